Source: an optimization exercise on an open RTL-to-GDS flow (aim: small area and a short achievable clock period). Production flows keep margins and buffers that such runs may drop.
Function was checked by simulation only, so behaviour that the tests miss may differ from the original.
Order is by start time. A run may have started before the one above it ended, and the first run may already hold edits.
Not every run is shown, and edits may drop behaviour that the tests do not exercise.

==> flow/design.v <==
module pc(
	        input wire         clk,
	        input wire         is_jump,
	        input wire         is_branch,
	        input wire         is_exception,
	        input wire         reset,
	        input wire [31:0]  pc_jump,
	        input wire [31:0]  pc_branch,
	        input wire         pc_write,
          output wire [31:0] out_pc
	        );
   wire [31:0]               in_pc;
   reg [31:0]                pc;
   assign in_pc = is_jump?		 	pc_jump :
				          is_branch?	 	pc_branch:
				          is_exception? 32'h2000: pc+4;
   always @(posedge clk) begin
	    if (reset) pc <= 32'h1000;
	    else if (pc_write) pc <= in_pc;
   end
   assign out_pc = reset?32'h1000: pc;
endmodule
module fetch(
	           input wire                   clk,
	           input wire                   is_jump,
	           input wire                   is_branch,
	           input wire                   is_exception,
	           input wire                   reset,
	           input wire [32-1:0]  pc_jump,
	           input wire [32-1:0]  pc_branch,
	           output wire [32-1:0] pc_out,
	           input wire                   pc_write
	           );
	 pc pc(
	       .clk(clk),
	       .is_jump(is_jump),
	       .is_branch(is_branch),
	       .is_exception(is_exception),
	       .reset(reset),
	       .pc_jump(pc_jump),
	       .pc_branch(pc_branch),
	       .pc_write(pc_write),
         .out_pc(pc_out)
	       );
endmodule
module control (
                clk,
                we,
                reset,
                opcode,
                regwrite,	 
                memtoreg,	 
                branch,		 
                memwrite,	 
                memread,	 
                byteword,	 
                alusrc		 
                );
   input clk;
   input we;
   input reset;
   input [5:0] opcode;
	 output wire regwrite;
	 output wire branch;
	 output reg  alusrc;
	 output reg  byteword;
	 output reg  memwrite;
	 output reg  memread;
	 output reg  memtoreg;
   assign branch = (opcode == 6'h4 | opcode == 6'h5)? 1: 0;
   assign regwrite = (   opcode == 6'h0 
                       | opcode == 6'h20 
                       | opcode == 6'h23 
                       | opcode == 6'h9 
                       | opcode == 6'h8 
                       | opcode == 6'hF 
                       | opcode == 6'hD) ? 1 : 0;
	 always @(posedge clk) begin
      if (reset) begin
        memtoreg 	<= 1'b0;
        memwrite 	<= 0;
        memread 	<= 0;
        byteword 	<= 1'b0;
        alusrc 		<= 1'b0;
      end
      else begin
         if (we) begin
         case (opcode)
           6'h0: begin
              memtoreg 	<= 0;
              memwrite 	<= 0;
              memread 	<= 0;
              byteword 	<= 1'b0;
              alusrc 		<= 1;
           end
           6'h20: begin
              memtoreg 	<= 1;
              memwrite 	<= 0;
              memread 	<= 1;
              byteword 	<= 0;
              alusrc 		<= 0;
           end
           6'h23: begin
              memtoreg 	<= 1;
              memwrite 	<= 0;
              memread 	<= 1;
              byteword 	<= 1;
              alusrc 		<= 0;
           end
           6'h28: begin
              memtoreg 	<= 1'b0;
              memwrite 	<= 1;
              memread 	<= 0;
              byteword 	<= 0;
              alusrc 		<= 0;
           end
           6'h2b: begin
              memtoreg 	<= 1'b0;
              memwrite 	<= 1;
              memread 	<= 0;
              byteword 	<= 1;
              alusrc 		<= 0;
           end
           6'h4: begin
              memtoreg 	<= 1'b0;
              memwrite 	<= 0;
              memread 	<= 0;
              byteword 	<= 1'b0;
              alusrc 		<= 1;
           end
           6'h2: begin
              memtoreg 	<= 1'b0;
              memwrite 	<= 0;
              memread 	<= 0;
              byteword 	<= 1'b0;
              alusrc 		<= 1'b0;
           end
           6'h9: begin
              memtoreg 	<= 1'b0;
              memwrite 	<= 0;
              memread 	<= 0;
              byteword 	<= 1'b0;
              alusrc 		<= 0;
           end
           6'h8: begin
              memtoreg 	<= 1'b0;
              memwrite 	<= 0;
              memread 	<= 0;
              byteword 	<= 1'b0;
              alusrc 		<= 0;
           end
           6'hF: begin
              memtoreg <= 1'b0;
              memwrite <= 0;
              memread <= 0;
              byteword <= 1'b0;
              alusrc <= 0;
           end
           6'hD: begin
              memtoreg <= 1'b0;
              memwrite <= 0;
              memread <= 0;
              byteword <= 1'b0;
              alusrc <= 0;
           end
           6'h5: begin
              memtoreg <= 1'b0;
              memwrite <= 0;
              memread <= 0;
              byteword <= 1'b0;
              alusrc <= 1;
           end
           6'hff: begin
              memtoreg 	<= 1'b0;
              memwrite 	<= 0;
              memread 	<= 0;
              byteword 	<= 1'b0;
              alusrc 	<= 1'b0;
           end
           default: begin
              memtoreg 	<= 1'b0;
              memwrite 	<= 0;
              memread 	<= 0;
              byteword 	<= 1'b0;
              alusrc 	<= 1'b0;
           end
         endcase  
         end
      end
	 end
endmodule
module decode_top(
    clk,		     
    reset,		     
    we,
    pc,		         
    instruction,	 
    out_pc,
    src_reg1,		 
    src_reg2,		 
    dest_reg,	     
    mimmediat,	     
    regwrite,	     
    memtoreg,	     
    branch,	         
    memwrite,	     
    memread,	     
    byteword,	     
    alusrc,          
    funct_code,      
    op_code,
    shamt,           
    is_mult,          
    jump_addr,       
    is_jump,          
    out_addr_reg1,
    out_addr_reg2
);
    input wire clk;
    input wire reset;
    input wire we;
    input wire [32-1:0] pc;
    input wire [32-1:0] instruction;
    output wire [5-1:0] src_reg1;		 
    output wire [5-1:0] src_reg2;		 
    output reg [32-1:0]  out_pc;
    output reg [5-1:0] out_addr_reg1;
    output reg [5-1:0] out_addr_reg2;
    output wire [5-1:0]  dest_reg;
    output reg [4:0]            shamt;
    output reg [32-1:0] mimmediat;
    output [32-1:0] jump_addr;
    output is_jump; 
    output wire regwrite;
    output memtoreg;
    output wire branch;
    output wire memwrite;
    output wire memread;
    output wire byteword;
    output wire alusrc;
    output reg[5:0] funct_code;
    output reg[5:0] op_code;
    output wire is_mult;
    wire [5:0]                   opcode;	 
    wire [5:0]                   functcode; 
    wire [5-1:0] dst;
    wire [5-1:0] dst_load;
    wire [32-1:0] jump_imm;
    wire [32-1:0]  uns_mimmediat;
    wire [32-1:0]  sig_mimmediat;
    assign opcode = instruction[31:26];
    assign functcode = instruction[5:0];
    assign dst = instruction[15:11];
    assign dst_load = instruction[20:16];
    assign src_reg1 = instruction[25:21];
    assign src_reg2 = instruction[20:16];
    assign jump_imm = instruction[25:0];
    assign jump_addr = pc & 32'hf0000000 | (jump_imm << 2);
    assign is_jump = (opcode == 6'h2);
   assign sig_mimmediat[32-1:0] = {{11{instruction[15]}},instruction[15:0]};
   assign uns_mimmediat[32-1:0] = {{11{1'b0}},instruction[15:0]};
   assign dest_reg = 
          (opcode == 6'h28 | opcode == 6'h2b) ? 0
        : (opcode == 6'h23 | opcode == 6'hD | opcode == 6'h8 | opcode == 6'hF) ? dst_load
        : (opcode == 6'hff) ? {5{1'b0}}
        : dst;
    assign is_mult = (opcode == 6'h0 && functcode == 6'h18) ? 1
        : 0;
    always @(posedge clk) begin            
        if (we) begin
            shamt <= instruction[10:6];
            out_pc <= pc;
            op_code <= opcode;
            funct_code <= functcode;
            out_addr_reg1 <= src_reg1;
            mimmediat <= sig_mimmediat;
            if (opcode == 6'h23) begin
                out_addr_reg2 <= 5'b0;
            end
            else begin
                out_addr_reg2 <= src_reg2;
            end
        end
    end
    control control (
        .clk(clk),
        .we(we),
        .reset(reset),
        .opcode(opcode),
        .memwrite(memwrite),
        .memread(memread),
        .memtoreg(memtoreg),
        .branch(branch),
        .regwrite(regwrite),
        .alusrc(alusrc),
        .byteword(byteword)
    );
endmodule
module regfile(
	             input wire                  clk,
               input wire                  reset,
	             input wire [5-1:0]  rreg1,
               input wire [5-1:0]  rreg2,
	             output wire [32-1:0] rdata1,
	             output wire [32-1:0] rdata2,
	             input wire                  regwrite,
	             input wire [5-1:0]  wreg,
	             input wire [32-1:0]  wdata
               );
   integer                                 i;
   reg [32-1:0]                     mem [32-1:0];
   assign rdata1 = ((rreg1 == wreg) && regwrite)? wdata : mem[rreg1][32-1:0];
   assign rdata2 = ((rreg2 == wreg) && regwrite)? wdata : mem[rreg2][32-1:0];
   always @(posedge clk) 
     begin
        if (reset) begin
		       for (i = 0; i < 32; i = i+1) begin
			        mem[i] <= {32{1'b0}};
		       end
	      end else if (regwrite == 1 && wreg != 0)
	        begin
		         mem[wreg] <= wdata;
	        end
     end
endmodule
module alu(
	input wire [4:0]           aluop,
	input wire [32-1:0] src1,
	input wire [32-1:0] src2,
  input wire [4:0]           shamt, 
	output reg                 zero,
	output reg                 overflow,
	output reg [32-1:0] out
	);
	wire [32-1:0] sum  = src1 + src2;
	wire [32-1:0] diff = src1 - src2;
	always @* begin
		zero = 0;
		overflow = 0;
		out = {32{1'b0}};
		case (aluop)
		5'h1: begin
					out = sum;
					if ((src1[32-1] == src2[32-1]) && (sum[32-1] != src1[32-1])) overflow = 1;
			end
		5'h2: begin
					out = diff;
					if ((src1[32-1] != src2[32-1]) && (diff[32-1] != src1[32-1])) overflow = 1;
		end
    5'h6: begin
       out = src1 | src2;
    end
    5'h7: begin
       out = {src2[15:0],{16{1'b0}}};
    end
     5'h8: begin
        out = src1 << shamt;
     end
		5'h4: begin
					out = src1;
			end
		5'h5: begin
					out = 32'd0;
			end
		default: ;
		endcase
	end
endmodule
module alucontrol(
	input wire [5:0] funct,
	input wire [5:0] opcode,
	output reg [4:0] aluop_out
);
always @* begin
		aluop_out = 5'h0;
		case (opcode)
			6'h20:       aluop_out = 5'h1;
			6'h23:       aluop_out = 5'h1;
			6'h28:       aluop_out = 5'h1;
			6'h9:        aluop_out = 5'h1;
			6'h8:      aluop_out = 5'h1;
      6'h4:       aluop_out = 5'h2;
			6'h2b:       aluop_out = 5'h1;
      6'hD:       aluop_out = 5'h6;
      6'hF:       aluop_out = 5'h7;
			6'h10:       aluop_out = 5'h4;
			6'h2:      aluop_out = 5'h5;
			6'h0:
		    case (funct)
			    6'h20: aluop_out = 5'h1;
			    6'h18: aluop_out = 5'h3;
			    6'h22: aluop_out = 5'h2;
          6'h0: aluop_out = 5'h8;
			    default: ;
		    endcase
      default: ;
    endcase
end
endmodule
module exec1(
    input wire                  clk,
    input wire                  regwrite_in,  
    input wire                  alusrc,  
    input wire                  reset,
    input wire                  we, 
    input wire [5:0]            opcode,  
    input wire [5:0]            funct_code,  
    input wire [32-1:0]  reg1_data,  
    input wire [32-1:0]  reg2_data,  
    input wire [32-1:0]  immediat,  
    input wire [32-1:0] old_pc,  
    input wire [5-1:0]  dst_reg_in,  
    input wire                  do_read, 
    input wire                  do_write, 
    input wire                  is_byte,
    input wire [4:0]            shamt,  
    input wire                  memtoreg, 
    input wire [1:0]            forward_src1,  
    input wire [1:0]            forward_src2,  
    input wire [32-1:0]  wb_forward,  
    input wire [32-1:0]  mem_forward,  
    input wire [32-1:0]  dc_memresult_forward,  
    output reg                  regwrite_out,  
    output reg                  zero,  
    output reg [32-1:0]  data_store,
    output reg                  overflow,  
    output reg [32-1:0]  alu_result,  
    output wire [32-1:0] wire_alu_result,  
    output reg                  do_read_out,
    output reg                  do_write_out,
    output reg                  is_byte_out,
    output reg                  memtoreg_out,
    output reg [5-1:0]  dst_reg  
);
   wire                                  alu_zero;
   wire                                  alu_overflow;
   wire [32-1:0]                  aluresult;
   wire [4:0]                            aluop;
   wire [32-1:0]                  operand1;
   wire [32-1:0]                  operand2;
   wire [32-1:0]                  reg2_fw_selection;
    assign operand1 = (forward_src1 == 0) ? reg1_data
        : (forward_src1 == 1) ? mem_forward
        : (forward_src1 == 2) ? wb_forward : 32'b0;
    assign reg2_fw_selection = (forward_src2 == 0) ? reg2_data
        : (forward_src2 == 1) ? mem_forward
        : (forward_src2 == 2) ? wb_forward : dc_memresult_forward;
    assign operand2 = alusrc ? reg2_fw_selection : immediat;
    assign wire_alu_result = aluresult;
    always @(posedge clk) begin
        if (reset) begin
            do_read_out <= 1'b0;
            memtoreg_out <= 1'b0;
            data_store <= {32{1'b0}};
            zero <= 1'b0;
            overflow <= 1'b0;
            alu_result <= {32{1'b0}};
            dst_reg <= {5{1'b0}};
            regwrite_out <= 1'b0;
            do_write_out <= 1'b0;
            is_byte_out <= 1'b0;
        end else if (we) begin
            do_read_out <= do_read;
            memtoreg_out <= memtoreg;
            data_store <= reg2_fw_selection;
            zero <= alu_zero;
            overflow <= alu_overflow;
            alu_result <= aluresult;
            dst_reg <= dst_reg_in;
            regwrite_out <= regwrite_in;
            do_write_out <= do_write;
            is_byte_out <= is_byte;
        end  
    end  
    alucontrol alucontrol(
        .funct(funct_code),
        .opcode(opcode),
        .aluop_out(aluop)
    );
    alu alu(
        .aluop(aluop),
        .src1(operand1),
        .src2(operand2),
        .shamt(shamt),
        .zero(alu_zero),
        .overflow(alu_overflow),
        .out(aluresult)
    );
endmodule
module M1(
          input wire                 clk,
          input wire                 reset,
          input wire                 we,
          input wire                 regwrite_mult_in,  
          input wire [5-1:0] wreg_in,  
          input wire [5:0]           opcode,
          input wire [5:0]           funct_code,
          input wire [32-1:0] src1,
          input wire [32-1:0] src2,
          output reg                 regwrite_out,
          output reg                 m1zero,
          output reg                 m1overflow,
          output reg [5-1:0] dst_reg,
          output reg [32-1:0] m1result
          );
   wire [((32*2)-1):0] temp;  
   assign temp = src1*src2;
   always @(posedge clk) begin
      if (reset) begin
        regwrite_out <= 1'd0;
        m1zero <= 1'd0;
        m1overflow <= 1'd0;
        dst_reg <= {5{1'd0}};
        m1result <= {32{1'd0}};
      end
        if (we) begin
            case (opcode)
                6'h0: begin
                    case (funct_code)
                        6'h18: begin
                            m1zero <= 0;
                            m1result <= temp[32-1:0];
                            if({32{m1result[32-1]}} != temp[((32*2)-1):32]) m1overflow <= 1;
                            else m1overflow <= 0;
                        end
                        default:
                        ;
                    endcase
                end
            default:
            ;
            endcase
            regwrite_out <= regwrite_mult_in;
            dst_reg <= wreg_in;
        end
	 end
endmodule
module M2(
          input wire                 clk,
          input wire                 reset,
          input wire                 we,
          input wire                 regwrite_mult_in,  
          input wire [5-1:0] wreg_in,  
          input wire [32-1:0] pre_m1result,
          input wire                 pre_zero,
          input wire                 pre_overflow,
          output reg                 regwrite_out,
          output reg                 zero,
          output reg                 overflow,
          output reg [32-1:0] m2result,
          output reg [5-1:0] dst_reg
          );
	 always @(posedge clk) begin
            if (reset) begin
               regwrite_out <= 1'd0;
               zero <= 1'd0;
               overflow <= 1'd0;
               m2result <= {32{1'd0}};
               dst_reg <= {5{1'd0}};
            end
            if (we) begin
		        m2result <= pre_m1result;
		        zero <= pre_zero;
		        overflow <= pre_overflow;
                regwrite_out <= regwrite_mult_in;
               dst_reg <= wreg_in;
            end
	 end
endmodule
module M3(
          input wire                 clk,
          input wire                 reset,
          input wire                 we,
          input wire                 regwrite_mult_in,  
          input wire [5-1:0] wreg_in,  
          input wire [32-1:0] pre_m2result,
          input wire                 pre_zero,
          input wire                 pre_overflow,
          output reg                 regwrite_out,
          output reg                 zero,
          output reg                 overflow,
          output reg [32-1:0] m3result,
          output reg [5-1:0] dst_reg
          );
   always @(posedge clk) begin
            if (reset) begin
               regwrite_out <= 1'd0;
               zero <= 1'd0;
               overflow <= 1'd0;
               m3result <= {32{1'd0}};
               dst_reg <= {5{1'd0}};
            end
            if (we) begin
            m3result <= pre_m2result;
            zero <= pre_zero;
            overflow <= pre_overflow;
             regwrite_out <= regwrite_mult_in;
               dst_reg <= wreg_in;
            end
   end
endmodule
module M4(
          input wire                 clk,
          input wire                 reset,
          input wire                 we,
          input wire                 regwrite_mult_in,  
          input wire [5-1:0] wreg_in,  
          input wire [32-1:0] pre_m3result,
          input wire                 pre_zero,
          input wire                 pre_overflow,
          output reg                 regwrite_out,
          output reg                 zero,
          output reg                 overflow,
          output reg [32-1:0] m4result,
          output reg [5-1:0] dst_reg
          );
   always @(posedge clk) begin
            if (reset) begin
               regwrite_out <= 1'd0;
               zero <= 1'd0;
               overflow <= 1'd0;
               m4result <= {32{1'd0}};
               dst_reg <= {5{1'd0}};
            end
            if (we) begin
            m4result <= pre_m3result;
            zero <= pre_zero;
            overflow <= pre_overflow;
        regwrite_out <= regwrite_mult_in;
               dst_reg <= wreg_in;
            end
   end
endmodule  
module M5(
          input wire                 clk,
          input wire                 reset,
          input wire                 we,
          input wire                 regwrite_mult_in,  
          input wire [5-1:0] wreg_in,  
          input wire [32-1:0] pre_m4result,
          input wire                 pre_zero,
          input wire                 pre_overflow,
          output reg                 regwrite_out,
          output reg                 zero,
          output reg                 overflow,
          output reg [32-1:0] m5result,
          output reg [5-1:0] dst_reg
          );
      always @(posedge clk) begin
            if (reset) begin
               regwrite_out <= 1'd0;
               zero <= 1'd0;
               overflow <= 1'd0;
               m5result <= {32{1'd0}};
               dst_reg <= {5{1'd0}};
            end
            if (we) begin
                  m5result <= pre_m4result;
                  zero <= pre_zero;
                  overflow <= pre_overflow;
              regwrite_out <= regwrite_mult_in;
               dst_reg <= wreg_in;
            end
      end
endmodule
module cache (
	input wire clk,
	input wire reset,
	input wire [32-1:0] addr,
	input wire do_read,
	input wire is_byte,
	input wire do_write,
	input wire [32-1:0] data_in,
	output wire [32-1:0] data_out,
	output reg hit,
	output reg mem_write_req,
	output reg [32-1:0] mem_write_addr,
	output reg [128-1:0] mem_write_data,
	input wire mem_write_ack,
	output reg mem_read_req,
	output reg [32-1:0] mem_read_addr,
	input wire [128-1:0] mem_read_data,
	input wire mem_read_ack
);
parameter DEPTH = 4;  
localparam WB   = $clog2(128) - 3;  
localparam DB   = $clog2(DEPTH);  
wire [WB-1:0]     offset = addr[WB-1:0];
wire [DB-1:0]     index  = addr[WB+DB-1:WB];
wire [31-WB-DB:0] tag    = addr[31:WB+DB];
wire [DB-1:0]     mem_read_index = mem_read_addr[WB+DB-1:WB];
wire [31-WB-DB:0] mem_read_tag   = mem_read_addr[31:WB+DB];
reg [DEPTH-1:0]  validbits;
reg [DEPTH-1:0]  dirtybits;
reg [31-WB-DB:0] tags [0:DEPTH-1];
reg [128-1:0]  lines [0:DEPTH-1];
wire [128-1:0] line_out = lines[index];
wire [31:0]      word_out = (128 == 32) ?
	line_out :
	line_out[(addr[WB-1:2]+1)*32-1-:32];
wire [7:0]       byte_out = line_out[(offset+1)*8-1-:8];
wire hit_int = (tags[index] == tag) && validbits[index]? 1: 0;
wire do_sth = do_read | do_write;
wire write_done = mem_write_req & mem_write_ack;
wire fill = mem_read_req & mem_read_ack & (~mem_write_req | write_done);
   assign data_out = (hit && is_byte)?{24'h000000, byte_out}: hit? word_out: 32'h00000000;
always @* if (~do_sth | reset)
	hit = 1'b0;
else hit = hit_int;
integer i;
always @(posedge clk) begin
	if (reset) begin
		validbits <= {DEPTH{1'b0}};
		dirtybits <= {DEPTH{1'b0}};
		mem_write_req  <= 0;
		mem_write_addr <= 0;
		mem_write_data <= 0;
		mem_read_req   <= 0;
		mem_read_addr  <= 0;
	end else begin
		if (write_done) mem_write_req <= 1'b0;
		if (fill) begin
			lines[mem_read_index]     <= mem_read_data;
			tags[mem_read_index]      <= mem_read_tag;
			validbits[mem_read_index] <= 1'b1;
			dirtybits[mem_read_index] <= 1'b0;
			mem_read_req <= 1'b0;
		end
		if (do_sth) begin
			if (hit_int) begin
				if (do_write) begin
					if (is_byte) lines[index][(offset+1)*8-1-:8] <= data_in[7:0];
					else if (128 == 32) lines[index] <= data_in;
					else lines[index][(addr[WB-1:2]+1)*32-1-:32] <= data_in;
					dirtybits[index] <= 1'b1;
				end
			end else if (~mem_read_req & ~mem_write_req) begin
				if (validbits[index] & dirtybits[index]) begin
					mem_write_addr <= {tags[index], index, {WB{1'b0}}};
					mem_write_data <= lines[index];
					mem_write_req <= 1'b1;
				end
				validbits[index] <= 1'b0;
				mem_read_addr <= {tag, index, {WB{1'b0}}};
				mem_read_req <= 1'b1;
			end
		end
	end
end
endmodule
module arbiter (
	input wire clk,
	input wire reset,
	input wire ic_read_req,
	output reg ic_read_ack,
	input wire [32-1:0] ic_read_addr,
	output reg [128-1:0] ic_read_data,
	input wire dc_read_req,
	output reg dc_read_ack,
	input wire [32-1:0] dc_read_addr,
	output reg [128-1:0] dc_read_data,
	input wire dc_write_req,
	output reg dc_write_ack,
	input wire [32-1:0] dc_write_addr,
	input wire [128-1:0] dc_write_data,
	output reg mem_enable,
	output reg mem_rw,	 
	input wire mem_ack,
	output reg [32-1:0] mem_addr,
	output reg [128-1:0] mem_data_in,
	input wire [128-1:0] mem_data_out
);
reg [1:0] arb_state;
wire done = mem_enable & mem_ack;
always @(posedge clk) begin
	if (reset) begin
		arb_state    <= 2'b00;
		mem_enable   <= 1'b0;
		mem_rw       <= 1'b1;
		mem_addr     <= 0;
		mem_data_in  <= 0;
		ic_read_ack  <= 1'b0;
		dc_read_ack  <= 1'b0;
		dc_write_ack <= 1'b0;
		ic_read_data <= 0;
		dc_read_data <= 0;
	end else begin
		ic_read_ack  <= 1'b0;
		dc_read_ack  <= 1'b0;
		dc_write_ack <= 1'b0;
		case (arb_state)
			2'b00: begin  
				if (~mem_ack) begin
					if (dc_write_req & ~dc_write_ack) begin
						arb_state <= 2'b10;
						mem_rw <= 1'b0;
						mem_addr <= dc_write_addr;
						mem_data_in <= dc_write_data;
						mem_enable <= 1'b1;
					end else if (dc_read_req & ~dc_read_ack) begin
						arb_state <= 2'b11;
						mem_rw <= 1'b1;
						mem_addr <= dc_read_addr;
						mem_enable <= 1'b1;
					end else if (ic_read_req & ~ic_read_ack) begin
						arb_state <= 2'b01;
						mem_rw <= 1'b1;
						mem_addr <= ic_read_addr;
						mem_enable <= 1'b1;
					end
				end
			end
			2'b01: begin  
				if (done) begin
					ic_read_data <= mem_data_out;
					ic_read_ack <= 1'b1;
					mem_enable <= 1'b0;
				end
				if (~mem_enable & ~mem_ack) arb_state <= 2'b00;
			end
			2'b10: begin  
				if (done) begin
					dc_write_ack <= 1'b1;
					mem_enable <= 1'b0;
				end
				if (~mem_enable & ~mem_ack) arb_state <= 2'b00;
			end
			2'b11: begin  
				if (done) begin
					dc_read_data <= mem_data_out;
					dc_read_ack <= 1'b1;
					mem_enable <= 1'b0;
				end
				if (~mem_enable & ~mem_ack) arb_state <= 2'b00;
			end
		endcase
	end
end
endmodule
module forwarding_control(
    if_id_branch_src1,  
    if_id_branch_src2,  
    id_ex_src1,      
    id_ex_src2,      
    id_ex_dst_reg,   
    ex_mem_regwrite,    
    ex_mem_dest_reg,    
    ex_mem_readmem,     
    id_ex_writemem,    
    mem_wb_regwrite,     
    mem_wb_dest_reg,     
    forward_src1,     
    forward_src2,     
    forward_mem,       
    forward_branch_src1,  
    forward_branch_src2   
 );
    input wire [5-1:0] if_id_branch_src1;
    input wire [5-1:0] if_id_branch_src2;
    input wire [5-1:0] id_ex_src1;
    input wire [5-1:0] id_ex_src2;
    input wire [5-1:0] id_ex_dst_reg;
    input wire                 ex_mem_regwrite;
    input wire                 ex_mem_readmem;
    input wire [5-1:0] ex_mem_dest_reg;
    input wire                 id_ex_writemem;
    input wire                 mem_wb_regwrite;
    input wire [5-1:0] mem_wb_dest_reg;
    output wire [1:0]          forward_src1;
    output wire [1:0]          forward_src2;
    output wire [1:0]          forward_mem;
    output wire               forward_branch_src1;
    output wire               forward_branch_src2;
   assign forward_branch_src1 = (ex_mem_regwrite && (id_ex_dst_reg == if_id_branch_src1));
   assign forward_branch_src2 = (ex_mem_regwrite && (id_ex_dst_reg == if_id_branch_src2));
   assign forward_src1 = (ex_mem_regwrite && ex_mem_dest_reg != 0
                         && (ex_mem_dest_reg == id_ex_src1))? 2'b01:
                          (mem_wb_regwrite && mem_wb_dest_reg != 0
                           && (mem_wb_dest_reg == id_ex_src1))? 2'b10: 2'b00;
   assign forward_src2 = (ex_mem_regwrite && ex_mem_dest_reg != 0
                                                  && (ex_mem_dest_reg == id_ex_src2) && ~ex_mem_readmem)? 2'b01:
                                                  (mem_wb_regwrite && mem_wb_dest_reg != 0
                                                   && (mem_wb_dest_reg == id_ex_src2))? 2'b10:
                         (ex_mem_readmem && ex_mem_dest_reg != 0 && id_ex_writemem && (ex_mem_dest_reg == id_ex_src2))? 2'b11: 2'b00;
   assign forward_mem = (ex_mem_regwrite && id_ex_writemem && ex_mem_dest_reg != 0
                         && (ex_mem_dest_reg == id_ex_src2))? 2'b01: 2'b00;
endmodule
 module hazard_control(
    id_ex_reg_addr1,      
    id_ex_reg_addr2,      
    ex_mem_memread,
    id_ex_memwrite,
    ex_mem_dst_reg,
    stall        
 );
    input wire [5-1:0] id_ex_reg_addr1;
    input wire [5-1:0] id_ex_reg_addr2;
    input wire ex_mem_memread;
    input wire id_ex_memwrite;
    input wire [5-1:0] ex_mem_dst_reg;
    output wire stall;
    assign stall = (ex_mem_memread
        && ((ex_mem_dst_reg == id_ex_reg_addr1) || ((ex_mem_dst_reg == id_ex_reg_addr2 ) && ~id_ex_memwrite)));
endmodule
 module hazard_control_mult(
    id_dst_reg,
    id_src1,
    id_src2,
    id_regwrite,
    id_is_mult,
    m1_dst_reg,
    m1_regwrite,
    m2_dst_reg,
    m2_regwrite,
    m3_dst_reg,
    m3_regwrite,
    m4_dst_reg,
    m4_regwrite,
    m5_dst_reg,
    m5_regwrite,
    id_ex_dst_reg,
    id_ex_regwrite,
    ex_mem_dst_reg,
    ex_mem_regwrite,
    stall
 );
    input wire [5-1:0]  id_dst_reg;
    input wire [5-1:0]  id_src1;
    input wire [5-1:0]  id_src2;
    input wire                  id_regwrite;
    input wire                  id_is_mult;
    input wire [5-1:0]  m1_dst_reg;
    input wire                  m1_regwrite;
    input wire [5-1:0]  m2_dst_reg;
    input wire                  m2_regwrite;
    input wire [5-1:0]  m3_dst_reg;
    input wire                  m3_regwrite;
    input wire [5-1:0]  m4_dst_reg;
    input wire                  m4_regwrite;
    input wire [5-1:0]  m5_dst_reg;
    input wire                  m5_regwrite;
    input wire [5-1:0]  id_ex_dst_reg;
    input wire                  id_ex_regwrite;
    input wire [5-1:0]  ex_mem_dst_reg;
    input wire                  ex_mem_regwrite;
    output wire stall;
    assign stall =   
              (id_src1 == m1_dst_reg && m1_regwrite && id_src1 != 0) ? 1
            : (id_src2 == m1_dst_reg && m1_regwrite && id_src2 != 0) ? 1
            : (id_src1 == m2_dst_reg && m2_regwrite && id_src2 != 0) ? 1
            : (id_src2 == m2_dst_reg && m2_regwrite && id_src2 != 0) ? 1
            : (id_src1 == m3_dst_reg && m3_regwrite && id_src2 != 0) ? 1
            : (id_src2 == m3_dst_reg && m3_regwrite && id_src2 != 0) ? 1
            : (id_src1 == m4_dst_reg && m4_regwrite && id_src2 != 0) ? 1
            : (id_src2 == m4_dst_reg && m4_regwrite && id_src2 != 0) ? 1
            : (id_src1 == m5_dst_reg && m5_regwrite && id_src2 != 0) ? 1
            : (id_src2 == m5_dst_reg && m5_regwrite && id_src2 != 0) ? 1
            : (id_dst_reg == m1_dst_reg && id_regwrite && m1_regwrite && id_dst_reg != 0) ? 1  
            : (id_dst_reg == m2_dst_reg && id_regwrite && m2_regwrite && id_dst_reg != 0) ? 1  
            : (id_dst_reg == m3_dst_reg && id_regwrite && m3_regwrite && id_dst_reg != 0) ? 1  
            : (id_is_mult && id_src1 == id_ex_dst_reg && id_ex_regwrite && id_src1 != 0) ? 1   
            : (id_is_mult && id_src2 == id_ex_dst_reg && id_ex_regwrite && id_src2 != 0) ? 1
            : (id_is_mult && id_src1 == ex_mem_dst_reg && ex_mem_regwrite && id_src1 != 0) ? 1
            : (id_is_mult && id_src2 == ex_mem_dst_reg && ex_mem_regwrite && id_src2 != 0) ? 1
            : 0;
endmodule
module cpu(
    input wire                  clk,
    input wire                  reset,
    output wire                 mem_enable,
    output wire                 mem_rw,
    input wire                  mem_ack,
    output wire [32-1:0] mem_addr,
    input wire [128-1:0]     mem_data_out,
    output wire [128-1:0]    mem_data_in,
    output wire                 dbg_wb_en,
    output wire [5-1:0] dbg_wb_reg,
    output wire [32-1:0] dbg_wb_data
);
    wire [5-1:0] addr_reg1;
    wire [5-1:0] addr_reg2;
    reg  [5-1:0] id_dest_reg;
    wire [5-1:0] id_dest_reg_wire;
    wire                 id_regwrite_wire;
    wire                 id_regwrite_mult_in_wire;
    wire 		         ex_regwrite;
    wire [5-1:0] ex_dst_reg;
    wire                 id_memread;
    wire                 id_memwrite;
    wire                  ex_do_write;
    wire                  ex_do_read;
    wire                 hazard_stall;
    wire                 hazard_stall_mult;
    reg [5-1:0]  id_addr_reg1;
    reg [5-1:0]  id_addr_reg2;
    reg                   id_regwrite;
    reg                   id_regwrite_mult_in;
   wire [5-1:0]  m1_dst_reg;
   wire m1_regwrite_out;
   wire [5-1:0]  m2_dst_reg;
   wire m2_regwrite_out;
   wire [5-1:0]  m3_dst_reg;
   wire m3_regwrite_out;
   wire [5-1:0]  m4_dst_reg;
   wire m4_regwrite_out;
   wire [5-1:0]  m5_dst_reg;
   wire m5_regwrite_out;
    hazard_control hazards (
        .id_ex_reg_addr1(id_addr_reg1),
        .id_ex_reg_addr2(id_addr_reg2),
        .ex_mem_memread(ex_do_read),
        .id_ex_memwrite(id_memwrite),
        .ex_mem_dst_reg(ex_dst_reg),
        .stall(hazard_stall)
    );
    hazard_control_mult hazards_mult (
        .id_dst_reg(id_dest_reg_wire),
        .id_src1(addr_reg1),
        .id_src2(addr_reg2),
        .id_regwrite(id_regwrite_wire),
        .id_is_mult(id_regwrite_mult_in_wire),
        .m1_dst_reg(id_dest_reg),
        .m1_regwrite(id_regwrite_mult_in),
        .m2_dst_reg(m1_dst_reg),
        .m2_regwrite(m1_regwrite_out),
        .m3_dst_reg(m2_dst_reg),
        .m3_regwrite(m2_regwrite_out),
        .m4_dst_reg(m3_dst_reg),
        .m4_regwrite(m3_regwrite_out),
        .m5_dst_reg(m4_dst_reg),
        .m5_regwrite(m4_regwrite_out),
        .id_ex_dst_reg(id_dest_reg),
        .id_ex_regwrite(id_regwrite),
        .ex_mem_dst_reg(ex_dst_reg),
        .ex_mem_regwrite(ex_regwrite),
        .stall(hazard_stall_mult)
    );
    wire [5-1:0] id_src1;
    wire [5-1:0] id_src2;
    reg [5-1:0]  dc_dst_reg;  
    reg                  dc_regwrite;
    wire [1:0]           forward_src1;
    wire [1:0]           forward_src2;
    wire [1:0]           forward_mem;
    wire                 forward_branch_src1;
    wire                 forward_branch_src2;
    reg [32-1:0] if_instruction; 
    forwarding_control forwarding (
        .if_id_branch_src1(if_instruction[25:21]),
        .if_id_branch_src2(if_instruction[20:16]),
        .id_ex_src1(id_src1),
        .id_ex_src2(id_src2),
        .id_ex_dst_reg(id_dest_reg),
        .ex_mem_regwrite(ex_regwrite),
        .ex_mem_dest_reg(ex_dst_reg),
        .ex_mem_readmem(ex_do_read),
        .mem_wb_regwrite(dc_regwrite),
        .mem_wb_dest_reg(dc_dst_reg),
        .id_ex_writemem(id_memwrite),
        .forward_src1(forward_src1),
        .forward_src2(forward_src2),
        .forward_mem(forward_mem),
        .forward_branch_src1(forward_branch_src1),
        .forward_branch_src2(forward_branch_src2)
    );
    wire [5-1:0]                wb_wreg;  
    wire [32-1:0]                wb_wdata;  
    wire                                wb_regwrite;  
    wire [32-1:0]               addr_branch;
    reg                                 pc_write;
    wire                                id_is_jump;
    wire [32-1:0]               id_pc_jump;
    wire                                is_branch;
    wire                                if_is_exception = 1'b0;
    reg [32-1:0]                if_pc;
   wire [32-1:0]                pc;
   reg                                  if_id_write;
   reg                                  if_id_reset;
    reg                                 pc_reset;
    fetch fetch(
        .clk(clk),
        .is_jump(id_is_jump),
        .is_branch(is_branch),
        .is_exception(if_is_exception),
        .reset(pc_reset),
        .pc_jump(id_pc_jump),
        .pc_branch(addr_branch),
        .pc_out(pc),
        .pc_write(pc_write)
    );
    wire                                ic_is_byte;
    wire [32-1:0]                ic_data_out;
    wire [32-1:0]                ic_memresult_wire;
    wire                                ic_hit;
    wire                                ic_mem_read_req;
    wire [32-1:0]                ic_mem_read_addr;
    wire [128-1:0]                   ic_mem_read_data;
    wire                                ic_mem_read_ack;
    cache Icache(
        .clk(clk),
        .reset(reset),
        .addr(pc),
        .do_read(1'b1 & (~is_branch)),
        .is_byte(1'b0),
        .do_write(1'b0),
        .data_in(32'h0),
        .data_out(ic_memresult_wire),
        .hit(ic_hit),
        .mem_write_req(),
        .mem_write_addr(),
        .mem_write_data(),
        .mem_write_ack(1'b0),
        .mem_read_req(ic_mem_read_req),
        .mem_read_addr(ic_mem_read_addr),
        .mem_read_data(ic_mem_read_data),
        .mem_read_ack(ic_mem_read_ack)
    );
    always @(posedge clk) begin
        if (if_id_reset) begin
           if_instruction <= 32'hffffffff;  
           if_pc <= {32{1'b0}};
        end
        else if (if_id_write) begin
          if_instruction[32-1:0] <= ic_memresult_wire;
           if_pc <= pc;
        end
    end
    wire                                ex_zero;
    wire                                ex_overflow;
    wire [32-1:0]                ex_result;
    reg                                id_ex_write;
    reg                                id_ex_reset;
    wire [32-1:0] data_reg1;
    wire [32-1:0] data_reg2;
    wire                  id_bne;
    wire [32-1:0] id_pc;
    reg [32-1:0] id_data_reg1;
    reg [32-1:0] id_data_reg2;
   wire [32-1:0] id_mimmediat;
   wire                   id_memtoreg;
   wire                   id_is_branch;
   wire                   id_byteword;
   wire                   id_alusrc;
   wire [5:0]             id_opcode;
   wire [5:0]             id_funct_code;
   wire [32-1:0]   id_branch_1;
   wire [32-1:0]   id_branch_2;
   wire [4:0]             id_shamt;
    regfile registers(
        .clk(clk),
        .reset(reset),
        .rreg1(addr_reg1),
        .rreg2(addr_reg2),
        .wreg(wb_wreg),
        .wdata(wb_wdata),
        .regwrite(wb_regwrite),
        .rdata1(data_reg1),
        .rdata2(data_reg2)
    );
   decode_top decode(
        .clk(clk),
        .reset(id_ex_reset),
        .instruction(if_instruction),
        .pc(if_pc),
        .out_pc(id_pc),
        .we(id_ex_write),
        .src_reg1(addr_reg1),
        .src_reg2(addr_reg2),
        .dest_reg(id_dest_reg_wire),	     
        .mimmediat(id_mimmediat),	     
        .regwrite(id_regwrite_wire),	 
        .memtoreg(id_memtoreg),      
        .branch(id_is_branch),	     
        .memwrite(id_memwrite),	 
        .memread(id_memread),	     
        .byteword(id_byteword),	 
        .alusrc(id_alusrc),	     
        .funct_code(id_funct_code),		     
        .op_code(id_opcode),
        .shamt(id_shamt),  
        .is_mult(id_regwrite_mult_in_wire),
        .is_jump(id_is_jump),
        .jump_addr(id_pc_jump),
        .out_addr_reg1(id_src1),
        .out_addr_reg2(id_src2)
    );
   wire [32-1:0]   ex_wire_alu_result; 
   assign addr_branch = if_pc+4 + ({{16{if_instruction[15]}},if_instruction[15:0]} << 2);
   assign is_branch = id_is_branch & id_bne;
   assign id_branch_1 = forward_branch_src1? ex_wire_alu_result: data_reg1;
   assign id_branch_2 = forward_branch_src2? ex_wire_alu_result: data_reg2;
   assign id_bne = (id_branch_1 != id_branch_2);
   always @(posedge clk) begin  
      if (id_ex_reset) begin
        id_data_reg1 <= 32'b0;
        id_data_reg2 <= 32'b0;
        id_addr_reg1 <= 32'b0;
        id_addr_reg2 <= 32'b0;
        id_dest_reg <= 32'b0;
        id_regwrite <= 0;
        id_regwrite_mult_in <= 0;
      end
      else if (id_ex_write) begin 
        id_data_reg1 <= data_reg1;
        id_data_reg2 <= data_reg2;
        id_addr_reg1 <= addr_reg1;
        id_addr_reg2 <= addr_reg2;
        id_dest_reg <= id_dest_reg_wire;
        id_regwrite <= id_regwrite_wire;
        id_regwrite_mult_in <= id_regwrite_mult_in_wire;
      end
   end
   wire [32-1:0]                ex_reg_to_mem; 
   wire                                ex_memtoreg;
   wire                                ex_is_byte;
   wire                                ex_is_branch;
   reg                                ex_mem_reset;
   reg                                ex_mem_write;
   wire [32-1:0]               dc_memresult_forward;
   exec1 exec1(
               .clk(clk),
               .regwrite_in(id_regwrite),
               .alusrc(id_alusrc),
               .reset(ex_mem_reset),
               .we(ex_mem_write),
               .opcode(id_opcode),
               .funct_code(id_funct_code),
               .reg1_data(id_data_reg1),
               .reg2_data(id_data_reg2),
               .immediat(id_mimmediat),
               .old_pc(id_pc),
               .shamt(id_shamt),
               .dst_reg_in(id_dest_reg),
               .do_read(id_memread),
               .do_write(id_memwrite),
               .is_byte(~id_byteword),
               .memtoreg(id_memtoreg),
               .forward_src1(forward_src1),
               .forward_src2(forward_src2),
               .wb_forward(wb_wdata),
               .mem_forward(ex_result),  
               .dc_memresult_forward(dc_memresult_forward),
               .regwrite_out(ex_regwrite),
               .zero(ex_zero),
               .data_store(ex_reg_to_mem),
               .overflow(ex_overflow),
               .wire_alu_result(ex_wire_alu_result),
               .alu_result(ex_result),
               .do_write_out(ex_do_write),
               .do_read_out(ex_do_read),
               .is_byte_out(ex_is_byte),
               .memtoreg_out(ex_memtoreg),
               .dst_reg(ex_dst_reg)
               );
    wire                                m1_zero;
    wire                                m1_overflow;
    wire [32-1:0]                m1_result;
    M1 M1(
        .clk(clk),
        .regwrite_mult_in(id_regwrite_mult_in),
        .wreg_in(id_dest_reg),
        .reset(ex_mem_reset),
        .we(ex_mem_write),
        .opcode(id_opcode),
        .funct_code(id_funct_code),
        .src1(id_data_reg1),
        .src2(id_data_reg2),
        .regwrite_out(m1_regwrite_out),
        .m1zero(m1_zero),
        .m1overflow(m1_overflow),
        .dst_reg(m1_dst_reg),
        .m1result(m1_result)
    );
   wire                                m2_zero;
   wire                                m2_overflow;
   wire [32-1:0]                m2_result;
   M2 M2(
	       .clk(clk),
	       .regwrite_mult_in(m1_regwrite_out),
         .pre_m1result(m1_result),
         .reset(ex_mem_reset),
         .we(ex_mem_write),
         .pre_zero(m1_zero),
         .pre_overflow(m1_overflow),
         .wreg_in(m1_dst_reg),
         .regwrite_out(m2_regwrite_out),
         .zero(m2_zero),
         .overflow(m2_overflow),
	       .m2result(m2_result),
         .dst_reg(m2_dst_reg)
	       );
   wire                                m3_zero;
   wire                                m3_overflow;
   wire [32-1:0]                m3_result;
   M3 M3(
	       .clk(clk),
	       .regwrite_mult_in(m2_regwrite_out),
         .pre_m2result(m2_result),
         .reset(ex_mem_reset),
         .we(ex_mem_write),
         .pre_zero(m2_zero),
         .pre_overflow(m2_overflow),
         .wreg_in(m2_dst_reg),
         .regwrite_out(m3_regwrite_out),
         .zero(m3_zero),
         .overflow(m3_overflow),
	       .m3result(m3_result),
         .dst_reg(m3_dst_reg)
	       );
   wire                                m4_zero;
   wire                                m4_overflow;
   wire [32-1:0]                m4_result;
   M4 M4(
	       .clk(clk),
	       .regwrite_mult_in(m3_regwrite_out),
         .pre_m3result(m3_result),
         .reset(ex_mem_reset),
         .we(ex_mem_write),
         .pre_zero(m3_zero),
         .pre_overflow(m3_overflow),
         .wreg_in(m3_dst_reg),
         .regwrite_out(m4_regwrite_out),
         .zero(m4_zero),
         .overflow(m4_overflow),
	       .m4result(m4_result),
         .dst_reg(m4_dst_reg)
	       );
   wire                                m5_zero;
   wire                                m5_overflow;
   wire [32-1:0]                m5_result;
   M5 M5(
	       .clk(clk),
	       .regwrite_mult_in(m4_regwrite_out),
         .pre_m4result(m4_result),
         .reset(ex_mem_reset),
         .we(ex_mem_write),
         .pre_zero(m4_zero),
         .pre_overflow(m4_overflow),
         .wreg_in(m4_dst_reg),
         .regwrite_out(m5_regwrite_out),
         .zero(m5_zero),
         .overflow(m5_overflow),
	       .m5result(m5_result),
         .dst_reg(m5_dst_reg)
	       );
   reg [32-1:0]                 dc_wdata;
   wire                                dc_is_byte;
   wire                                dc_is_write;
   reg [32-1:0]                 dc_memresult;
   wire                                dc_hit;
   wire                                dc_mem_write_req;
   wire [32-1:0]                dc_mem_write_addr;
   wire [128-1:0]                   dc_mem_write_data;
   wire                                dc_mem_write_ack;
   wire                                dc_mem_read_req;
   wire [32-1:0]                dc_mem_read_addr;
   wire [128-1:0]                   dc_mem_read_data;
   wire                                dc_mem_read_ack;
   reg                                 mem_wb_reset;
   reg                                 mem_wb_write;
    cache Dcache(
        .clk(clk),
        .reset(reset),
        .addr(ex_result),
        .do_read(ex_do_read),
        .is_byte(ex_is_byte),
        .do_write(ex_do_write),
        .data_in(ex_reg_to_mem),
        .data_out(dc_memresult_forward),
        .hit(dc_hit),
        .mem_write_req(dc_mem_write_req),
        .mem_write_addr(dc_mem_write_addr),
        .mem_write_data(dc_mem_write_data),
        .mem_write_ack(dc_mem_write_ack),
        .mem_read_req(dc_mem_read_req),
        .mem_read_addr(dc_mem_read_addr),
        .mem_read_data(dc_mem_read_data),
        .mem_read_ack(dc_mem_read_ack)
    );
    assign wb_wreg = dc_regwrite? dc_dst_reg : m5_dst_reg;
    assign wb_wdata = dc_regwrite? dc_wdata : m5_result;
    assign wb_regwrite = m5_regwrite_out | dc_regwrite;
    assign dbg_wb_en = wb_regwrite;
    assign dbg_wb_reg = wb_wreg;
    assign dbg_wb_data = wb_wdata;
   always @(posedge clk) begin
      if (mem_wb_reset) begin
        dc_dst_reg <= {5{1'b0}};
        dc_regwrite <= 1'b0;
        dc_wdata <= {32{1'b0}};
        dc_memresult <= {32{1'b0}};
      end
      else if (mem_wb_write) begin
         dc_dst_reg <= ex_dst_reg;
         dc_regwrite <= ex_regwrite;
         dc_memresult <= dc_memresult_forward;
         dc_wdata <= ex_memtoreg? dc_memresult_forward : ex_result;
      end
   end
    arbiter Arbiter(
        .clk(clk),
        .reset(reset),
        .ic_read_req(ic_mem_read_req),
        .ic_read_ack(ic_mem_read_ack),
        .ic_read_addr(ic_mem_read_addr),
        .ic_read_data(ic_mem_read_data),
        .dc_read_req(dc_mem_read_req),
        .dc_read_ack(dc_mem_read_ack),
        .dc_read_addr(dc_mem_read_addr),
        .dc_read_data(dc_mem_read_data),
        .dc_write_req(dc_mem_write_req),
        .dc_write_ack(dc_mem_write_ack),
        .dc_write_addr(dc_mem_write_addr),
        .dc_write_data(dc_mem_write_data),
        .mem_enable(mem_enable),
        .mem_rw(mem_rw),
        .mem_ack(mem_ack),
        .mem_addr(mem_addr),
        .mem_data_in(mem_data_in),
        .mem_data_out(mem_data_out)
    );
   wire dc_enable = ex_do_read | ex_do_write;
   wire ic_stall = ~ic_hit & ~reset;
   wire dc_stall = ~dc_hit & dc_enable;
   always @* begin
      if (reset) begin
         pc_reset <= 1'b1;
         pc_write <= 1'b1;
         if_id_reset <= 1'b1;
         if_id_write <= 1'b1;
         id_ex_reset <= 1'b1;
         id_ex_write <= 1'b1;
         ex_mem_reset <= 1'b1;
         ex_mem_write <= 1'b1;
         mem_wb_reset <= 1'b1;
         mem_wb_write <= 1'b1;
      end else if (dc_stall) begin  
         pc_reset <= 1'b0;
         pc_write <= 1'b0;
         if_id_reset <= 1'b0;
         if_id_write <= 1'b0;
         id_ex_reset <= 1'b0;
         id_ex_write <= 1'b0;
         ex_mem_reset <= 1'b0;
         ex_mem_write <= 1'b0;
         mem_wb_reset <= 1'b1;
         mem_wb_write <= 1'b0;
      end  
      else if (hazard_stall_mult) begin
         pc_reset <= 1'b0;
         pc_write <= 1'b0;
         if_id_reset <= 1'b0;
         if_id_write <= 1'b0;
         id_ex_reset <= 1'b1;
         id_ex_write <= 1'b1;
         ex_mem_reset <= 1'b0;
         ex_mem_write <= 1'b1;
         mem_wb_reset <= 1'b0;
         mem_wb_write <= 1'b1;
      end  
      else if (hazard_stall) begin
         pc_reset <= 1'b0;
         pc_write <= 1'b0;
         if_id_reset <= 1'b0;
         if_id_write <= 1'b0;
         id_ex_reset <= 1'b0;
         id_ex_write <= 1'b0;
         ex_mem_reset <= 1'b1;
         ex_mem_write <= 1'b1;
         mem_wb_reset <= 1'b0;
         mem_wb_write <= 1'b1;
      end  
      else if(is_branch) begin
         pc_reset <= 1'b0;
         pc_write <= 1'b1;
         if_id_reset <= 1'b1;
         if_id_write <= 1'b1;
         id_ex_reset <= 1'b0;
         id_ex_write <= 1'b1;
         ex_mem_reset <= 1'b0;
         ex_mem_write <= 1'b1;
         mem_wb_reset <= 1'b0;
         mem_wb_write <= 1'b1;
      end
      else if(ic_stall) begin
         pc_reset <= 1'b0;
         pc_write <= 1'b0;
         if_id_reset <= 1'b1;
         if_id_write <= 1'b1;
         id_ex_reset <= 1'b0;
         id_ex_write <= 1'b1;
         ex_mem_reset <= 1'b0;
         ex_mem_write <= 1'b1;
         mem_wb_reset <= 1'b0;
         mem_wb_write <= 1'b1;
      end  
      else begin
         pc_reset <= 1'b0;
         pc_write <= 1'b1;
         if_id_reset <= 1'b0;
         if_id_write <= 1'b1;
         id_ex_reset <= 1'b0;
         id_ex_write <= 1'b1;
         ex_mem_reset <= 1'b0;
         ex_mem_write <= 1'b1;
         mem_wb_reset <= 1'b0;
         mem_wb_write <= 1'b1;
      end
    end
endmodule
==> flow/run.sh <==
#!/bin/bash
# synth_recipe.tcl (not shown) runs the flow's synth.tcl, then flattens the netlist and writes it again
# the make line also repeats each setting of config.mk as NAME=value (left out here)
make -C /OpenROAD-flow-scripts/flow DESIGN_CONFIG=/design/flow/config.mk WORK_HOME=/design/flow/orfs CLKGATE_MAP_FILE= SYNTH_SCRIPT=/design/flow/synth_recipe.tcl finish
==> flow/config.mk <==
export PLATFORM = sky130hd
export DESIGN_NAME = cpu
export DESIGN_NICKNAME = cpu
export VERILOG_FILES = /design/flow/design.v
export SDC_FILE = /design/flow/constraint.sdc
export NUM_CORES = 4
export LEC_CHECK = 0
export CAP_MARGIN = 20
export CORE_MARGIN = 2
export CORE_UTILIZATION = 40
export SLEW_MARGIN = 20
==> flow/constraint.sdc <==
create_clock -name core_clock -period 11.0 [get_ports {clk}]
set_input_delay 2.2000 -clock core_clock [delete_from_list [all_inputs] [get_ports {clk}]]
set_output_delay 2.2000 -clock core_clock [all_outputs]
set_load 0.01 [all_outputs]
==> results by group, run 1 <==
Outcome
  • Outcome: complete, no violations

Synth
  • Synth warn: 17
  • Dominant register cell in the synthesized netlist: sky130_fd_sc_hd__edfxtp_1
  • Netlist area before placement: 180000 µm²
  • Async S/R FF share, synth: 0
  • Sequential area share after synthesis: 0.516
  • Number of enable-type register cells in the synthesized netlist: 2446
  • Count of state elements after synthesis: 3429
  • Syn Area/Cell: 11.0 µm²
  • Number of unique standard cell types used by synthesis: 122
  • Synth Instances: 16400

Layout
  • Area growth from synthesis to final layout: 13.2%
  • Most flop-heavy register: registers.mem
  • Share of cells above drive strength 1: 0.139
  • Layout Nets: 17300
  • Filler cells: 41300
  • Max reg flops: 1024
  • Area of the multi-input gates: 80800 µm²
  • Combined flip-flop and latch cell area: 93200 µm²
  • Registers with the most flip-flops: registers.mem: 1024 flops, Dcache.lines: 512 flops, Icache.lines: 512 flops

Setup path
  • Family of cells with the greatest summed delay on the critical path: compound AO/OA/AOI/OAI gates
  • Worst reg2reg path endpoint: fetch.pc.pc[15]
  • Classification of the worst setup path: register to register
  • Reg-to-reg slack, setup: 500 ps
  • Cell type with the highest occurrence count on the critical path: sky130_fd_sc_hd__buf_4
  • CP required: 11900 ps
  • Type of destination of the critical path: register
  • Critical Path Stages: 35
  • Launching element type of the critical path: register
  • Peak per-stage delay on the critical path: 690 ps
  • Worst path bufs/invs: 5
  • Arrival time reported for the critical path endpoint: 11400 ps
  • Logic depth of the worst register-to-register path: 35
  • Worst setup path endpoint: fetch.pc.pc[15]
  • Slowest CP cell: sky130_fd_sc_hd__o31ai_1
  • Highest fanout seen on the critical path: 40

Placement
  • Gp weighted congestion: 1.09
  • Port buffer count: 326
  • HPWL after DPL: 546000 µm

Clock network
  • Clock tree from TritonCTS: done
  • Number of buffers created by CTS: 372
  • Clock Pin Slew Worst Setup and Hold Paths: 60 ps
  • Total number of H-tree levels: 5
  • Total clock sinks: 3429
  • Clock tree root buffer cell: sky130_fd_sc_hd__clkbuf_16
  • Clock buffer depth: 4
  • Total of hold buffers inserted after clock tree synthesis: 0
  • Skew-Pair Late Insertion Delay: 1010 ps

STA
  • Post-Route Skew: 103 ps
  • Sum of negative setup slack: 0 ps
  • Count of final setup violators: 0
  • Highest attainable clock frequency: 95.2 MHz
  • Crit path time final: 10500 ps
  • Worst-margin pin slew: 1320 ps
  • Period utilisation layout: 0.955
  • Final hold violations: 0
  • Remaining max-slew budget at the tightest pin: 0.121
  • Setup repair after global routing missed its margin: no
  • Number of max-slew violations in the final report: 0

Die
  • Number of core rows: 246
  • Initial Util: 0.402
  • CORE AREA: 449000 µm²
  • Die Width: 676 µm
  • Die Span Y: 676 µm
  • Die outline area: 457000 µm²
  • Count of boundary I/O pins: 331

Global route
  • Largest net degree at the start of global routing: 267
  • Via count of the first global-routing pass: 132000
  • GR Overflow Total: 0
  • Total Routing Usage GR: 0.328
  • Global-route wire length before repair: 1050000 µm
  • Number of antenna violations at the first check in global routing: 64

Drt
  • Average wire per cell in the routed design: 33.7 µm
  • Number of remaining DRC errors: 0
  • Total Wirelength: 767000 µm
  • Via density per instance: 6.17
  • Remaining number of nets flagged by the antenna check after routing: 0
  • First-pass iteration count of the detailed router: 10
  • Overall via count from detail_route: 140000
  • Initial detailed-routing violation count: 20600

Worst hold path
  • Min-delay worst type: register to register

Flow run
  • Max-cap viol count: 0
what timing repair did:
item	4_1_cts	5_1_grt
setup endpoints to repair	0	76
hold endpoints to repair	0	0
resized for setup	0	1
buffers inserted	0	1
worst reg2reg max path, delay by kind of cell (launching register included):
kind	cells	cell delay, ps
adders and majority gates	1	430
AOI/OAI and AO/OA	18	5140
and+or+nand+nor	8	2070
muxes	1	380
buffers and inverters	5	1480
DFF	1	610
xor gates and xnor gates	2	310
synthesized netlist by cell type, types with 17 or more instances:
cell type	instances	area (µm²)
sky130_fd_sc_hd__a32oi_1	24	210
sky130_fd_sc_hd__mux4_2	770	17300
sky130_fd_sc_hd__and2_1	329	2060
sky130_fd_sc_hd__o21ai_0	528	2640
sky130_fd_sc_hd__clkbuf_1	1007	3780
sky130_fd_sc_hd__a22oi_1	162	1220
sky130_fd_sc_hd__a21o_1	34	255
sky130_fd_sc_hd__o21a_1	36	270
sky130_fd_sc_hd__nand2b_1	67	419
sky130_fd_sc_hd__nor2_1	1863	6990
sky130_fd_sc_hd__nor3_1	166	831
sky130_fd_sc_hd__o221ai_1	44	385
sky130_fd_sc_hd__nand3_1	166	831
sky130_fd_sc_hd__o311ai_0	23	201
sky130_fd_sc_hd__nand4_1	38	238
sky130_fd_sc_hd__nor2b_1	125	782
sky130_fd_sc_hd__a211oi_1	77	578
sky130_fd_sc_hd__and3_1	89	557
sky130_fd_sc_hd__inv_1	642	2410
sky130_fd_sc_hd__or3_1	30	188
sky130_fd_sc_hd__buf_4	26	195
sky130_fd_sc_hd__xnor2_1	238	2080
sky130_fd_sc_hd__edfxtp_1	2446	73500
sky130_fd_sc_hd__a222oi_1	17	170
sky130_fd_sc_hd__dfxtp_1	983	19700
sky130_fd_sc_hd__a311oi_1	17	149
sky130_fd_sc_hd__nor4_1	73	457
sky130_fd_sc_hd__a221oi_1	128	1120
sky130_fd_sc_hd__o22ai_1	83	519
sky130_fd_sc_hd__mux2i_1	309	3090
sky130_fd_sc_hd__nand2_1	2567	9640
sky130_fd_sc_hd__a31oi_1	134	838
sky130_fd_sc_hd__a21oi_1	1445	7230
sky130_fd_sc_hd__o211ai_1	81	608
sky130_fd_sc_hd__or4_1	17	128
sky130_fd_sc_hd__a22o_1	59	517
sky130_fd_sc_hd__buf_6	25	282
sky130_fd_sc_hd__fa_1	410	8210
sky130_fd_sc_hd__ha_1	229	2870
sky130_fd_sc_hd__buf_2	119	596
sky130_fd_sc_hd__o31ai_1	62	465
sky130_fd_sc_hd__buf_1	114	428
sky130_fd_sc_hd__xor2_1	128	1120
sky130_fd_sc_hd__or2_2	22	138
sky130_fd_sc_hd__mux2_2	85	957
how the worst min path moves through the flow:
stage | startpoint | cells after the start | endpoint
2_1_floorplan | if_instruction[28] | 0 | decode.op_code[2]
3_3_place_gp | Icache.dirtybits[2] | 2 | Icache.dirtybits[2]
3_5_place_dp | Icache.dirtybits[2] | 2 | Icache.dirtybits[2]
4_1_cts | Dcache.mem_write_data[105] | 2 | Arbiter.mem_data_in[105]
5_1_grt | Icache.dirtybits[2] | 2 | Icache.dirtybits[2]
6_report | Dcache.mem_write_data[105] | 2 | Arbiter.mem_data_in[105]
routing by layer:
layer  track usage  routed length [µm]  vias up
met5             0                 284        -
met4         0.196               56200       42
met3        0.0838               84500     1893
met2         0.494              337000     8761
met1         0.426              289000    70600
li1              -                   -    59100
logic make-up (layout without fill, tap and decap cells):
family / after synthesis / in the layout / synth area share
fa+ha+maj: 639 / 639 / 0.0614
compound gates: 3203 / 3203 / 0.110
simple gates: 5640 / 5640 / 0.133
other cells: 1 / 59 / 0.0000208
buf+inv: 1941 / 2307 / 0.0428
xor+xnor: 366 / 366 / 0.0178
flops: 3429 / 3429 / 0.516
mux: 1174 / 1174 / 0.119
through the flow:
step	cells	util	hold slack (ps)	setup WS, ps	instance area, µm²
after floorplan	16400	-	406	623	181000
after global placement	22100	0.428	422	292	192000
after detailed placement	22100	0.428	425	214	192000
after CTS	22700	0.455	399	606	204000
after global routing	22700	0.455	448	121	204000
final	22800	0.455	399	498	204000
cell type report:
| class | instances | area share |
|---|---|---|
| flip-flops and latches | 3429 | 0.456 |
| multi-input cells | 11100 | 0.395 |
| clock buffers | 532 | 0.0514 |
| repair buffers | 973 | 0.0418 |
| well taps | 5952 | 0.0364 |
| inverters | 649 | 0.0120 |
| clock inverters | 153 | 0.00670 |
| diodes | 23 | 0.000282 |
cells in the final DEF, fill, tap and decap left out, drive strengths merged, types with 37 or more instances in the layout:
cell type / instances
nor3: 170
ha: 229
and2: 334
mux2: 86
a211oi: 82
dfxtp: 983
mux2i: 318
o31ai: 72
fa: 410
nand2: 2568
o211ai: 82
edfxtp: 2446
nor4: 78
mux4: 770
nor2: 1865
and3: 89
o21a: 37
nor2b: 125
clkinv: 119
o21ai: 545
clkdlybuf4s50: 325
nand4: 39
nand3: 166
a31oi: 139
a22o: 59
inv: 666
a21oi: 1448
clkbuf: 533
o221ai: 44
a22oi: 162
xor2: 128
o22ai: 83
a221oi: 133
xnor2: 238
nand2b: 67
buf: 647
Power of run 1 is not shown: the default activity estimate is doubtful for this run.
==> run 2, diff against run 1 <==
==> flow/design.v (replaced) <==
module cpu(
    input wire                  clk,
    input wire                  reset,
    output wire                 mem_enable,
    output wire                 mem_rw,
    input wire                  mem_ack,
    output wire [32-1:0] mem_addr,
    input wire [128-1:0]     mem_data_out,
    output wire [128-1:0]    mem_data_in,
    output wire                 dbg_wb_en,
    output wire [5-1:0] dbg_wb_reg,
    output wire [32-1:0] dbg_wb_data
);
   integer i;
   reg [31:2]  pc;
   reg [31:0]  if_instruction;
   reg [31:2]  if_pc;
   reg [31:0]  id_data_reg1, id_data_reg2;
   reg [4:0]   id_addr_reg1, id_addr_reg2;    
   reg [4:0]   id_dest_reg;
   reg         id_regwrite, id_regwrite_mult_in;
   reg [4:0]   id_src1, id_src2;              
   reg [4:0]   id_shamt;
   reg [15:0]  id_imm;
   reg         id_op_add, id_op_sub, id_op_or, id_op_lui, id_op_sll, id_op_mov;
   reg         id_memread, id_memwrite, id_byteword, id_alusrc;
   reg [31:0]  ex_result;
   reg [31:0]  ex_data_store;
   reg [4:0]   ex_dst_reg;
   reg         ex_regwrite, ex_do_read, ex_do_write, ex_memtoreg, ex_is_byte;
   reg [31:0]  m1_result, m2_result, m3_result, m4_result, m5_result;
   reg [4:0]   m1_dst_reg, m2_dst_reg, m3_dst_reg, m4_dst_reg, m5_dst_reg;
   reg         m1_regwrite, m2_regwrite, m3_regwrite, m4_regwrite, m5_regwrite;
   reg [31:0]  dc_wdata;
   reg [4:0]   dc_dst_reg;
   reg         dc_regwrite;
   reg [31:0]  rf [1:31];
   reg [127:0] ic_line [0:3];
   reg [25:0]  ic_tag [0:3];
   reg [3:0]   ic_valid;
   reg         ic_req;
   reg [31:4]  ic_req_addr;
   reg [127:0] dc_line [0:3];
   reg [25:0]  dc_tag [0:3];
   reg [3:0]   dc_valid;
   reg [3:0]   dc_dirty;
   reg         dc_wreq, dc_rreq;
   reg [1:0]   arb_state;
   reg         arb_enable;
   reg         ic_read_ack, dc_read_ack, dc_write_ack;
   wire        wb_regwrite = m5_regwrite | dc_regwrite;
   wire [4:0]  wb_wreg     = dc_regwrite ? dc_dst_reg : m5_dst_reg;
   wire [31:0] wb_wdata    = dc_regwrite ? dc_wdata : m5_result;
   assign dbg_wb_en   = wb_regwrite;
   assign dbg_wb_reg  = wb_wreg;
   assign dbg_wb_data = wb_wdata;
   wire [5:0]  opcode = if_instruction[31:26];
   wire [5:0]  functc = if_instruction[5:0];
   wire [4:0]  rs     = if_instruction[25:21];
   wire [4:0]  rt     = if_instruction[20:16];
   wire [4:0]  rd     = if_instruction[15:11];
   wire op_rtype = opcode == 6'h0;
   wire op_ldb   = opcode == 6'h20;
   wire op_ldw   = opcode == 6'h23;
   wire op_stb   = opcode == 6'h28;
   wire op_stw   = opcode == 6'h2b;
   wire op_li    = opcode == 6'h9;
   wire op_addi  = opcode == 6'h8;
   wire op_ori   = opcode == 6'hD;
   wire op_lui   = opcode == 6'hF;
   wire op_beq   = opcode == 6'h4;
   wire op_bne   = opcode == 6'h5;
   wire op_mov   = opcode == 6'h10;
   wire op_jump  = opcode == 6'h2;
   wire op_stall = opcode == 6'h3f;
   wire [4:0] id_dest_wire =
          (op_stb | op_stw) ? 5'd0
        : (op_ldw | op_ori | op_addi | op_lui) ? rt
        : op_stall ? 5'd0
        : rd;
   wire id_regwrite_wire = op_rtype | op_ldb | op_ldw | op_li | op_addi | op_lui | op_ori;
   wire id_is_mult = op_rtype & (functc == 6'h18);
   wire [31:0] rf1 = (rs == 5'd0) ? 32'd0 : rf[rs];
   wire [31:0] rf2 = (rt == 5'd0) ? 32'd0 : rf[rt];
   wire [31:0] data_reg1 = ((rs == wb_wreg) && wb_regwrite) ? wb_wdata : rf1;
   wire [31:0] data_reg2 = ((rt == wb_wreg) && wb_regwrite) ? wb_wdata : rf2;
   wire [1:0]   dc_idx  = ex_result[5:4];
   wire [25:0]  dc_rtag = ex_result[31:6];
   wire [127:0] dc_lout = dc_line[dc_idx];
   wire [31:0]  dc_word = dc_lout[ex_result[3:2]*32 +: 32];
   wire [7:0]   dc_byte = dc_lout[ex_result[3:0]*8 +: 8];
   wire [31:0]  dc_data_out = ex_is_byte ? {24'h0, dc_byte} : dc_word;
   wire         dc_hit_int = dc_valid[dc_idx] && (dc_tag[dc_idx] == dc_rtag);
   wire         dc_do = ex_do_read | ex_do_write;
   wire ex_fw1 = ex_regwrite && ex_dst_reg != 0 && ex_dst_reg == id_src1;
   wire dc_fw1 = dc_regwrite && dc_dst_reg != 0 && dc_dst_reg == id_src1;
   wire ex_fw2 = ex_regwrite && ex_dst_reg != 0 && ex_dst_reg == id_src2 && ~ex_do_read;
   wire dc_fw2 = dc_regwrite && dc_dst_reg != 0 && dc_dst_reg == id_src2;
   wire ld_fw2 = ex_do_read && ex_dst_reg != 0 && id_memwrite && ex_dst_reg == id_src2;
   wire [31:0] operand1 = ex_fw1 ? ex_result : dc_fw1 ? dc_wdata : id_data_reg1;
   wire [31:0] reg2_sel = ex_fw2 ? ex_result : dc_fw2 ? dc_wdata : id_data_reg2;
   wire [31:0] reg2_fw  = (ex_fw2 | dc_fw2 | ~ld_fw2) ? reg2_sel : dc_data_out;
   wire [31:0] operand2 = id_alusrc ? reg2_sel : {5'd0, {11{id_imm[15]}}, id_imm};
   wire [31:0] sum  = operand1 + operand2;
   wire [31:0] diff = operand1 - operand2;
   wire [31:0] alu_out =
          id_op_add ? sum
        : id_op_sub ? diff
        : id_op_or  ? (operand1 | operand2)
        : id_op_lui ? {operand2[15:0], 16'h0}
        : id_op_sll ? (operand1 << id_shamt)
        : id_op_mov ? operand1
        : 32'd0;
   wire fwb1 = ex_regwrite && (id_dest_reg == rs);
   wire fwb2 = ex_regwrite && (id_dest_reg == rt);
   wire [31:0] br1 = fwb1 ? alu_out : data_reg1;
   wire [31:0] br2 = fwb2 ? alu_out : data_reg2;
   wire is_branch = (op_beq | op_bne) & (br1 != br2);
   wire lu_stall = ex_do_read &&
        ((ex_dst_reg == id_addr_reg1) || ((ex_dst_reg == id_addr_reg2) && ~id_memwrite));
   wire rs_nz = rs != 0;
   wire rt_nz = rt != 0;
   wire raw1 = id_regwrite_mult_in && ((rs == id_dest_reg && rs_nz) || (rt == id_dest_reg && rt_nz));
   wire rawn = rt_nz && (
          (m1_regwrite && (rs == m1_dst_reg || rt == m1_dst_reg))
        | (m2_regwrite && (rs == m2_dst_reg || rt == m2_dst_reg))
        | (m3_regwrite && (rs == m3_dst_reg || rt == m3_dst_reg))
        | (m4_regwrite && (rs == m4_dst_reg || rt == m4_dst_reg)));
   wire waw = id_regwrite_wire && id_dest_wire != 0 && (
          (id_regwrite_mult_in && id_dest_wire == id_dest_reg)
        | (m1_regwrite && id_dest_wire == m1_dst_reg)
        | (m2_regwrite && id_dest_wire == m2_dst_reg));
   wire rawm = id_is_mult && (
          (id_regwrite && ((rs == id_dest_reg && rs_nz) || (rt == id_dest_reg && rt_nz)))
        | (ex_regwrite && ((rs == ex_dst_reg && rs_nz) || (rt == ex_dst_reg && rt_nz))));
   wire mult_stall = raw1 | rawn | waw | rawm;
   wire [1:0]   ic_idx  = pc[5:4];
   wire [127:0] ic_lout = ic_line[ic_idx];
   wire [31:0]  ic_word = ic_lout[pc[3:2]*32 +: 32];
   wire         ic_hit_int = ic_valid[ic_idx] && (ic_tag[ic_idx] == pc[31:6]);
   wire dc_stall = dc_do & ~dc_hit_int;
   wire go        = ~dc_stall & ~mult_stall & ~lu_stall;
   wire pc_write  = go & (is_branch | ic_hit_int);
   wire if_bubble = is_branch | ~ic_hit_int;
   wire id_ex_reset = ~dc_stall & mult_stall;
   wire id_ex_write = ~dc_stall & (mult_stall | ~lu_stall);
   wire ex_mem_reset = ~dc_stall & ~mult_stall & lu_stall;
   wire ex_mem_write = ~dc_stall;
   wire [31:2] pc_branch = if_pc + 30'd1 + {{14{if_instruction[15]}}, if_instruction[15:0]};
   wire [31:2] pc_jump   = {if_pc[31:28], if_instruction[25:0]};
   always @(posedge clk) begin
      if (reset) pc <= 32'h1000 >> 2;
      else if (pc_write) pc <= op_jump ? pc_jump : is_branch ? pc_branch : pc + 30'd1;
   end
   always @(posedge clk) begin
      if (reset) if_instruction <= 32'hffffffff;
      else if (go) if_instruction <= if_bubble ? 32'hffffffff : ic_word;
      if (reset | go) if_pc <= pc;
   end
   always @(posedge clk) begin
      if (reset | id_ex_reset) begin
         id_data_reg1 <= 32'd0;
         id_data_reg2 <= 32'd0;
         id_addr_reg1 <= 5'd0;
         id_addr_reg2 <= 5'd0;
         id_dest_reg <= 5'd0;
         id_regwrite <= 1'b0;
         id_regwrite_mult_in <= 1'b0;
         id_memread <= 1'b0;
         id_memwrite <= 1'b0;
         id_byteword <= 1'b0;
         id_alusrc <= 1'b0;
      end else if (id_ex_write) begin
         id_data_reg1 <= data_reg1;
         id_data_reg2 <= data_reg2;
         id_addr_reg1 <= rs;
         id_addr_reg2 <= rt;
         id_dest_reg <= id_dest_wire;
         id_regwrite <= id_regwrite_wire;
         id_regwrite_mult_in <= id_is_mult;
         id_memread <= op_ldb | op_ldw;
         id_memwrite <= op_stb | op_stw;
         id_byteword <= op_ldw | op_stw;
         id_alusrc <= op_rtype | op_beq | op_bne;
      end
      if (reset | id_ex_write) begin
         id_src1 <= rs;
         id_src2 <= op_ldw ? 5'd0 : rt;
         id_shamt <= if_instruction[10:6];
         id_imm <= if_instruction[15:0];
         id_op_add <= op_ldb | op_ldw | op_stb | op_stw | op_li | op_addi
                      | (op_rtype & functc == 6'h20);
         id_op_sub <= op_beq | (op_rtype & functc == 6'h22);
         id_op_or  <= op_ori;
         id_op_lui <= op_lui;
         id_op_sll <= op_rtype & functc == 6'h0;
         id_op_mov <= op_mov;
      end
   end
   always @(posedge clk) begin
      if (reset | ex_mem_reset) begin
         ex_regwrite <= 1'b0;
         ex_do_read <= 1'b0;
         ex_do_write <= 1'b0;
      end else if (ex_mem_write) begin
         ex_regwrite <= id_regwrite;
         ex_do_read <= id_memread;
         ex_do_write <= id_memwrite;
      end
      if (reset | ex_mem_write) begin
         ex_result <= alu_out;
         ex_data_store <= reg2_fw;
         ex_dst_reg <= id_dest_reg;
         ex_memtoreg <= id_memread;
         ex_is_byte <= ~id_byteword;
      end
   end
   wire [31:0] product = id_data_reg1 * id_data_reg2;
   always @(posedge clk) begin
      if (reset | ex_mem_write) begin
         m1_result <= product;
         m2_result <= m1_result;
         m3_result <= m2_result;
         m4_result <= m3_result;
         m5_result <= m4_result;
         m1_dst_reg <= id_dest_reg;
         m2_dst_reg <= m1_dst_reg;
         m3_dst_reg <= m2_dst_reg;
         m4_dst_reg <= m3_dst_reg;
         m5_dst_reg <= m4_dst_reg;
         m1_regwrite <= id_regwrite_mult_in;
         m2_regwrite <= m1_regwrite;
         m3_regwrite <= m2_regwrite;
         m4_regwrite <= m3_regwrite;
         m5_regwrite <= m4_regwrite;
      end
   end
   always @(posedge clk) begin
      dc_regwrite <= ~reset & ~dc_stall & ex_regwrite;
      dc_dst_reg <= ex_dst_reg;
      dc_wdata <= ex_memtoreg ? dc_data_out : ex_result;
   end
   always @(posedge clk) begin
      for (i = 1; i < 32; i = i + 1) begin
         if (reset) rf[i] <= 32'd0;
         else if (wb_regwrite && wb_wreg == i) rf[i] <= wb_wdata;
      end
   end
   wire arb_done = arb_enable & mem_ack;
   always @(posedge clk) begin
      if (reset) begin
         arb_state <= 2'b00;
         arb_enable <= 1'b0;
         ic_read_ack <= 1'b0;
         dc_read_ack <= 1'b0;
         dc_write_ack <= 1'b0;
      end else begin
         ic_read_ack <= 1'b0;
         dc_read_ack <= 1'b0;
         dc_write_ack <= 1'b0;
         case (arb_state)
            2'b00: begin
               if (~mem_ack) begin
                  if (dc_wreq & ~dc_write_ack) begin
                     arb_state <= 2'b10;
                     arb_enable <= 1'b1;
                  end else if (dc_rreq & ~dc_read_ack) begin
                     arb_state <= 2'b11;
                     arb_enable <= 1'b1;
                  end else if (ic_req & ~ic_read_ack) begin
                     arb_state <= 2'b01;
                     arb_enable <= 1'b1;
                  end
               end
            end
            default: begin
               if (arb_done) begin
                  ic_read_ack <= arb_state == 2'b01;
                  dc_write_ack <= arb_state == 2'b10;
                  dc_read_ack <= arb_state == 2'b11;
                  arb_enable <= 1'b0;
               end
               if (~arb_enable & ~mem_ack) arb_state <= 2'b00;
            end
         endcase
      end
   end
   assign mem_enable  = arb_enable;
   assign mem_rw      = arb_state != 2'b10;
   assign mem_addr    = arb_state == 2'b01 ? {ic_req_addr, 4'h0}
                      : arb_state == 2'b10 ? {dc_tag[dc_idx], dc_idx, 4'h0}
                      : {ex_result[31:4], 4'h0};
   assign mem_data_in = dc_lout;
   wire [1:0] ic_fidx = ic_req_addr[5:4];
   always @(posedge clk) begin
      if (reset) begin
         ic_valid <= 4'b0;
         ic_req <= 1'b0;
      end else begin
         if (ic_read_ack) begin
            ic_tag[ic_fidx] <= ic_req_addr[31:6];
            ic_valid[ic_fidx] <= 1'b1;
            ic_req <= 1'b0;
         end
         if (~is_branch & ~ic_hit_int & ~ic_req) begin
            ic_valid[ic_idx] <= 1'b0;
            ic_req_addr <= pc[31:4];
            ic_req <= 1'b1;
         end
      end
   end
   always @(posedge clk) begin
      if (arb_done && arb_state == 2'b01) ic_line[ic_fidx] <= mem_data_out;
   end
   always @(posedge clk) begin
      if (reset) begin
         dc_valid <= 4'b0;
         dc_dirty <= 4'b0;
         dc_wreq <= 1'b0;
         dc_rreq <= 1'b0;
      end else begin
         if (dc_write_ack) dc_wreq <= 1'b0;
         if (dc_read_ack) begin
            dc_tag[dc_idx] <= dc_rtag;
            dc_valid[dc_idx] <= 1'b1;
            dc_dirty[dc_idx] <= 1'b0;
            dc_rreq <= 1'b0;
         end
         if (dc_do) begin
            if (dc_hit_int) begin
               if (ex_do_write) dc_dirty[dc_idx] <= 1'b1;
            end else if (~dc_rreq & ~dc_wreq) begin
               if (dc_valid[dc_idx] & dc_dirty[dc_idx]) dc_wreq <= 1'b1;
               dc_valid[dc_idx] <= 1'b0;
               dc_rreq <= 1'b1;
            end
         end
      end
   end
   always @(posedge clk) begin
      if (arb_done && arb_state == 2'b11)
         dc_line[dc_idx] <= mem_data_out;
      else if (~reset & dc_do & dc_hit_int & ex_do_write) begin
         if (ex_is_byte) dc_line[dc_idx][ex_result[3:0]*8 +: 8] <= ex_data_store[7:0];
         else dc_line[dc_idx][ex_result[3:2]*32 +: 32] <= ex_data_store;
      end
   end
endmodule
==> results by group, run 2 <==
Outcome
  • Outcome: complete, no violations

Clock network
  • Post-CTS setup-driven buffer insertion count: 0
  • Post_cts resized: 0
  • Clock buffer depth: 4
  • Clock tree from TritonCTS: done
  • Clock Pin Slew Worst Setup and Hold Paths: 60 ps
  • Total clock sinks: 2783
  • Total number of H-tree levels: 5
  • Number of buffers created by CTS: 311
  • Skew-Pair Late Insertion Delay: 970 ps
  • Clock tree root buffer cell: sky130_fd_sc_hd__clkbuf_16
  • Total of hold buffers inserted after clock tree synthesis: 0

Synth
  • Top cells by instance count after synthesis: 1578 x sky130_fd_sc_hd__edfxtp_1, 1513 x sky130_fd_sc_hd__nor2_1, 1205 x sky130_fd_sc_hd__dfxtp_1
  • Count of state elements after synthesis: 2783
  • Dominant register cell in the synthesized netlist: sky130_fd_sc_hd__edfxtp_1
  • Cell type contributing the most total cell area after synthesis: sky130_fd_sc_hd__edfxtp_1
  • Sequential area share after synthesis: 0.490
  • Number of enable-type register cells in the synthesized netlist: 1578
  • Top-area cell type share of the netlist area: 0.325
  • Syn Area/Cell: 10.9 µm²
  • Synth Instances: 13400
  • Synth warn: 34
  • Async S/R FF share, synth: 0
  • Netlist area before placement: 146000 µm²
  • Most area-consuming cells after synthesis: sky130_fd_sc_hd__edfxtp_1 32%, sky130_fd_sc_hd__dfxtp_1 17%, sky130_fd_sc_hd__mux4_2 5.9%, sky130_fd_sc_hd__fa_1 5.6%, sky130_fd_sc_hd__a211oi_1 5.5%
  • Most common cell in the netlist: sky130_fd_sc_hd__edfxtp_1
  • Number of unique standard cell types used by synthesis: 107

Setup path
  • Peak per-stage delay on the critical path: 920 ps
  • Arrival time reported for the critical path endpoint: 10350 ps
  • Launching element type of the critical path: register
  • Highest fanout seen on the critical path: 46
  • Type of destination of the critical path: register
  • Slowest CP cell: sky130_fd_sc_hd__a2111oi_0
  • Classification of the worst setup path: register to register
  • CP required: 11820 ps

STA
  • Worst-margin pin slew: 1370 ps
  • Crit path time final: 9520 ps
  • Count of final setup violators: 0
  • Number of max-slew violations in the final report: 0
  • Remaining max-slew budget at the tightest pin: 0.0772
  • Post-Route Skew: 89.4 ps
  • Period utilisation layout: 0.866
  • Setup repair after global routing missed its margin: no
  • Final hold violations: 0
  • Highest attainable clock frequency: 105 MHz
  • Sum of negative setup slack: 0 ps

Die
  • Count of boundary I/O pins: 331
  • Die Width: 608 µm
  • Initial Util: 0.402
  • Die Span Y: 608 µm
  • Number of core rows: 221
  • Die outline area: 370000 µm²
  • CORE AREA: 363000 µm²

Drt
  • Remaining number of nets flagged by the antenna check after routing: 0
  • Number of remaining DRC errors: 0
  • First-pass iteration count of the detailed router: 9
  • Total Wirelength: 657000 µm
  • Overall via count from detail_route: 122000
  • Average wire per cell in the routed design: 35.8 µm
  • Initial detailed-routing violation count: 21300
  • Via density per instance: 6.64

Layout
  • Most common cell after layout, fill and taps aside: sky130_fd_sc_hd__edfxtp_1
  • Filler cells: 33400
  • Share of cells above drive strength 1: 0.120
  • Area growth from synthesis to final layout: 13.7%
  • Registers with the most flip-flops: rf: 992 flops, dc_line: 512 flops, ic_line: 512 flops
  • Most flop-heavy register: rf
  • Max reg flops: 992
  • Layout Nets: 14100
  • Leading cell types in the layout, fill and taps excluded: 1578 x sky130_fd_sc_hd__edfxtp_1, 1410 x sky130_fd_sc_hd__nor2_1, 1186 x sky130_fd_sc_hd__dfxtp_1

Global route
  • Via count of the first global-routing pass: 114000
  • Number of antenna violations at the first check in global routing: 71
  • GR Overflow Total: 0
  • Total Routing Usage GR: 0.344
  • Largest net degree at the start of global routing: 189
  • Global-route wire length before repair: 907000 µm

Flow run
  • Max-cap viol count: 0

Worst hold path
  • Min-delay worst type: register to register

Placement
  • HPWL after DPL: 443000 µm
  • Port buffer count: 326
  • Gp weighted congestion: 1.04
[run 2: cell types whose count changed after synthesis, sizes merged, moves of 222 or more]
cell	before	now
a211oi	82	1070
edfxtp	2446	1578
nor2	1865	1514
nand2	2568	748
dfxtp	983	1205
mux4	770	383
a21oi	1448	483
a22oi	162	737
[run 2: worst max-delay path, delay by kind of cell (launching register included)]
kind / cells / cell delay (ps)
XOR/XNOR: 1 / 200
multiplexers: 2 / 710
AO/OA/AOI/OAI: 12 / 3860
buffers and inverters: 4 / 1030
AND/OR/NAND/NOR: 7 / 2270
adder cells (fa/ha/maj): 1 / 480
flip-flops: 1 / 810
[run 2: kinds of logic (layout without fill, tap and decap cells)]
logic type      count (synthesis)  after routing  synth area share
mux                           644            644            0.0778
compound gates               3531           3531             0.171
other cells                     1             40         0.0000257
fa+ha+maj                     658            658            0.0776
xor+xnor                      323            323            0.0194
buf+inv                      1749           1892            0.0461
simple gates                 3691           3691             0.118
flops                        2783           2783             0.490
[run 2: area by class of cell]
class / instances / area, µm² / share of cell area
diodes: 36 / 90.1 / 0.000543
clock buffers: 415 / 8690 / 0.0524
clock inverters: 144 / 1670 / 0.0101
inverters: 590 / 2220 / 0.0134
multi-input cells: 8851 / 69000 / 0.416
flip-flops and latches: 2783 / 71600 / 0.431
well taps: 4794 / 6000 / 0.0362
repair buffers: 743 / 6610 / 0.0398
[run 2: metal layers]
layer  global-route usage  vias up  wire length (µm)  part of all wire
li1                     -    49700                 -                 -
met1                0.440    59900            241000              0.37
met2                0.495     9628            273000              0.41
met3                0.105     2580             87100              0.13
met4                0.238       26             56700             0.086
met5                    0        -               171           0.00026
[run 2: final timing paths]
check,from,endpoint,slack (ps),cells past startpoint
worst max register to register,dc_regwrite,pc[25],1480,27
worst max-delay path,dc_regwrite,pc[25],1480,27
worst min register to register,m1_result[5],m2_result[5],400,0
worst min-delay path,m1_result[5],m2_result[5],400,0
[run 2: stage by stage]
| stage | util | cell area, µm² | hold WS, ps | worst slack (ps) | std cells |
|---|---|---|---|---|---|
| final | 0.457 | 166000 | 400 | 1480 | 18400 |
| after detailed placement | 0.428 | 155000 | 405 | 1820 | 17800 |
| after global placement | 0.428 | 155000 | 400 | 1770 | 17800 |
| after CTS | 0.457 | 166000 | 403 | 1790 | 18300 |
| after global routing | 0.457 | 166000 | 406 | 1070 | 18300 |
| after floorplan | - | 146000 | 360 | 2280 | 13400 |
Power of run 2 is not shown: the default activity estimate is doubtful for this run.
==> run 3, diff against run 2 <==
--- a/flow/design.v
+++ b/flow/design.v
@@ -1,2 +1,1596 @@
+module mul_tree1(
+   input wire [31:0] a,
+   input wire [31:0] b,
+   output wire [121:0] cs
+);
+   wire t0 = (a[0] & b[0]);
+   wire t1 = (a[0] & b[1]);
+   wire t2 = (a[1] & b[0]);
+   wire t3 = (a[0] & b[2]);
+   wire t4 = (a[1] & b[1]);
+   wire t5 = (a[2] & b[0]);
+   wire t6 = (a[0] & b[3]);
+   wire t7 = (a[1] & b[2]);
+   wire t8 = (a[2] & b[1]);
+   wire t9 = (a[3] & b[0]);
+   wire t10 = (a[0] & b[4]);
+   wire t11 = (a[1] & b[3]);
+   wire t12 = (a[2] & b[2]);
+   wire t13 = (a[3] & b[1]);
+   wire t14 = (a[4] & b[0]);
+   wire t15 = (a[0] & b[5]);
+   wire t16 = (a[1] & b[4]);
+   wire t17 = (a[2] & b[3]);
+   wire t18 = (a[3] & b[2]);
+   wire t19 = (a[4] & b[1]);
+   wire t20 = (a[5] & b[0]);
+   wire t21 = (a[0] & b[6]);
+   wire t22 = (a[1] & b[5]);
+   wire t23 = (a[2] & b[4]);
+   wire t24 = (a[3] & b[3]);
+   wire t25 = (a[4] & b[2]);
+   wire t26 = (a[5] & b[1]);
+   wire t27 = (a[6] & b[0]);
+   wire t28 = (a[0] & b[7]);
+   wire t29 = (a[1] & b[6]);
+   wire t30 = (a[2] & b[5]);
+   wire t31 = (a[3] & b[4]);
+   wire t32 = (a[4] & b[3]);
+   wire t33 = (a[5] & b[2]);
+   wire t34 = (a[6] & b[1]);
+   wire t35 = (a[7] & b[0]);
+   wire t36 = (a[0] & b[8]);
+   wire t37 = (a[1] & b[7]);
+   wire t38 = (a[2] & b[6]);
+   wire t39 = (a[3] & b[5]);
+   wire t40 = (a[4] & b[4]);
+   wire t41 = (a[5] & b[3]);
+   wire t42 = (a[6] & b[2]);
+   wire t43 = (a[7] & b[1]);
+   wire t44 = (a[8] & b[0]);
+   wire t45 = (a[0] & b[9]);
+   wire t46 = (a[1] & b[8]);
+   wire t47 = (a[2] & b[7]);
+   wire t48 = (a[3] & b[6]);
+   wire t49 = (a[4] & b[5]);
+   wire t50 = (a[5] & b[4]);
+   wire t51 = (a[6] & b[3]);
+   wire t52 = (a[7] & b[2]);
+   wire t53 = (a[8] & b[1]);
+   wire t54 = (a[9] & b[0]);
+   wire t55 = (a[0] & b[10]);
+   wire t56 = (a[1] & b[9]);
+   wire t57 = (a[2] & b[8]);
+   wire t58 = (a[3] & b[7]);
+   wire t59 = (a[4] & b[6]);
+   wire t60 = (a[5] & b[5]);
+   wire t61 = (a[6] & b[4]);
+   wire t62 = (a[7] & b[3]);
+   wire t63 = (a[8] & b[2]);
+   wire t64 = (a[9] & b[1]);
+   wire t65 = (a[10] & b[0]);
+   wire t66 = (a[0] & b[11]);
+   wire t67 = (a[1] & b[10]);
+   wire t68 = (a[2] & b[9]);
+   wire t69 = (a[3] & b[8]);
+   wire t70 = (a[4] & b[7]);
+   wire t71 = (a[5] & b[6]);
+   wire t72 = (a[6] & b[5]);
+   wire t73 = (a[7] & b[4]);
+   wire t74 = (a[8] & b[3]);
+   wire t75 = (a[9] & b[2]);
+   wire t76 = (a[10] & b[1]);
+   wire t77 = (a[11] & b[0]);
+   wire t78 = (a[0] & b[12]);
+   wire t79 = (a[1] & b[11]);
+   wire t80 = (a[2] & b[10]);
+   wire t81 = (a[3] & b[9]);
+   wire t82 = (a[4] & b[8]);
+   wire t83 = (a[5] & b[7]);
+   wire t84 = (a[6] & b[6]);
+   wire t85 = (a[7] & b[5]);
+   wire t86 = (a[8] & b[4]);
+   wire t87 = (a[9] & b[3]);
+   wire t88 = (a[10] & b[2]);
+   wire t89 = (a[11] & b[1]);
+   wire t90 = (a[12] & b[0]);
+   wire t91 = (a[0] & b[13]);
+   wire t92 = (a[1] & b[12]);
+   wire t93 = (a[2] & b[11]);
+   wire t94 = (a[3] & b[10]);
+   wire t95 = (a[4] & b[9]);
+   wire t96 = (a[5] & b[8]);
+   wire t97 = (a[6] & b[7]);
+   wire t98 = (a[7] & b[6]);
+   wire t99 = (a[8] & b[5]);
+   wire t100 = (a[9] & b[4]);
+   wire t101 = (a[10] & b[3]);
+   wire t102 = (a[11] & b[2]);
+   wire t103 = (a[12] & b[1]);
+   wire t104 = (a[13] & b[0]);
+   wire t105 = (a[0] & b[14]);
+   wire t106 = (a[1] & b[13]);
+   wire t107 = (a[2] & b[12]);
+   wire t108 = (a[3] & b[11]);
+   wire t109 = (a[4] & b[10]);
+   wire t110 = (a[5] & b[9]);
+   wire t111 = (a[6] & b[8]);
+   wire t112 = (a[7] & b[7]);
+   wire t113 = (a[8] & b[6]);
+   wire t114 = (a[9] & b[5]);
+   wire t115 = (a[10] & b[4]);
+   wire t116 = (a[11] & b[3]);
+   wire t117 = (a[12] & b[2]);
+   wire t118 = (a[13] & b[1]);
+   wire t119 = (a[14] & b[0]);
+   wire t120 = (a[0] & b[15]);
+   wire t121 = (a[1] & b[14]);
+   wire t122 = (a[2] & b[13]);
+   wire t123 = (a[3] & b[12]);
+   wire t124 = (a[4] & b[11]);
+   wire t125 = (a[5] & b[10]);
+   wire t126 = (a[6] & b[9]);
+   wire t127 = (a[7] & b[8]);
+   wire t128 = (a[8] & b[7]);
+   wire t129 = (a[9] & b[6]);
+   wire t130 = (a[10] & b[5]);
+   wire t131 = (a[11] & b[4]);
+   wire t132 = (a[12] & b[3]);
+   wire t133 = (a[13] & b[2]);
+   wire t134 = (a[14] & b[1]);
+   wire t135 = (a[15] & b[0]);
+   wire t136 = (a[0] & b[16]);
+   wire t137 = (a[1] & b[15]);
+   wire t138 = (a[2] & b[14]);
+   wire t139 = (a[3] & b[13]);
+   wire t140 = (a[4] & b[12]);
+   wire t141 = (a[5] & b[11]);
+   wire t142 = (a[6] & b[10]);
+   wire t143 = (a[7] & b[9]);
+   wire t144 = (a[8] & b[8]);
+   wire t145 = (a[9] & b[7]);
+   wire t146 = (a[10] & b[6]);
+   wire t147 = (a[11] & b[5]);
+   wire t148 = (a[12] & b[4]);
+   wire t149 = (a[13] & b[3]);
+   wire t150 = (a[14] & b[2]);
+   wire t151 = (a[15] & b[1]);
+   wire t152 = (a[16] & b[0]);
+   wire t153 = (a[0] & b[17]);
+   wire t154 = (a[1] & b[16]);
+   wire t155 = (a[2] & b[15]);
+   wire t156 = (a[3] & b[14]);
+   wire t157 = (a[4] & b[13]);
+   wire t158 = (a[5] & b[12]);
+   wire t159 = (a[6] & b[11]);
+   wire t160 = (a[7] & b[10]);
+   wire t161 = (a[8] & b[9]);
+   wire t162 = (a[9] & b[8]);
+   wire t163 = (a[10] & b[7]);
+   wire t164 = (a[11] & b[6]);
+   wire t165 = (a[12] & b[5]);
+   wire t166 = (a[13] & b[4]);
+   wire t167 = (a[14] & b[3]);
+   wire t168 = (a[15] & b[2]);
+   wire t169 = (a[16] & b[1]);
+   wire t170 = (a[17] & b[0]);
+   wire t171 = (a[0] & b[18]);
+   wire t172 = (a[1] & b[17]);
+   wire t173 = (a[2] & b[16]);
+   wire t174 = (a[3] & b[15]);
+   wire t175 = (a[4] & b[14]);
+   wire t176 = (a[5] & b[13]);
+   wire t177 = (a[6] & b[12]);
+   wire t178 = (a[7] & b[11]);
+   wire t179 = (a[8] & b[10]);
+   wire t180 = (a[9] & b[9]);
+   wire t181 = (a[10] & b[8]);
+   wire t182 = (a[11] & b[7]);
+   wire t183 = (a[12] & b[6]);
+   wire t184 = (a[13] & b[5]);
+   wire t185 = (a[14] & b[4]);
+   wire t186 = (a[15] & b[3]);
+   wire t187 = (a[16] & b[2]);
+   wire t188 = (a[17] & b[1]);
+   wire t189 = (a[18] & b[0]);
+   wire t190 = (a[0] & b[19]);
+   wire t191 = (a[1] & b[18]);
+   wire t192 = (a[2] & b[17]);
+   wire t193 = (a[3] & b[16]);
+   wire t194 = (a[4] & b[15]);
+   wire t195 = (a[5] & b[14]);
+   wire t196 = (a[6] & b[13]);
+   wire t197 = (a[7] & b[12]);
+   wire t198 = (a[8] & b[11]);
+   wire t199 = (a[9] & b[10]);
+   wire t200 = (a[10] & b[9]);
+   wire t201 = (a[11] & b[8]);
+   wire t202 = (a[12] & b[7]);
+   wire t203 = (a[13] & b[6]);
+   wire t204 = (a[14] & b[5]);
+   wire t205 = (a[15] & b[4]);
+   wire t206 = (a[16] & b[3]);
+   wire t207 = (a[17] & b[2]);
+   wire t208 = (a[18] & b[1]);
+   wire t209 = (a[19] & b[0]);
+   wire t210 = (a[0] & b[20]);
+   wire t211 = (a[1] & b[19]);
+   wire t212 = (a[2] & b[18]);
+   wire t213 = (a[3] & b[17]);
+   wire t214 = (a[4] & b[16]);
+   wire t215 = (a[5] & b[15]);
+   wire t216 = (a[6] & b[14]);
+   wire t217 = (a[7] & b[13]);
+   wire t218 = (a[8] & b[12]);
+   wire t219 = (a[9] & b[11]);
+   wire t220 = (a[10] & b[10]);
+   wire t221 = (a[11] & b[9]);
+   wire t222 = (a[12] & b[8]);
+   wire t223 = (a[13] & b[7]);
+   wire t224 = (a[14] & b[6]);
+   wire t225 = (a[15] & b[5]);
+   wire t226 = (a[16] & b[4]);
+   wire t227 = (a[17] & b[3]);
+   wire t228 = (a[18] & b[2]);
+   wire t229 = (a[19] & b[1]);
+   wire t230 = (a[20] & b[0]);
+   wire t231 = (a[0] & b[21]);
+   wire t232 = (a[1] & b[20]);
+   wire t233 = (a[2] & b[19]);
+   wire t234 = (a[3] & b[18]);
+   wire t235 = (a[4] & b[17]);
+   wire t236 = (a[5] & b[16]);
+   wire t237 = (a[6] & b[15]);
+   wire t238 = (a[7] & b[14]);
+   wire t239 = (a[8] & b[13]);
+   wire t240 = (a[9] & b[12]);
+   wire t241 = (a[10] & b[11]);
+   wire t242 = (a[11] & b[10]);
+   wire t243 = (a[12] & b[9]);
+   wire t244 = (a[13] & b[8]);
+   wire t245 = (a[14] & b[7]);
+   wire t246 = (a[15] & b[6]);
+   wire t247 = (a[16] & b[5]);
+   wire t248 = (a[17] & b[4]);
+   wire t249 = (a[18] & b[3]);
+   wire t250 = (a[19] & b[2]);
+   wire t251 = (a[20] & b[1]);
+   wire t252 = (a[21] & b[0]);
+   wire t253 = (a[0] & b[22]);
+   wire t254 = (a[1] & b[21]);
+   wire t255 = (a[2] & b[20]);
+   wire t256 = (a[3] & b[19]);
+   wire t257 = (a[4] & b[18]);
+   wire t258 = (a[5] & b[17]);
+   wire t259 = (a[6] & b[16]);
+   wire t260 = (a[7] & b[15]);
+   wire t261 = (a[8] & b[14]);
+   wire t262 = (a[9] & b[13]);
+   wire t263 = (a[10] & b[12]);
+   wire t264 = (a[11] & b[11]);
+   wire t265 = (a[12] & b[10]);
+   wire t266 = (a[13] & b[9]);
+   wire t267 = (a[14] & b[8]);
+   wire t268 = (a[15] & b[7]);
+   wire t269 = (a[16] & b[6]);
+   wire t270 = (a[17] & b[5]);
+   wire t271 = (a[18] & b[4]);
+   wire t272 = (a[19] & b[3]);
+   wire t273 = (a[20] & b[2]);
+   wire t274 = (a[21] & b[1]);
+   wire t275 = (a[22] & b[0]);
+   wire t276 = (a[0] & b[23]);
+   wire t277 = (a[1] & b[22]);
+   wire t278 = (a[2] & b[21]);
+   wire t279 = (a[3] & b[20]);
+   wire t280 = (a[4] & b[19]);
+   wire t281 = (a[5] & b[18]);
+   wire t282 = (a[6] & b[17]);
+   wire t283 = (a[7] & b[16]);
+   wire t284 = (a[8] & b[15]);
+   wire t285 = (a[9] & b[14]);
+   wire t286 = (a[10] & b[13]);
+   wire t287 = (a[11] & b[12]);
+   wire t288 = (a[12] & b[11]);
+   wire t289 = (a[13] & b[10]);
+   wire t290 = (a[14] & b[9]);
+   wire t291 = (a[15] & b[8]);
+   wire t292 = (a[16] & b[7]);
+   wire t293 = (a[17] & b[6]);
+   wire t294 = (a[18] & b[5]);
+   wire t295 = (a[19] & b[4]);
+   wire t296 = (a[20] & b[3]);
+   wire t297 = (a[21] & b[2]);
+   wire t298 = (a[22] & b[1]);
+   wire t299 = (a[23] & b[0]);
+   wire t300 = (a[0] & b[24]);
+   wire t301 = (a[1] & b[23]);
+   wire t302 = (a[2] & b[22]);
+   wire t303 = (a[3] & b[21]);
+   wire t304 = (a[4] & b[20]);
+   wire t305 = (a[5] & b[19]);
+   wire t306 = (a[6] & b[18]);
+   wire t307 = (a[7] & b[17]);
+   wire t308 = (a[8] & b[16]);
+   wire t309 = (a[9] & b[15]);
+   wire t310 = (a[10] & b[14]);
+   wire t311 = (a[11] & b[13]);
+   wire t312 = (a[12] & b[12]);
+   wire t313 = (a[13] & b[11]);
+   wire t314 = (a[14] & b[10]);
+   wire t315 = (a[15] & b[9]);
+   wire t316 = (a[16] & b[8]);
+   wire t317 = (a[17] & b[7]);
+   wire t318 = (a[18] & b[6]);
+   wire t319 = (a[19] & b[5]);
+   wire t320 = (a[20] & b[4]);
+   wire t321 = (a[21] & b[3]);
+   wire t322 = (a[22] & b[2]);
+   wire t323 = (a[23] & b[1]);
+   wire t324 = (a[24] & b[0]);
+   wire t325 = (a[0] & b[25]);
+   wire t326 = (a[1] & b[24]);
+   wire t327 = (a[2] & b[23]);
+   wire t328 = (a[3] & b[22]);
+   wire t329 = (a[4] & b[21]);
+   wire t330 = (a[5] & b[20]);
+   wire t331 = (a[6] & b[19]);
+   wire t332 = (a[7] & b[18]);
+   wire t333 = (a[8] & b[17]);
+   wire t334 = (a[9] & b[16]);
+   wire t335 = (a[10] & b[15]);
+   wire t336 = (a[11] & b[14]);
+   wire t337 = (a[12] & b[13]);
+   wire t338 = (a[13] & b[12]);
+   wire t339 = (a[14] & b[11]);
+   wire t340 = (a[15] & b[10]);
+   wire t341 = (a[16] & b[9]);
+   wire t342 = (a[17] & b[8]);
+   wire t343 = (a[18] & b[7]);
+   wire t344 = (a[19] & b[6]);
+   wire t345 = (a[20] & b[5]);
+   wire t346 = (a[21] & b[4]);
+   wire t347 = (a[22] & b[3]);
+   wire t348 = (a[23] & b[2]);
+   wire t349 = (a[24] & b[1]);
+   wire t350 = (a[25] & b[0]);
+   wire t351 = (a[0] & b[26]);
+   wire t352 = (a[1] & b[25]);
+   wire t353 = (a[2] & b[24]);
+   wire t354 = (a[3] & b[23]);
+   wire t355 = (a[4] & b[22]);
+   wire t356 = (a[5] & b[21]);
+   wire t357 = (a[6] & b[20]);
+   wire t358 = (a[7] & b[19]);
+   wire t359 = (a[8] & b[18]);
+   wire t360 = (a[9] & b[17]);
+   wire t361 = (a[10] & b[16]);
+   wire t362 = (a[11] & b[15]);
+   wire t363 = (a[12] & b[14]);
+   wire t364 = (a[13] & b[13]);
+   wire t365 = (a[14] & b[12]);
+   wire t366 = (a[15] & b[11]);
+   wire t367 = (a[16] & b[10]);
+   wire t368 = (a[17] & b[9]);
+   wire t369 = (a[18] & b[8]);
+   wire t370 = (a[19] & b[7]);
+   wire t371 = (a[20] & b[6]);
+   wire t372 = (a[21] & b[5]);
+   wire t373 = (a[22] & b[4]);
+   wire t374 = (a[23] & b[3]);
+   wire t375 = (a[24] & b[2]);
+   wire t376 = (a[25] & b[1]);
+   wire t377 = (a[26] & b[0]);
+   wire t378 = (a[0] & b[27]);
+   wire t379 = (a[1] & b[26]);
+   wire t380 = (a[2] & b[25]);
+   wire t381 = (a[3] & b[24]);
+   wire t382 = (a[4] & b[23]);
+   wire t383 = (a[5] & b[22]);
+   wire t384 = (a[6] & b[21]);
+   wire t385 = (a[7] & b[20]);
+   wire t386 = (a[8] & b[19]);
+   wire t387 = (a[9] & b[18]);
+   wire t388 = (a[10] & b[17]);
+   wire t389 = (a[11] & b[16]);
+   wire t390 = (a[12] & b[15]);
+   wire t391 = (a[13] & b[14]);
+   wire t392 = (a[14] & b[13]);
+   wire t393 = (a[15] & b[12]);
+   wire t394 = (a[16] & b[11]);
+   wire t395 = (a[17] & b[10]);
+   wire t396 = (a[18] & b[9]);
+   wire t397 = (a[19] & b[8]);
+   wire t398 = (a[20] & b[7]);
+   wire t399 = (a[21] & b[6]);
+   wire t400 = (a[22] & b[5]);
+   wire t401 = (a[23] & b[4]);
+   wire t402 = (a[24] & b[3]);
+   wire t403 = (a[25] & b[2]);
+   wire t404 = (a[26] & b[1]);
+   wire t405 = (a[27] & b[0]);
+   wire t406 = (a[0] & b[28]);
+   wire t407 = (a[1] & b[27]);
+   wire t408 = (a[2] & b[26]);
+   wire t409 = (a[3] & b[25]);
+   wire t410 = (a[4] & b[24]);
+   wire t411 = (a[5] & b[23]);
+   wire t412 = (a[6] & b[22]);
+   wire t413 = (a[7] & b[21]);
+   wire t414 = (a[8] & b[20]);
+   wire t415 = (a[9] & b[19]);
+   wire t416 = (a[10] & b[18]);
+   wire t417 = (a[11] & b[17]);
+   wire t418 = (a[12] & b[16]);
+   wire t419 = (a[13] & b[15]);
+   wire t420 = (a[14] & b[14]);
+   wire t421 = (a[15] & b[13]);
+   wire t422 = (a[16] & b[12]);
+   wire t423 = (a[17] & b[11]);
+   wire t424 = (a[18] & b[10]);
+   wire t425 = (a[19] & b[9]);
+   wire t426 = (a[20] & b[8]);
+   wire t427 = (a[21] & b[7]);
+   wire t428 = (a[22] & b[6]);
+   wire t429 = (a[23] & b[5]);
+   wire t430 = (a[24] & b[4]);
+   wire t431 = (a[25] & b[3]);
+   wire t432 = (a[26] & b[2]);
+   wire t433 = (a[27] & b[1]);
+   wire t434 = (a[28] & b[0]);
+   wire t435 = (a[0] & b[29]);
+   wire t436 = (a[1] & b[28]);
+   wire t437 = (a[2] & b[27]);
+   wire t438 = (a[3] & b[26]);
+   wire t439 = (a[4] & b[25]);
+   wire t440 = (a[5] & b[24]);
+   wire t441 = (a[6] & b[23]);
+   wire t442 = (a[7] & b[22]);
+   wire t443 = (a[8] & b[21]);
+   wire t444 = (a[9] & b[20]);
+   wire t445 = (a[10] & b[19]);
+   wire t446 = (a[11] & b[18]);
+   wire t447 = (a[12] & b[17]);
+   wire t448 = (a[13] & b[16]);
+   wire t449 = (a[14] & b[15]);
+   wire t450 = (a[15] & b[14]);
+   wire t451 = (a[16] & b[13]);
+   wire t452 = (a[17] & b[12]);
+   wire t453 = (a[18] & b[11]);
+   wire t454 = (a[19] & b[10]);
+   wire t455 = (a[20] & b[9]);
+   wire t456 = (a[21] & b[8]);
+   wire t457 = (a[22] & b[7]);
+   wire t458 = (a[23] & b[6]);
+   wire t459 = (a[24] & b[5]);
+   wire t460 = (a[25] & b[4]);
+   wire t461 = (a[26] & b[3]);
+   wire t462 = (a[27] & b[2]);
+   wire t463 = (a[28] & b[1]);
+   wire t464 = (a[29] & b[0]);
+   wire t465 = (a[0] & b[30]);
+   wire t466 = (a[1] & b[29]);
+   wire t467 = (a[2] & b[28]);
+   wire t468 = (a[3] & b[27]);
+   wire t469 = (a[4] & b[26]);
+   wire t470 = (a[5] & b[25]);
+   wire t471 = (a[6] & b[24]);
+   wire t472 = (a[7] & b[23]);
+   wire t473 = (a[8] & b[22]);
+   wire t474 = (a[9] & b[21]);
+   wire t475 = (a[10] & b[20]);
+   wire t476 = (a[11] & b[19]);
+   wire t477 = (a[12] & b[18]);
+   wire t478 = (a[13] & b[17]);
+   wire t479 = (a[14] & b[16]);
+   wire t480 = (a[15] & b[15]);
+   wire t481 = (a[16] & b[14]);
+   wire t482 = (a[17] & b[13]);
+   wire t483 = (a[18] & b[12]);
+   wire t484 = (a[19] & b[11]);
+   wire t485 = (a[20] & b[10]);
+   wire t486 = (a[21] & b[9]);
+   wire t487 = (a[22] & b[8]);
+   wire t488 = (a[23] & b[7]);
+   wire t489 = (a[24] & b[6]);
+   wire t490 = (a[25] & b[5]);
+   wire t491 = (a[26] & b[4]);
+   wire t492 = (a[27] & b[3]);
+   wire t493 = (a[28] & b[2]);
+   wire t494 = (a[29] & b[1]);
+   wire t495 = (a[30] & b[0]);
+   wire t496 = (a[0] & b[31]);
+   wire t497 = (a[1] & b[30]);
+   wire t498 = (a[2] & b[29]);
+   wire t499 = (a[3] & b[28]);
+   wire t500 = (a[4] & b[27]);
+   wire t501 = (a[5] & b[26]);
+   wire t502 = (a[6] & b[25]);
+   wire t503 = (a[7] & b[24]);
+   wire t504 = (a[8] & b[23]);
+   wire t505 = (a[9] & b[22]);
+   wire t506 = (a[10] & b[21]);
+   wire t507 = (a[11] & b[20]);
+   wire t508 = (a[12] & b[19]);
+   wire t509 = (a[13] & b[18]);
+   wire t510 = (a[14] & b[17]);
+   wire t511 = (a[15] & b[16]);
+   wire t512 = (a[16] & b[15]);
+   wire t513 = (a[17] & b[14]);
+   wire t514 = (a[18] & b[13]);
+   wire t515 = (a[19] & b[12]);
+   wire t516 = (a[20] & b[11]);
+   wire t517 = (a[21] & b[10]);
+   wire t518 = (a[22] & b[9]);
+   wire t519 = (a[23] & b[8]);
+   wire t520 = (a[24] & b[7]);
+   wire t521 = (a[25] & b[6]);
+   wire t522 = (a[26] & b[5]);
+   wire t523 = (a[27] & b[4]);
+   wire t524 = (a[28] & b[3]);
+   wire t525 = (a[29] & b[2]);
+   wire t526 = (a[30] & b[1]);
+   wire t527 = (a[31] & b[0]);
+   wire t528 = t406 ^ t407;
+   wire t529 = t406 & t407;
+   wire t530 = t435 ^ t436 ^ t437;
+   wire t531 = (t435 & t436) | (t435 & t437) | (t436 & t437);
+   wire t532 = t438 ^ t439;
+   wire t533 = t438 & t439;
+   wire t534 = t465 ^ t466 ^ t467;
+   wire t535 = (t465 & t466) | (t465 & t467) | (t466 & t467);
+   wire t536 = t468 ^ t469 ^ t470;
+   wire t537 = (t468 & t469) | (t468 & t470) | (t469 & t470);
+   wire t538 = t471 ^ t472;
+   wire t539 = t471 & t472;
+   wire t540 = t496 ^ t497 ^ t498;
+   wire t541 = (t496 & t497) | (t496 & t498) | (t497 & t498);
+   wire t542 = t499 ^ t500 ^ t501;
+   wire t543 = (t499 & t500) | (t499 & t501) | (t500 & t501);
+   wire t544 = t502 ^ t503 ^ t504;
+   wire t545 = (t502 & t503) | (t502 & t504) | (t503 & t504);
+   wire t546 = t505 ^ t506;
+   wire t547 = t505 & t506;
+   wire t548 = t190 ^ t191;
+   wire t549 = t190 & t191;
+   wire t550 = t210 ^ t211 ^ t212;
+   wire t551 = (t210 & t211) | (t210 & t212) | (t211 & t212);
+   wire t552 = t213 ^ t214;
+   wire t553 = t213 & t214;
+   wire t554 = t231 ^ t232 ^ t233;
+   wire t555 = (t231 & t232) | (t231 & t233) | (t232 & t233);
+   wire t556 = t234 ^ t235 ^ t236;
+   wire t557 = (t234 & t235) | (t234 & t236) | (t235 & t236);
+   wire t558 = t237 ^ t238;
+   wire t559 = t237 & t238;
+   wire t560 = t253 ^ t254 ^ t255;
+   wire t561 = (t253 & t254) | (t253 & t255) | (t254 & t255);
+   wire t562 = t256 ^ t257 ^ t258;
+   wire t563 = (t256 & t257) | (t256 & t258) | (t257 & t258);
+   wire t564 = t259 ^ t260 ^ t261;
+   wire t565 = (t259 & t260) | (t259 & t261) | (t260 & t261);
+   wire t566 = t262 ^ t263;
+   wire t567 = t262 & t263;
+   wire t568 = t276 ^ t277 ^ t278;
+   wire t569 = (t276 & t277) | (t276 & t278) | (t277 & t278);
+   wire t570 = t279 ^ t280 ^ t281;
+   wire t571 = (t279 & t280) | (t279 & t281) | (t280 & t281);
+   wire t572 = t282 ^ t283 ^ t284;
+   wire t573 = (t282 & t283) | (t282 & t284) | (t283 & t284);
+   wire t574 = t285 ^ t286 ^ t287;
+   wire t575 = (t285 & t286) | (t285 & t287) | (t286 & t287);
+   wire t576 = t288 ^ t289;
+   wire t577 = t288 & t289;
+   wire t578 = t300 ^ t301 ^ t302;
+   wire t579 = (t300 & t301) | (t300 & t302) | (t301 & t302);
+   wire t580 = t303 ^ t304 ^ t305;
+   wire t581 = (t303 & t304) | (t303 & t305) | (t304 & t305);
+   wire t582 = t306 ^ t307 ^ t308;
+   wire t583 = (t306 & t307) | (t306 & t308) | (t307 & t308);
+   wire t584 = t309 ^ t310 ^ t311;
+   wire t585 = (t309 & t310) | (t309 & t311) | (t310 & t311);
+   wire t586 = t312 ^ t313 ^ t314;
+   wire t587 = (t312 & t313) | (t312 & t314) | (t313 & t314);
+   wire t588 = t315 ^ t316;
+   wire t589 = t315 & t316;
+   wire t590 = t325 ^ t326 ^ t327;
+   wire t591 = (t325 & t326) | (t325 & t327) | (t326 & t327);
+   wire t592 = t328 ^ t329 ^ t330;
+   wire t593 = (t328 & t329) | (t328 & t330) | (t329 & t330);
+   wire t594 = t331 ^ t332 ^ t333;
+   wire t595 = (t331 & t332) | (t331 & t333) | (t332 & t333);
+   wire t596 = t334 ^ t335 ^ t336;
+   wire t597 = (t334 & t335) | (t334 & t336) | (t335 & t336);
+   wire t598 = t337 ^ t338 ^ t339;
+   wire t599 = (t337 & t338) | (t337 & t339) | (t338 & t339);
+   wire t600 = t340 ^ t341 ^ t342;
+   wire t601 = (t340 & t341) | (t340 & t342) | (t341 & t342);
+   wire t602 = t343 ^ t344;
+   wire t603 = t343 & t344;
+   wire t604 = t351 ^ t352 ^ t353;
+   wire t605 = (t351 & t352) | (t351 & t353) | (t352 & t353);
+   wire t606 = t354 ^ t355 ^ t356;
+   wire t607 = (t354 & t355) | (t354 & t356) | (t355 & t356);
+   wire t608 = t357 ^ t358 ^ t359;
+   wire t609 = (t357 & t358) | (t357 & t359) | (t358 & t359);
+   wire t610 = t360 ^ t361 ^ t362;
+   wire t611 = (t360 & t361) | (t360 & t362) | (t361 & t362);
+   wire t612 = t363 ^ t364 ^ t365;
+   wire t613 = (t363 & t364) | (t363 & t365) | (t364 & t365);
+   wire t614 = t366 ^ t367 ^ t368;
+   wire t615 = (t366 & t367) | (t366 & t368) | (t367 & t368);
+   wire t616 = t369 ^ t370 ^ t371;
+   wire t617 = (t369 & t370) | (t369 & t371) | (t370 & t371);
+   wire t618 = t372 ^ t373;
+   wire t619 = t372 & t373;
+   wire t620 = t378 ^ t379 ^ t380;
+   wire t621 = (t378 & t379) | (t378 & t380) | (t379 & t380);
+   wire t622 = t381 ^ t382 ^ t383;
+   wire t623 = (t381 & t382) | (t381 & t383) | (t382 & t383);
+   wire t624 = t384 ^ t385 ^ t386;
+   wire t625 = (t384 & t385) | (t384 & t386) | (t385 & t386);
+   wire t626 = t387 ^ t388 ^ t389;
+   wire t627 = (t387 & t388) | (t387 & t389) | (t388 & t389);
+   wire t628 = t390 ^ t391 ^ t392;
+   wire t629 = (t390 & t391) | (t390 & t392) | (t391 & t392);
+   wire t630 = t393 ^ t394 ^ t395;
+   wire t631 = (t393 & t394) | (t393 & t395) | (t394 & t395);
+   wire t632 = t396 ^ t397 ^ t398;
+   wire t633 = (t396 & t397) | (t396 & t398) | (t397 & t398);
+   wire t634 = t399 ^ t400 ^ t401;
+   wire t635 = (t399 & t400) | (t399 & t401) | (t400 & t401);
+   wire t636 = t402 ^ t403;
+   wire t637 = t402 & t403;
+   wire t638 = t528 ^ t408 ^ t409;
+   wire t639 = (t528 & t408) | (t528 & t409) | (t408 & t409);
+   wire t640 = t410 ^ t411 ^ t412;
+   wire t641 = (t410 & t411) | (t410 & t412) | (t411 & t412);
+   wire t642 = t413 ^ t414 ^ t415;
+   wire t643 = (t413 & t414) | (t413 & t415) | (t414 & t415);
+   wire t644 = t416 ^ t417 ^ t418;
+   wire t645 = (t416 & t417) | (t416 & t418) | (t417 & t418);
+   wire t646 = t419 ^ t420 ^ t421;
+   wire t647 = (t419 & t420) | (t419 & t421) | (t420 & t421);
+   wire t648 = t422 ^ t423 ^ t424;
+   wire t649 = (t422 & t423) | (t422 & t424) | (t423 & t424);
+   wire t650 = t425 ^ t426 ^ t427;
+   wire t651 = (t425 & t426) | (t425 & t427) | (t426 & t427);
+   wire t652 = t428 ^ t429 ^ t430;
+   wire t653 = (t428 & t429) | (t428 & t430) | (t429 & t430);
+   wire t654 = t431 ^ t432 ^ t433;
+   wire t655 = (t431 & t432) | (t431 & t433) | (t432 & t433);
+   wire t656 = t530 ^ t532 ^ t440;
+   wire t657 = (t530 & t532) | (t530 & t440) | (t532 & t440);
+   wire t658 = t441 ^ t442 ^ t443;
+   wire t659 = (t441 & t442) | (t441 & t443) | (t442 & t443);
+   wire t660 = t444 ^ t445 ^ t446;
+   wire t661 = (t444 & t445) | (t444 & t446) | (t445 & t446);
+   wire t662 = t447 ^ t448 ^ t449;
+   wire t663 = (t447 & t448) | (t447 & t449) | (t448 & t449);
+   wire t664 = t450 ^ t451 ^ t452;
+   wire t665 = (t450 & t451) | (t450 & t452) | (t451 & t452);
+   wire t666 = t453 ^ t454 ^ t455;
+   wire t667 = (t453 & t454) | (t453 & t455) | (t454 & t455);
+   wire t668 = t456 ^ t457 ^ t458;
+   wire t669 = (t456 & t457) | (t456 & t458) | (t457 & t458);
+   wire t670 = t459 ^ t460 ^ t461;
+   wire t671 = (t459 & t460) | (t459 & t461) | (t460 & t461);
+   wire t672 = t462 ^ t463 ^ t464;
+   wire t673 = (t462 & t463) | (t462 & t464) | (t463 & t464);
+   wire t674 = t534 ^ t536 ^ t538;
+   wire t675 = (t534 & t536) | (t534 & t538) | (t536 & t538);
+   wire t676 = t473 ^ t474 ^ t475;
+   wire t677 = (t473 & t474) | (t473 & t475) | (t474 & t475);
+   wire t678 = t476 ^ t477 ^ t478;
+   wire t679 = (t476 & t477) | (t476 & t478) | (t477 & t478);
+   wire t680 = t479 ^ t480 ^ t481;
+   wire t681 = (t479 & t480) | (t479 & t481) | (t480 & t481);
+   wire t682 = t482 ^ t483 ^ t484;
+   wire t683 = (t482 & t483) | (t482 & t484) | (t483 & t484);
+   wire t684 = t485 ^ t486 ^ t487;
+   wire t685 = (t485 & t486) | (t485 & t487) | (t486 & t487);
+   wire t686 = t488 ^ t489 ^ t490;
+   wire t687 = (t488 & t489) | (t488 & t490) | (t489 & t490);
+   wire t688 = t491 ^ t492 ^ t493;
+   wire t689 = (t491 & t492) | (t491 & t493) | (t492 & t493);
+   wire t690 = t494 ^ t495 ^ t531;
+   wire t691 = (t494 & t495) | (t494 & t531) | (t495 & t531);
+   wire t692 = t540 ^ t542 ^ t544;
+   wire t693 = (t540 & t542) | (t540 & t544) | (t542 & t544);
+   wire t694 = t546 ^ t507 ^ t508;
+   wire t695 = (t546 & t507) | (t546 & t508) | (t507 & t508);
+   wire t696 = t509 ^ t510 ^ t511;
+   wire t697 = (t509 & t510) | (t509 & t511) | (t510 & t511);
+   wire t698 = t512 ^ t513 ^ t514;
+   wire t699 = (t512 & t513) | (t512 & t514) | (t513 & t514);
+   wire t700 = t515 ^ t516 ^ t517;
+   wire t701 = (t515 & t516) | (t515 & t517) | (t516 & t517);
+   wire t702 = t518 ^ t519 ^ t520;
+   wire t703 = (t518 & t519) | (t518 & t520) | (t519 & t520);
+   wire t704 = t521 ^ t522 ^ t523;
+   wire t705 = (t521 & t522) | (t521 & t523) | (t522 & t523);
+   wire t706 = t524 ^ t525 ^ t526;
+   wire t707 = (t524 & t525) | (t524 & t526) | (t525 & t526);
+   wire t708 = t527 ^ t535 ^ t537;
+   wire t709 = (t527 & t535) | (t527 & t537) | (t535 & t537);
+   wire t710 = t91 ^ t92;
+   wire t711 = t91 & t92;
+   wire t712 = t105 ^ t106 ^ t107;
+   wire t713 = (t105 & t106) | (t105 & t107) | (t106 & t107);
+   wire t714 = t108 ^ t109;
+   wire t715 = t108 & t109;
+   wire t716 = t120 ^ t121 ^ t122;
+   wire t717 = (t120 & t121) | (t120 & t122) | (t121 & t122);
+   wire t718 = t123 ^ t124 ^ t125;
+   wire t719 = (t123 & t124) | (t123 & t125) | (t124 & t125);
+   wire t720 = t126 ^ t127;
+   wire t721 = t126 & t127;
+   wire t722 = t136 ^ t137 ^ t138;
+   wire t723 = (t136 & t137) | (t136 & t138) | (t137 & t138);
+   wire t724 = t139 ^ t140 ^ t141;
+   wire t725 = (t139 & t140) | (t139 & t141) | (t140 & t141);
+   wire t726 = t142 ^ t143 ^ t144;
+   wire t727 = (t142 & t143) | (t142 & t144) | (t143 & t144);
+   wire t728 = t145 ^ t146;
+   wire t729 = t145 & t146;
+   wire t730 = t153 ^ t154 ^ t155;
+   wire t731 = (t153 & t154) | (t153 & t155) | (t154 & t155);
+   wire t732 = t156 ^ t157 ^ t158;
+   wire t733 = (t156 & t157) | (t156 & t158) | (t157 & t158);
+   wire t734 = t159 ^ t160 ^ t161;
+   wire t735 = (t159 & t160) | (t159 & t161) | (t160 & t161);
+   wire t736 = t162 ^ t163 ^ t164;
+   wire t737 = (t162 & t163) | (t162 & t164) | (t163 & t164);
+   wire t738 = t165 ^ t166;
+   wire t739 = t165 & t166;
+   wire t740 = t171 ^ t172 ^ t173;
+   wire t741 = (t171 & t172) | (t171 & t173) | (t172 & t173);
+   wire t742 = t174 ^ t175 ^ t176;
+   wire t743 = (t174 & t175) | (t174 & t176) | (t175 & t176);
+   wire t744 = t177 ^ t178 ^ t179;
+   wire t745 = (t177 & t178) | (t177 & t179) | (t178 & t179);
+   wire t746 = t180 ^ t181 ^ t182;
+   wire t747 = (t180 & t181) | (t180 & t182) | (t181 & t182);
+   wire t748 = t183 ^ t184 ^ t185;
+   wire t749 = (t183 & t184) | (t183 & t185) | (t184 & t185);
+   wire t750 = t186 ^ t187;
+   wire t751 = t186 & t187;
+   wire t752 = t548 ^ t192 ^ t193;
+   wire t753 = (t548 & t192) | (t548 & t193) | (t192 & t193);
+   wire t754 = t194 ^ t195 ^ t196;
+   wire t755 = (t194 & t195) | (t194 & t196) | (t195 & t196);
+   wire t756 = t197 ^ t198 ^ t199;
+   wire t757 = (t197 & t198) | (t197 & t199) | (t198 & t199);
+   wire t758 = t200 ^ t201 ^ t202;
+   wire t759 = (t200 & t201) | (t200 & t202) | (t201 & t202);
+   wire t760 = t203 ^ t204 ^ t205;
+   wire t761 = (t203 & t204) | (t203 & t205) | (t204 & t205);
+   wire t762 = t206 ^ t207 ^ t208;
+   wire t763 = (t206 & t207) | (t206 & t208) | (t207 & t208);
+   wire t764 = t550 ^ t552 ^ t215;
+   wire t765 = (t550 & t552) | (t550 & t215) | (t552 & t215);
+   wire t766 = t216 ^ t217 ^ t218;
+   wire t767 = (t216 & t217) | (t216 & t218) | (t217 & t218);
+   wire t768 = t219 ^ t220 ^ t221;
+   wire t769 = (t219 & t220) | (t219 & t221) | (t220 & t221);
+   wire t770 = t222 ^ t223 ^ t224;
+   wire t771 = (t222 & t223) | (t222 & t224) | (t223 & t224);
+   wire t772 = t225 ^ t226 ^ t227;
+   wire t773 = (t225 & t226) | (t225 & t227) | (t226 & t227);
+   wire t774 = t228 ^ t229 ^ t230;
+   wire t775 = (t228 & t229) | (t228 & t230) | (t229 & t230);
+   wire t776 = t554 ^ t556 ^ t558;
+   wire t777 = (t554 & t556) | (t554 & t558) | (t556 & t558);
+   wire t778 = t239 ^ t240 ^ t241;
+   wire t779 = (t239 & t240) | (t239 & t241) | (t240 & t241);
+   wire t780 = t242 ^ t243 ^ t244;
+   wire t781 = (t242 & t243) | (t242 & t244) | (t243 & t244);
+   wire t782 = t245 ^ t246 ^ t247;
+   wire t783 = (t245 & t246) | (t245 & t247) | (t246 & t247);
+   wire t784 = t248 ^ t249 ^ t250;
+   wire t785 = (t248 & t249) | (t248 & t250) | (t249 & t250);
+   wire t786 = t251 ^ t252 ^ t551;
+   wire t787 = (t251 & t252) | (t251 & t551) | (t252 & t551);
+   wire t788 = t560 ^ t562 ^ t564;
+   wire t789 = (t560 & t562) | (t560 & t564) | (t562 & t564);
+   wire t790 = t566 ^ t264 ^ t265;
+   wire t791 = (t566 & t264) | (t566 & t265) | (t264 & t265);
+   wire t792 = t266 ^ t267 ^ t268;
+   wire t793 = (t266 & t267) | (t266 & t268) | (t267 & t268);
+   wire t794 = t269 ^ t270 ^ t271;
+   wire t795 = (t269 & t270) | (t269 & t271) | (t270 & t271);
+   wire t796 = t272 ^ t273 ^ t274;
+   wire t797 = (t272 & t273) | (t272 & t274) | (t273 & t274);
+   wire t798 = t275 ^ t555 ^ t557;
+   wire t799 = (t275 & t555) | (t275 & t557) | (t555 & t557);
+   wire t800 = t568 ^ t570 ^ t572;
+   wire t801 = (t568 & t570) | (t568 & t572) | (t570 & t572);
+   wire t802 = t574 ^ t576 ^ t290;
+   wire t803 = (t574 & t576) | (t574 & t290) | (t576 & t290);
+   wire t804 = t291 ^ t292 ^ t293;
+   wire t805 = (t291 & t292) | (t291 & t293) | (t292 & t293);
+   wire t806 = t294 ^ t295 ^ t296;
+   wire t807 = (t294 & t295) | (t294 & t296) | (t295 & t296);
+   wire t808 = t297 ^ t298 ^ t299;
+   wire t809 = (t297 & t298) | (t297 & t299) | (t298 & t299);
+   wire t810 = t561 ^ t563 ^ t565;
+   wire t811 = (t561 & t563) | (t561 & t565) | (t563 & t565);
+   wire t812 = t578 ^ t580 ^ t582;
+   wire t813 = (t578 & t580) | (t578 & t582) | (t580 & t582);
+   wire t814 = t584 ^ t586 ^ t588;
+   wire t815 = (t584 & t586) | (t584 & t588) | (t586 & t588);
+   wire t816 = t317 ^ t318 ^ t319;
+   wire t817 = (t317 & t318) | (t317 & t319) | (t318 & t319);
+   wire t818 = t320 ^ t321 ^ t322;
+   wire t819 = (t320 & t321) | (t320 & t322) | (t321 & t322);
+   wire t820 = t323 ^ t324 ^ t569;
+   wire t821 = (t323 & t324) | (t323 & t569) | (t324 & t569);
+   wire t822 = t571 ^ t573 ^ t575;
+   wire t823 = (t571 & t573) | (t571 & t575) | (t573 & t575);
+   wire t824 = t590 ^ t592 ^ t594;
+   wire t825 = (t590 & t592) | (t590 & t594) | (t592 & t594);
+   wire t826 = t596 ^ t598 ^ t600;
+   wire t827 = (t596 & t598) | (t596 & t600) | (t598 & t600);
+   wire t828 = t602 ^ t345 ^ t346;
+   wire t829 = (t602 & t345) | (t602 & t346) | (t345 & t346);
+   wire t830 = t347 ^ t348 ^ t349;
+   wire t831 = (t347 & t348) | (t347 & t349) | (t348 & t349);
+   wire t832 = t350 ^ t579 ^ t581;
+   wire t833 = (t350 & t579) | (t350 & t581) | (t579 & t581);
+   wire t834 = t583 ^ t585 ^ t587;
+   wire t835 = (t583 & t585) | (t583 & t587) | (t585 & t587);
+   wire t836 = t604 ^ t606 ^ t608;
+   wire t837 = (t604 & t606) | (t604 & t608) | (t606 & t608);
+   wire t838 = t610 ^ t612 ^ t614;
+   wire t839 = (t610 & t612) | (t610 & t614) | (t612 & t614);
+   wire t840 = t616 ^ t618 ^ t374;
+   wire t841 = (t616 & t618) | (t616 & t374) | (t618 & t374);
+   wire t842 = t375 ^ t376 ^ t377;
+   wire t843 = (t375 & t376) | (t375 & t377) | (t376 & t377);
+   wire t844 = t591 ^ t593 ^ t595;
+   wire t845 = (t591 & t593) | (t591 & t595) | (t593 & t595);
+   wire t846 = t597 ^ t599 ^ t601;
+   wire t847 = (t597 & t599) | (t597 & t601) | (t599 & t601);
+   wire t848 = t620 ^ t622 ^ t624;
+   wire t849 = (t620 & t622) | (t620 & t624) | (t622 & t624);
+   wire t850 = t626 ^ t628 ^ t630;
+   wire t851 = (t626 & t628) | (t626 & t630) | (t628 & t630);
+   wire t852 = t632 ^ t634 ^ t636;
+   wire t853 = (t632 & t634) | (t632 & t636) | (t634 & t636);
+   wire t854 = t404 ^ t405 ^ t605;
+   wire t855 = (t404 & t405) | (t404 & t605) | (t405 & t605);
+   wire t856 = t607 ^ t609 ^ t611;
+   wire t857 = (t607 & t609) | (t607 & t611) | (t609 & t611);
+   wire t858 = t613 ^ t615 ^ t617;
+   wire t859 = (t613 & t615) | (t613 & t617) | (t615 & t617);
+   wire t860 = t638 ^ t640 ^ t642;
+   wire t861 = (t638 & t640) | (t638 & t642) | (t640 & t642);
+   wire t862 = t644 ^ t646 ^ t648;
+   wire t863 = (t644 & t646) | (t644 & t648) | (t646 & t648);
+   wire t864 = t650 ^ t652 ^ t654;
+   wire t865 = (t650 & t652) | (t650 & t654) | (t652 & t654);
+   wire t866 = t434 ^ t621 ^ t623;
+   wire t867 = (t434 & t621) | (t434 & t623) | (t621 & t623);
+   wire t868 = t625 ^ t627 ^ t629;
+   wire t869 = (t625 & t627) | (t625 & t629) | (t627 & t629);
+   wire t870 = t631 ^ t633 ^ t635;
+   wire t871 = (t631 & t633) | (t631 & t635) | (t633 & t635);
+   wire t872 = t656 ^ t658 ^ t660;
+   wire t873 = (t656 & t658) | (t656 & t660) | (t658 & t660);
+   wire t874 = t662 ^ t664 ^ t666;
+   wire t875 = (t662 & t664) | (t662 & t666) | (t664 & t666);
+   wire t876 = t668 ^ t670 ^ t672;
+   wire t877 = (t668 & t670) | (t668 & t672) | (t670 & t672);
+   wire t878 = t529 ^ t639 ^ t641;
+   wire t879 = (t529 & t639) | (t529 & t641) | (t639 & t641);
+   wire t880 = t643 ^ t645 ^ t647;
+   wire t881 = (t643 & t645) | (t643 & t647) | (t645 & t647);
+   wire t882 = t649 ^ t651 ^ t653;
+   wire t883 = (t649 & t651) | (t649 & t653) | (t651 & t653);
+   wire t884 = t674 ^ t676 ^ t678;
+   wire t885 = (t674 & t676) | (t674 & t678) | (t676 & t678);
+   wire t886 = t680 ^ t682 ^ t684;
+   wire t887 = (t680 & t682) | (t680 & t684) | (t682 & t684);
+   wire t888 = t686 ^ t688 ^ t690;
+   wire t889 = (t686 & t688) | (t686 & t690) | (t688 & t690);
+   wire t890 = t533 ^ t657 ^ t659;
+   wire t891 = (t533 & t657) | (t533 & t659) | (t657 & t659);
+   wire t892 = t661 ^ t663 ^ t665;
+   wire t893 = (t661 & t663) | (t661 & t665) | (t663 & t665);
+   wire t894 = t667 ^ t669 ^ t671;
+   wire t895 = (t667 & t669) | (t667 & t671) | (t669 & t671);
+   wire t896 = t692 ^ t694 ^ t696;
+   wire t897 = (t692 & t694) | (t692 & t696) | (t694 & t696);
+   wire t898 = t698 ^ t700 ^ t702;
+   wire t899 = (t698 & t700) | (t698 & t702) | (t700 & t702);
+   wire t900 = t704 ^ t706 ^ t708;
+   wire t901 = (t704 & t706) | (t704 & t708) | (t706 & t708);
+   wire t902 = t539 ^ t675 ^ t677;
+   wire t903 = (t539 & t675) | (t539 & t677) | (t675 & t677);
+   wire t904 = t679 ^ t681 ^ t683;
+   wire t905 = (t679 & t681) | (t679 & t683) | (t681 & t683);
+   wire t906 = t685 ^ t687 ^ t689;
+   wire t907 = (t685 & t687) | (t685 & t689) | (t687 & t689);
+   wire t908 = t45 ^ t46;
+   wire t909 = t45 & t46;
+   wire t910 = t55 ^ t56 ^ t57;
+   wire t911 = (t55 & t56) | (t55 & t57) | (t56 & t57);
+   wire t912 = t58 ^ t59;
+   wire t913 = t58 & t59;
+   wire t914 = t66 ^ t67 ^ t68;
+   wire t915 = (t66 & t67) | (t66 & t68) | (t67 & t68);
+   wire t916 = t69 ^ t70 ^ t71;
+   wire t917 = (t69 & t70) | (t69 & t71) | (t70 & t71);
+   wire t918 = t72 ^ t73;
+   wire t919 = t72 & t73;
+   wire t920 = t78 ^ t79 ^ t80;
+   wire t921 = (t78 & t79) | (t78 & t80) | (t79 & t80);
+   wire t922 = t81 ^ t82 ^ t83;
+   wire t923 = (t81 & t82) | (t81 & t83) | (t82 & t83);
+   wire t924 = t84 ^ t85 ^ t86;
+   wire t925 = (t84 & t85) | (t84 & t86) | (t85 & t86);
+   wire t926 = t87 ^ t88;
+   wire t927 = t87 & t88;
+   wire t928 = t710 ^ t93 ^ t94;
+   wire t929 = (t710 & t93) | (t710 & t94) | (t93 & t94);
+   wire t930 = t95 ^ t96 ^ t97;
+   wire t931 = (t95 & t96) | (t95 & t97) | (t96 & t97);
+   wire t932 = t98 ^ t99 ^ t100;
+   wire t933 = (t98 & t99) | (t98 & t100) | (t99 & t100);
+   wire t934 = t101 ^ t102 ^ t103;
+   wire t935 = (t101 & t102) | (t101 & t103) | (t102 & t103);
+   wire t936 = t712 ^ t714 ^ t110;
+   wire t937 = (t712 & t714) | (t712 & t110) | (t714 & t110);
+   wire t938 = t111 ^ t112 ^ t113;
+   wire t939 = (t111 & t112) | (t111 & t113) | (t112 & t113);
+   wire t940 = t114 ^ t115 ^ t116;
+   wire t941 = (t114 & t115) | (t114 & t116) | (t115 & t116);
+   wire t942 = t117 ^ t118 ^ t119;
+   wire t943 = (t117 & t118) | (t117 & t119) | (t118 & t119);
+   wire t944 = t716 ^ t718 ^ t720;
+   wire t945 = (t716 & t718) | (t716 & t720) | (t718 & t720);
+   wire t946 = t128 ^ t129 ^ t130;
+   wire t947 = (t128 & t129) | (t128 & t130) | (t129 & t130);
+   wire t948 = t131 ^ t132 ^ t133;
+   wire t949 = (t131 & t132) | (t131 & t133) | (t132 & t133);
+   wire t950 = t134 ^ t135 ^ t713;
+   wire t951 = (t134 & t135) | (t134 & t713) | (t135 & t713);
+   wire t952 = t722 ^ t724 ^ t726;
+   wire t953 = (t722 & t724) | (t722 & t726) | (t724 & t726);
+   wire t954 = t728 ^ t147 ^ t148;
+   wire t955 = (t728 & t147) | (t728 & t148) | (t147 & t148);
+   wire t956 = t149 ^ t150 ^ t151;
+   wire t957 = (t149 & t150) | (t149 & t151) | (t150 & t151);
+   wire t958 = t152 ^ t717 ^ t719;
+   wire t959 = (t152 & t717) | (t152 & t719) | (t717 & t719);
+   wire t960 = t730 ^ t732 ^ t734;
+   wire t961 = (t730 & t732) | (t730 & t734) | (t732 & t734);
+   wire t962 = t736 ^ t738 ^ t167;
+   wire t963 = (t736 & t738) | (t736 & t167) | (t738 & t167);
+   wire t964 = t168 ^ t169 ^ t170;
+   wire t965 = (t168 & t169) | (t168 & t170) | (t169 & t170);
+   wire t966 = t723 ^ t725 ^ t727;
+   wire t967 = (t723 & t725) | (t723 & t727) | (t725 & t727);
+   wire t968 = t740 ^ t742 ^ t744;
+   wire t969 = (t740 & t742) | (t740 & t744) | (t742 & t744);
+   wire t970 = t746 ^ t748 ^ t750;
+   wire t971 = (t746 & t748) | (t746 & t750) | (t748 & t750);
+   wire t972 = t188 ^ t189 ^ t731;
+   wire t973 = (t188 & t189) | (t188 & t731) | (t189 & t731);
+   wire t974 = t733 ^ t735 ^ t737;
+   wire t975 = (t733 & t735) | (t733 & t737) | (t735 & t737);
+   wire t976 = t752 ^ t754 ^ t756;
+   wire t977 = (t752 & t754) | (t752 & t756) | (t754 & t756);
+   wire t978 = t758 ^ t760 ^ t762;
+   wire t979 = (t758 & t760) | (t758 & t762) | (t760 & t762);
+   wire t980 = t209 ^ t741 ^ t743;
+   wire t981 = (t209 & t741) | (t209 & t743) | (t741 & t743);
+   wire t982 = t745 ^ t747 ^ t749;
+   wire t983 = (t745 & t747) | (t745 & t749) | (t747 & t749);
+   wire t984 = t764 ^ t766 ^ t768;
+   wire t985 = (t764 & t766) | (t764 & t768) | (t766 & t768);
+   wire t986 = t770 ^ t772 ^ t774;
+   wire t987 = (t770 & t772) | (t770 & t774) | (t772 & t774);
+   wire t988 = t549 ^ t753 ^ t755;
+   wire t989 = (t549 & t753) | (t549 & t755) | (t753 & t755);
+   wire t990 = t757 ^ t759 ^ t761;
+   wire t991 = (t757 & t759) | (t757 & t761) | (t759 & t761);
+   wire t992 = t776 ^ t778 ^ t780;
+   wire t993 = (t776 & t778) | (t776 & t780) | (t778 & t780);
+   wire t994 = t782 ^ t784 ^ t786;
+   wire t995 = (t782 & t784) | (t782 & t786) | (t784 & t786);
+   wire t996 = t553 ^ t765 ^ t767;
+   wire t997 = (t553 & t765) | (t553 & t767) | (t765 & t767);
+   wire t998 = t769 ^ t771 ^ t773;
+   wire t999 = (t769 & t771) | (t769 & t773) | (t771 & t773);
+   wire t1000 = t788 ^ t790 ^ t792;
+   wire t1001 = (t788 & t790) | (t788 & t792) | (t790 & t792);
+   wire t1002 = t794 ^ t796 ^ t798;
+   wire t1003 = (t794 & t796) | (t794 & t798) | (t796 & t798);
+   wire t1004 = t559 ^ t777 ^ t779;
+   wire t1005 = (t559 & t777) | (t559 & t779) | (t777 & t779);
+   wire t1006 = t781 ^ t783 ^ t785;
+   wire t1007 = (t781 & t783) | (t781 & t785) | (t783 & t785);
+   wire t1008 = t800 ^ t802 ^ t804;
+   wire t1009 = (t800 & t802) | (t800 & t804) | (t802 & t804);
+   wire t1010 = t806 ^ t808 ^ t810;
+   wire t1011 = (t806 & t808) | (t806 & t810) | (t808 & t810);
+   wire t1012 = t567 ^ t789 ^ t791;
+   wire t1013 = (t567 & t789) | (t567 & t791) | (t789 & t791);
+   wire t1014 = t793 ^ t795 ^ t797;
+   wire t1015 = (t793 & t795) | (t793 & t797) | (t795 & t797);
+   wire t1016 = t812 ^ t814 ^ t816;
+   wire t1017 = (t812 & t814) | (t812 & t816) | (t814 & t816);
+   wire t1018 = t818 ^ t820 ^ t822;
+   wire t1019 = (t818 & t820) | (t818 & t822) | (t820 & t822);
+   wire t1020 = t577 ^ t801 ^ t803;
+   wire t1021 = (t577 & t801) | (t577 & t803) | (t801 & t803);
+   wire t1022 = t805 ^ t807 ^ t809;
+   wire t1023 = (t805 & t807) | (t805 & t809) | (t807 & t809);
+   wire t1024 = t824 ^ t826 ^ t828;
+   wire t1025 = (t824 & t826) | (t824 & t828) | (t826 & t828);
+   wire t1026 = t830 ^ t832 ^ t834;
+   wire t1027 = (t830 & t832) | (t830 & t834) | (t832 & t834);
+   wire t1028 = t589 ^ t813 ^ t815;
+   wire t1029 = (t589 & t813) | (t589 & t815) | (t813 & t815);
+   wire t1030 = t817 ^ t819 ^ t821;
+   wire t1031 = (t817 & t819) | (t817 & t821) | (t819 & t821);
+   wire t1032 = t836 ^ t838 ^ t840;
+   wire t1033 = (t836 & t838) | (t836 & t840) | (t838 & t840);
+   wire t1034 = t842 ^ t844 ^ t846;
+   wire t1035 = (t842 & t844) | (t842 & t846) | (t844 & t846);
+   wire t1036 = t603 ^ t825 ^ t827;
+   wire t1037 = (t603 & t825) | (t603 & t827) | (t825 & t827);
+   wire t1038 = t829 ^ t831 ^ t833;
+   wire t1039 = (t829 & t831) | (t829 & t833) | (t831 & t833);
+   wire t1040 = t848 ^ t850 ^ t852;
+   wire t1041 = (t848 & t850) | (t848 & t852) | (t850 & t852);
+   wire t1042 = t854 ^ t856 ^ t858;
+   wire t1043 = (t854 & t856) | (t854 & t858) | (t856 & t858);
+   wire t1044 = t619 ^ t837 ^ t839;
+   wire t1045 = (t619 & t837) | (t619 & t839) | (t837 & t839);
+   wire t1046 = t841 ^ t843 ^ t845;
+   wire t1047 = (t841 & t843) | (t841 & t845) | (t843 & t845);
+   wire t1048 = t860 ^ t862 ^ t864;
+   wire t1049 = (t860 & t862) | (t860 & t864) | (t862 & t864);
+   wire t1050 = t866 ^ t868 ^ t870;
+   wire t1051 = (t866 & t868) | (t866 & t870) | (t868 & t870);
+   wire t1052 = t637 ^ t849 ^ t851;
+   wire t1053 = (t637 & t849) | (t637 & t851) | (t849 & t851);
+   wire t1054 = t853 ^ t855 ^ t857;
+   wire t1055 = (t853 & t855) | (t853 & t857) | (t855 & t857);
+   wire t1056 = t872 ^ t874 ^ t876;
+   wire t1057 = (t872 & t874) | (t872 & t876) | (t874 & t876);
+   wire t1058 = t878 ^ t880 ^ t882;
+   wire t1059 = (t878 & t880) | (t878 & t882) | (t880 & t882);
+   wire t1060 = t655 ^ t861 ^ t863;
+   wire t1061 = (t655 & t861) | (t655 & t863) | (t861 & t863);
+   wire t1062 = t865 ^ t867 ^ t869;
+   wire t1063 = (t865 & t867) | (t865 & t869) | (t867 & t869);
+   wire t1064 = t884 ^ t886 ^ t888;
+   wire t1065 = (t884 & t886) | (t884 & t888) | (t886 & t888);
+   wire t1066 = t890 ^ t892 ^ t894;
+   wire t1067 = (t890 & t892) | (t890 & t894) | (t892 & t894);
+   wire t1068 = t673 ^ t873 ^ t875;
+   wire t1069 = (t673 & t873) | (t673 & t875) | (t873 & t875);
+   wire t1070 = t877 ^ t879 ^ t881;
+   wire t1071 = (t877 & t879) | (t877 & t881) | (t879 & t881);
+   wire t1072 = t896 ^ t898 ^ t900;
+   wire t1073 = (t896 & t898) | (t896 & t900) | (t898 & t900);
+   wire t1074 = t902 ^ t904 ^ t906;
+   wire t1075 = (t902 & t904) | (t902 & t906) | (t904 & t906);
+   wire t1076 = t691 ^ t885 ^ t887;
+   wire t1077 = (t691 & t885) | (t691 & t887) | (t885 & t887);
+   wire t1078 = t889 ^ t891 ^ t893;
+   wire t1079 = (t889 & t891) | (t889 & t893) | (t891 & t893);
+   wire t1080 = t21 ^ t22;
+   wire t1081 = t21 & t22;
+   wire t1082 = t28 ^ t29 ^ t30;
+   wire t1083 = (t28 & t29) | (t28 & t30) | (t29 & t30);
+   wire t1084 = t31 ^ t32;
+   wire t1085 = t31 & t32;
+   wire t1086 = t36 ^ t37 ^ t38;
+   wire t1087 = (t36 & t37) | (t36 & t38) | (t37 & t38);
+   wire t1088 = t39 ^ t40 ^ t41;
+   wire t1089 = (t39 & t40) | (t39 & t41) | (t40 & t41);
+   wire t1090 = t42 ^ t43;
+   wire t1091 = t42 & t43;
+   wire t1092 = t908 ^ t47 ^ t48;
+   wire t1093 = (t908 & t47) | (t908 & t48) | (t47 & t48);
+   wire t1094 = t49 ^ t50 ^ t51;
+   wire t1095 = (t49 & t50) | (t49 & t51) | (t50 & t51);
+   wire t1096 = t52 ^ t53 ^ t54;
+   wire t1097 = (t52 & t53) | (t52 & t54) | (t53 & t54);
+   wire t1098 = t910 ^ t912 ^ t60;
+   wire t1099 = (t910 & t912) | (t910 & t60) | (t912 & t60);
+   wire t1100 = t61 ^ t62 ^ t63;
+   wire t1101 = (t61 & t62) | (t61 & t63) | (t62 & t63);
+   wire t1102 = t64 ^ t65 ^ t909;
+   wire t1103 = (t64 & t65) | (t64 & t909) | (t65 & t909);
+   wire t1104 = t914 ^ t916 ^ t918;
+   wire t1105 = (t914 & t916) | (t914 & t918) | (t916 & t918);
+   wire t1106 = t74 ^ t75 ^ t76;
+   wire t1107 = (t74 & t75) | (t74 & t76) | (t75 & t76);
+   wire t1108 = t77 ^ t911 ^ t913;
+   wire t1109 = (t77 & t911) | (t77 & t913) | (t911 & t913);
+   wire t1110 = t920 ^ t922 ^ t924;
+   wire t1111 = (t920 & t922) | (t920 & t924) | (t922 & t924);
+   wire t1112 = t926 ^ t89 ^ t90;
+   wire t1113 = (t926 & t89) | (t926 & t90) | (t89 & t90);
+   wire t1114 = t915 ^ t917 ^ t919;
+   wire t1115 = (t915 & t917) | (t915 & t919) | (t917 & t919);
+   wire t1116 = t928 ^ t930 ^ t932;
+   wire t1117 = (t928 & t930) | (t928 & t932) | (t930 & t932);
+   wire t1118 = t934 ^ t104 ^ t921;
+   wire t1119 = (t934 & t104) | (t934 & t921) | (t104 & t921);
+   wire t1120 = t923 ^ t925 ^ t927;
+   wire t1121 = (t923 & t925) | (t923 & t927) | (t925 & t927);
+   wire t1122 = t936 ^ t938 ^ t940;
+   wire t1123 = (t936 & t938) | (t936 & t940) | (t938 & t940);
+   wire t1124 = t942 ^ t711 ^ t929;
+   wire t1125 = (t942 & t711) | (t942 & t929) | (t711 & t929);
+   wire t1126 = t931 ^ t933 ^ t935;
+   wire t1127 = (t931 & t933) | (t931 & t935) | (t933 & t935);
+   wire t1128 = t944 ^ t946 ^ t948;
+   wire t1129 = (t944 & t946) | (t944 & t948) | (t946 & t948);
+   wire t1130 = t950 ^ t715 ^ t937;
+   wire t1131 = (t950 & t715) | (t950 & t937) | (t715 & t937);
+   wire t1132 = t939 ^ t941 ^ t943;
+   wire t1133 = (t939 & t941) | (t939 & t943) | (t941 & t943);
+   wire t1134 = t952 ^ t954 ^ t956;
+   wire t1135 = (t952 & t954) | (t952 & t956) | (t954 & t956);
+   wire t1136 = t958 ^ t721 ^ t945;
+   wire t1137 = (t958 & t721) | (t958 & t945) | (t721 & t945);
+   wire t1138 = t947 ^ t949 ^ t951;
+   wire t1139 = (t947 & t949) | (t947 & t951) | (t949 & t951);
+   wire t1140 = t960 ^ t962 ^ t964;
+   wire t1141 = (t960 & t962) | (t960 & t964) | (t962 & t964);
+   wire t1142 = t966 ^ t729 ^ t953;
+   wire t1143 = (t966 & t729) | (t966 & t953) | (t729 & t953);
+   wire t1144 = t955 ^ t957 ^ t959;
+   wire t1145 = (t955 & t957) | (t955 & t959) | (t957 & t959);
+   wire t1146 = t968 ^ t970 ^ t972;
+   wire t1147 = (t968 & t970) | (t968 & t972) | (t970 & t972);
+   wire t1148 = t974 ^ t739 ^ t961;
+   wire t1149 = (t974 & t739) | (t974 & t961) | (t739 & t961);
+   wire t1150 = t963 ^ t965 ^ t967;
+   wire t1151 = (t963 & t965) | (t963 & t967) | (t965 & t967);
+   wire t1152 = t976 ^ t978 ^ t980;
+   wire t1153 = (t976 & t978) | (t976 & t980) | (t978 & t980);
+   wire t1154 = t982 ^ t751 ^ t969;
+   wire t1155 = (t982 & t751) | (t982 & t969) | (t751 & t969);
+   wire t1156 = t971 ^ t973 ^ t975;
+   wire t1157 = (t971 & t973) | (t971 & t975) | (t973 & t975);
+   wire t1158 = t984 ^ t986 ^ t988;
+   wire t1159 = (t984 & t986) | (t984 & t988) | (t986 & t988);
+   wire t1160 = t990 ^ t763 ^ t977;
+   wire t1161 = (t990 & t763) | (t990 & t977) | (t763 & t977);
+   wire t1162 = t979 ^ t981 ^ t983;
+   wire t1163 = (t979 & t981) | (t979 & t983) | (t981 & t983);
+   wire t1164 = t992 ^ t994 ^ t996;
+   wire t1165 = (t992 & t994) | (t992 & t996) | (t994 & t996);
+   wire t1166 = t998 ^ t775 ^ t985;
+   wire t1167 = (t998 & t775) | (t998 & t985) | (t775 & t985);
+   wire t1168 = t987 ^ t989 ^ t991;
+   wire t1169 = (t987 & t989) | (t987 & t991) | (t989 & t991);
+   wire t1170 = t1000 ^ t1002 ^ t1004;
+   wire t1171 = (t1000 & t1002) | (t1000 & t1004) | (t1002 & t1004);
+   wire t1172 = t1006 ^ t787 ^ t993;
+   wire t1173 = (t1006 & t787) | (t1006 & t993) | (t787 & t993);
+   wire t1174 = t995 ^ t997 ^ t999;
+   wire t1175 = (t995 & t997) | (t995 & t999) | (t997 & t999);
+   wire t1176 = t1008 ^ t1010 ^ t1012;
+   wire t1177 = (t1008 & t1010) | (t1008 & t1012) | (t1010 & t1012);
+   wire t1178 = t1014 ^ t799 ^ t1001;
+   wire t1179 = (t1014 & t799) | (t1014 & t1001) | (t799 & t1001);
+   wire t1180 = t1003 ^ t1005 ^ t1007;
+   wire t1181 = (t1003 & t1005) | (t1003 & t1007) | (t1005 & t1007);
+   wire t1182 = t1016 ^ t1018 ^ t1020;
+   wire t1183 = (t1016 & t1018) | (t1016 & t1020) | (t1018 & t1020);
+   wire t1184 = t1022 ^ t811 ^ t1009;
+   wire t1185 = (t1022 & t811) | (t1022 & t1009) | (t811 & t1009);
+   wire t1186 = t1011 ^ t1013 ^ t1015;
+   wire t1187 = (t1011 & t1013) | (t1011 & t1015) | (t1013 & t1015);
+   wire t1188 = t1024 ^ t1026 ^ t1028;
+   wire t1189 = (t1024 & t1026) | (t1024 & t1028) | (t1026 & t1028);
+   wire t1190 = t1030 ^ t823 ^ t1017;
+   wire t1191 = (t1030 & t823) | (t1030 & t1017) | (t823 & t1017);
+   wire t1192 = t1019 ^ t1021 ^ t1023;
+   wire t1193 = (t1019 & t1021) | (t1019 & t1023) | (t1021 & t1023);
+   wire t1194 = t1032 ^ t1034 ^ t1036;
+   wire t1195 = (t1032 & t1034) | (t1032 & t1036) | (t1034 & t1036);
+   wire t1196 = t1038 ^ t835 ^ t1025;
+   wire t1197 = (t1038 & t835) | (t1038 & t1025) | (t835 & t1025);
+   wire t1198 = t1027 ^ t1029 ^ t1031;
+   wire t1199 = (t1027 & t1029) | (t1027 & t1031) | (t1029 & t1031);
+   wire t1200 = t1040 ^ t1042 ^ t1044;
+   wire t1201 = (t1040 & t1042) | (t1040 & t1044) | (t1042 & t1044);
+   wire t1202 = t1046 ^ t847 ^ t1033;
+   wire t1203 = (t1046 & t847) | (t1046 & t1033) | (t847 & t1033);
+   wire t1204 = t1035 ^ t1037 ^ t1039;
+   wire t1205 = (t1035 & t1037) | (t1035 & t1039) | (t1037 & t1039);
+   wire t1206 = t1048 ^ t1050 ^ t1052;
+   wire t1207 = (t1048 & t1050) | (t1048 & t1052) | (t1050 & t1052);
+   wire t1208 = t1054 ^ t859 ^ t1041;
+   wire t1209 = (t1054 & t859) | (t1054 & t1041) | (t859 & t1041);
+   wire t1210 = t1043 ^ t1045 ^ t1047;
+   wire t1211 = (t1043 & t1045) | (t1043 & t1047) | (t1045 & t1047);
+   wire t1212 = t1056 ^ t1058 ^ t1060;
+   wire t1213 = (t1056 & t1058) | (t1056 & t1060) | (t1058 & t1060);
+   wire t1214 = t1062 ^ t871 ^ t1049;
+   wire t1215 = (t1062 & t871) | (t1062 & t1049) | (t871 & t1049);
+   wire t1216 = t1051 ^ t1053 ^ t1055;
+   wire t1217 = (t1051 & t1053) | (t1051 & t1055) | (t1053 & t1055);
+   wire t1218 = t1064 ^ t1066 ^ t1068;
+   wire t1219 = (t1064 & t1066) | (t1064 & t1068) | (t1066 & t1068);
+   wire t1220 = t1070 ^ t883 ^ t1057;
+   wire t1221 = (t1070 & t883) | (t1070 & t1057) | (t883 & t1057);
+   wire t1222 = t1059 ^ t1061 ^ t1063;
+   wire t1223 = (t1059 & t1061) | (t1059 & t1063) | (t1061 & t1063);
+   wire t1224 = t1072 ^ t1074 ^ t1076;
+   wire t1225 = (t1072 & t1074) | (t1072 & t1076) | (t1074 & t1076);
+   wire t1226 = t1078 ^ t895 ^ t1065;
+   wire t1227 = (t1078 & t895) | (t1078 & t1065) | (t895 & t1065);
+   wire t1228 = t1067 ^ t1069 ^ t1071;
+   wire t1229 = (t1067 & t1069) | (t1067 & t1071) | (t1069 & t1071);
+   wire t1230 = t10 ^ t11;
+   wire t1231 = t10 & t11;
+   wire t1232 = t15 ^ t16 ^ t17;
+   wire t1233 = (t15 & t16) | (t15 & t17) | (t16 & t17);
+   wire t1234 = t18 ^ t19;
+   wire t1235 = t18 & t19;
+   wire t1236 = t1080 ^ t23 ^ t24;
+   wire t1237 = (t1080 & t23) | (t1080 & t24) | (t23 & t24);
+   wire t1238 = t25 ^ t26 ^ t27;
+   wire t1239 = (t25 & t26) | (t25 & t27) | (t26 & t27);
+   wire t1240 = t1082 ^ t1084 ^ t33;
+   wire t1241 = (t1082 & t1084) | (t1082 & t33) | (t1084 & t33);
+   wire t1242 = t34 ^ t35 ^ t1081;
+   wire t1243 = (t34 & t35) | (t34 & t1081) | (t35 & t1081);
+   wire t1244 = t1086 ^ t1088 ^ t1090;
+   wire t1245 = (t1086 & t1088) | (t1086 & t1090) | (t1088 & t1090);
+   wire t1246 = t44 ^ t1083 ^ t1085;
+   wire t1247 = (t44 & t1083) | (t44 & t1085) | (t1083 & t1085);
+   wire t1248 = t1092 ^ t1094 ^ t1096;
+   wire t1249 = (t1092 & t1094) | (t1092 & t1096) | (t1094 & t1096);
+   wire t1250 = t1087 ^ t1089 ^ t1091;
+   wire t1251 = (t1087 & t1089) | (t1087 & t1091) | (t1089 & t1091);
+   wire t1252 = t1098 ^ t1100 ^ t1102;
+   wire t1253 = (t1098 & t1100) | (t1098 & t1102) | (t1100 & t1102);
+   wire t1254 = t1093 ^ t1095 ^ t1097;
+   wire t1255 = (t1093 & t1095) | (t1093 & t1097) | (t1095 & t1097);
+   wire t1256 = t1104 ^ t1106 ^ t1108;
+   wire t1257 = (t1104 & t1106) | (t1104 & t1108) | (t1106 & t1108);
+   wire t1258 = t1099 ^ t1101 ^ t1103;
+   wire t1259 = (t1099 & t1101) | (t1099 & t1103) | (t1101 & t1103);
+   wire t1260 = t1110 ^ t1112 ^ t1114;
+   wire t1261 = (t1110 & t1112) | (t1110 & t1114) | (t1112 & t1114);
+   wire t1262 = t1105 ^ t1107 ^ t1109;
+   wire t1263 = (t1105 & t1107) | (t1105 & t1109) | (t1107 & t1109);
+   wire t1264 = t1116 ^ t1118 ^ t1120;
+   wire t1265 = (t1116 & t1118) | (t1116 & t1120) | (t1118 & t1120);
+   wire t1266 = t1111 ^ t1113 ^ t1115;
+   wire t1267 = (t1111 & t1113) | (t1111 & t1115) | (t1113 & t1115);
+   wire t1268 = t1122 ^ t1124 ^ t1126;
+   wire t1269 = (t1122 & t1124) | (t1122 & t1126) | (t1124 & t1126);
+   wire t1270 = t1117 ^ t1119 ^ t1121;
+   wire t1271 = (t1117 & t1119) | (t1117 & t1121) | (t1119 & t1121);
+   wire t1272 = t1128 ^ t1130 ^ t1132;
+   wire t1273 = (t1128 & t1130) | (t1128 & t1132) | (t1130 & t1132);
+   wire t1274 = t1123 ^ t1125 ^ t1127;
+   wire t1275 = (t1123 & t1125) | (t1123 & t1127) | (t1125 & t1127);
+   wire t1276 = t1134 ^ t1136 ^ t1138;
+   wire t1277 = (t1134 & t1136) | (t1134 & t1138) | (t1136 & t1138);
+   wire t1278 = t1129 ^ t1131 ^ t1133;
+   wire t1279 = (t1129 & t1131) | (t1129 & t1133) | (t1131 & t1133);
+   wire t1280 = t1140 ^ t1142 ^ t1144;
+   wire t1281 = (t1140 & t1142) | (t1140 & t1144) | (t1142 & t1144);
+   wire t1282 = t1135 ^ t1137 ^ t1139;
+   wire t1283 = (t1135 & t1137) | (t1135 & t1139) | (t1137 & t1139);
+   wire t1284 = t1146 ^ t1148 ^ t1150;
+   wire t1285 = (t1146 & t1148) | (t1146 & t1150) | (t1148 & t1150);
+   wire t1286 = t1141 ^ t1143 ^ t1145;
+   wire t1287 = (t1141 & t1143) | (t1141 & t1145) | (t1143 & t1145);
+   wire t1288 = t1152 ^ t1154 ^ t1156;
+   wire t1289 = (t1152 & t1154) | (t1152 & t1156) | (t1154 & t1156);
+   wire t1290 = t1147 ^ t1149 ^ t1151;
+   wire t1291 = (t1147 & t1149) | (t1147 & t1151) | (t1149 & t1151);
+   wire t1292 = t1158 ^ t1160 ^ t1162;
+   wire t1293 = (t1158 & t1160) | (t1158 & t1162) | (t1160 & t1162);
+   wire t1294 = t1153 ^ t1155 ^ t1157;
+   wire t1295 = (t1153 & t1155) | (t1153 & t1157) | (t1155 & t1157);
+   wire t1296 = t1164 ^ t1166 ^ t1168;
+   wire t1297 = (t1164 & t1166) | (t1164 & t1168) | (t1166 & t1168);
+   wire t1298 = t1159 ^ t1161 ^ t1163;
+   wire t1299 = (t1159 & t1161) | (t1159 & t1163) | (t1161 & t1163);
+   wire t1300 = t1170 ^ t1172 ^ t1174;
+   wire t1301 = (t1170 & t1172) | (t1170 & t1174) | (t1172 & t1174);
+   wire t1302 = t1165 ^ t1167 ^ t1169;
+   wire t1303 = (t1165 & t1167) | (t1165 & t1169) | (t1167 & t1169);
+   wire t1304 = t1176 ^ t1178 ^ t1180;
+   wire t1305 = (t1176 & t1178) | (t1176 & t1180) | (t1178 & t1180);
+   wire t1306 = t1171 ^ t1173 ^ t1175;
+   wire t1307 = (t1171 & t1173) | (t1171 & t1175) | (t1173 & t1175);
+   wire t1308 = t1182 ^ t1184 ^ t1186;
+   wire t1309 = (t1182 & t1184) | (t1182 & t1186) | (t1184 & t1186);
+   wire t1310 = t1177 ^ t1179 ^ t1181;
+   wire t1311 = (t1177 & t1179) | (t1177 & t1181) | (t1179 & t1181);
+   wire t1312 = t1188 ^ t1190 ^ t1192;
+   wire t1313 = (t1188 & t1190) | (t1188 & t1192) | (t1190 & t1192);
+   wire t1314 = t1183 ^ t1185 ^ t1187;
+   wire t1315 = (t1183 & t1185) | (t1183 & t1187) | (t1185 & t1187);
+   wire t1316 = t1194 ^ t1196 ^ t1198;
+   wire t1317 = (t1194 & t1196) | (t1194 & t1198) | (t1196 & t1198);
+   wire t1318 = t1189 ^ t1191 ^ t1193;
+   wire t1319 = (t1189 & t1191) | (t1189 & t1193) | (t1191 & t1193);
+   wire t1320 = t1200 ^ t1202 ^ t1204;
+   wire t1321 = (t1200 & t1202) | (t1200 & t1204) | (t1202 & t1204);
+   wire t1322 = t1195 ^ t1197 ^ t1199;
+   wire t1323 = (t1195 & t1197) | (t1195 & t1199) | (t1197 & t1199);
+   wire t1324 = t1206 ^ t1208 ^ t1210;
+   wire t1325 = (t1206 & t1208) | (t1206 & t1210) | (t1208 & t1210);
+   wire t1326 = t1201 ^ t1203 ^ t1205;
+   wire t1327 = (t1201 & t1203) | (t1201 & t1205) | (t1203 & t1205);
+   wire t1328 = t1212 ^ t1214 ^ t1216;
+   wire t1329 = (t1212 & t1214) | (t1212 & t1216) | (t1214 & t1216);
+   wire t1330 = t1207 ^ t1209 ^ t1211;
+   wire t1331 = (t1207 & t1209) | (t1207 & t1211) | (t1209 & t1211);
+   wire t1332 = t1218 ^ t1220 ^ t1222;
+   wire t1333 = (t1218 & t1220) | (t1218 & t1222) | (t1220 & t1222);
+   wire t1334 = t1213 ^ t1215 ^ t1217;
+   wire t1335 = (t1213 & t1215) | (t1213 & t1217) | (t1215 & t1217);
+   wire t1336 = t1224 ^ t1226 ^ t1228;
+   wire t1337 = (t1224 & t1226) | (t1224 & t1228) | (t1226 & t1228);
+   wire t1338 = t1219 ^ t1221 ^ t1223;
+   wire t1339 = (t1219 & t1221) | (t1219 & t1223) | (t1221 & t1223);
+   assign cs[0] = t0;
+   assign cs[1] = t1;
+   assign cs[2] = t2;
+   assign cs[3] = t3;
+   assign cs[4] = t4;
+   assign cs[5] = t5;
+   assign cs[6] = t6;
+   assign cs[7] = t7;
+   assign cs[8] = t8;
+   assign cs[9] = t9;
+   assign cs[10] = t1230;
+   assign cs[11] = t12;
+   assign cs[12] = t13;
+   assign cs[13] = t14;
+   assign cs[14] = t1232;
+   assign cs[15] = t1234;
+   assign cs[16] = t20;
+   assign cs[17] = t1231;
+   assign cs[18] = t1236;
+   assign cs[19] = t1238;
+   assign cs[20] = t1233;
+   assign cs[21] = t1235;
+   assign cs[22] = t1240;
+   assign cs[23] = t1242;
+   assign cs[24] = t1237;
+   assign cs[25] = t1239;
+   assign cs[26] = t1244;
+   assign cs[27] = t1246;
+   assign cs[28] = t1241;
+   assign cs[29] = t1243;
+   assign cs[30] = t1248;
+   assign cs[31] = t1250;
+   assign cs[32] = t1245;
+   assign cs[33] = t1247;
+   assign cs[34] = t1252;
+   assign cs[35] = t1254;
+   assign cs[36] = t1249;
+   assign cs[37] = t1251;
+   assign cs[38] = t1256;
+   assign cs[39] = t1258;
+   assign cs[40] = t1253;
+   assign cs[41] = t1255;
+   assign cs[42] = t1260;
+   assign cs[43] = t1262;
+   assign cs[44] = t1257;
+   assign cs[45] = t1259;
+   assign cs[46] = t1264;
+   assign cs[47] = t1266;
+   assign cs[48] = t1261;
+   assign cs[49] = t1263;
+   assign cs[50] = t1268;
+   assign cs[51] = t1270;
+   assign cs[52] = t1265;
+   assign cs[53] = t1267;
+   assign cs[54] = t1272;
+   assign cs[55] = t1274;
+   assign cs[56] = t1269;
+   assign cs[57] = t1271;
+   assign cs[58] = t1276;
+   assign cs[59] = t1278;
+   assign cs[60] = t1273;
+   assign cs[61] = t1275;
+   assign cs[62] = t1280;
+   assign cs[63] = t1282;
+   assign cs[64] = t1277;
+   assign cs[65] = t1279;
+   assign cs[66] = t1284;
+   assign cs[67] = t1286;
+   assign cs[68] = t1281;
+   assign cs[69] = t1283;
+   assign cs[70] = t1288;
+   assign cs[71] = t1290;
+   assign cs[72] = t1285;
+   assign cs[73] = t1287;
+   assign cs[74] = t1292;
+   assign cs[75] = t1294;
+   assign cs[76] = t1289;
+   assign cs[77] = t1291;
+   assign cs[78] = t1296;
+   assign cs[79] = t1298;
+   assign cs[80] = t1293;
+   assign cs[81] = t1295;
+   assign cs[82] = t1300;
+   assign cs[83] = t1302;
+   assign cs[84] = t1297;
+   assign cs[85] = t1299;
+   assign cs[86] = t1304;
+   assign cs[87] = t1306;
+   assign cs[88] = t1301;
+   assign cs[89] = t1303;
+   assign cs[90] = t1308;
+   assign cs[91] = t1310;
+   assign cs[92] = t1305;
+   assign cs[93] = t1307;
+   assign cs[94] = t1312;
+   assign cs[95] = t1314;
+   assign cs[96] = t1309;
+   assign cs[97] = t1311;
+   assign cs[98] = t1316;
+   assign cs[99] = t1318;
+   assign cs[100] = t1313;
+   assign cs[101] = t1315;
+   assign cs[102] = t1320;
+   assign cs[103] = t1322;
+   assign cs[104] = t1317;
+   assign cs[105] = t1319;
+   assign cs[106] = t1324;
+   assign cs[107] = t1326;
+   assign cs[108] = t1321;
+   assign cs[109] = t1323;
+   assign cs[110] = t1328;
+   assign cs[111] = t1330;
+   assign cs[112] = t1325;
+   assign cs[113] = t1327;
+   assign cs[114] = t1332;
+   assign cs[115] = t1334;
+   assign cs[116] = t1329;
+   assign cs[117] = t1331;
+   assign cs[118] = t1336;
+   assign cs[119] = t1338;
+   assign cs[120] = t1333;
+   assign cs[121] = t1335;
+endmodule
+module mul_tree2(
+   input wire [121:0] cs,
+   output wire [31:0] p
+);
+   wire u0 = cs[6] ^ cs[7];
+   wire u1 = cs[6] & cs[7];
+   wire u2 = cs[10] ^ cs[11] ^ cs[12];
+   wire u3 = (cs[10] & cs[11]) | (cs[10] & cs[12]) | (cs[11] & cs[12]);
+   wire u4 = cs[14] ^ cs[15] ^ cs[16];
+   wire u5 = (cs[14] & cs[15]) | (cs[14] & cs[16]) | (cs[15] & cs[16]);
+   wire u6 = cs[18] ^ cs[19] ^ cs[20];
+   wire u7 = (cs[18] & cs[19]) | (cs[18] & cs[20]) | (cs[19] & cs[20]);
+   wire u8 = cs[22] ^ cs[23] ^ cs[24];
+   wire u9 = (cs[22] & cs[23]) | (cs[22] & cs[24]) | (cs[23] & cs[24]);
+   wire u10 = cs[26] ^ cs[27] ^ cs[28];
+   wire u11 = (cs[26] & cs[27]) | (cs[26] & cs[28]) | (cs[27] & cs[28]);
+   wire u12 = cs[30] ^ cs[31] ^ cs[32];
+   wire u13 = (cs[30] & cs[31]) | (cs[30] & cs[32]) | (cs[31] & cs[32]);
+   wire u14 = cs[34] ^ cs[35] ^ cs[36];
+   wire u15 = (cs[34] & cs[35]) | (cs[34] & cs[36]) | (cs[35] & cs[36]);
+   wire u16 = cs[38] ^ cs[39] ^ cs[40];
+   wire u17 = (cs[38] & cs[39]) | (cs[38] & cs[40]) | (cs[39] & cs[40]);
+   wire u18 = cs[42] ^ cs[43] ^ cs[44];
+   wire u19 = (cs[42] & cs[43]) | (cs[42] & cs[44]) | (cs[43] & cs[44]);
+   wire u20 = cs[46] ^ cs[47] ^ cs[48];
+   wire u21 = (cs[46] & cs[47]) | (cs[46] & cs[48]) | (cs[47] & cs[48]);
+   wire u22 = cs[50] ^ cs[51] ^ cs[52];
+   wire u23 = (cs[50] & cs[51]) | (cs[50] & cs[52]) | (cs[51] & cs[52]);
+   wire u24 = cs[54] ^ cs[55] ^ cs[56];
+   wire u25 = (cs[54] & cs[55]) | (cs[54] & cs[56]) | (cs[55] & cs[56]);
+   wire u26 = cs[58] ^ cs[59] ^ cs[60];
+   wire u27 = (cs[58] & cs[59]) | (cs[58] & cs[60]) | (cs[59] & cs[60]);
+   wire u28 = cs[62] ^ cs[63] ^ cs[64];
+   wire u29 = (cs[62] & cs[63]) | (cs[62] & cs[64]) | (cs[63] & cs[64]);
+   wire u30 = cs[66] ^ cs[67] ^ cs[68];
+   wire u31 = (cs[66] & cs[67]) | (cs[66] & cs[68]) | (cs[67] & cs[68]);
+   wire u32 = cs[70] ^ cs[71] ^ cs[72];
+   wire u33 = (cs[70] & cs[71]) | (cs[70] & cs[72]) | (cs[71] & cs[72]);
+   wire u34 = cs[74] ^ cs[75] ^ cs[76];
+   wire u35 = (cs[74] & cs[75]) | (cs[74] & cs[76]) | (cs[75] & cs[76]);
+   wire u36 = cs[78] ^ cs[79] ^ cs[80];
+   wire u37 = (cs[78] & cs[79]) | (cs[78] & cs[80]) | (cs[79] & cs[80]);
+   wire u38 = cs[82] ^ cs[83] ^ cs[84];
+   wire u39 = (cs[82] & cs[83]) | (cs[82] & cs[84]) | (cs[83] & cs[84]);
+   wire u40 = cs[86] ^ cs[87] ^ cs[88];
+   wire u41 = (cs[86] & cs[87]) | (cs[86] & cs[88]) | (cs[87] & cs[88]);
+   wire u42 = cs[90] ^ cs[91] ^ cs[92];
+   wire u43 = (cs[90] & cs[91]) | (cs[90] & cs[92]) | (cs[91] & cs[92]);
+   wire u44 = cs[94] ^ cs[95] ^ cs[96];
+   wire u45 = (cs[94] & cs[95]) | (cs[94] & cs[96]) | (cs[95] & cs[96]);
+   wire u46 = cs[98] ^ cs[99] ^ cs[100];
+   wire u47 = (cs[98] & cs[99]) | (cs[98] & cs[100]) | (cs[99] & cs[100]);
+   wire u48 = cs[102] ^ cs[103] ^ cs[104];
+   wire u49 = (cs[102] & cs[103]) | (cs[102] & cs[104]) | (cs[103] & cs[104]);
+   wire u50 = cs[106] ^ cs[107] ^ cs[108];
+   wire u51 = (cs[106] & cs[107]) | (cs[106] & cs[108]) | (cs[107] & cs[108]);
+   wire u52 = cs[110] ^ cs[111] ^ cs[112];
+   wire u53 = (cs[110] & cs[111]) | (cs[110] & cs[112]) | (cs[111] & cs[112]);
+   wire u54 = cs[114] ^ cs[115] ^ cs[116];
+   wire u55 = (cs[114] & cs[115]) | (cs[114] & cs[116]) | (cs[115] & cs[116]);
+   wire u56 = cs[118] ^ cs[119] ^ cs[120];
+   wire u57 = (cs[118] & cs[119]) | (cs[118] & cs[120]) | (cs[119] & cs[120]);
+   wire u58 = cs[3] ^ cs[4];
+   wire u59 = cs[3] & cs[4];
+   wire u60 = u0 ^ cs[8] ^ cs[9];
+   wire u61 = (u0 & cs[8]) | (u0 & cs[9]) | (cs[8] & cs[9]);
+   wire u62 = u2 ^ cs[13] ^ u1;
+   wire u63 = (u2 & cs[13]) | (u2 & u1) | (cs[13] & u1);
+   wire u64 = u4 ^ cs[17] ^ u3;
+   wire u65 = (u4 & cs[17]) | (u4 & u3) | (cs[17] & u3);
+   wire u66 = u6 ^ cs[21] ^ u5;
+   wire u67 = (u6 & cs[21]) | (u6 & u5) | (cs[21] & u5);
+   wire u68 = u8 ^ cs[25] ^ u7;
+   wire u69 = (u8 & cs[25]) | (u8 & u7) | (cs[25] & u7);
+   wire u70 = u10 ^ cs[29] ^ u9;
+   wire u71 = (u10 & cs[29]) | (u10 & u9) | (cs[29] & u9);
+   wire u72 = u12 ^ cs[33] ^ u11;
+   wire u73 = (u12 & cs[33]) | (u12 & u11) | (cs[33] & u11);
+   wire u74 = u14 ^ cs[37] ^ u13;
+   wire u75 = (u14 & cs[37]) | (u14 & u13) | (cs[37] & u13);
+   wire u76 = u16 ^ cs[41] ^ u15;
+   wire u77 = (u16 & cs[41]) | (u16 & u15) | (cs[41] & u15);
+   wire u78 = u18 ^ cs[45] ^ u17;
+   wire u79 = (u18 & cs[45]) | (u18 & u17) | (cs[45] & u17);
+   wire u80 = u20 ^ cs[49] ^ u19;
+   wire u81 = (u20 & cs[49]) | (u20 & u19) | (cs[49] & u19);
+   wire u82 = u22 ^ cs[53] ^ u21;
+   wire u83 = (u22 & cs[53]) | (u22 & u21) | (cs[53] & u21);
+   wire u84 = u24 ^ cs[57] ^ u23;
+   wire u85 = (u24 & cs[57]) | (u24 & u23) | (cs[57] & u23);
+   wire u86 = u26 ^ cs[61] ^ u25;
+   wire u87 = (u26 & cs[61]) | (u26 & u25) | (cs[61] & u25);
+   wire u88 = u28 ^ cs[65] ^ u27;
+   wire u89 = (u28 & cs[65]) | (u28 & u27) | (cs[65] & u27);
+   wire u90 = u30 ^ cs[69] ^ u29;
+   wire u91 = (u30 & cs[69]) | (u30 & u29) | (cs[69] & u29);
+   wire u92 = u32 ^ cs[73] ^ u31;
+   wire u93 = (u32 & cs[73]) | (u32 & u31) | (cs[73] & u31);
+   wire u94 = u34 ^ cs[77] ^ u33;
+   wire u95 = (u34 & cs[77]) | (u34 & u33) | (cs[77] & u33);
+   wire u96 = u36 ^ cs[81] ^ u35;
+   wire u97 = (u36 & cs[81]) | (u36 & u35) | (cs[81] & u35);
+   wire u98 = u38 ^ cs[85] ^ u37;
+   wire u99 = (u38 & cs[85]) | (u38 & u37) | (cs[85] & u37);
+   wire u100 = u40 ^ cs[89] ^ u39;
+   wire u101 = (u40 & cs[89]) | (u40 & u39) | (cs[89] & u39);
+   wire u102 = u42 ^ cs[93] ^ u41;
+   wire u103 = (u42 & cs[93]) | (u42 & u41) | (cs[93] & u41);
+   wire u104 = u44 ^ cs[97] ^ u43;
+   wire u105 = (u44 & cs[97]) | (u44 & u43) | (cs[97] & u43);
+   wire u106 = u46 ^ cs[101] ^ u45;
+   wire u107 = (u46 & cs[101]) | (u46 & u45) | (cs[101] & u45);
+   wire u108 = u48 ^ cs[105] ^ u47;
+   wire u109 = (u48 & cs[105]) | (u48 & u47) | (cs[105] & u47);
+   wire u110 = u50 ^ cs[109] ^ u49;
+   wire u111 = (u50 & cs[109]) | (u50 & u49) | (cs[109] & u49);
+   wire u112 = u52 ^ cs[113] ^ u51;
+   wire u113 = (u52 & cs[113]) | (u52 & u51) | (cs[113] & u51);
+   wire u114 = u54 ^ cs[117] ^ u53;
+   wire u115 = (u54 & cs[117]) | (u54 & u53) | (cs[117] & u53);
+   wire u116 = u56 ^ cs[121] ^ u55;
+   wire u117 = (u56 & cs[121]) | (u56 & u55) | (cs[121] & u55);
+   wire [31:0] r0 = {u116, u114, u112, u110, u108, u106, u104, u102, u100, u98, u96, u94, u92, u90, u88, u86, u84, u82, u80, u78, u76, u74, u72, u70, u68, u66, u64, u62, u60, u58, cs[1], cs[0]};
+   wire [31:0] r1 = {u115, u113, u111, u109, u107, u105, u103, u101, u99, u97, u95, u93, u91, u89, u87, u85, u83, u81, u79, u77, u75, u73, u71, u69, u67, u65, u63, u61, u59, cs[5], cs[2], 1'b0};
+   assign p = r0 + r1;
+endmodule
 module cpu(
     input wire                  clk,
@@ -16,4 +1610,5 @@
    reg [31:0]  if_instruction;
    reg [31:2]  if_pc;
+   reg [31:0]  pr1, pr2;
    reg [31:0]  id_data_reg1, id_data_reg2;
    reg [4:0]   id_addr_reg1, id_addr_reg2;    
@@ -29,5 +1624,5 @@
    reg [4:0]   ex_dst_reg;
    reg         ex_regwrite, ex_do_read, ex_do_write, ex_memtoreg, ex_is_byte;
-   reg [31:0]  m1_result, m2_result, m3_result, m4_result, m5_result;
+   reg [31:0]  m2_result, m3_result, m4_result, m5_result;
    reg [4:0]   m1_dst_reg, m2_dst_reg, m3_dst_reg, m4_dst_reg, m5_dst_reg;
    reg         m1_regwrite, m2_regwrite, m3_regwrite, m4_regwrite, m5_regwrite;
@@ -81,8 +1676,9 @@
    wire id_regwrite_wire = op_rtype | op_ldb | op_ldw | op_li | op_addi | op_lui | op_ori;
    wire id_is_mult = op_rtype & (functc == 6'h18);
-   wire [31:0] rf1 = (rs == 5'd0) ? 32'd0 : rf[rs];
-   wire [31:0] rf2 = (rt == 5'd0) ? 32'd0 : rf[rt];
-   wire [31:0] data_reg1 = ((rs == wb_wreg) && wb_regwrite) ? wb_wdata : rf1;
-   wire [31:0] data_reg2 = ((rt == wb_wreg) && wb_regwrite) ? wb_wdata : rf2;
+   reg fwb1, fwb2, br_op;
+   reg s1_dc, s1_m5, s2_dc, s2_m5;
+   reg bx_dc, bx_m5, bx_p1, bx_p2;
+   wire [31:0] data_reg1 = s1_dc ? dc_wdata : s1_m5 ? m5_result : pr1;
+   wire [31:0] data_reg2 = s2_dc ? dc_wdata : s2_m5 ? m5_result : pr2;
    wire [1:0]   dc_idx  = ex_result[5:4];
    wire [25:0]  dc_rtag = ex_result[31:6];
@@ -93,30 +1689,36 @@
    wire         dc_hit_int = dc_valid[dc_idx] && (dc_tag[dc_idx] == dc_rtag);
    wire         dc_do = ex_do_read | ex_do_write;
-   wire ex_fw1 = ex_regwrite && ex_dst_reg != 0 && ex_dst_reg == id_src1;
-   wire dc_fw1 = dc_regwrite && dc_dst_reg != 0 && dc_dst_reg == id_src1;
-   wire ex_fw2 = ex_regwrite && ex_dst_reg != 0 && ex_dst_reg == id_src2 && ~ex_do_read;
-   wire dc_fw2 = dc_regwrite && dc_dst_reg != 0 && dc_dst_reg == id_src2;
-   wire ld_fw2 = ex_do_read && ex_dst_reg != 0 && id_memwrite && ex_dst_reg == id_src2;
+   reg ex_fw1, dc_fw1, ex_fw2, dc_fw2, ld_fw2;
    wire [31:0] operand1 = ex_fw1 ? ex_result : dc_fw1 ? dc_wdata : id_data_reg1;
    wire [31:0] reg2_sel = ex_fw2 ? ex_result : dc_fw2 ? dc_wdata : id_data_reg2;
    wire [31:0] reg2_fw  = (ex_fw2 | dc_fw2 | ~ld_fw2) ? reg2_sel : dc_data_out;
    wire [31:0] operand2 = id_alusrc ? reg2_sel : {5'd0, {11{id_imm[15]}}, id_imm};
-   wire [31:0] sum  = operand1 + operand2;
-   wire [31:0] diff = operand1 - operand2;
-   wire [31:0] alu_out =
-          id_op_add ? sum
-        : id_op_sub ? diff
-        : id_op_or  ? (operand1 | operand2)
+   wire [32:0] addsub = {operand1, 1'b1} + {operand2 ^ {32{id_op_sub}}, id_op_sub};
+   function sum_eq;
+      input [31:0] a, b, x;
+      input        cin;
+      reg [31:0]   t, g;
+      begin
+         t = a ^ b ^ x;                      
+         g = (a & b) | (t & (a | b));        
+         sum_eq = (t == {g[30:0], cin});
+      end
+   endfunction
+   wire [31:0] alu_logic =
+          id_op_or  ? (operand1 | operand2)
         : id_op_lui ? {operand2[15:0], 16'h0}
         : id_op_sll ? (operand1 << id_shamt)
         : id_op_mov ? operand1
         : 32'd0;
-   wire fwb1 = ex_regwrite && (id_dest_reg == rs);
-   wire fwb2 = ex_regwrite && (id_dest_reg == rt);
-   wire [31:0] br1 = fwb1 ? alu_out : data_reg1;
-   wire [31:0] br2 = fwb2 ? alu_out : data_reg2;
-   wire is_branch = (op_beq | op_bne) & (br1 != br2);
-   wire lu_stall = ex_do_read &&
-        ((ex_dst_reg == id_addr_reg1) || ((ex_dst_reg == id_addr_reg2) && ~id_memwrite));
+   wire [31:0] br_x = bx_dc ? dc_wdata : bx_m5 ? m5_result : bx_p2 ? pr2 : pr1;
+   wire alu_eq_x = id_op_add ? sum_eq(operand1, operand2, br_x, 1'b0)
+                 : id_op_sub ? sum_eq(operand1, ~operand2, br_x, 1'b1)
+                 : (alu_logic == br_x);
+   wire br_ne = (fwb1 & fwb2) ? 1'b0
+              : (fwb1 | fwb2) ? ~alu_eq_x
+              : (data_reg1 != data_reg2);
+   wire is_branch = br_op & br_ne;
+   wire [31:0] alu_out = (id_op_add | id_op_sub) ? addsub[32:1] : alu_logic;
+   reg lu_stall;
    wire rs_nz = rs != 0;
    wire rt_nz = rt != 0;
@@ -141,5 +1743,4 @@
    wire dc_stall = dc_do & ~dc_hit_int;
    wire go        = ~dc_stall & ~mult_stall & ~lu_stall;
-   wire pc_write  = go & (is_branch | ic_hit_int);
    wire if_bubble = is_branch | ~ic_hit_int;
    wire id_ex_reset = ~dc_stall & mult_stall;
@@ -151,5 +1752,21 @@
    always @(posedge clk) begin
       if (reset) pc <= 32'h1000 >> 2;
-      else if (pc_write) pc <= op_jump ? pc_jump : is_branch ? pc_branch : pc + 30'd1;
+      else if (go & is_branch) pc <= pc_branch;
+      else if (go & ic_hit_int) pc <= op_jump ? pc_jump : pc + 30'd1;
+   end
+   wire [4:0]  nrs = ic_word[25:21];
+   wire [4:0]  nrt = ic_word[20:16];
+   wire [31:0] rd_n1 = (wb_regwrite && wb_wreg == nrs) ? wb_wdata : rf[nrs];
+   wire [31:0] rd_n2 = (wb_regwrite && wb_wreg == nrt) ? wb_wdata : rf[nrt];
+   wire [31:0] rd_h1 = (wb_regwrite && wb_wreg == rs && rs != 5'd0) ? wb_wdata : pr1;
+   wire [31:0] rd_h2 = (wb_regwrite && wb_wreg == rt && rt != 5'd0) ? wb_wdata : pr2;
+   always @(posedge clk) begin
+      if (go) begin
+         pr1 <= (nrs == 5'd0) ? 32'd0 : rd_n1;
+         pr2 <= (nrt == 5'd0) ? 32'd0 : rd_n2;
+      end else begin
+         pr1 <= rd_h1;
+         pr2 <= rd_h2;
+      end
    end
    always @(posedge clk) begin
@@ -198,4 +1815,57 @@
       end
    end
+   wire [4:0] src1_n = id_ex_write ? rs : id_src1;
+   wire [4:0] src2_n = id_ex_write ? (op_ldw ? 5'd0 : rt) : id_src2;
+   wire memwrite_n = id_ex_reset ? 1'b0 : id_ex_write ? (op_stb | op_stw) : id_memwrite;
+   wire ex_rw_n  = ex_mem_reset ? 1'b0 : ex_mem_write ? id_regwrite : ex_regwrite;
+   wire ex_rd_n  = ex_mem_reset ? 1'b0 : ex_mem_write ? id_memread : ex_do_read;
+   wire [4:0] ex_dst_n = ex_mem_write ? id_dest_reg : ex_dst_reg;
+   wire dc_rw_n  = ~dc_stall & ex_regwrite;
+   always @(posedge clk) begin
+      if (reset) begin
+         ex_fw1 <= 1'b0;
+         dc_fw1 <= 1'b0;
+         ex_fw2 <= 1'b0;
+         dc_fw2 <= 1'b0;
+         ld_fw2 <= 1'b0;
+      end else begin
+         ex_fw1 <= ex_rw_n && ex_dst_n != 0 && ex_dst_n == src1_n;
+         dc_fw1 <= dc_rw_n && ex_dst_reg != 0 && ex_dst_reg == src1_n;
+         ex_fw2 <= ex_rw_n && ex_dst_n != 0 && ex_dst_n == src2_n && ~ex_rd_n;
+         dc_fw2 <= dc_rw_n && ex_dst_reg != 0 && ex_dst_reg == src2_n;
+         ld_fw2 <= ex_rd_n && ex_dst_n != 0 && memwrite_n && ex_dst_n == src2_n;
+      end
+   end
+   wire [4:0] rs_n = go ? nrs : rs;
+   wire [4:0] rt_n = go ? nrt : rt;
+   wire [4:0] id_dest_n = id_ex_reset ? 5'd0 : id_ex_write ? id_dest_wire : id_dest_reg;
+   wire       m5_rw_n   = ex_mem_write ? m4_regwrite : m5_regwrite;
+   wire [4:0] m5_dst_n  = ex_mem_write ? m4_dst_reg : m5_dst_reg;
+   wire       wb_rw_n   = m5_rw_n | dc_rw_n;
+   wire [4:0] wb_wreg_n = dc_rw_n ? ex_dst_reg : m5_dst_n;
+   wire       word_br   = (ic_word[31:26] == 6'h4) | (ic_word[31:26] == 6'h5);
+   wire       byp1_n    = wb_rw_n && wb_wreg_n == rs_n;
+   wire       byp2_n    = wb_rw_n && wb_wreg_n == rt_n;
+   wire       fwb1_n    = ex_rw_n && id_dest_n == rs_n;
+   wire [4:0] addr1_n = id_ex_reset ? 5'd0 : id_ex_write ? rs : id_addr_reg1;
+   wire [4:0] addr2_n = id_ex_reset ? 5'd0 : id_ex_write ? rt : id_addr_reg2;
+   always @(posedge clk) begin
+      if (reset) lu_stall <= 1'b0;
+      else lu_stall <= ex_rd_n && ((ex_dst_n == addr1_n) || ((ex_dst_n == addr2_n) && ~memwrite_n));
+   end
+   always @(posedge clk) begin
+      s1_dc <= byp1_n & dc_rw_n;
+      s1_m5 <= byp1_n & ~dc_rw_n;
+      s2_dc <= byp2_n & dc_rw_n;
+      s2_m5 <= byp2_n & ~dc_rw_n;
+      bx_dc <= (fwb1_n ? byp2_n : byp1_n) & dc_rw_n;
+      bx_m5 <= (fwb1_n ? byp2_n : byp1_n) & ~dc_rw_n;
+      bx_p2 <= fwb1_n & ~byp2_n;
+      bx_p1 <= ~fwb1_n & ~byp1_n;
+      fwb1 <= fwb1_n;
+      fwb2 <= ex_rw_n && id_dest_n == rt_n;
+      if (reset) br_op <= 1'b0;
+      else if (go) br_op <= ~if_bubble & word_br;
+   end
    always @(posedge clk) begin
       if (reset | ex_mem_reset) begin
@@ -216,9 +1886,13 @@
       end
    end
-   wire [31:0] product = id_data_reg1 * id_data_reg2;
+   wire [121:0] mul_cs;
+   wire [31:0]  mul_p;
+   reg  [121:0] m1_cs;
+   mul_tree1 mul_tree1 (.a(id_data_reg1), .b(id_data_reg2), .cs(mul_cs));
+   mul_tree2 mul_tree2 (.cs(m1_cs), .p(mul_p));
    always @(posedge clk) begin
       if (reset | ex_mem_write) begin
-         m1_result <= product;
-         m2_result <= m1_result;
+         m1_cs <= mul_cs;
+         m2_result <= mul_p;
          m3_result <= m2_result;
          m4_result <= m3_result;
@@ -305,8 +1979,8 @@
          if (~is_branch & ~ic_hit_int & ~ic_req) begin
             ic_valid[ic_idx] <= 1'b0;
-            ic_req_addr <= pc[31:4];
             ic_req <= 1'b1;
          end
       end
+      if (~ic_req) ic_req_addr <= pc[31:4];
    end
    always @(posedge clk) begin
==> flow/flow/run.sh (new file) <==
#!/bin/bash
set -euo pipefail
bash standard.sh SETUP_SLACK_MARGIN=7 finish > flow_make.log 2>&1
==> flow/standard.sh (new file) <==
#!/bin/bash
# synth_recipe.tcl (not shown) runs the flow's synth.tcl, then flattens the netlist and writes it again
# the make line also repeats each setting of config.mk as NAME=value (left out here)
make -C /OpenROAD-flow-scripts/flow DESIGN_CONFIG=/design/flow/config.mk WORK_HOME=/design/flow/orfs CLKGATE_MAP_FILE= SYNTH_SCRIPT=/design/flow/synth_recipe.tcl "${@:-finish}"
--- a/flow/config.mk
+++ b/flow/config.mk
@@ -8,4 +8,5 @@
 export CAP_MARGIN = 20
 export CORE_MARGIN = 2
-export CORE_UTILIZATION = 40
+export CORE_UTILIZATION = 50
 export SLEW_MARGIN = 20
+export TNS_END_PERCENT = 0
removed: flow/run.sh
==> results by group, run 3 <==
Outcome
  • Outcome: complete, no violations

Global route
  • Largest net degree at the start of global routing: 222
  • Total Routing Usage GR: 0.456
  • Via count of the first global-routing pass: 120000
  • GR Overflow Total: 0
  • Global-route wire length before repair: 975000 µm
  • Number of antenna violations at the first check in global routing: 68

Setup path
  • Worst reg2reg path endpoint: ic_valid[1]
  • Worst setup path endpoint: ic_valid[1]
  • CP cell instances: buf_6 -> mux2i_2 -> mux4_2 -> mux4_2 -> o211ai_1 -> nand3_1 -> xnor2_1 -> a2111oi_4 -> nand4_1 -> nor4_4 -> a31oi_4 -> buf_12 -> nor4_2 -> a311oi_1
  • Arrival time reported for the critical path endpoint: 6210 ps
  • Family of cells with the greatest summed delay on the critical path: simple AND/OR/NAND/NOR gates
  • Critical Path Stages: 14
  • Classification of the worst setup path: register to register
  • Reg-to-reg slack, setup: 5590 ps
  • Launching element type of the critical path: register
  • Timing startpoint of the critical path: id_data_reg1[9]
  • Peak per-stage delay on the critical path: 630 ps
  • Logic depth of the worst register-to-register path: 14
  • CP required: 11800 ps
  • FF-to-FF Start: id_data_reg1[9]
  • Cell type with the highest occurrence count on the critical path: sky130_fd_sc_hd__mux4_2
  • Highest fanout seen on the critical path: 25
  • Worst path bufs/invs: 2
  • Slowest CP cell: sky130_fd_sc_hd__nor4_2
  • Type of destination of the critical path: register

STA
  • Setup repair after global routing missed its margin: yes
  • Remaining max-slew budget at the tightest pin: 0.109
  • Period utilisation layout: 0.492
  • Highest attainable clock frequency: 185 MHz
  • Worst-margin pin slew: 1340 ps
  • Count of final setup violators: 0
  • Final hold violations: 0
  • Number of max-slew violations in the final report: 0
  • Sum of negative setup slack: 0 ps
  • Post-Route Skew: 91.1 ps
  • Crit path time final: 5410 ps

Synth
  • Syn Area/Cell: 11.5 µm²
  • Async S/R FF share, synth: 0
  • Number of unique standard cell types used by synthesis: 94
  • Netlist area before placement: 151000 µm²
  • Count of state elements after synthesis: 2953
  • Synth warn: 34
  • Number of enable-type register cells in the synthesized netlist: 1732
  • Synth Instances: 13200
  • Sequential area share after synthesis: 0.506
  • Cell type contributing the most total cell area after synthesis: sky130_fd_sc_hd__edfxtp_1
  • Most common cell in the netlist: sky130_fd_sc_hd__edfxtp_1
  • Most area-consuming cells after synthesis: sky130_fd_sc_hd__edfxtp_1 34%, sky130_fd_sc_hd__dfxtp_1 16%, sky130_fd_sc_hd__mux4_2 6.2%, sky130_fd_sc_hd__fa_1 6.2%, sky130_fd_sc_hd__a211oi_1 5.1%
  • Top cells by instance count after synthesis: 1732 x sky130_fd_sc_hd__edfxtp_1, 1664 x sky130_fd_sc_hd__nor2_1, 1221 x sky130_fd_sc_hd__dfxtp_1
  • Dominant register cell in the synthesized netlist: sky130_fd_sc_hd__edfxtp_1
  • Top-area cell type share of the netlist area: 0.344

Placement
  • Port buffer count: 326
  • Gp weighted congestion: 1.11
  • Cell area after placement: 159000 µm²
  • HPWL after DPL: 452000 µm

Die
  • Count of boundary I/O pins: 331
  • Die Width: 554 µm
  • Die outline area: 307000 µm²
  • Number of core rows: 201
  • Initial Util: 0.503
  • CORE AREA: 300000 µm²
  • Die Span Y: 554 µm

Drt
  • First-pass iteration count of the detailed router: 10
  • Met2 wirelength from detailed routing: 293000 µm
  • Average wire per cell in the routed design: 40.6 µm
  • Total Wirelength: 716000 µm
  • Initial detailed-routing violation count: 23200
  • Via density per instance: 7.15
  • Uppermost metal layer occupied by signal nets: met5
  • Detailed route wirelength on metal3: 98800 µm
  • Post-Route M1 WL: 258000 µm
  • Overall via count from detail_route: 126000
  • Number of remaining DRC errors: 0
  • Remaining number of nets flagged by the antenna check after routing: 0

Clock network
  • Clock tree root buffer cell: sky130_fd_sc_hd__clkbuf_16
  • Total clock sinks: 2953
  • Clock Pin Slew Worst Setup and Hold Paths: 60 ps
  • Number of buffers created by CTS: 323
  • Total number of H-tree levels: 5
  • Clock buffer depth: 4
  • Total of hold buffers inserted after clock tree synthesis: 0
  • Skew-Pair Late Insertion Delay: 990 ps
  • Clock tree from TritonCTS: done

Layout
  • Layout Nets: 14100
  • Leading cell types in the layout, fill and taps excluded: 1732 x sky130_fd_sc_hd__edfxtp_1, 1542 x sky130_fd_sc_hd__nor2_1, 1175 x sky130_fd_sc_hd__dfxtp_1
  • Share of cells above drive strength 1: 0.151
  • Design Area, Final: 175000 µm²
  • Most flop-heavy register: rf
  • Registers with the most flip-flops: rf: 992 flops, dc_line: 512 flops, ic_line: 512 flops
  • Max reg flops: 992
  • Most common cell after layout, fill and taps aside: sky130_fd_sc_hd__edfxtp_1
  • Area growth from synthesis to final layout: 15.9%

Worst hold path
  • Launch point of the worst hold path: m2_result[1]
  • Min-delay worst type: register to register

Flow run
  • Max-cap viol count: 0
==> run 3: kinds of logic (layout without fill, tap and decap cells) <==
kind of cell	Yosys count	in the layout	share of synthesized area
and+or+nand+nor	3478	3481	0.105
DFF	2953	2953	0.506
other	1	47	0.0000248
muxes	822	825	0.0901
buffers and inverters	1617	2083	0.0407
AOI/OAI and AO/OA	3187	3188	0.156
xor gates and xnor gates	477	477	0.0277
adders and majority gates	623	623	0.0749
==> run 3: worst min-delay path by stage <==
stage,to,slack (ps),cells after the start
finish,m3_result[1],410,0
global route,m5_result[7],420,0
CTS,m3_result[15],410,0
detailed placement,m3_result[4],400,0
global placement,m5_result[0],400,0
floorplan,dc_dst_reg[0],360,0
==> run 3: worst reg2reg max path, delay by kind of cell, from the launching register on <==
| kind | cells | cell delay [ps] |
|---|---|---|
| AOI/OAI and AO/OA | 4 | 990 |
| xor gates and xnor gates | 1 | 240 |
| buffers and inverters | 2 | 620 |
| DFF | 1 | 560 |
| muxes | 3 | 1410 |
| and+or+nand+nor | 4 | 1480 |
==> run 3: stage by stage <==
step	std cells	utilization	hold slack [ps]	worst slack [ps]
after floorplan	13200	-	363	2800
after CTS	17600	0.582	413	5830
after global routing	17600	0.583	423	5610
after detailed placement	16700	0.531	405	3570
final	17600	0.583	410	5590
after global placement	16700	0.531	402	3780
==> run 3: what timing repair did <==
action                      CTS  global route
setup endpoints to repair  3110          2895
setup buffers               196            23
gates resized for setup     679            52
cloned                       44             1
pin swaps                    28            12
==> run 3: area by class of cell <==
class	count	area, µm²
Tap cell	3958	4950
Inverter	541	2090
Sequential cell	2953	76500
Multi-Input combinational cell	8598	70800
Clock buffer	432	8950
Timing Repair Buffer	948	9950
Clock inverter	162	1750
Fill cell	24800	125000
Antenna cell	43	108
==> run 3: routing by layer <==
layer | vias up | global-route usage
met5 | - | 0.00547
met4 | 28 | 0.336
met3 | 2884 | 0.155
met2 | 10800 | 0.641
met1 | 62700 | 0.583
li1 | 49600 | -
Power of run 3 is not shown: the default activity estimate is doubtful for this run.
==> run 4, diff against run 3 <==
==> flow/run.sh (new file) <==
#!/bin/bash
# synth_recipe.tcl (not shown) runs the flow's synth.tcl, then flattens the netlist and writes it again
# the make line also repeats each setting of config.mk as NAME=value (left out here)
make -C /OpenROAD-flow-scripts/flow DESIGN_CONFIG=/design/flow/config.mk WORK_HOME=/design/flow/orfs CLKGATE_MAP_FILE= SYNTH_SCRIPT=/design/flow/synth_recipe.tcl finish
--- a/flow/config.mk
+++ b/flow/config.mk
@@ -8,5 +8,6 @@
 export CAP_MARGIN = 20
 export CORE_MARGIN = 2
-export CORE_UTILIZATION = 50
+export CORE_UTILIZATION = 45
+export SETUP_SLACK_MARGIN = 5
 export SLEW_MARGIN = 20
 export TNS_END_PERCENT = 0
removed: flow/flow/run.sh
removed: flow/standard.sh
==> results by group, run 4 <==
STA
  • Crit path time final: 6260 ps
  • Setup repair after global routing missed its margin: yes
  • Remaining max-slew budget at the tightest pin: 0.121
  • Number of max-slew violations in the final report: 0
  • Worst-margin pin slew: 1320 ps
  • Count of final setup violators: 0
  • Highest attainable clock frequency: 160 MHz
  • Worst-case setup margin in the final layout: 4740 ps
  • Period utilisation layout: 0.569
  • Sum of negative setup slack: 0 ps
  • Post-Route Skew: 124 ps
  • Final hold violations: 0

Clock network
  • Clock buffer depth: 4
  • Clock Pin Slew Worst Setup and Hold Paths: 60 ps
  • Skew-Pair Late Insertion Delay: 1040 ps
  • Clock tree from TritonCTS: done
  • Number of buffers created by CTS: 326
  • Total of hold buffers inserted after clock tree synthesis: 0
  • Total number of H-tree levels: 5
  • Clock tree root buffer cell: sky130_fd_sc_hd__clkbuf_16
  • Total clock sinks: 2953

Global route
  • Met1 Track Usage GR: 0.510
  • Total Routing Usage GR: 0.387
  • Number of antenna violations at the first check in global routing: 71
  • Layer with the highest usage: met2
  • Global-route track usage on met3: 0.145
  • Via count of the first global-routing pass: 117000
  • Largest net degree at the start of global routing: 214
  • Global-route wire length before repair: 930000 µm
  • Grt met2 use: 0.543
  • GR Overflow Total: 0

Synth
  • Netlist area before placement: 151000 µm²
  • Sequential area share after synthesis: 0.506
  • Most area-consuming cells after synthesis: sky130_fd_sc_hd__edfxtp_1 34%, sky130_fd_sc_hd__dfxtp_1 16%, sky130_fd_sc_hd__mux4_2 6.2%, sky130_fd_sc_hd__fa_1 6.2%, sky130_fd_sc_hd__a211oi_1 5.1%
  • Cell type contributing the most total cell area after synthesis: sky130_fd_sc_hd__edfxtp_1
  • Dominant combinational cell family by area after synthesis: compound AO/OA/AOI/OAI gates
  • Compound-Gate Fraction of Synth Area: 0.156
  • Number of unique standard cell types used by synthesis: 94
  • Post-Synth Adder-Cell Area: 0.0749
  • Synth warn: 34
  • Most common cell in the netlist: sky130_fd_sc_hd__edfxtp_1
  • Async S/R FF share, synth: 0
  • Synth Instances: 13200
  • Syn Area/Cell: 11.5 µm²
  • Number of enable-type register cells in the synthesized netlist: 1732
  • Post-synthesis xor/xnor area fraction: 0.0277
  • Top-area cell type share of the netlist area: 0.344
  • Portion of netlist area occupied by mux cells: 0.0901
  • Top cells by instance count after synthesis: 1732 x sky130_fd_sc_hd__edfxtp_1, 1664 x sky130_fd_sc_hd__nor2_1, 1221 x sky130_fd_sc_hd__dfxtp_1
  • Post-synthesis simple-gate area fraction: 0.105
  • Dominant register cell in the synthesized netlist: sky130_fd_sc_hd__edfxtp_1
  • Count of state elements after synthesis: 2953

Layout
  • Registers with the most flip-flops: rf: 992 flops, dc_line: 512 flops, ic_line: 512 flops
  • Max reg flops: 992
  • Area growth from synthesis to final layout: 13.4%
  • Area of the multi-input gates: 70000 µm²
  • Final core occ: 0.514
  • Filler cells: 28900
  • Combined flip-flop and latch cell area: 76500 µm²
  • Leading cell types in the layout, fill and taps excluded: 1732 x sky130_fd_sc_hd__edfxtp_1, 1556 x sky130_fd_sc_hd__nor2_1, 1197 x sky130_fd_sc_hd__dfxtp_1
  • Share of cells above drive strength 1: 0.122
  • Layout Nets: 13800
  • Most flop-heavy register: rf
  • Most common cell after layout, fill and taps aside: sky130_fd_sc_hd__edfxtp_1
  • Design Area, Final: 171000 µm²

Drt
  • Total Wirelength: 676000 µm
  • Remaining number of nets flagged by the antenna check after routing: 0
  • Average wire per cell in the routed design: 38.0 µm
  • First-pass iteration count of the detailed router: 13
  • Via density per instance: 6.99
  • Overall via count from detail_route: 124000
  • Initial detailed-routing violation count: 22600
  • Number of remaining DRC errors: 0

Placement
  • HPWL after DPL: 428000 µm
  • DP Worst Slack: 4060 ps
  • Gp weighted congestion: 1.08
  • Cell area after placement: 160000 µm²
  • Port buffer count: 326

Setup path
  • CP required: 8800 ps
  • Type of destination of the critical path: primary output
  • Reg-to-reg slack, setup: 4840 ps
  • Classification of the worst setup path: register to primary output
  • Highest fanout seen on the critical path: 34
  • Arrival time reported for the critical path endpoint: 4060 ps
  • Logic depth of the worst register-to-register path: 14
  • Worst reg2reg path endpoint: pr1[6]
  • Launching element type of the critical path: register
  • Worst setup path endpoint: dbg_wb_data[2]
  • Timing startpoint of the critical path: dc_regwrite

Die
  • Die outline area: 340000 µm²
  • Number of core rows: 212
  • CORE AREA: 334000 µm²
  • Initial Util: 0.453
  • Count of boundary I/O pins: 331
  • Die Span Y: 583 µm
  • Die Width: 583 µm

Flow run
  • Max-cap viol count: 0

Outcome
  • Outcome: complete, no violations

Worst hold path
  • Min-delay worst type: register to register
-- run 4: cell counts after synthesis --
Identical to the previous run, type by type.
-- run 4: area by class of cell --
cell class / instances / share of cell area
Timing Repair Buffer: 673 / 0.0358
Inverter: 541 / 0.0119
Clock inverter: 155 / 0.0115
Sequential cell: 2953 / 0.446
Clock buffer: 438 / 0.0531
Multi-Input combinational cell: 8599 / 0.409
Antenna cell: 50 / 0.000730
Tap cell: 4387 / 0.0320
-- run 4: cell families (layout without fill, tap and decap cells) --
group                    Yosys count  in the layout
buffers and inverters           1617           1807
multiplexers                     822            828
AO/OA/AOI/OAI                   3187           3188
XOR/XNOR                         477            477
adder cells (fa/ha/maj)          623            623
AND/OR/NAND/NOR                 3478           3479
other                              1             54
flip-flops                      2953           2953
-- run 4: repair_timing --
action | 4_1_cts | 5_1_grt
gates cloned | 7 | 1
gates resized for setup | 28 | 16
setup buffers | 2 | 3
pin swaps | 1 | 2
endpoints found under the setup margin | 381 | 254
-- run 4: through the flow --
| stage | cells | hold WS, ps |
|---|---|---|
| after floorplan | 13200 | 363 |
| after global routing | 17800 | 423 |
| after detailed placement | 17100 | 406 |
| after global placement | 17100 | 404 |
| final | 17800 | 416 |
| after CTS | 17700 | 416 |
-- run 4: routing by layer --
metal | up-vias | part of all wire
li1 | 49100 | -
met1 | 61600 | 0.37
met2 | 10600 | 0.41
met3 | 2958 | 0.14
met4 | 60 | 0.073
met5 | - | 0.0013
-- run 4: critical path: stages, from the launching register on --
cell                              delay [ps]
sky130_fd_sc_hd__dfxtp_4                 560
sky130_fd_sc_hd__buf_8                   630
sky130_fd_sc_hd__mux2i_4                 870
sky130_fd_sc_hd__inv_1                   360
sky130_fd_sc_hd__clkdlybuf4s50_1         570
-- run 4: worst min-delay path by stage --
stage	end	start	depth (start not counted)	slack (ps)
after floorplan	dc_dst_reg[0]	ex_dst_reg[0]	0	360
after global placement	m3_result[8]	m2_result[8]	0	400
final	m4_result[16]	m3_result[16]	0	420
after CTS	m5_result[22]	m4_result[22]	0	420
after detailed placement	m5_result[16]	m4_result[16]	0	410
after global routing	m4_result[12]	m3_result[12]	0	420
Power of run 4 is not shown: the default activity estimate is doubtful for this run.
==> run 5, diff against run 4 <==
--- a/flow/design.v
+++ b/flow/design.v
@@ -1714,5 +1714,9 @@
    wire alu_eq_x = id_op_add ? sum_eq(operand1, operand2, br_x, 1'b0)
                  : id_op_sub ? sum_eq(operand1, ~operand2, br_x, 1'b1)
-                 : (alu_logic == br_x);
+                 : id_op_or  ? ((operand1 | operand2) == br_x)
+                 : id_op_lui ? ({operand2[15:0], 16'h0} == br_x)
+                 : id_op_sll ? ((operand1 << id_shamt) == br_x)
+                 : id_op_mov ? (operand1 == br_x)
+                 : (br_x == 32'd0);
    wire br_ne = (fwb1 & fwb2) ? 1'b0
               : (fwb1 | fwb2) ? ~alu_eq_x
==> flow/flow/run.sh (new file) <==
#!/bin/bash
set -euo pipefail
bash standard.sh SETUP_SLACK_MARGIN=7 finish > flow_make.log 2>&1
==> flow/standard.sh (new file) <==
#!/bin/bash
# synth_recipe.tcl (not shown) runs the flow's synth.tcl, then flattens the netlist and writes it again
# the make line also repeats each setting of config.mk as NAME=value (left out here)
make -C /OpenROAD-flow-scripts/flow DESIGN_CONFIG=/design/flow/config.mk WORK_HOME=/design/flow/orfs CLKGATE_MAP_FILE= SYNTH_SCRIPT=/design/flow/synth_recipe.tcl "${@:-finish}"
--- a/flow/config.mk
+++ b/flow/config.mk
@@ -8,6 +8,5 @@
 export CAP_MARGIN = 20
 export CORE_MARGIN = 2
-export CORE_UTILIZATION = 45
-export SETUP_SLACK_MARGIN = 5
+export CORE_UTILIZATION = 50
 export SLEW_MARGIN = 20
 export TNS_END_PERCENT = 0
removed: flow/run.sh
==> results by group, run 5 <==
Outcome
  • Outcome: complete, no violations

STA
  • Remaining max-slew budget at the tightest pin: 0.158
  • Crit path time final: 5250 ps
  • Count of final setup violators: 0
  • Setup repair after global routing missed its margin: yes
  • Period utilisation layout: 0.477
  • Sum of negative setup slack: 0 ps
  • Worst-margin pin slew: 1260 ps
  • Final hold violations: 0
  • Number of max-slew violations in the final report: 0
  • Highest attainable clock frequency: 191 MHz
  • Post-Route Skew: 95.8 ps

Drt
  • Number of remaining DRC errors: 0
  • Remaining number of nets flagged by the antenna check after routing: 0
  • Average wire per cell in the routed design: 39.8 µm
  • Overall via count from detail_route: 128000
  • Via density per instance: 7.18
  • Total Wirelength: 710000 µm
  • First-pass iteration count of the detailed router: 13
  • Initial detailed-routing violation count: 24300

Placement
  • Port buffer count: 326
  • HPWL after DPL: 446000 µm
  • Gp weighted congestion: 1.07

Worst hold path
  • Min-delay worst type: register to register

Clock network
  • Skew-Pair Late Insertion Delay: 990 ps
  • Clock Pin Slew Worst Setup and Hold Paths: 60 ps
  • Number of buffers created by CTS: 327
  • Total clock sinks: 2953
  • Clock tree from TritonCTS: done
  • Clock tree root buffer cell: sky130_fd_sc_hd__clkbuf_16
  • Total number of H-tree levels: 5
  • Total of hold buffers inserted after clock tree synthesis: 0
  • Clock buffer depth: 4

Setup path
  • Peak per-stage delay on the critical path: 910 ps
  • Arrival time reported for the critical path endpoint: 6010 ps
  • Highest fanout seen on the critical path: 23
  • Classification of the worst setup path: register to register
  • Slowest CP cell: sky130_fd_sc_hd__nor2_4
  • Launching element type of the critical path: register
  • Type of destination of the critical path: register
  • Cell type with the highest occurrence count on the critical path: sky130_fd_sc_hd__mux4_2
  • CP cell instances: bufbuf_16 -> mux4_2 -> mux4_2 -> buf_12 -> nor2b_1 -> nand2b_1 -> nor2_4 -> buf_4 -> a22o_1 -> a221oi_1 -> nand4_1 -> o22ai_2 -> o22ai_1
  • CP required: 11760 ps

Layout
  • Area growth from synthesis to final layout: 16.7%
  • Leading cell types in the layout, fill and taps excluded: 1732 x sky130_fd_sc_hd__edfxtp_1, 1359 x sky130_fd_sc_hd__nor2_1, 1148 x sky130_fd_sc_hd__dfxtp_1
  • Share of cells above drive strength 1: 0.165
  • Layout Nets: 14200
  • Most flop-heavy register: rf
  • Registers with the most flip-flops: rf: 992 flops, dc_line: 512 flops, ic_line: 512 flops
  • Most common cell after layout, fill and taps aside: sky130_fd_sc_hd__edfxtp_1
  • Max reg flops: 992

Synth
  • Syn Area/Cell: 11.5 µm²
  • Number of unique standard cell types used by synthesis: 87
  • Cell type contributing the most total cell area after synthesis: sky130_fd_sc_hd__edfxtp_1
  • Sequential area share after synthesis: 0.501
  • Number of enable-type register cells in the synthesized netlist: 1732
  • Netlist area before placement: 153000 µm²
  • Most area-consuming cells after synthesis: sky130_fd_sc_hd__edfxtp_1 34%, sky130_fd_sc_hd__dfxtp_1 16%, sky130_fd_sc_hd__fa_1 6.2%, sky130_fd_sc_hd__mux4_2 6.1%, sky130_fd_sc_hd__a211oi_1 5.1%
  • Synth warn: 34
  • Top cells by instance count after synthesis: 1732 x sky130_fd_sc_hd__edfxtp_1, 1476 x sky130_fd_sc_hd__nor2_1, 1221 x sky130_fd_sc_hd__dfxtp_1
  • Synth Instances: 13200
  • Async S/R FF share, synth: 0
  • Count of state elements after synthesis: 2953
  • Most common cell in the netlist: sky130_fd_sc_hd__edfxtp_1
  • Dominant register cell in the synthesized netlist: sky130_fd_sc_hd__edfxtp_1
  • Top-area cell type share of the netlist area: 0.341

Die
  • Initial Util: 0.503
  • Count of boundary I/O pins: 331
  • CORE AREA: 303000 µm²
  • Number of core rows: 202
  • Die outline area: 309000 µm²
  • Die Span Y: 556 µm
  • Die Width: 556 µm

Global route
  • Total Routing Usage GR: 0.447
  • Largest net degree at the start of global routing: 189
  • Number of antenna violations at the first check in global routing: 97
  • GR Overflow Total: 0
  • Global-route wire length before repair: 963000 µm
  • Via count of the first global-routing pass: 120000

Flow run
  • Max-cap viol count: 0
==> run 5: worst max-delay path, delay by kind of cell, from the launching register on <==
| family | cells | cell delay, ps |
|---|---|---|
| simple gates | 4 | 1560 |
| flops | 1 | 460 |
| compound gates | 4 | 690 |
| buf+inv | 3 | 1260 |
| mux | 2 | 1050 |
==> run 5: routing by layer <==
metal | share of wire | global-route usage | vias to the layer above
li1 | - | - | 50100
met1 | 0.37 | 0.585 | 63300
met2 | 0.40 | 0.612 | 11400
met3 | 0.16 | 0.199 | 3164
met4 | 0.074 | 0.250 | 40
met5 | 0.00057 | 0.00391 | -
==> run 5: layout make-up <==
class | count | area (µm²)
Clock inverter | 162 | 1920
Sequential cell | 2953 | 76600
Fill cell | 24800 | 125000
Inverter | 532 | 2090
Tap cell | 3978 | 4980
Timing Repair inverter | 1 | 8.76
Timing Repair Buffer | 1008 | 10600
Antenna cell | 102 | 255
Clock buffer | 441 | 9220
Multi-Input combinational cell | 8659 | 72300
==> run 5: cell families (layout without fill, tap and decap cells) <==
| logic type | after synthesis | in the layout | share of synthesized area |
|---|---|---|---|
| mux | 995 | 999 | 0.101 |
| other cells | 1 | 106 | 0.0000246 |
| fa+ha+maj | 622 | 622 | 0.0742 |
| buf+inv | 1644 | 2144 | 0.0412 |
| compound gates | 3114 | 3114 | 0.149 |
| simple gates | 3366 | 3372 | 0.102 |
| flops | 2953 | 2953 | 0.501 |
| xor+xnor | 548 | 548 | 0.0315 |
==> run 5: timing repair <==
item,4_1_cts,5_1_grt
resized for setup,468,246
setup buffers,144,104
cloned,40,14
endpoints found under the hold margin,0,0
endpoints found under the setup margin,2953,3279
pin swaps,15,32
==> run 5: per-stage QoR <==
step           hold WS [ps]  area, µm²  utilization  instances  setup slack (ps)
6_report                413     178000        0.587      17800              5750
3_5_place_dp            405     161000        0.531      16800              3780
2_1_floorplan           363     153000            -      13200              2950
3_3_place_gp            401     161000        0.530      16800              3480
4_1_cts                 418     176000        0.579      17600              5830
5_1_grt                 422     178000        0.586      17700              5840
==> run 5: final timing paths <==
check,startpoint,end,slack [ps],cells after the start
worst max register to register,register,pr2[28],5750,13
worst max-delay path,register,pr2[28],5750,13
worst min register to register,m2_result[11],m3_result[11],410,0
worst min-delay path,m2_result[11],m3_result[11],410,0
Power of run 5 is not shown: the default activity estimate is doubtful for this run.

static timing again, ports no longer ideal:
The flow's constraints put no driver on any port. The routed layouts listed below were extracted and timed again, unchanged, in two steps. Step 1: set_driving_cell puts a clkbuf_16 on clk and a buf_2 on each other input, an assumption about the parent block. Step 2 moves the port delays by t, midway between the first and last clock arrival at a register: inputs arrive t later, outputs are due t later. That takes back most of the time a late clock gives input paths. a / b / c = ideal / step 1 / step 2; a / b = the first two.
| run | t (ns) | setup slack, ns | clock arrival spread, ns |
|---|---|---|---|
| run 1 | 1.088 | 0.498 / 0.498 / -0.089 | 0.104 / 0.104 |
| run 2 | 1.036 | 1.477 / 1.477 / 1.477 | 0.093 / 0.092 |
| run 3 | 1.058 | 5.590 / 5.590 / 4.750 | 0.091 / 0.091 |
| run 4 | 1.076 | 4.744 / 4.651 / 4.837 | 0.134 / 0.134 |
| run 5 | 1.059 | 5.752 / 5.721 / 4.995 | 0.098 / 0.097 |
With both steps, setup timing fails in run 1, where it was met with ideal ports. For run 3, which loses most, drivers alone change the setup slack by 0.000 ns; drivers and shift together by -0.840 ns.
